Background: an optimization exercise with open tools, aiming at small area. Do not read the settings as production practice.
Where RTL was checked, it was by simulation tests only, not by an equivalence proof against the original.
Order is by start time. A run may have started before the one above it ended, and the first run may already hold edits.
Not every run is shown, and edits may drop behaviour that the tests do not exercise.
No functional check of the RTL was part of runs 4 to 6 and 8 to 11.
Power and IR drop assume default switching activity.

### flow/run.sh
#!/bin/bash
# synth_recipe.tcl (not shown) runs the flow's synth.tcl, then flattens the netlist and writes it again
# the make line also repeats each setting of config.mk as NAME=value (left out here)
make -C /OpenROAD-flow-scripts/flow DESIGN_CONFIG=/design/flow/config.mk WORK_HOME=/design/flow/orfs CLKGATE_MAP_FILE= SYNTH_SCRIPT=/design/flow/synth_recipe.tcl finish
### flow/config.mk
export PLATFORM = sky130hd
export DESIGN_NAME = debug_controller
export DESIGN_NICKNAME = debug_controller
export VERILOG_FILES = /design/flow/design.v
export SDC_FILE = /design/flow/constraint.sdc
export NUM_CORES = 4
export LEC_CHECK = 0
export CAP_MARGIN = 20
export CORE_MARGIN = 2
export CORE_UTILIZATION = 40
export SLEW_MARGIN = 20
### flow/constraint.sdc
create_clock -name core_clock -period 7.0 [get_ports {clk}]
set_input_delay 1.4000 -clock core_clock [delete_from_list [all_inputs] [get_ports {clk}]]
set_output_delay 1.4000 -clock core_clock [all_outputs]
set_load 0.01 [all_outputs]
### flow/design.v
`timescale 1ns / 1ps
module uart_rx #(parameter CLKS_PER_BIT=-1)(
    input        i_Clock,
    input        i_Rst,
    input        i_Rx_Serial,
    output       o_Rx_DV,
    output [7:0] o_Rx_Byte
);
    localparam CNT_SIZE = $clog2(CLKS_PER_BIT);   
    localparam s_IDLE         = 3'b000;
    localparam s_RX_START_BIT = 3'b001;
    localparam s_RX_DATA_BITS = 3'b010;
    localparam s_RX_STOP_BIT  = 3'b011;
    localparam s_CLEANUP      = 3'b100;
    reg r_Rx_Data_R;
    reg r_Rx_Data;
    logic [CNT_SIZE-1:0]  r_Clock_Count;
    logic [2:0]           r_Bit_Index;  
    logic [7:0]           r_Rx_Byte;
    logic                 r_Rx_DV;
    logic [2:0]           r_SM_Main;
    always_ff @(posedge i_Clock) begin
        if (i_Rst) begin
            r_Rx_Data_R <= 1'b1;
            r_Rx_Data   <= 1'b1;
        end
        else begin
            r_Rx_Data_R <= i_Rx_Serial;
            r_Rx_Data   <= r_Rx_Data_R;
        end
    end
    always_ff @(posedge i_Clock) begin
      if (i_Rst) begin
        r_Clock_Count <= 0;
        r_Bit_Index   <= 0;
        r_Rx_Byte     <= 0;
        r_Rx_DV       <= 0;
        r_SM_Main     <= 0;
      end
      else begin
        case (r_SM_Main)
            s_IDLE: begin
                r_Rx_DV       <= 1'b0;
                r_Clock_Count <= 0;
                r_Bit_Index   <= 0;
                if (r_Rx_Data == 1'b0)
                    r_SM_Main <= s_RX_START_BIT;
                else
                    r_SM_Main <= s_IDLE;
            end  
            s_RX_START_BIT: begin
                if (r_Clock_Count == (CLKS_PER_BIT-1)/2) begin
                    if (r_Rx_Data == 1'b0)
                    begin
                        r_Clock_Count <= 0;   
                        r_SM_Main     <= s_RX_DATA_BITS;
                    end
                    else
                        r_SM_Main <= s_IDLE;
                end
                else begin
                    r_Clock_Count <= r_Clock_Count + 1;
                    r_SM_Main     <= s_RX_START_BIT;
                end
            end  
            s_RX_DATA_BITS: begin
                if (r_Clock_Count < CLKS_PER_BIT-1) begin
                    r_Clock_Count <= r_Clock_Count + 1;
                    r_SM_Main     <= s_RX_DATA_BITS;
                end
                else begin
                    r_Clock_Count          <= 0;
                    r_Rx_Byte[r_Bit_Index] <= r_Rx_Data;
                    if (r_Bit_Index < 7) begin
                        r_Bit_Index <= r_Bit_Index + 1;
                        r_SM_Main   <= s_RX_DATA_BITS;
                    end
                    else begin
                        r_Bit_Index <= 0;
                        r_SM_Main   <= s_RX_STOP_BIT;
                    end
                end  
            end  
            s_RX_STOP_BIT: begin
                if (r_Clock_Count < CLKS_PER_BIT-1) begin
                    r_Clock_Count <= r_Clock_Count + 1;
                    r_SM_Main     <= s_RX_STOP_BIT;
                end
                else begin
                    r_Rx_DV       <= 1'b1;
                    r_Clock_Count <= 0;
                    r_SM_Main     <= s_CLEANUP;
                end
            end  
            s_CLEANUP: begin
                r_SM_Main <= s_IDLE;
                r_Rx_DV   <= 1'b0;
            end  
            default: r_SM_Main <= s_IDLE;
        endcase  
      end
    end  
    assign o_Rx_DV   = r_Rx_DV;
    assign o_Rx_Byte = r_Rx_Byte;
endmodule  
`timescale 1ns / 1ps
module uart_rx_word #(
    parameter CLK_RATE = -1,            
    parameter BAUD = -1,                
    parameter IB_TIMEOUT = 200          
    )(
    input clk,
    input rst,
    input srx,
    output ready,   
    output [31:0] rx_word
    );
    localparam TIMEOUT_CLKS = CLK_RATE * IB_TIMEOUT * 1000;
    enum logic [0:0] {
        WAIT_RX_BYTE,
        OUTPUT_WORD
    } state;
    logic [$clog2(TIMEOUT_CLKS+1)-1:0] timeout_counter;
    logic [1:0] num_bytes_recvd;
    logic [23:0] r_rx_bytes;   
    logic [31:0] r_rx_word;   
    wire rx_byte_ready;
    wire [7:0] rx_byte;
    uart_rx #(.CLKS_PER_BIT(CLK_RATE*1_000_000/BAUD)) uart_rx(
        .i_Clock(clk),
        .i_Rst(rst),
        .i_Rx_Serial(srx),
        .o_Rx_DV(rx_byte_ready),
        .o_Rx_Byte(rx_byte)
    );
    assign rx_word = r_rx_word;
    assign ready = (state == OUTPUT_WORD);
    always_ff @(posedge clk) begin
        if (rst) begin
            state <= WAIT_RX_BYTE;
            timeout_counter <= 0;
            num_bytes_recvd <= 0;
            r_rx_bytes <= 0;
            r_rx_word <= 0;
        end
        else begin
            case (state)
                WAIT_RX_BYTE: begin
                    if (rx_byte_ready) begin
                        if (num_bytes_recvd == 3) begin   
                            r_rx_word <= {r_rx_bytes, rx_byte};   
                            num_bytes_recvd <= 0;
                            state <= OUTPUT_WORD;
                        end
                        else begin
                            num_bytes_recvd <= num_bytes_recvd + 1;
                        end
                        r_rx_bytes <= {r_rx_bytes[15:0], rx_byte};   
                        timeout_counter <= 0;
                    end
                    else if (timeout_counter == TIMEOUT_CLKS) begin
                        num_bytes_recvd <= 0;   
                    end
                    else begin
                        timeout_counter <= timeout_counter + 1;
                    end
                end
                OUTPUT_WORD: begin   
                    state <= WAIT_RX_BYTE;
                end
                default:
                    state <= WAIT_RX_BYTE;
            endcase
        end
    end
endmodule
`timescale 1ns / 1ps
module uart_tx #(parameter CLKS_PER_BIT = -1)(
    input        i_Clock,
    input        i_Rst,
    input        i_Tx_DV,
    input [7:0]  i_Tx_Byte,
    output       o_Tx_Active,
    output logic o_Tx_Serial,
    output       o_Tx_Done
);
    localparam CNT_SIZE = $clog2(CLKS_PER_BIT);   
    localparam s_IDLE         = 3'b000;
    localparam s_TX_START_BIT = 3'b001;
    localparam s_TX_DATA_BITS = 3'b010;
    localparam s_TX_STOP_BIT  = 3'b011;
    localparam s_CLEANUP      = 3'b100;
    logic [2:0]           r_SM_Main;
    logic [CNT_SIZE-1:0]  r_Clock_Count;
    logic [2:0]           r_Bit_Index;
    logic [7:0]           r_Tx_Data;
    logic                 r_Tx_Done;
    logic                 r_Tx_Active;
    always_ff @(posedge i_Clock) begin
      if (i_Rst) begin
        o_Tx_Serial   <= 1'b1;
        r_SM_Main     <= 0;
        r_Clock_Count <= 0;
        r_Bit_Index   <= 0;
        r_Tx_Data     <= 0;
        r_Tx_Done     <= 0;
        r_Tx_Active   <= 0;
      end
      else begin
        case (r_SM_Main)
            s_IDLE: begin
                o_Tx_Serial   <= 1'b1;          
                r_Tx_Done     <= 1'b0;
                r_Clock_Count <= 0;
                r_Bit_Index   <= 0;
                if (i_Tx_DV == 1'b1) begin
                    r_Tx_Active <= 1'b1;
                    r_Tx_Data   <= i_Tx_Byte;
                    r_SM_Main   <= s_TX_START_BIT;
                end
                else
                    r_SM_Main <= s_IDLE;
            end  
            s_TX_START_BIT: begin
                o_Tx_Serial <= 1'b0;
                if (r_Clock_Count < CLKS_PER_BIT-1) begin
                    r_Clock_Count <= r_Clock_Count + 1;
                    r_SM_Main     <= s_TX_START_BIT;
                end
                else begin
                    r_Clock_Count <= 0;
                    r_SM_Main     <= s_TX_DATA_BITS;
                end
            end  
            s_TX_DATA_BITS: begin
                o_Tx_Serial <= r_Tx_Data[r_Bit_Index];
                if (r_Clock_Count < CLKS_PER_BIT-1) begin
                    r_Clock_Count <= r_Clock_Count + 1;
                    r_SM_Main     <= s_TX_DATA_BITS;
                end
                else begin
                    r_Clock_Count <= 0;
                    if (r_Bit_Index < 7) begin
                        r_Bit_Index <= r_Bit_Index + 1;
                        r_SM_Main   <= s_TX_DATA_BITS;
                    end
                    else begin
                        r_Bit_Index <= 0;
                        r_SM_Main   <= s_TX_STOP_BIT;
                    end
                end
            end  
            s_TX_STOP_BIT: begin
                o_Tx_Serial <= 1'b1;
                if (r_Clock_Count < CLKS_PER_BIT-1) begin
                    r_Clock_Count <= r_Clock_Count + 1;
                    r_SM_Main     <= s_TX_STOP_BIT;
                end
                else begin
                    r_Tx_Done     <= 1'b1;
                    r_Clock_Count <= 0;
                    r_SM_Main     <= s_CLEANUP;
                    r_Tx_Active   <= 1'b0;
                end
            end  
            s_CLEANUP: begin
                r_Tx_Done <= 1'b1;
                r_SM_Main <= s_IDLE;
            end
            default: r_SM_Main <= s_IDLE;
        endcase  
      end
    end  
    assign o_Tx_Active = r_Tx_Active;
    assign o_Tx_Done   = r_Tx_Done;
endmodule  
`timescale 1ns / 1ps
module uart_tx_word #(
    parameter CLK_RATE = -1,   
    parameter BAUD = -1    
    )(
    input clk,
    input rst,
    input start,   
    input [31:0] tx_word,
    output stx,
    output idle    
    );
    enum logic [1:0] {
        IDLE,
        WAIT_START,
        INIT_TX_BYTE,
        WAIT_TX_BYTE
    } state;
    logic [1:0] sending_byte_num;
    logic [31:0] r_tx_word;
    wire byte_start;
    wire byte_busy;
    uart_tx #(.CLKS_PER_BIT(CLK_RATE*1_000_000/BAUD)) uart_tx(
        .i_Clock(clk),
        .i_Rst(rst),
        .i_Tx_DV(byte_start),
        .i_Tx_Byte(r_tx_word[31:24]),
        .o_Tx_Active(byte_busy),
        .o_Tx_Serial(stx),
        .o_Tx_Done()
    );
    assign byte_start = (state == INIT_TX_BYTE);
    assign idle = (state == IDLE);
    always_ff @(posedge clk) begin
        if (rst) begin
            state <= IDLE;
            sending_byte_num <= 0;
            r_tx_word <= 0;
        end
        else begin
            case (state)
                IDLE: begin
                    if (start) begin
                        r_tx_word <= tx_word;
                        sending_byte_num <= 0;
                        state <= WAIT_START;
                    end
                end
                WAIT_START: begin
                    if (!byte_busy) begin
                        state <= INIT_TX_BYTE;
                    end
                end
                INIT_TX_BYTE: begin
                    state <= WAIT_TX_BYTE;
                end
                WAIT_TX_BYTE: begin
                    if (!byte_busy) begin
                        if (sending_byte_num == 3) begin
                            sending_byte_num <= 0;
                            state <= IDLE;
                        end
                        else begin
                            r_tx_word <= {r_tx_word[23:0], 8'd0};   
                            sending_byte_num <= sending_byte_num + 1;
                            state <= INIT_TX_BYTE;
                        end
                    end
                end
            endcase
        end
    end
endmodule
`timescale 1ns / 1ps
module serial_driver #(
    parameter CLK_RATE = 50,   
    parameter BAUD = 115200,   
    parameter TIMEOUT = 200    
    )(
    input logic             clk,
    input logic             reset,
    input logic             srx,
    output logic            stx,
    input logic              ctrlr_busy,
    input logic       [31:0] d_rd,
    input logic       [1:0]  error,
    output logic [3:0]  cmd,
    output logic [31:0] addr,
    output logic [31:0] d_in,
    output logic        out_valid
);
    localparam PROGRAM        = 4'h000F;
    localparam FN_MEM_WR_WORD = 4'h000C;
    localparam TIMEOUT_COUNT  = TIMEOUT*CLK_RATE*'d1000;
    logic [31:0] l_rx_word;
    logic l_rx_ready;
    uart_rx_word #(.CLK_RATE(CLK_RATE), .BAUD(BAUD)) rx(
        .clk(clk),
        .srx(srx),
        .rst(reset),
        .ready(l_rx_ready),
        .rx_word(l_rx_word)
    );
    logic [31:0] r_tx_word;
    logic r_tx_start;  
    logic l_tx_idle;
    uart_tx_word #(.CLK_RATE(CLK_RATE), .BAUD(BAUD)) tx(
        .clk(clk),
        .rst(reset),
        .start(r_tx_start),
        .tx_word(r_tx_word),
        .stx(stx),
        .idle(l_tx_idle)
    );
    typedef enum logic [3:0] {
        S_WAIT_CMD,
        S_ECHO_CMD,
        S_WAIT_ADDR,
        S_ECHO_ADDR,
        S_WAIT_DATA,
        S_ECHO_DATA,
        S_CTRLR,
        S_SEND_DATA,
        S_SEND_ERROR,
        S_PROG_RCV,
        S_PROG_WR
    } STATE;
    STATE r_ps;
    logic [31:0] r_addr, r_d_in;
    logic [3:0] r_cmd;
    logic r_out_valid;
    logic [31:0] r_time;
    assign out_valid = r_out_valid;
    assign cmd = r_cmd;
    assign d_in = r_d_in;
    assign addr = r_addr;
    always_ff @(posedge clk) begin
      if (reset) begin
        r_ps        <= S_WAIT_CMD;
        r_tx_start  <= 0;
        r_tx_word   <= 0;
        r_out_valid <= 0;
        r_time      <= 0;
        r_addr      <= 0;
        r_d_in      <= 0;
        r_cmd       <= 0;
      end
      else begin
        case(r_ps)
            S_WAIT_CMD: begin
                if (l_rx_ready) begin
                    if (l_rx_word[3:0] == PROGRAM) begin
                        r_ps  <= S_PROG_RCV;
                        r_cmd <= FN_MEM_WR_WORD;
                        r_addr <= 0;
                    end
                    else begin
                        r_cmd <= l_rx_word[3:0];
                        r_ps <= S_ECHO_CMD;
                        r_tx_start <= 1;
                        r_tx_word <= {28'b0, l_rx_word[3:0]};
                    end
                end
            end  
            S_ECHO_CMD: begin
                r_tx_start <= 0;
                if (l_tx_idle && !r_tx_start) begin
                    r_ps <= S_WAIT_ADDR;
                end
            end  
            S_WAIT_ADDR: begin
                r_time <= r_time + 1;
                if (l_rx_ready) begin
                    r_addr <= l_rx_word;
                    r_ps <= S_ECHO_ADDR;
                    r_tx_start <= 1;
                    r_tx_word <= l_rx_word;
                    r_time <= 0;
                end
                else if (r_time > TIMEOUT_COUNT) begin
                    r_time <= 0;
                    r_ps <= S_WAIT_CMD;
                end
            end  
            S_ECHO_ADDR: begin
                r_tx_start <= 0;
                if (l_tx_idle && !r_tx_start) begin
                    r_ps <= S_WAIT_DATA;
                end
            end  
            S_WAIT_DATA: begin
                r_time <= r_time + 1;
                if (l_rx_ready) begin
                    r_d_in <= l_rx_word;
                    r_ps <= S_ECHO_DATA;
                    r_tx_start <= 1;
                    r_tx_word <= l_rx_word;
                    r_time <= 0;
                end
                else if (r_time > TIMEOUT_COUNT) begin
                    r_time <= 0;
                    r_ps <= S_WAIT_CMD;
                end
            end  
            S_ECHO_DATA: begin
                r_tx_start <= 0;
                if (l_tx_idle && !r_tx_start) begin
                    r_ps <= S_CTRLR;
                    r_out_valid <= 1;
                end
            end  
            S_CTRLR: begin
                r_out_valid <= 0;
                if (!ctrlr_busy && !r_out_valid) begin
                    r_ps <= S_SEND_DATA;
                    r_tx_word <= d_rd;
                    r_tx_start <= 1;
                end
            end  
            S_SEND_DATA: begin
                r_tx_start <= 0;
                if (l_tx_idle && !r_tx_start) begin
                    r_ps <= S_SEND_ERROR;
                    r_tx_word <= error;
                    r_tx_start <= 1;
                end
            end  
            S_SEND_ERROR: begin
                r_tx_start <= 0;
                if (l_tx_idle && !r_tx_start) begin
                    r_ps <= S_WAIT_CMD;
                end
            end
            S_PROG_RCV: begin
                if (l_rx_ready) begin
                    r_d_in <= l_rx_word;
                    r_out_valid <= 1;
                    r_time <= 0;
                    r_ps <= S_PROG_WR;
                end
                else if (r_time >= TIMEOUT_COUNT) begin
                    r_time     <= 0;
                    r_ps       <= S_WAIT_CMD;
                end
                else begin
                    r_time <= r_time + 1;
                end
            end
            S_PROG_WR: begin
                r_out_valid <= 0;
                r_addr <= r_addr + 4;
                r_ps <= S_PROG_RCV;
            end
        endcase  
      end
    end  
endmodule  
`timescale 1ns / 1ps
module controller_fsm #(
    parameter CLK_RATE = 50,     
    parameter TIMEOUT  = 200    
    )(
    input logic clk,
    input logic rst,
    input logic [3:0] cmd,
    input logic [31:0] addr,
    input logic in_valid,
    input logic [31:0] pc,
    input logic mcu_busy,
    output logic pause,
    output logic reset,
    output logic resume,
    output logic out_valid,
    output logic reg_rd,
    output logic mem_rd,
    output logic reg_wr,
    output logic mem_wr,
    output logic [1:0] mem_size,
    output logic ctrlr_busy,
    output logic error
);
    localparam FN_NONE         = 4'h0;
    localparam FN_PAUSE        = 4'h1;
    localparam FN_RESUME       = 4'h2;
    localparam FN_STEP         = 4'h3;
    localparam FN_RESET        = 4'h4;
    localparam FN_STATUS       = 4'h5;
    localparam FN_MEM_RD_BYTE  = 4'h6;
    localparam FN_MEM_RD_WORD  = 4'h7;
    localparam FN_REG_RD       = 4'h8;
    localparam FN_BR_PT_ADD    = 4'h9;
    localparam FN_BR_PT_RM     = 4'hA;
    localparam FN_MEM_WR_BYTE  = 4'hB;
    localparam FN_MEM_WR_WORD  = 4'hC;
    localparam FN_REG_WR       = 4'hD;
    localparam TIMEOUT_COUNT  = TIMEOUT*CLK_RATE*'d1000;
    logic r_mcu_paused;
    logic r_ctrlr_busy;
    assign ctrlr_busy = (r_ctrlr_busy || in_valid);
    logic [31:0] r_time;
    localparam MAX_BREAK_PTS = 8;
    logic [32:0] break_pts[MAX_BREAK_PTS];
    logic l_bp_hit;
    logic r_bp_en;
    localparam S_IDLE = 1'b0;
    localparam S_WAIT = 1'b1;
    logic r_ps;
    always_comb begin
        l_bp_hit = 0;
        for (int i = 0; i < MAX_BREAK_PTS; i++) begin
            if ((break_pts[i][32] == 1) && (break_pts[i][31:0] == pc)) begin
                l_bp_hit = 1;
            end
        end
    end
    logic       l_bp_free;
    logic [2:0] l_bp_slot;
    always_comb begin
        l_bp_free = 0;
        l_bp_slot = 0;
        for (int i = MAX_BREAK_PTS-1; i >= 0; i--) begin
            if (break_pts[i][32] == 0) begin
                l_bp_free = 1;
                l_bp_slot = i[2:0];
            end
        end
    end
    always_ff @(posedge clk) begin
      if (rst) begin
        pause        <= 0;
        reset        <= 0;
        resume       <= 0;
        out_valid    <= 0;
        reg_rd       <= 0;
        mem_rd       <= 0;
        reg_wr       <= 0;
        mem_wr       <= 0;
        mem_size     <= 2;
        error        <= 0;
        r_mcu_paused <= 0;
        r_ctrlr_busy <= 0;
        r_time       <= 0;
        r_bp_en      <= 1;
        r_ps         <= S_IDLE;
        for (int i = 0; i < MAX_BREAK_PTS; i++) begin
            break_pts[i] <= 0;
        end
      end
      else begin
        case(r_ps)
            S_IDLE: begin
                if (in_valid) begin
                    r_ctrlr_busy <= 1;
                    case(cmd)
                        FN_PAUSE: begin
                            pause        <= 1;
                            out_valid    <= 1;
                            r_mcu_paused <= 1;
                            r_ps         <= S_WAIT;
                        end
                        FN_RESUME: begin
                            resume       <= 1;
                            out_valid    <= 1;
                            r_bp_en      <= 1;
                            r_mcu_paused <= 0;
                            r_ps         <= S_WAIT;
                        end
                        FN_RESET: begin
                            reset        <= 1;
                            out_valid    <= 1;
                            r_mcu_paused <= 0;
                            r_ps         <= S_IDLE;
                        end
                        FN_BR_PT_ADD: begin
                            r_ps <= S_IDLE;
                            if (l_bp_free) begin
                                break_pts[l_bp_slot][31:0] <= addr;
                                break_pts[l_bp_slot][32]   <= 1'b1;
                            end
                        end
                        FN_BR_PT_RM: begin
                            r_ps <= S_IDLE;
                            if (addr < MAX_BREAK_PTS)
                                break_pts[addr[2:0]][32] <= 0;
                        end
                        FN_MEM_RD_WORD: begin
                            mem_rd    <= 1;
                            mem_size  <= 2;
                            out_valid <= 1;
                            r_ps      <= S_WAIT;
                        end
                        FN_MEM_WR_WORD: begin
                            mem_wr    <= 1;
                            mem_size  <= 2;
                            out_valid <= 1;
                            r_ps      <= S_WAIT;
                        end
                        FN_MEM_RD_BYTE: begin
                            mem_rd    <= 1;
                            mem_size  <= 0;
                            out_valid <= 1;
                            r_ps      <= S_WAIT;
                        end
                        FN_MEM_WR_BYTE: begin
                            mem_wr    <= 1;
                            mem_size  <= 0;
                            out_valid <= 1;
                            r_ps      <= S_WAIT;
                        end
                        FN_REG_RD: begin
                            reg_rd    <= 1;
                            out_valid <= 1;
                            r_ps      <= S_WAIT;
                        end
                        FN_REG_WR: begin
                            reg_wr    <= 1;
                            out_valid <= 1;
                            r_ps      <= S_WAIT;
                        end
                        default: begin
                            reg_wr    <= 0;
                            mem_wr    <= 0;
                        end
                    endcase  
                end  
                else if (!r_mcu_paused && l_bp_hit && r_bp_en) begin
                    pause        <= 1;
                    out_valid    <= 1;
                    r_mcu_paused <= 1;
                    r_bp_en      <= 0;
                    r_ps         <= S_WAIT;
                end
                else begin
                    pause        <= 0;
                    resume       <= 0;
                    reset        <= 0;
                    mem_rd       <= 0;
                    mem_wr       <= 0;
                    reg_rd       <= 0;
                    reg_wr       <= 0;
                    out_valid    <= 0;
                    r_ctrlr_busy <= 0;
                    r_ps         <= S_IDLE;
                end
            end  
            S_WAIT: begin
                out_valid <= 0;
                r_time <= r_time + 1;
                if (!mcu_busy) begin
                    pause        <= 0;
                    resume       <= 0;
                    reset        <= 0;
                    mem_rd       <= 0;
                    mem_wr       <= 0;
                    reg_rd       <= 0;
                    reg_wr       <= 0;
                    error        <= 0;
                    r_time       <= 0;
                    r_ps         <= S_IDLE;
                end
                else if (r_time > TIMEOUT_COUNT) begin
                    error        <= 1;
                    r_time       <= 0;
                    r_ps         <= S_IDLE;
                end
            end
        endcase  
      end
    end  
endmodule  
`timescale 1ns / 1ps
module debug_controller #(
    parameter BAUD = 625000,  
    parameter CLK_RATE = 10,  
    parameter TIMEOUT  = 1    
    )(
    input logic clk,
    input logic rst,
    input logic srx,
    output logic stx,
    input logic [31:0] pc,
    input logic mcu_busy,
    input logic [31:0] d_rd,
    input logic error,
    output logic [31:0] d_in,
    output logic [31:0] addr,
    output logic pause,
    output logic resume,
    output logic reset,
    output logic reg_rd,
    output logic reg_wr,
    output logic mem_rd,
    output logic mem_wr,
    output logic [1:0] mem_size,
    output logic valid
);
    localparam ERR_TIMEOUT = 2;
    localparam ERR_MCU = 1;
    localparam ERR_NONE = 0;
    logic l_ctrlr_busy, l_serial_valid, l_ctrlr_error;
    logic [3:0] r_cmd;
    logic [31:0] r_addr, r_d_in;
    logic [3:0] l_cmd;
    logic [31:0] l_addr, l_d_in;
    logic [1:0] r_ec;
    assign addr = l_addr;
    assign d_in = l_d_in;
    always_ff @(posedge clk) begin
      if (rst) begin
        r_ec <= ERR_NONE;
      end
      else begin
        if (l_serial_valid) begin
            r_cmd <= l_cmd;
            r_addr <= l_addr;
            r_d_in <= l_d_in;
            r_ec <= ERR_NONE;
        end
        if (l_ctrlr_error) begin
            r_ec <= ERR_TIMEOUT;
        end
        if (error) begin
            r_ec <= ERR_MCU;
        end
      end
    end
    serial_driver #(
        .BAUD(BAUD),
        .CLK_RATE(CLK_RATE),
        .TIMEOUT(TIMEOUT)
    ) serial(
        .clk(clk),
        .reset(rst),
        .srx(srx),
        .error(r_ec),
        .ctrlr_busy(l_ctrlr_busy),
        .d_rd(d_rd),
        .stx(stx),
        .cmd(l_cmd),
        .addr(l_addr),
        .d_in(l_d_in),
        .out_valid(l_serial_valid)
    );
    controller_fsm #(
        .CLK_RATE(CLK_RATE),
        .TIMEOUT(TIMEOUT)
    ) fsm(
        .clk(clk),
        .rst(rst),
        .cmd(l_cmd),
        .addr(l_addr),
        .in_valid(l_serial_valid),
        .pc(pc),
        .mcu_busy(mcu_busy),
        .pause(pause),
        .reset(reset),
        .resume(resume),
        .reg_rd(reg_rd),
        .reg_wr(reg_wr),
        .mem_rd(mem_rd),
        .mem_wr(mem_wr),
        .mem_size(mem_size),
        .out_valid(valid),
        .error(l_ctrlr_error),
        .ctrlr_busy(l_ctrlr_busy)
    );
endmodule  
==> results of run 1 <==
## worst max-delay path: stages
cell	delay (ps)
clkbuf_8	320
inv_1	220
nand4_2	180
nor3_4	410
a311oi_1	130
a21oi_1	190
nand2_1	580
o21ai_4	1060
## state kept, by name (all words and copies together) (netlist names), 8 cells and up
register,count
serial.r_tx_word,32
serial.rx.uart_rx.r_Rx_Byte,8
serial.rx.r_rx_word,32
serial.rx.timeout_counter,21
serial.r_time,32
serial.r_addr,32
fsm.r_time,32
serial.tx.uart_tx.r_Tx_Data,8
serial.rx.r_rx_bytes,24
fsm.break_pts,264
serial.tx.r_tx_word,32
serial.r_d_in,32
## logic make-up after synthesis
group | after synthesis | synth area share (%)
and+or+nand+nor | 1212 | 21.5
DFF | 607 | 52.1
buffers and inverters | 245 | 3.92
xor gates and xnor gates | 329 | 10.1
adders and majority gates | 20 | 0.881
AOI/OAI and AO/OA | 467 | 10.2
muxes | 32 | 1.22
other | 1 | 0.0132
## layout make-up
type | instances | area [um^2]
fill | 6628 | 37700
clock inverter | 18 | 90.1
tap | 940 | 1180
sequential | 607 | 14800
clock buffer | 93 | 1870
multi-input combinational | 2061 | 12600
inverter | 34 | 128
timing repair buffer | 189 | 1790
## cells in the final DEF (no fill, tap or decap), types with 7 or more instances in the layout
cell type	n
clkinv_1	8
a21oi_1	201
and3_1	33
clkdlybuf4s50_1	141
inv_1	32
nor3_1	61
xor2_1	233
ha_1	19
nand4_1	51
or2_2	7
or3_1	14
a221oi_1	8
nand3_1	70
edfxtp_1	264
nand3b_1	17
o31ai_1	7
clkbuf_16	69
nand2b_1	12
a31oi_1	20
mux2i_1	29
o21ai_4	8
a22oi_1	42
o21ai_0	63
and2_1	246
nand2_1	311
xnor2_1	96
a211oi_1	65
nor4_1	74
nor2_1	267
buf_4	46
clkbuf_1	19
clkinv_2	10
dfxtp_1	343
## power groups by stage
stage	Clock (mW)	Combinational, mW	Sequential (mW)
after CTS	3.31	0.970	4.04
after floorplan	0	0.737	4.04
after detailed placement	0	0.965	4.12
after global placement	0	0.944	4.11
after global routing	3.45	1.07	4.07
final	3.26	0.973	4.04
## metal layers
metal / vias up / track usage [%]
met3: 195 / 4.99
met5: - / 0
met2: 839 / 38.0
met4: 2 / 9.57
li1: 10200 / -
met1: 10600 / 30.4
## synth_stat cells, drive strengths merged (7+ instances only)
cell type and number:
dfxtp 343, nand2 313, nor2 276, edfxtp 264, and2 246, xor2 233
a21oi 202, clkbuf 133, xnor2 96, buf 78, nor4 75, o21ai 74
nand3 70, a211oi 66, nor3 64, nand4 53, a22oi 42, and3 33
inv 32, mux2i 29, a31oi 20, ha 20, nand3b 17, or3 15
nand2b 12, a221oi 8, or2 8, nor3b 7, o31ai 7
## final timing paths
path | startpoint | endpoint | slack [ps] | cells after the start
worst min register to register | serial.rx.uart_rx.r_Rx_Data_R | serial.rx.uart_rx.r_Rx_Data | 420 | 1
worst min-delay path | serial.rx.uart_rx.r_Rx_Data_R | serial.rx.uart_rx.r_Rx_Data | 420 | 1
worst max-delay path | rst | fsm.break_pts[5][25] | 2640 | 8
worst max register to register | serial.r_addr[3] | fsm.break_pts[5][25] | 2690 | 7
==> reports/qor.yml, run 1 <==
net-switching-power_mw: 2.19
clock_sinks: 607
num_io_pins: 144
status: "finished clean"
route.met3.wl_um: 7080
finalSetupViolCount: 0
dr.pass1.iters: 5
wl_met2_um: 40900
avgSynthCellArea_um2: 9.75
synth_nets: 3002
drtAntennaViolNets: 0
synthArstFlopShare_pct: 0
design_area_mm2: 0.0325
yosysSeqAreaShare_pct: 52.1
dp.cells: 3830
yosysTopAreaCell: "edfxtp_1"
cap_violations: 0
worstMarginPinSlew_ps: 1070
nets: 3049
die_area_mm2: 0.0731
dp_hpwl_um: 57500
synthFlopType: "dfxtp_1"
clkTransAtPathRegs_ps: 60
cts_buffers: 67
synth_edf_count: 264
synth.top_cell.area_share_pct: 27.9
ctsResizeCount: 0
drive_gt1_share_pct: 6.30
cts_tree: "done"
clock_skew_ps: 42.0
slew_headroom_pct: 28.4
synth_seq_cells: 607
worstPathRequired_ps: 7210
die_x_um: 270
grt_overflow: 0
p_sw_share_pct: 26.5
initial_utilization_pct: 40.5
yosys-top-cells-area: "edfxtp_1 28%, dfxtp_1 24%, xor2_1 7.2%, and2_1 5.4%, nand2_1 4.1%"
crit_fanout: 112
arrival_ps: 4570
holdWs_ps: 425
synthDistinctLibCells: 84
drt-initial-drc-count: 2118
power_density_mw_per_mm2: 255
wl_per_cell_um: 22.3
gp_congestion: 0.899
placed_cell_area_mm2: 0.0305
grt_pass1_vias: 21100
drc: 0
met1_length_um: 36100
antenna_found_initial: 5
fin_ws_ps: 2640
syn_to_final_growth_pct: 14.4
min_path_type: "flop to flop"
p_leak_nw: 11.2
hold_viol: 0
cp-end-kind: "flop"
via_per_inst: 5.54
p_total_mw: 8.28
p_int_mw: 6.08
grt_max_degree: 113
power_frac_comb_pct: 11.8
clockBufferDepth: 3
yosys_warnings: 7
vias: 21800
holdBufCountCts: 0
stdcell_count: 3942
antennaDiodeCount: 0
rows: 97
core_area_mm2: 0.0701
postCtsSetupBuffers: 0
rsz0062_at_grt: "false"
post-route-util_pct: 46.3
peakVddDrop_mv: 0.129
syn_inst: 2913
setup_tns_ps: 0
grt_pass1_wl_um: 130000
min_period_ps: 4360
drt-total-wl_um: 87700
final_max_slew_viol_count: 0
critPathKind: "input port to flop"
grt_usage_pct: 23.5
die_h_um: 270
fin_crit_sh_pct: 62.3
clk_latency_ps: 620
max_freq_ghz: 0.229
synth_area_mm2: 0.0284
top_layer: "met5"
htree_levels: 3
dp_slack_ps: 2040
cts-root-buf: "clkbuf_16"
clkPwrFrac_pct: 39.4
start_kind: "input port"
seq_power_share_pct: 48.9
port_buffers: 142
==> run 2, diff against run 1 <==
==> flow/design.v (replaced) <==
`timescale 1ns / 1ps
module debug_controller #(
    parameter BAUD = 625000,  
    parameter CLK_RATE = 10,  
    parameter TIMEOUT  = 1    
    )(
    input logic clk,
    input logic rst,
    input logic srx,
    output logic stx,
    input logic [31:0] pc,
    input logic mcu_busy,
    input logic [31:0] d_rd,
    input logic error,
    output logic [31:0] d_in,
    output logic [31:0] addr,
    output logic pause,
    output logic resume,
    output logic reset,
    output logic reg_rd,
    output logic reg_wr,
    output logic mem_rd,
    output logic mem_wr,
    output logic [1:0] mem_size,
    output logic valid
);
    localparam R_IDLE  = 3'd0;
    localparam R_START = 3'd1;
    localparam R_DATA  = 3'd2;
    localparam R_STOP  = 3'd3;
    localparam R_CLEAN = 3'd4;
    logic       rxd1, rxd;
    logic [2:0] rs;
    logic [6:0] rc;
    logic [31:0] rxsr;       
    always_ff @(posedge clk) begin
        if (rst) begin
            rxd1 <= 1'b1;
            rxd  <= 1'b1;
        end
        else begin
            rxd1 <= srx;
            rxd  <= rxd1;
        end
    end
    always_ff @(posedge clk) begin
        if (rst) begin
            rs <= R_IDLE;
            rc <= 0;
        end
        else begin
            case (rs)
                R_IDLE: begin
                    rc <= 0;
                    if (!rxd) rs <= R_START;
                end
                R_START: begin
                    if (rc[2:0] == 3'd7) begin
                        rc <= 0;
                        rs <= rxd ? R_IDLE : R_DATA;
                    end
                    else rc <= rc + 1;
                end
                R_DATA: begin
                    rc <= rc + 1;
                    if (rc == 7'd127) rs <= R_STOP;
                end
                R_STOP: begin
                    rc <= rc + 1;
                    if (rc[3:0] == 4'd15) rs <= R_CLEAN;
                end
                default: rs <= R_IDLE;
            endcase
        end
    end
    always_ff @(posedge clk) begin
        if (rs == R_DATA && rc[3:0] == 4'd15)
            rxsr <= {rxd, rxsr[31:1]};
    end
    wire rx_dv = (rs == R_CLEAN);
    logic [1:0]  nb;
    logic        rdy;
    logic [20:0] ibt;
    wire ibt_hit = (ibt == 21'h1f0f7d);
    always_ff @(posedge clk) begin
        if (rst || rx_dv) ibt <= 21'd1;
        else              ibt <= {ibt[19:0], ibt[20] ^ ibt[18]};
    end
    always_ff @(posedge clk) begin
        if (rst) begin
            nb  <= 0;
            rdy <= 0;
        end
        else begin
            rdy <= rx_dv && (nb == 2'd3);
            if (rx_dv)        nb <= nb + 1;
            else if (ibt_hit) nb <= 0;
        end
    end
    wire [31:0] rxw = {rxsr[7:0], rxsr[15:8], rxsr[23:16], rxsr[31:24]};
    localparam S_WAIT_CMD   = 4'd0;
    localparam S_ECHO_CMD   = 4'd1;
    localparam S_WAIT_ADDR  = 4'd2;
    localparam S_ECHO_ADDR  = 4'd3;
    localparam S_WAIT_DATA  = 4'd4;
    localparam S_ECHO_DATA  = 4'd5;
    localparam S_CTRLR      = 4'd6;
    localparam S_SEND_DATA  = 4'd7;
    localparam S_SEND_ERROR = 4'd8;
    localparam S_PROG_RCV   = 4'd9;
    localparam S_PROG_WR    = 4'd10;
    logic [3:0]  ss;
    logic [31:0] r_addr, r_d_in;
    logic [3:0]  r_cmd;
    logic        s_valid;
    logic [1:0]  r_ec;
    logic        cbusy;       
    logic [7:0]  tr;
    logic [5:0]  th;
    logic        txb;         
    logic [31:0] txsr;        
    wire s_cnt   = (ss == S_WAIT_ADDR) || (ss == S_WAIT_DATA) || (ss == S_PROG_RCV);
    wire tr_wrap = (tr == 8'd161);
    wire to_wait = (th == 6'd61) && (tr == 8'd119);    
    wire to_prog = (th == 6'd61) && (tr == 8'd118);    
    wire ld_echo = rdy && (((ss == S_WAIT_CMD) && (rxw[3:0] != 4'hF)) ||
                           (ss == S_WAIT_ADDR) || (ss == S_WAIT_DATA));
    wire ld_cmd  = (ss == S_WAIT_CMD);
    wire ld_d    = (ss == S_CTRLR) && !cbusy && !s_valid;
    wire ld_e    = (ss == S_SEND_DATA) && !txb;
    wire tx_load = ld_echo || ld_d || ld_e;
    wire tx_shift = txb && (tr[3:0] == 4'd15) && (tr[7:4] != 4'd0) && (tr[7:4] <= 4'd8);
    always_ff @(posedge clk) begin
        if (tx_load) begin
            tr <= 8'd159;
            th <= 0;
        end
        else if (rst || !(s_cnt || txb)) begin
            tr <= 0;
            th <= 0;
        end
        else begin
            tr <= tr_wrap ? 8'd0 : tr + 1;
            th <= th + tr_wrap;
        end
    end
    always_ff @(posedge clk) begin
        if (rst)                              txb <= 0;
        else if (tx_load)                     txb <= 1;
        else if (th == 6'd4 && tr == 8'd160)  txb <= 0;
    end
    always_ff @(posedge clk) begin
        if (ld_echo)
            txsr <= ld_cmd ? {4'b0, rxsr[27:24], 24'b0} : rxsr;
        else if (ld_d)
            txsr <= {d_rd[7:0], d_rd[15:8], d_rd[23:16], d_rd[31:24]};
        else if (ld_e)
            txsr <= {6'b0, r_ec, 24'b0};
        else if (tx_shift)
            txsr <= {1'b0, txsr[31:1]};
    end
    always_ff @(posedge clk) begin
        if (rst) stx <= 1'b1;
        else     stx <= !txb || ((tr[7:4] != 4'd0) && ((tr[7:4] > 4'd8) || txsr[0]));
    end
    always_ff @(posedge clk) begin
        if (rst) begin
            ss      <= S_WAIT_CMD;
            s_valid <= 0;
            r_addr  <= 0;
            r_d_in  <= 0;
            r_cmd   <= 0;
        end
        else begin
            case (ss)
                S_WAIT_CMD: begin
                    if (rdy) begin
                        if (rxw[3:0] == 4'hF) begin
                            ss     <= S_PROG_RCV;
                            r_cmd  <= 4'hC;
                            r_addr <= 0;
                        end
                        else begin
                            r_cmd <= rxw[3:0];
                            ss    <= S_ECHO_CMD;
                        end
                    end
                end
                S_ECHO_CMD:  if (!txb) ss <= S_WAIT_ADDR;
                S_WAIT_ADDR: begin
                    if (rdy) begin
                        r_addr <= rxw;
                        ss     <= S_ECHO_ADDR;
                    end
                    else if (to_wait) ss <= S_WAIT_CMD;
                end
                S_ECHO_ADDR: if (!txb) ss <= S_WAIT_DATA;
                S_WAIT_DATA: begin
                    if (rdy) begin
                        r_d_in <= rxw;
                        ss     <= S_ECHO_DATA;
                    end
                    else if (to_wait) ss <= S_WAIT_CMD;
                end
                S_ECHO_DATA: begin
                    if (!txb) begin
                        ss      <= S_CTRLR;
                        s_valid <= 1;
                    end
                end
                S_CTRLR: begin
                    s_valid <= 0;
                    if (!cbusy && !s_valid) ss <= S_SEND_DATA;
                end
                S_SEND_DATA:  if (!txb) ss <= S_SEND_ERROR;
                S_SEND_ERROR: if (!txb) ss <= S_WAIT_CMD;
                S_PROG_RCV: begin
                    if (rdy) begin
                        r_d_in  <= rxw;
                        s_valid <= 1;
                        ss      <= S_PROG_WR;
                    end
                    else if (to_prog) ss <= S_WAIT_CMD;
                end
                S_PROG_WR: begin
                    s_valid <= 0;
                    r_addr  <= r_addr + 4;
                    ss      <= S_PROG_RCV;
                end
                default: ss <= S_WAIT_CMD;
            endcase
        end
    end
    assign addr = r_addr;
    assign d_in = r_d_in;
    localparam FN_PAUSE        = 4'h1;
    localparam FN_RESUME       = 4'h2;
    localparam FN_RESET        = 4'h4;
    localparam FN_MEM_RD_BYTE  = 4'h6;
    localparam FN_MEM_RD_WORD  = 4'h7;
    localparam FN_REG_RD       = 4'h8;
    localparam FN_BR_PT_ADD    = 4'h9;
    localparam FN_BR_PT_RM     = 4'hA;
    localparam FN_MEM_WR_BYTE  = 4'hB;
    localparam FN_MEM_WR_WORD  = 4'hC;
    localparam FN_REG_WR       = 4'hD;
    logic        c_wait;      
    logic        c_err;
    logic        mcu_paused;
    logic        bp_en;
    logic        ms1;
    logic [13:0] ct;          
    wire c_to = (ct == 14'h11bb);    
    logic [7:0]  bpv;
    logic [31:0] bpa [8];
    logic        bp_hit;
    logic        bp_free;
    logic [2:0]  bp_slot;
    always_comb begin
        bp_hit = 0;
        for (int i = 0; i < 8; i++)
            if (bpv[i] && (bpa[i] == pc)) bp_hit = 1;
    end
    always_comb begin
        bp_free = 0;
        bp_slot = 0;
        for (int i = 7; i >= 0; i--) begin
            if (!bpv[i]) begin
                bp_free = 1;
                bp_slot = i[2:0];
            end
        end
    end
    wire c_cmd  = !c_wait && s_valid;
    wire bp_add = c_cmd && (r_cmd == FN_BR_PT_ADD) && bp_free;
    wire bp_rm  = c_cmd && (r_cmd == FN_BR_PT_RM) && (r_addr[31:3] == 0);
    always_ff @(posedge clk) begin
        if (rst) bpv <= 0;
        else begin
            if (bp_add) bpv[bp_slot] <= 1'b1;
            if (bp_rm)  bpv[r_addr[2:0]] <= 1'b0;
        end
    end
    always_ff @(posedge clk) begin
        for (int i = 0; i < 8; i++)
            if (bp_add && bp_slot == i) bpa[i] <= r_addr;
    end
    always_ff @(posedge clk) begin
        if (!c_wait) ct <= 14'd1;
        else         ct <= {ct[12:0], ct[13] ^ ct[12]};
    end
    always_ff @(posedge clk) begin
        if (rst) begin
            pause      <= 0;
            reset      <= 0;
            resume     <= 0;
            valid      <= 0;
            reg_rd     <= 0;
            mem_rd     <= 0;
            reg_wr     <= 0;
            mem_wr     <= 0;
            ms1        <= 1;
            c_err      <= 0;
            mcu_paused <= 0;
            cbusy      <= 0;
            bp_en      <= 1;
            c_wait     <= 0;
        end
        else if (!c_wait) begin
            if (s_valid) begin
                cbusy <= 1;
                case (r_cmd)
                    FN_PAUSE: begin
                        pause      <= 1;
                        valid      <= 1;
                        mcu_paused <= 1;
                        c_wait     <= 1;
                    end
                    FN_RESUME: begin
                        resume     <= 1;
                        valid      <= 1;
                        bp_en      <= 1;
                        mcu_paused <= 0;
                        c_wait     <= 1;
                    end
                    FN_RESET: begin
                        reset      <= 1;
                        valid      <= 1;
                        mcu_paused <= 0;
                    end
                    FN_BR_PT_ADD, FN_BR_PT_RM: ;
                    FN_MEM_RD_WORD: begin
                        mem_rd <= 1;
                        ms1    <= 1;
                        valid  <= 1;
                        c_wait <= 1;
                    end
                    FN_MEM_WR_WORD: begin
                        mem_wr <= 1;
                        ms1    <= 1;
                        valid  <= 1;
                        c_wait <= 1;
                    end
                    FN_MEM_RD_BYTE: begin
                        mem_rd <= 1;
                        ms1    <= 0;
                        valid  <= 1;
                        c_wait <= 1;
                    end
                    FN_MEM_WR_BYTE: begin
                        mem_wr <= 1;
                        ms1    <= 0;
                        valid  <= 1;
                        c_wait <= 1;
                    end
                    FN_REG_RD: begin
                        reg_rd <= 1;
                        valid  <= 1;
                        c_wait <= 1;
                    end
                    FN_REG_WR: begin
                        reg_wr <= 1;
                        valid  <= 1;
                        c_wait <= 1;
                    end
                    default: begin
                        reg_wr <= 0;
                        mem_wr <= 0;
                    end
                endcase
            end
            else if (!mcu_paused && bp_hit && bp_en) begin
                pause      <= 1;
                valid      <= 1;
                mcu_paused <= 1;
                bp_en      <= 0;
                c_wait     <= 1;
            end
            else begin
                pause  <= 0;
                resume <= 0;
                reset  <= 0;
                mem_rd <= 0;
                mem_wr <= 0;
                reg_rd <= 0;
                reg_wr <= 0;
                valid  <= 0;
                cbusy  <= 0;
            end
        end
        else begin
            valid <= 0;
            if (!mcu_busy) begin
                pause  <= 0;
                resume <= 0;
                reset  <= 0;
                mem_rd <= 0;
                mem_wr <= 0;
                reg_rd <= 0;
                reg_wr <= 0;
                c_err  <= 0;
                c_wait <= 0;
            end
            else if (c_to) begin
                c_err  <= 1;
                c_wait <= 0;
            end
        end
    end
    assign mem_size = {ms1, 1'b0};
    always_ff @(posedge clk) begin
        if (rst) r_ec <= 0;
        else begin
            if (s_valid) r_ec <= 2'd0;
            if (c_err)   r_ec <= 2'd2;
            if (error)   r_ec <= 2'd1;
        end
    end
endmodule  
==> run 2 against run 1 <==
Effect of this change: still clean on timing, DRC and antenna; clock skew is 28 ps lower; total power down 23%; setup slack better by 43 ps; cell count down 33%.
==> reports/qor.yml, run 2 <==
wl_per_cell_um: 22.5  # was 22.3 um
yosys_warnings: 2  # was 7
power_density_mw_per_mm2: 257  # was 255 mW/mm^2
finalSetupViolCount: 0  # unchanged
core_area_mm2: 0.0515  # was 0.0701 mm^2
post-route-util_pct: 48.2  # was 46.3%
min_path_type: "flop to flop"  # unchanged
drt-total-wl_um: 59800  # was 87700 um
dp_slack_ps: 2150  # was 2040 ps
antenna_found_initial: 1  # was 5
design_area_mm2: 0.0248  # was 0.0325 mm^2
die_area_mm2: 0.0541  # was 0.0731 mm^2
gp_congestion: 0.882  # was 0.899
arrival_ps: 4800  # was 4570 ps
synthArstFlopShare_pct: 0  # unchanged
fin_crit_sh_pct: 61.7  # was 62.3%
layout_commonest_cell: "edfxtp_1"  # was dfxtp_1
synth.top_cell.area_share_pct: 46.0  # was 27.9%
setup_tns_ps: 0  # unchanged
clock_sinks: 483  # was 607
drt-initial-drc-count: 1356  # was 2118
drive_gt1_share_pct: 7.55  # was 6.30%
yosysMostFrequentCell: "edfxtp_1"  # was dfxtp_1
yosysSeqAreaShare_pct: 61.6  # was 52.1%
yosys-top-cells-area: "edfxtp_1 46%, dfxtp_1 16%, xnor2_1 8.9%, nand2_1 3.1%, a21oi_1 3.0%"  # was edfxtp_1 28%, dfxtp_1 24%, xor2_1 7.2%, and2_1 5.4%, nand2_1 4.1%
rows: 83  # was 97
status: "finished clean"  # unchanged
synth_nets: 1886  # was 3002
worstMarginPinSlew_ps: 1130  # was 1070 ps
largest_reg_flops: 256  # was 264
dp_hpwl_um: 40100  # was 57500 um
postCtsSetupBuffers: 0  # unchanged
max_freq_ghz: 0.232  # was 0.229 GHz
synth_seq_cells: 483  # was 607
synth_area_mm2: 0.0209  # was 0.0284 mm^2
initial_utilization_pct: 40.6  # was 40.5%
slew_headroom_pct: 23.8  # was 28.4%
synth_common_cells: "320 x edfxtp_1, 213 x xnor2_1, 174 x nand2_1"  # was 343 x dfxtp_1, 312 x nand2_1, 272 x nor2_1
grt_pass1_vias: 14100  # was 21100
syn_to_final_growth_pct: 18.9  # was 14.4%
fin_ws_ps: 2680  # was 2640 ps
most-common-layout-cells: "320 x edfxtp_1, 213 x xnor2_1, 174 x nand2_1"  # was 343 x dfxtp_1, 311 x nand2_1, 267 x nor2_1
dr.pass1.iters: 7  # was 5
cap_violations: 0  # unchanged
hold_viol: 0  # unchanged
antennaDiodeCount: 0  # unchanged
synthDistinctLibCells: 73  # was 84
critPathKind: "input port to flop"  # unchanged
regMostFlops: "bpa"  # was fsm.break_pts
grt_overflow: 0  # unchanged
crit_fanout: 8  # was 112
avgSynthCellArea_um2: 11.6  # was 9.75 um^2
clockBufferDepth: 3  # unchanged
p_leak_nw: 8.24  # was 11.2 nW
placed_cell_area_mm2: 0.0231  # was 0.0305 mm^2
cts_buffers: 51  # was 67
clock_skew_ps: 14.5  # was 42.0 ps
min_period_ps: 4320  # was 4360 ps
drtAntennaViolNets: 0  # unchanged
final_max_slew_viol_count: 0  # unchanged
synthFlopType: "edfxtp_1"  # was dfxtp_1
stdcell_count: 2653  # was 3942
ctsResizeCount: 0  # unchanged
yosysTopAreaCell: "edfxtp_1"  # unchanged
die_x_um: 233  # was 270 um
drc: 0  # unchanged
peakVddDrop_mv: 0.179  # was 0.129 mV
grt_max_degree: 79  # was 113
port_buffers: 142  # unchanged
dp.cells: 2558  # was 3830
clk_latency_ps: 600  # was 620 ps
cts-root-buf: "clkbuf_16"  # unchanged
cts_tree: "done"  # unchanged
cp-end-kind: "flop"  # unchanged
syn_inst: 1796  # was 2913
grt_usage_pct: 22.2  # was 23.5%
nets: 2021  # was 3049
vias: 14600  # was 21800
start_kind: "input port"  # unchanged
holdBufCountCts: 0  # unchanged
rsz0062_at_grt: "false"  # unchanged
htree_levels: 2  # was 3
via_per_inst: 5.50  # was 5.54
synth_edf_count: 320  # was 264
clkTransAtPathRegs_ps: 60  # about the same
worstPathRequired_ps: 7480  # was 7210 ps
grt_pass1_wl_um: 89900  # was 130000 um
n_fill_cell: 4618  # was 6628
num_io_pins: 144  # unchanged
die_h_um: 233  # was 270 um
[run 2: worst paths after layout]
kind,startpoint,to,slack [ps],depth (start not counted)
worst min register to register,rxd1,rxd,420,1
worst min-delay path,rxd1,rxd,420,1
worst max-delay path,pc[12],mem_wr,2680,9
worst max register to register,ss[2],tr[4],3540,10
[run 2: cells by family (layout without fill, tap and decap cells)]
family	Yosys count	in the layout	synth area share (%)
XOR/XNOR	281	281	11.8
adder cells (fa/ha/maj)	22	22	1.30
AO/OA/AOI/OAI	283	283	8.17
other	1	1	0.0179
flip-flops	483	483	61.6
multiplexers	4	4	0.192
buffers and inverters	128	305	2.54
AND/OR/NAND/NOR	594	594	14.4
[run 2: final cells by class]
class	count	area [um^2]	share of cell area, %
clock buffers	76	1560	6.26
multi-input cells	1185	7520	30.3
flip-flops and latches	483	12900	51.8
repair buffers	186	1750	7.04
well taps	680	851	3.42
clock inverters	19	204	0.821
inverters	24	90.1	0.363
[run 2: stage by stage]
stage               hold WS, ps  power (mW)
global placement            406        3.61
CTS                         421        6.43
floorplan                   389        3.47
global route                425        6.59
detailed placement          404        3.62
finish                      418        6.39
[run 2: where the power goes]
| part | total, mW | internal [mW] | leakage (nW) | switching, mW |
|---|---|---|---|---|
| Sequential | 3.10 | 3.04 | 4.26 | 0.0588 |
| Combinational | 0.466 | 0.189 | 3.12 | 0.278 |
| Clock | 2.82 | 1.68 | 0.862 | 1.14 |
| Total | 6.39 | 4.91 | 8.24 | 1.48 |
[run 2: worst max-delay path, cell delays in order]
cell and delay (ps):
clkdlybuf4s50_1 800, xnor2_1 360, nand4_1 250, nor4_1 820, nand4_1 180, o22ai_1 210, o41ai_2 250, o211a_1 300
o221a_1 210
[run 2: per-layer routing]
layer  GRT usage [%]  up-vias  share of wire [%]
met3            3.13       80                6.5
li1                -     6747                  -
met1            30.5     7240                 43
met5               0        -                  0
met2            36.7      537                 48
met4            6.13        0                2.3
==> run 3, diff against run 2 <==
==> flow/flow/run.sh (new file) <==
#!/bin/bash
set -euo pipefail
export BUFFER_PORTS_ARGS="-buffer_cell sky130_fd_sc_hd__buf_1"
export CTS_ARGS="-sink_clustering_enable -repair_clock_nets -dont_use_dummy_load -buf_list {sky130_fd_sc_hd__clkbuf_4 sky130_fd_sc_hd__clkbuf_8}"
bash standard.sh > flow.log 2>&1
==> flow/standard.sh (new file) <==
#!/bin/bash
# synth_recipe.tcl (not shown) runs the flow's synth.tcl, then flattens the netlist and writes it again
# the make line also repeats each setting of config.mk as NAME=value (left out here)
make -C /OpenROAD-flow-scripts/flow DESIGN_CONFIG=/design/flow/config.mk WORK_HOME=/design/flow/orfs CLKGATE_MAP_FILE= SYNTH_SCRIPT=/design/flow/synth_recipe.tcl "${@:-finish}"
removed: flow/run.sh
==> run 3 against run 2 <==
Effect of this change: wire length is 0.77% higher; design area fell by 6.1%; critical path type unchanged; still clean on timing, DRC and antenna; combinational power is 6.4% lower; highest routed layer unchanged; largest cell class unchanged; register-to-register slack lost 170 ps.
==> reports/qor.yml, run 3 <==
net-switching-power_mw: 1.34  # was 1.48 mW
worstMarginPinSlew_ps: 952  # was 1130 ps
nets: 2049  # was 2021
clk_latency_ps: 670  # was 600 ps
synthDistinctLibCells: 73  # unchanged
fin_crit_sh_pct: 57.0  # was 61.7%
placed_cell_area_mm2: 0.0222  # was 0.0231 mm^2
min_path_type: "flop to flop"  # unchanged
cts-root-buf: "clkbuf_8"  # was clkbuf_16
finalSetupViolCount: 0  # unchanged
clockBufferDepth: 3  # unchanged
holdBufCountCts: 0  # unchanged
status: "finished clean"  # unchanged
cap_violations: 0  # unchanged
synth_nets: 1886  # unchanged
grt_overflow: 0  # unchanged
n_fill_cell: 4847  # was 4618
die_h_um: 233  # unchanged
core_area_mm2: 0.0515  # unchanged
most-common-layout-cells: "320 x edfxtp_1, 213 x xnor2_1, 174 x nand2_1"  # unchanged
power_density_mw_per_mm2: 239  # was 257 mW/mm^2
cpMostUsedCell: "nand4_1"  # unchanged
via_per_inst: 5.59  # was 5.50
slowest_delay_ps: 810  # was 820 ps
peakVddDrop_mv: 0.102  # was 0.179 mV
die_area_mm2: 0.0541  # unchanged
die_x_um: 233  # unchanged
dp_hpwl_um: 40300  # was 40100 um
p_sw_share_pct: 24.1  # was 23.1%
yosysMostFrequentCell: "edfxtp_1"  # unchanged
worstPathCellList: "buf_1, xnor2_1, nand4_1, nor4_1, nand4_1, o22ai_1, o41ai_2, buf_4, o211a_1, o221a_1"  # was clkdlybuf4s50_1, xnor2_1, nand4_1, nor4_1, nand4_1, o22ai_1, o41ai_2, o211a_1, o221a_1
antenna_found_initial: 1  # unchanged
ctsResizeCount: 0  # unchanged
worstPathRequired_ps: 7530  # was 7480 ps
gp_congestion: 0.924  # was 0.882
synth_edf_count: 320  # unchanged
arrival_ps: 4520  # was 4800 ps
port_buffers: 142  # unchanged
yosysTopAreaCell: "edfxtp_1"  # unchanged
grt_pass1_wl_um: 90400  # was 89900 um
synthArstFlopShare_pct: 0  # unchanged
yosysSeqAreaShare_pct: 61.6  # unchanged
grt_pass1_vias: 14400  # was 14100
p_int_mw: 4.23  # was 4.91 mW
synth_area_mm2: 0.0209  # unchanged
slew_headroom_pct: 36.5  # was 23.8%
wl_per_cell_um: 22.8  # was 22.5 um
seq_power_share_pct: 55.7  # was 48.5%
p_total_mw: 5.58  # was 6.39 mW
grt_usage_pct: 22.4  # was 22.2%
synth_seq_cells: 483  # unchanged
critPathKind: "input port to flop"  # unchanged
crit_fanout: 8  # unchanged
final_max_slew_viol_count: 0  # unchanged
syn_inst: 1796  # unchanged
rsz0062_at_grt: "false"  # unchanged
clkTransAtPathRegs_ps: 60  # about the same
dp_slack_ps: 2450  # was 2150 ps
clock_sinks: 483  # unchanged
clock_skew_ps: 61.8  # was 14.5 ps
avgSynthCellArea_um2: 11.6  # unchanged
cts_buffers: 82  # was 51
cpMaxStageDelayCell: "nor4_1"  # unchanged
dr.pass1.iters: 6  # was 7
postCtsSetupBuffers: 0  # unchanged
synth_common_cells: "320 x edfxtp_1, 213 x xnor2_1, 174 x nand2_1"  # unchanged
drc: 0  # unchanged
fin_ws_ps: 3010  # was 2680 ps
stdcell_count: 2638  # was 2653
synth.top_cell.area_share_pct: 46.0  # unchanged
drtAntennaViolNets: 0  # unchanged
design_area_mm2: 0.0233  # was 0.0248 mm^2
layout_commonest_cell: "edfxtp_1"  # unchanged
yosys-top-cells-area: "edfxtp_1 46%, dfxtp_1 16%, xnor2_1 8.9%, nand2_1 3.1%, a21oi_1 3.0%"  # unchanged
grt_max_degree: 83  # was 79
setup_tns_ps: 0  # unchanged
largest_reg_flops: 256  # unchanged
cts_tree: "done"  # unchanged
power_frac_comb_pct: 7.8  # was 7.3%
drive_gt1_share_pct: 7.46  # was 7.55%
synthFlopType: "edfxtp_1"  # unchanged
hold_viol: 0  # unchanged
p_leak_nw: 7.61  # was 8.24 nW
min_period_ps: 3990  # was 4320 ps
rows: 83  # unchanged
cp-end-kind: "flop"  # unchanged
drt-total-wl_um: 60300  # was 59800 um
regMostFlops: "bpa"  # unchanged
cpLargestDelayFamily: "simple AND/OR/NAND/NOR gates"  # unchanged
clkPwrFrac_pct: 36.5  # was 44.2%
worst-path-buf-inv: 2  # was 1
htree_levels: 3  # was 2
vias: 14700  # was 14600
post-route-util_pct: 45.3  # was 48.2%
yosys_warnings: 2  # unchanged
holdWs_ps: 417  # was 418 ps
initial_utilization_pct: 40.6  # unchanged
drt-initial-drc-count: 1345  # was 1356
syn_to_final_growth_pct: 11.6  # was 18.9%
max_freq_ghz: 0.251  # was 0.232 GHz
start_kind: "input port"  # unchanged
num_io_pins: 144  # unchanged
dp.cells: 2555  # was 2558
## run 3: cell counts after synthesis
Identical to the previous run, type by type.
## run 3: worst register-to-register path: stages, from the launching register on
cell and delay (ps):
dfxtp_1 690, nand2b_1 330, nand2_1 160, and3_1 170
buf_4 300, a21o_1 760, nor2_2 330, nand2_1 140
buf_4 390
## run 3: cells by family after synthesis
logic type,share of synthesized area [%]
buffers and inverters,2.54
adders and majority gates,1.30
xor gates and xnor gates,11.8
and+or+nand+nor,14.4
muxes,0.192
DFF,61.6
AOI/OAI and AO/OA,8.17
other,0.0179
## run 3: final timing paths
| kind | slack, ps | endpoint | cells after the start | start |
|---|---|---|---|---|
| max | 3010 | mem_wr | 10 | pc[22] |
| min | 420 | rxd | 1 | rxd1 |
| max reg2reg | 3370 | txsr[21] | 8 | ss[1] |
| min reg2reg | 420 | rxd | 1 | rxd1 |
## run 3: cell type report
cell class              count  area, um^2  share of cell area [%]
repair buffers            183         845                    3.62
flip-flops and latches    483       12900                    55.2
diodes                      1        2.50                  0.0107
inverters                  24        90.1                   0.386
multi-input cells        1185        7530                    32.3
clock buffers              82        1130                    4.84
well taps                 680         851                    3.65
## run 3: routing by layer
metal | part of all wire, % | GRT usage [%] | vias to the layer above
met2 | 48 | 36.4 | 608
met3 | 7.6 | 4.40 | 92
met5 | 0 | 0 | -
met1 | 42 | 30.2 | 7297
li1 | - | - | 6743
met4 | 2.5 | 6.93 | 0
## run 3: power groups by stage
| stage | registers [mW] | clock network (mW) | logic, mW |
|---|---|---|---|
| 4_1_cts | 3.10 | 2.09 | 0.437 |
| 3_3_place_gp | 3.16 | 0 | 0.427 |
| 2_1_floorplan | 3.12 | 0 | 0.343 |
| 3_5_place_dp | 3.16 | 0 | 0.433 |
| 5_1_grt | 3.11 | 2.21 | 0.480 |
| 6_report | 3.10 | 2.04 | 0.436 |
==> run 4, diff against run 3 <==
--- a/flow/design.v
+++ b/flow/design.v
@@ -253,12 +253,18 @@
     wire c_to = (ct == 14'h11bb);    
     logic [7:0]  bpv;
-    logic [31:0] bpa [8];
+    logic [31:0] ring [8];
+    logic [2:0]  rot;
+    logic        pend;
+    logic [2:0]  pk;
     logic        bp_hit;
     logic        bp_free;
     logic [2:0]  bp_slot;
+    wire [15:0] vv    = {bpv, bpv} << rot;
+    wire [7:0]  vphys = vv[15:8];           
+    wire        ins   = pend && ((pk + rot) == 3'd7);
     always_comb begin
-        bp_hit = 0;
-        for (int i = 0; i < 8; i++)
-            if (bpv[i] && (bpa[i] == pc)) bp_hit = 1;
+        bp_hit = pend && (r_addr == pc);
+        for (int p = 0; p < 8; p++)
+            if (vphys[p] && (ring[p] == pc)) bp_hit = 1;
     end
     always_comb begin
@@ -276,13 +282,25 @@
     wire bp_rm  = c_cmd && (r_cmd == FN_BR_PT_RM) && (r_addr[31:3] == 0);
     always_ff @(posedge clk) begin
-        if (rst) bpv <= 0;
+        if (rst) begin
+            bpv  <= 0;
+            pend <= 0;
+            rot  <= 0;
+        end
         else begin
-            if (bp_add) bpv[bp_slot] <= 1'b1;
-            if (bp_rm)  bpv[r_addr[2:0]] <= 1'b0;
+            rot <= rot + 1;
+            if (bp_add) pend <= 1'b1;
+            if (ins) begin
+                pend     <= 1'b0;
+                bpv[pk]  <= 1'b1;
+            end
+            if (bp_rm) bpv[r_addr[2:0]] <= 1'b0;
         end
     end
     always_ff @(posedge clk) begin
-        for (int i = 0; i < 8; i++)
-            if (bp_add && bp_slot == i) bpa[i] <= r_addr;
+        if (bp_add) pk <= bp_slot;
+    end
+    always_ff @(posedge clk) begin
+        ring[0] <= ins ? r_addr : ring[7];
+        for (int p = 1; p < 8; p++) ring[p] <= ring[p-1];
     end
     always_ff @(posedge clk) begin
==> flow/flow/run.sh (replaced) <==
#!/bin/bash
set -euo pipefail
export BUFFER_PORTS_ARGS="-buffer_cell sky130_fd_sc_hd__buf_1"
export CTS_ARGS="-sink_clustering_enable -repair_clock_nets -dont_use_dummy_load -sink_clustering_size 20 -sink_clustering_max_diameter 60 -buf_list {sky130_fd_sc_hd__clkbuf_8 sky130_fd_sc_hd__clkbuf_16}"
bash standard.sh > flow.log 2>&1
==> run 4 against run 3 <==
Effect of this change: non-clock buffer count shrank 24; count of clock-buffer cells in the layout shrank 44; setup slack lost 170 ps; total power shrank 5.1%; clock skew shrank 24 ps; first-iteration DRC count shrank 28%; global-route usage shrank 0.49 points; sequential share of layout area shrank 6.0 points; die area shrank 6.9%; critical path depth shrank 1; critical endpoint is now bp_en.
==> reports/qor.yml, run 4 <==
critPathKind: "input port to flop"  # unchanged
cts-root-buf: "clkbuf_16"  # was clkbuf_8
min_period_ps: 4160  # was 3990 ps
clockBufferDepth: 3  # unchanged
htree_levels: 2  # was 3
rr_endpoint: "txsr[9]"  # was txsr[21]
cpMostUsedCell: "nor3_1"  # was nand4_1
p_sw_share_pct: 24.6  # was 24.1%
yosys-top-cells-area: "dfxtp_1 44%, xor2_1 13%, edfxtp_1 10%, nor2_1 2.7%, nor4_1 2.6%"  # was edfxtp_1 46%, dfxtp_1 16%, xnor2_1 8.9%, nand2_1 3.1%, a21oi_1 3.0%
synth.top_cell.area_share_pct: 43.6  # was 46.0%
drive_gt1_share_pct: 6.34  # was 7.46%
synth_edf_count: 67  # was 320
finalSetupViolCount: 0  # unchanged
vias: 13700  # was 14700
cts_tree: "done"  # unchanged
p_int_mw: 3.99  # was 4.23 mW
regMostFlops: "ring"  # was bpa
net-switching-power_mw: 1.30  # was 1.34 mW
clk_latency_ps: 560  # was 670 ps
grt_overflow: 0  # unchanged
worstMarginPinSlew_ps: 1150  # was 952 ps
synthDistinctLibCells: 72  # was 73
clkTransAtPathRegs_ps: 70  # was 60 ps
max_freq_ghz: 0.240  # was 0.251 GHz
crit_fanout: 9  # was 8
drt-total-wl_um: 55400  # was 60300 um
grt_pass1_wl_um: 83100  # was 90400 um
rows: 80  # was 83
hold_viol: 0  # unchanged
setup_tns_ps: 0  # unchanged
antenna_found_initial: 2  # was 1
peakVddDrop_mv: 0.184  # was 0.102 mV
clkPwrFrac_pct: 36.0  # was 36.5%
synth_area_mm2: 0.0194  # was 0.0209 mm^2
n_fill_cell: 4531  # was 4847
drc: 0  # unchanged
min_from: "ring[1][9]"  # was rxd1
drtAntennaViolNets: 0  # unchanged
holdBufCountCts: 0  # unchanged
seq_power_share_pct: 55.7  # about the same
nets: 2001  # was 2049
rr_startpoint: "ss[1]"  # unchanged
core_area_mm2: 0.0478  # was 0.0515 mm^2
die_area_mm2: 0.0503  # was 0.0541 mm^2
yosys_warnings: 2  # unchanged
drt-initial-drc-count: 967  # was 1345
design_area_mm2: 0.0213  # was 0.0233 mm^2
postCtsSetupBuffers: 0  # unchanged
syn_to_final_growth_pct: 9.55  # was 11.6%
initial_utilization_pct: 40.6  # about the same
status: "finished clean"  # unchanged
reg2reg_depth: 7  # was 8
power_frac_comb_pct: 8.3  # was 7.8%
port_buffers: 142  # unchanged
yosysMostFrequentCell: "dfxtp_1"  # was edfxtp_1
gp_congestion: 0.953  # was 0.924
die_h_um: 224  # was 233 um
r2r_slack_ps: 3340  # was 3370 ps
cap_violations: 0  # unchanged
p_leak_nw: 8.04  # was 7.61 nW
rsz0062_at_grt: "false"  # unchanged
avgSynthCellArea_um2: 10.6  # was 11.6 um^2
worstPathCellList: "buf_1, xor2_1, nor4_1, nand4_1, nor3_1, nor3_1, a311oi_2, nand2_2, a221o_1"  # was buf_1, xnor2_1, nand4_1, nor4_1, nand4_1, o22ai_1, o41ai_2, buf_4, o211a_1, o221a_1
yosysSeqAreaShare_pct: 54.0  # was 61.6%
grt_usage_pct: 21.9  # was 22.4%
fin_crit_sh_pct: 59.5  # was 57.0%
synthArstFlopShare_pct: 0  # unchanged
synthFlopType: "dfxtp_1"  # was edfxtp_1
holdWs_ps: 334  # was 417 ps
dp_hpwl_um: 41500  # was 40300 um
grt_pass1_vias: 13400  # was 14400
synth_seq_cells: 490  # was 483
slowest_delay_ps: 990  # was 810 ps
num_io_pins: 144  # unchanged
wl_per_cell_um: 21.9  # was 22.8 um
layout_commonest_cell: "dfxtp_1"  # was edfxtp_1
worstPathRequired_ps: 7430  # was 7530 ps
via_per_inst: 5.42  # was 5.59
yosysTopAreaCell: "dfxtp_1"  # was edfxtp_1
dr.pass1.iters: 5  # was 6
ctsResizeCount: 0  # unchanged
start_kind: "input port"  # unchanged
seq_area_mm2: 0.0105  # was 0.0129 mm^2
clock_sinks: 490  # was 483
cp-end-kind: "flop"  # unchanged
most-common-layout-cells: "423 x dfxtp_1, 295 x xor2_1, 141 x buf_1"  # was 320 x edfxtp_1, 213 x xnor2_1, 174 x nand2_1
arrival_ps: 4600  # was 4520 ps
cpMaxStageDelayCell: "nor4_1"  # unchanged
hold_end: "ring[2][9]"  # was rxd
placed_cell_area_mm2: 0.0203  # was 0.0222 mm^2
largest_reg_flops: 256  # unchanged
min_path_cells: 0  # was 1
grt_max_degree: 67  # was 83
final_max_slew_viol_count: 0  # unchanged
die_x_um: 224  # was 233 um
antennaDiodeCount: 0  # was 1
clock_skew_ps: 38.0  # was 61.8 ps
cts_buffers: 38  # was 82
power_density_mw_per_mm2: 249  # was 239 mW/mm^2
syn_inst: 1835  # was 1796
min_path_type: "flop to flop"  # unchanged
synth_common_cells: "423 x dfxtp_1, 295 x xor2_1, 142 x nor2_1"  # was 320 x edfxtp_1, 213 x xnor2_1, 174 x nand2_1
slew_headroom_pct: 22.8  # was 36.5%
synth_nets: 1925  # was 1886
multiInputGateArea_mm2: 0.00835  # was 0.00753 mm^2
run 4: worst max-delay path by stage:
stage / from / to / slack, ps / cells past startpoint
final: pc[25] / bp_en / 2840 / 9
after global routing: pc[25] / bp_en / 2770 / 9
after detailed placement: pc[25] / bp_en / 2430 / 9
after floorplan: tr[4] / txsr[0] / 3370 / 3
after global placement: pc[25] / bp_en / 2370 / 9
after CTS: ss[1] / txsr[9] / 2970 / 7
run 4: logic make-up (layout without fill, tap and decap cells):
logic type                 after synthesis  in the layout  share of synthesized area [%]
AOI/OAI and AO/OA                      249            249                           7.98
xor gates and xnor gates               321            321                           14.5
adders and majority gates               22             22                           1.44
buffers and inverters                  140            214                           3.26
DFF                                    490            490                           54.0
muxes                                   84             84                           5.06
other                                    1              1                         0.0193
and+or+nand+nor                        528            528                           13.8
run 4: critical path: cells and delay by family:
family | cells | cell delay [ps]
and+or+nand+nor | 5 | 1680
AOI/OAI and AO/OA | 2 | 860
xor gates and xnor gates | 1 | 140
buffers and inverters | 1 | 520
run 4: per-layer routing:
metal | wire [um] | global-route usage, %
met2 | 24300 | 33.3
met5 | 22 | 0
met4 | 1870 | 8.40
met3 | 4200 | 5.07
met1 | 25000 | 30.2
run 4: metrics by stage:
step	power [mW]	cells	worst slack, ps	utilization (%)
after global routing	5.50	2524	2770	44.5
after CTS	5.34	2524	2970	44.5
after detailed placement	3.44	2486	2430	42.5
after global placement	3.44	2486	2370	42.5
after floorplan	3.31	1835	3370	-
final	5.29	2524	2840	44.5
run 4: power by group through the flow:
stage / clock [mW] / combinational, mW / sequential, mW
after floorplan: 0 / 0.341 / 2.97
after global placement: 0 / 0.432 / 3.01
after detailed placement: 0 / 0.433 / 3.01
after CTS: 1.95 / 0.436 / 2.95
after global routing: 2.06 / 0.488 / 2.96
final: 1.91 / 0.438 / 2.95
run 4: layout make-up:
type,instances,area share [%]
sequential,490,49.2
multi-input combinational,1205,39.2
clock buffer,38,4.47
tap,615,3.62
timing repair buffer,159,3.12
inverter,17,0.300
==> run 5, diff against run 4 <==
==> flow/flow/run.sh (replaced) <==
#!/bin/bash
set -euo pipefail
export BUFFER_PORTS_ARGS="-buffer_cell sky130_fd_sc_hd__buf_1"
export CTS_ARGS="-sink_clustering_enable -repair_clock_nets -dont_use_dummy_load -sink_clustering_size 30 -sink_clustering_max_diameter 100 -buf_list {sky130_fd_sc_hd__clkbuf_16}"
bash standard.sh > flow.log 2>&1
==> run 5 against run 4 <==
Effect of this change: via count decreased by 1.0%; worst hold slack improved by 22 ps; still clean; combinational power about the same.
==> reports/qor.yml, run 5 <==
clock_sinks: 490  # unchanged
min_period_ps: 3990  # was 4160 ps
largest_reg_flops: 256  # unchanged
syn_inst: 1835  # unchanged
most-common-layout-cells: "423 x dfxtp_1, 295 x xor2_1, 141 x buf_1"  # unchanged
hold_viol: 0  # unchanged
reg2reg_depth: 7  # unchanged
synth_edf_count: 67  # unchanged
via_per_inst: 5.40  # was 5.42
multiInputGateArea_mm2: 0.00835  # unchanged
critPathKind: "input port to flop"  # unchanged
synth_seq_cells: 490  # unchanged
n_fill_cell: 4568  # was 4531
rows: 80  # unchanged
min_path_cells: 0  # unchanged
arrival_ps: 4450  # was 4600 ps
drt-total-wl_um: 55100  # was 55400 um
synthDistinctLibCells: 72  # unchanged
die_h_um: 224  # unchanged
drt-initial-drc-count: 1074  # was 967
port_buffers: 142  # unchanged
grt_usage_pct: 21.6  # was 21.9%
synthFlopType: "dfxtp_1"  # unchanged
gp_congestion: 0.953  # unchanged
final_max_slew_viol_count: 0  # unchanged
yosysSeqAreaShare_pct: 54.0  # unchanged
synth_nets: 1925  # unchanged
cp-end-kind: "flop"  # unchanged
postCtsSetupBuffers: 0  # unchanged
synth.top_cell.area_share_pct: 43.6  # unchanged
peakVddDrop_mv: 0.159  # was 0.184 mV
holdWs_ps: 355  # was 334 ps
worstMarginPinSlew_ps: 1050  # was 1150 ps
wl_per_cell_um: 22.0  # was 21.9 um
core_area_mm2: 0.0478  # unchanged
cts-root-buf: "clkbuf_16"  # unchanged
layout_commonest_cell: "dfxtp_1"  # unchanged
avgSynthCellArea_um2: 10.6  # unchanged
yosys-top-cells-area: "dfxtp_1 44%, xor2_1 13%, edfxtp_1 10%, nor2_1 2.7%, nor4_1 2.6%"  # unchanged
yosys_warnings: 2  # unchanged
clock_skew_ps: 38.8  # was 38.0 ps
vias: 13500  # was 13700
die_x_um: 224  # unchanged
drc: 0  # unchanged
fin_crit_sh_pct: 57.0  # was 59.5%
yosysMostFrequentCell: "dfxtp_1"  # unchanged
cts_buffers: 21  # was 38
ctsResizeCount: 0  # unchanged
clkTransAtPathRegs_ps: 110  # was 70 ps
setup_tns_ps: 0  # unchanged
placed_cell_area_mm2: 0.0203  # unchanged
clk_latency_ps: 560  # about the same
synth_area_mm2: 0.0194  # unchanged
antennaDiodeCount: 0  # unchanged
nets: 1984  # was 2001
num_io_pins: 144  # unchanged
p_leak_nw: 7.83  # was 8.04 nW
cts_tree: "done"  # unchanged
die_area_mm2: 0.0503  # unchanged
design_area_mm2: 0.0209  # was 0.0213 mm^2
max_freq_ghz: 0.251  # was 0.240 GHz
worstPathRequired_ps: 7470  # was 7430 ps
crit_fanout: 9  # unchanged
rsz0062_at_grt: "false"  # unchanged
grt_overflow: 0  # unchanged
yosysTopAreaCell: "dfxtp_1"  # unchanged
drive_gt1_share_pct: 5.50  # was 6.34%
regMostFlops: "ring"  # unchanged
dr.pass1.iters: 5  # unchanged
p_total_mw: 4.79  # was 5.29 mW
antenna_found_initial: 2  # unchanged
min_path_type: "flop to flop"  # unchanged
initial_utilization_pct: 40.6  # unchanged
grt_pass1_wl_um: 82600  # was 83100 um
synth_common_cells: "423 x dfxtp_1, 295 x xor2_1, 142 x nor2_1"  # unchanged
synthArstFlopShare_pct: 0  # unchanged
power_density_mw_per_mm2: 230  # was 249 mW/mm^2
status: "finished clean"  # unchanged
clockBufferDepth: 3  # unchanged
seq_area_mm2: 0.0105  # unchanged
dp_hpwl_um: 41500  # unchanged
grt_max_degree: 67  # unchanged
htree_levels: 1  # was 2
finalSetupViolCount: 0  # unchanged
syn_to_final_growth_pct: 7.36  # was 9.55%
grt_pass1_vias: 13200  # was 13400
holdBufCountCts: 0  # unchanged
start_kind: "input port"  # unchanged
drtAntennaViolNets: 0  # unchanged
cap_violations: 0  # unchanged
slew_headroom_pct: 30.3  # was 22.8%
r2r_slack_ps: 3340  # about the same
-- run 5: cell type report --
cell class	instances	area share (%)
flip-flops and latches	490	50.3
multi-input cells	1205	40.0
well taps	615	3.69
repair buffers	159	3.19
clock buffers	21	2.52
inverters	17	0.306
-- run 5: kinds of logic (layout without fill, tap and decap cells) --
logic type	count (synthesis)	count (layout)	share of synthesized area [%]
flip-flops	490	490	54.0
other	1	1	0.0193
multiplexers	84	84	5.06
AND/OR/NAND/NOR	528	528	13.8
AO/OA/AOI/OAI	249	249	7.98
adder cells (fa/ha/maj)	22	22	1.44
buffers and inverters	140	197	3.26
XOR/XNOR	321	321	14.5
-- run 5: power by group --
group	total, mW	internal [mW]	switching [mW]
logic	0.437	0.150	0.288
clock network	1.40	0.543	0.858
registers	2.95	2.88	0.0692
total	4.79	3.57	1.21
-- run 5: worst max-delay path, cell delays in order --
cell	delay, ps
buf_1	500
xor2_1	240
nor4_1	760
nand4_1	190
nor3_1	220
nor3_1	130
a311oi_2	500
nand2_2	140
a221o_1	360
-- run 5: per-stage QoR --
stage | cells | worst slack, ps | util [%]
after CTS | 2507 | 2970 | 43.6
after detailed placement | 2486 | 2430 | 42.5
after global routing | 2507 | 2910 | 43.6
after floorplan | 1835 | 3370 | -
after global placement | 2486 | 2370 | 42.5
final | 2507 | 3010 | 43.6
-- run 5: path summary, 6_finish.rpt --
check,from,to
setup / recovery,pc[16],bp_en
hold / removal,ring[1][4],ring[2][4]
setup reg to reg,ss[1],txsr[15]
hold reg to reg,ring[1][4],ring[2][4]
-- run 5: routing by layer --
metal	up-vias	global-route usage, %	wire (um)
met4	4	6.41	1670
met1	6583	30.2	25100
met2	388	33.4	24400
met3	73	4.74	3920
li1	6479	-	-
met5	-	0	27
==> run 6, diff against run 5 <==
--- a/flow/design.v
+++ b/flow/design.v
@@ -150,13 +150,13 @@
         else if (th == 6'd4 && tr == 8'd160)  txb <= 0;
     end
-    always_ff @(posedge clk) begin
-        if (ld_echo)
-            txsr <= ld_cmd ? {4'b0, rxsr[27:24], 24'b0} : rxsr;
-        else if (ld_d)
-            txsr <= {d_rd[7:0], d_rd[15:8], d_rd[23:16], d_rd[31:24]};
-        else if (ld_e)
-            txsr <= {6'b0, r_ec, 24'b0};
-        else if (tx_shift)
-            txsr <= {1'b0, txsr[31:1]};
+    wire [31:0] tx_rx  = rxsr & {{4{!ld_cmd}}, 4'hF, {24{!ld_cmd}}};
+    wire [31:0] tx_drd = {d_rd[7:0], d_rd[15:8], d_rd[23:16], d_rd[31:24]};
+    wire [31:0] tx_ec  = {6'b0, r_ec, 24'b0};
+    always_ff @(posedge clk) begin
+        if (tx_load || tx_shift)
+            txsr <= ({32{ld_echo}}  & tx_rx) |
+                    ({32{ld_d}}     & tx_drd) |
+                    ({32{ld_e}}     & tx_ec) |
+                    ({32{tx_shift}} & {1'b0, txsr[31:1]});
     end
     always_ff @(posedge clk) begin
@@ -168,5 +168,4 @@
             ss      <= S_WAIT_CMD;
             s_valid <= 0;
-            r_addr  <= 0;
             r_d_in  <= 0;
             r_cmd   <= 0;
@@ -179,5 +178,4 @@
                             ss     <= S_PROG_RCV;
                             r_cmd  <= 4'hC;
-                            r_addr <= 0;
                         end
                         else begin
@@ -190,5 +188,4 @@
                 S_WAIT_ADDR: begin
                     if (rdy) begin
-                        r_addr <= rxw;
                         ss     <= S_ECHO_ADDR;
                     end
@@ -225,5 +222,4 @@
                 S_PROG_WR: begin
                     s_valid <= 0;
-                    r_addr  <= r_addr + 4;
                     ss      <= S_PROG_RCV;
                 end
@@ -232,4 +228,13 @@
         end
     end
+    wire        a_clr = (ss == S_WAIT_CMD) && rdy && (rxw[3:0] == 4'hF);
+    wire        a_ld  = (ss == S_WAIT_ADDR) && rdy;
+    wire        a_inc = (ss == S_PROG_WR);
+    wire [29:0] a_nx  = r_addr[31:2] + 30'd1;
+    always_ff @(posedge clk) begin
+        if (rst || a_clr)  r_addr <= 0;
+        else if (a_ld)     r_addr <= rxw;
+        else if (a_inc)    r_addr[31:2] <= a_nx;
+    end
     assign addr = r_addr;
     assign d_in = r_d_in;
@@ -255,6 +260,4 @@
     logic [31:0] ring [8];
     logic [2:0]  rot;
-    logic        pend;
-    logic [2:0]  pk;
     logic        bp_hit;
     logic        bp_free;
@@ -262,7 +265,6 @@
     wire [15:0] vv    = {bpv, bpv} << rot;
     wire [7:0]  vphys = vv[15:8];           
-    wire        ins   = pend && ((pk + rot) == 3'd7);
     always_comb begin
-        bp_hit = pend && (r_addr == pc);
+        bp_hit = 0;
         for (int p = 0; p < 8; p++)
             if (vphys[p] && (ring[p] == pc)) bp_hit = 1;
@@ -279,26 +281,20 @@
     end
     wire c_cmd  = !c_wait && s_valid;
-    wire bp_add = c_cmd && (r_cmd == FN_BR_PT_ADD) && bp_free;
+    wire is_add = (r_cmd == FN_BR_PT_ADD);
+    wire bp_add = c_cmd && is_add && bp_free;
     wire bp_rm  = c_cmd && (r_cmd == FN_BR_PT_RM) && (r_addr[31:3] == 0);
+    wire ins    = is_add && bp_free && ((bp_slot + rot) == 3'd7);
     always_ff @(posedge clk) begin
         if (rst) begin
-            bpv  <= 0;
-            pend <= 0;
-            rot  <= 0;
+            bpv <= 0;
+            rot <= 0;
         end
         else begin
             rot <= rot + 1;
-            if (bp_add) pend <= 1'b1;
-            if (ins) begin
-                pend     <= 1'b0;
-                bpv[pk]  <= 1'b1;
-            end
-            if (bp_rm) bpv[r_addr[2:0]] <= 1'b0;
+            if (bp_add) bpv[bp_slot] <= 1'b1;
+            if (bp_rm)  bpv[r_addr[2:0]] <= 1'b0;
         end
     end
     always_ff @(posedge clk) begin
-        if (bp_add) pk <= bp_slot;
-    end
-    always_ff @(posedge clk) begin
         ring[0] <= ins ? r_addr : ring[7];
         for (int p = 1; p < 8; p++) ring[p] <= ring[p-1];
==> flow/flow/run.sh (replaced) <==
#!/bin/bash
set -euo pipefail
export BUFFER_PORTS_ARGS="-buffer_cell sky130_fd_sc_hd__buf_1"
export CTS_ARGS="-sink_clustering_enable -repair_clock_nets -dont_use_dummy_load -sink_clustering_size 25 -sink_clustering_max_diameter 80 -buf_list {sky130_fd_sc_hd__clkbuf_16}"
bash standard.sh > flow.log 2>&1
==> run 6 against run 5 <==
Effect of this change: still clean on timing, DRC and antenna; setup slack lost 110 ps; critical path depth stayed put; count of clock-buffer cells in the layout is 6 higher; combinational power shrank 59%; design area decreased by 2.1%; utilization is 0.44 points higher; global-route usage decreased by 0.15 points; clock skew fell by 0.72 ps; first-iteration DRC count down 4.5%; synthesized area decreased by 3.6%; die area shrank 3.5%; via count shrank 2.9%.
==> reports/qor.yml, run 6 <==
synth_seq_cells: 486  # was 490
cpMostUsedCell: "nor4_1"  # was nor3_1
finalSetupViolCount: 0  # unchanged
wl_per_cell_um: 21.6  # was 22.0 um
synth_nets: 1851  # was 1925
cp-end-kind: "flop"  # unchanged
yosysTopAreaCell: "dfxtp_1"  # unchanged
peakVddDrop_mv: 0.213  # was 0.159 mV
status: "finished clean"  # unchanged
syn_inst: 1762  # was 1835
clock_skew_ps: 38.1  # was 38.8 ps
start_kind: "input port"  # unchanged
hold_viol: 0  # unchanged
cts_buffers: 27  # was 21
drive_gt1_share_pct: 6.05  # was 5.50%
synth.top_cell.area_share_pct: 45.1  # was 43.6%
cpLargestDelayFamily: "simple AND/OR/NAND/NOR gates"  # unchanged
power_density_mw_per_mm2: 224  # was 230 mW/mm^2
postCtsSetupBuffers: 0  # unchanged
cts_tree: "done"  # unchanged
rsz0062_at_grt: "false"  # unchanged
ctsResizeCount: 0  # unchanged
crit_fanout: 8  # was 9
grt_max_degree: 47  # was 67
dp_hpwl_um: 39600  # was 41500 um
gp_congestion: 0.933  # was 0.953
p_total_mw: 4.57  # was 4.79 mW
cpMaxStageDelayCell: "nor4_1"  # unchanged
cap_violations: 0  # unchanged
slowest_delay_ps: 760  # about the same
setup_tns_ps: 0  # unchanged
synthFlopType: "dfxtp_1"  # unchanged
synthDistinctLibCells: 75  # was 72
drt-initial-drc-count: 1026  # was 1074
drc: 0  # unchanged
regMostFlops: "ring"  # unchanged
synthArstFlopShare_pct: 0  # unchanged
clkTransAtPathRegs_ps: 90  # was 110 ps
die_x_um: 220  # was 224 um
clockBufferDepth: 3  # unchanged
layout_commonest_cell: "dfxtp_1"  # unchanged
synth_common_cells: "422 x dfxtp_1, 265 x xor2_1, 131 x nand2_1"  # was 423 x dfxtp_1, 295 x xor2_1, 142 x nor2_1
slew_headroom_pct: 43.0  # was 30.3%
dp_slack_ps: 2470  # was 2430 ps
nets: 1926  # was 1984
cts-root-buf: "clkbuf_16"  # unchanged
syn_to_final_growth_pct: 8.94  # was 7.36%
n_fill_cell: 4394  # was 4568
core_area_mm2: 0.0464  # was 0.0478 mm^2
fin_crit_sh_pct: 58.5  # was 57.0%
avgSynthCellArea_um2: 10.6  # about the same
port_buffers: 142  # unchanged
worst-path-buf-inv: 1  # unchanged
p_leak_nw: 7.87  # was 7.83 nW
grt_usage_pct: 21.5  # was 21.6%
yosysSeqAreaShare_pct: 55.4  # was 54.0%
grt_overflow: 0  # unchanged
worstPathCellList: "buf_1, xor2_1, nor4_1, nand4_1, nor3_1, nor4_1, a21oi_1, nand3_1, a211o_1"  # was buf_1, xor2_1, nor4_1, nand4_1, nor3_1, nor3_1, a311oi_2, nand2_2, a221o_1
stdcell_count: 2444  # was 2507
synth_area_mm2: 0.0187  # was 0.0194 mm^2
num_io_pins: 144  # unchanged
htree_levels: 1  # unchanged
worstPathRequired_ps: 7460  # was 7470 ps
min_path_type: "flop to flop"  # unchanged
dp.cells: 2415  # was 2486
fin_ws_ps: 2910  # was 3010 ps
drt-total-wl_um: 52700  # was 55100 um
min_period_ps: 4090  # was 3990 ps
dr.pass1.iters: 8  # was 5
final_max_slew_viol_count: 0  # unchanged
arrival_ps: 4550  # was 4450 ps
drtAntennaViolNets: 0  # unchanged
yosys-top-cells-area: "dfxtp_1 45%, xor2_1 12%, edfxtp_1 10%, nor4_1 2.7%, a21oi_1 2.6%"  # was dfxtp_1 44%, xor2_1 13%, edfxtp_1 10%, nor2_1 2.7%, nor4_1 2.6%
antenna_found_initial: 4  # was 2
placed_cell_area_mm2: 0.0197  # was 0.0203 mm^2
most-common-layout-cells: "422 x dfxtp_1, 265 x xor2_1, 141 x buf_1"  # was 423 x dfxtp_1, 295 x xor2_1, 141 x buf_1
grt_pass1_wl_um: 78500  # was 82600 um
design_area_mm2: 0.0204  # was 0.0209 mm^2
die_area_mm2: 0.0486  # was 0.0503 mm^2
die_h_um: 220  # was 224 um
clock_sinks: 486  # was 490
clk_latency_ps: 580  # was 560 ps
initial_utilization_pct: 40.4  # was 40.6%
yosys_warnings: 2  # unchanged
max_freq_ghz: 0.244  # was 0.251 GHz
yosysMostFrequentCell: "dfxtp_1"  # unchanged
largest_reg_flops: 256  # unchanged
holdBufCountCts: 0  # unchanged
worstMarginPinSlew_ps: 848  # was 1050 ps
vias: 13100  # was 13500
rows: 79  # was 80
synth_edf_count: 64  # was 67
via_per_inst: 5.37  # was 5.40
critPathKind: "input port to flop"  # unchanged
grt_pass1_vias: 12900  # was 13200
-- run 6: cell types whose count changed after synthesis, moves of 22 or more --
cell / change
nor3_1: -22
nor2_1: -54
a22oi_1: -29
o21ai_0: -30
xor2_1: -30
mux2i_1: -31
inv_1: +33
a222oi_1: +33
nand2_1: +42
a21oi_1: +27
-- run 6: layout make-up --
cell class	instances	area [um^2]	share of cell area, %
diodes	2	5.00	0.0245
inverters	50	188	0.920
clock buffers	27	676	3.31
multi-input cells	1114	7760	38.0
repair buffers	158	654	3.21
well taps	607	759	3.72
flip-flops and latches	486	10400	50.8
-- run 6: where the power goes --
| part | switching [mW] | internal, mW | leakage, nW | total (mW) |
|---|---|---|---|---|
| sequential | 0.0118 | 2.82 | 3.92 | 2.83 |
| clock | 0.872 | 0.685 | 0.333 | 1.56 |
| combinational | 0.121 | 0.0593 | 3.62 | 0.180 |
-- run 6: cells by family after synthesis --
logic type      count (synthesis)  synth area share, %
compound gates                247                 8.52
xor+xnor                      282                 13.2
fa+ha+maj                      21                 1.43
buf+inv                       162                 3.44
flops                         486                 55.4
mux                            55                 3.71
other cells                     1               0.0200
simple gates                  508                 14.3
-- run 6: worst paths after layout --
| kind | start | cells after the start | slack [ps] | to |
|---|---|---|---|---|
| worst min register to register | ring[1][11] | 0 | 350 | ring[2][11] |
| worst max register to register | bpv[6] | 12 | 3680 | ring[0][7] |
| worst max-delay path | pc[9] | 9 | 2910 | bp_en |
| worst min-delay path | ring[1][11] | 0 | 350 | ring[2][11] |
-- run 6: worst reg2reg max path, delay by kind of cell (launching register included) --
kind                     cells  cell delay, ps
AO/OA/AOI/OAI                2             630
adder cells (fa/ha/maj)      2             480
flip-flops                   1             480
buffers and inverters        1             480
multiplexers                 1             450
AND/OR/NAND/NOR              4             450
XOR/XNOR                     2             240
-- run 6: per-layer routing --
layer  up-vias  global-route usage, %  wire length [um]
met3        74                   3.37              2680
met5         -                      0                11
li1       6277                      -                 -
met4         2                   7.25              1770
met1      6415                   28.1             23200
met2       363                   36.1             25100
-- run 6: per-stage QoR --
| stage | utilization [%] | hold slack, ps |
|---|---|---|
| after floorplan | - | 349 |
| after global placement | 42.5 | 351 |
| after detailed placement | 42.5 | 354 |
| after CTS | 44.0 | 346 |
| after global routing | 44.0 | 352 |
| final | 44.0 | 350 |
==> run 7, diff against run 6 <==
--- a/flow/design.v
+++ b/flow/design.v
@@ -150,13 +150,13 @@
         else if (th == 6'd4 && tr == 8'd160)  txb <= 0;
     end
-    wire [31:0] tx_rx  = rxsr & {{4{!ld_cmd}}, 4'hF, {24{!ld_cmd}}};
-    wire [31:0] tx_drd = {d_rd[7:0], d_rd[15:8], d_rd[23:16], d_rd[31:24]};
-    wire [31:0] tx_ec  = {6'b0, r_ec, 24'b0};
     always_ff @(posedge clk) begin
-        if (tx_load || tx_shift)
-            txsr <= ({32{ld_echo}}  & tx_rx) |
-                    ({32{ld_d}}     & tx_drd) |
-                    ({32{ld_e}}     & tx_ec) |
-                    ({32{tx_shift}} & {1'b0, txsr[31:1]});
+        if (ld_echo)
+            txsr <= ld_cmd ? {4'b0, rxsr[27:24], 24'b0} : rxsr;
+        else if (ld_d)
+            txsr <= {d_rd[7:0], d_rd[15:8], d_rd[23:16], d_rd[31:24]};
+        else if (ld_e)
+            txsr <= {6'b0, r_ec, 24'b0};
+        else if (tx_shift)
+            txsr <= {1'b0, txsr[31:1]};
     end
     always_ff @(posedge clk) begin
@@ -168,4 +168,5 @@
             ss      <= S_WAIT_CMD;
             s_valid <= 0;
+            r_addr  <= 0;
             r_d_in  <= 0;
             r_cmd   <= 0;
@@ -178,4 +179,5 @@
                             ss     <= S_PROG_RCV;
                             r_cmd  <= 4'hC;
+                            r_addr <= 0;
                         end
                         else begin
@@ -188,4 +190,5 @@
                 S_WAIT_ADDR: begin
                     if (rdy) begin
+                        r_addr <= rxw;
                         ss     <= S_ECHO_ADDR;
                     end
@@ -222,4 +225,5 @@
                 S_PROG_WR: begin
                     s_valid <= 0;
+                    r_addr  <= r_addr + 4;
                     ss      <= S_PROG_RCV;
                 end
@@ -228,13 +232,4 @@
         end
     end
-    wire        a_clr = (ss == S_WAIT_CMD) && rdy && (rxw[3:0] == 4'hF);
-    wire        a_ld  = (ss == S_WAIT_ADDR) && rdy;
-    wire        a_inc = (ss == S_PROG_WR);
-    wire [29:0] a_nx  = r_addr[31:2] + 30'd1;
-    always_ff @(posedge clk) begin
-        if (rst || a_clr)  r_addr <= 0;
-        else if (a_ld)     r_addr <= rxw;
-        else if (a_inc)    r_addr[31:2] <= a_nx;
-    end
     assign addr = r_addr;
     assign d_in = r_d_in;
==> run 7 against run 6 <==
Effect of this change: still clean; design area grew 0.67%; total power grew 6.7%; flip-flop and latch count is the same; via count grew 0.21%; worst hold slack lost 18 ps; die area grew 1.2%; setup slack gained 350 ps; global-route usage shrank 0.62 points; clock skew grew 29 ps.
==> reports/qor.yml, run 7 <==
drtAntennaViolNets: 0  # unchanged
yosysSeqAreaShare_pct: 54.7  # was 55.4%
rsz0062_at_grt: "false"  # unchanged
holdBufCountCts: 0  # unchanged
fin_crit_sh_pct: 53.5  # was 58.5%
grt_overflow: 0  # unchanged
drc: 0  # unchanged
yosys_warnings: 2  # unchanged
max_freq_ghz: 0.267  # was 0.244 GHz
cp-end-kind: "flop"  # unchanged
cts-root-buf: "clkbuf_16"  # unchanged
synth_nets: 1877  # was 1851
crit_fanout: 8  # unchanged
start_kind: "input port"  # unchanged
setup_tns_ps: 0  # unchanged
min_path_type: "flop to flop"  # unchanged
synth_common_cells: "422 x dfxtp_1, 143 x xnor2_1, 141 x xor2_1"  # was 422 x dfxtp_1, 265 x xor2_1, 131 x nand2_1
postCtsSetupBuffers: 0  # unchanged
status: "finished clean"  # unchanged
holdWs_ps: 332  # was 350 ps
die_x_um: 222  # was 220 um
yosysMostFrequentCell: "dfxtp_1"  # unchanged
wl_per_cell_um: 21.0  # was 21.6 um
final_max_slew_viol_count: 0  # unchanged
clkPwrFrac_pct: 31.3  # was 34.1%
htree_levels: 1  # unchanged
vias: 13200  # was 13100
clk_latency_ps: 600  # was 580 ps
min_period_ps: 3750  # was 4090 ps
die_area_mm2: 0.0492  # was 0.0486 mm^2
clock_sinks: 486  # unchanged
clockBufferDepth: 3  # unchanged
num_io_pins: 144  # unchanged
p_sw_share_pct: 24.7  # was 22.0%
slew_headroom_pct: 32.2  # was 43.0%
syn_inst: 1788  # was 1762
yosys-top-cells-area: "dfxtp_1 45%, edfxtp_1 10%, xnor2_1 6.6%, xor2_1 6.5%, nor2_1 2.7%"  # was dfxtp_1 45%, xor2_1 12%, edfxtp_1 10%, nor4_1 2.7%, a21oi_1 2.6%
layout_commonest_cell: "dfxtp_1"  # unchanged
port_buffers: 142  # unchanged
clock_skew_ps: 66.6  # was 38.1 ps
avgSynthCellArea_um2: 10.6  # about the same
worstPathRequired_ps: 7500  # was 7460 ps
grt_pass1_vias: 12900  # about the same
power_frac_comb_pct: 8.9  # was 3.9%
most-common-layout-cells: "422 x dfxtp_1, 143 x xnor2_1, 141 x xor2_1, 141 x buf_1, 134 x nor2_1"  # was 422 x dfxtp_1, 265 x xor2_1, 141 x buf_1
synthArstFlopShare_pct: 0  # unchanged
grt_max_degree: 79  # was 47
ctsResizeCount: 0  # unchanged
hold_viol: 0  # unchanged
p_leak_nw: 7.17  # was 7.87 nW
stdcell_count: 2470  # was 2444
via_per_inst: 5.33  # was 5.37
nets: 1953  # was 1926
synth_area_mm2: 0.0190  # was 0.0187 mm^2
antenna_found_initial: 1  # was 4
cap_violations: 0  # unchanged
yosysTopAreaCell: "dfxtp_1"  # unchanged
grt_pass1_wl_um: 79200  # was 78500 um
dp_hpwl_um: 38800  # was 39600 um
drt-initial-drc-count: 1056  # was 1026
synth_edf_count: 64  # unchanged
grt_usage_pct: 20.8  # was 21.5%
initial_utilization_pct: 40.6  # was 40.4%
drive_gt1_share_pct: 5.69  # was 6.05%
clkTransAtPathRegs_ps: 90  # about the same
worstMarginPinSlew_ps: 1020  # was 848 ps
peakVddDrop_mv: 0.199  # was 0.213 mV
synth_seq_cells: 486  # unchanged
p_int_mw: 3.67  # was 3.56 mW
reg2reg_depth: 8  # was 12
synth.top_cell.area_share_pct: 44.6  # was 45.1%
core_area_mm2: 0.0467  # was 0.0464 mm^2
gp_congestion: 0.961  # was 0.933
critPathKind: "input port to flop"  # unchanged
drt-total-wl_um: 52000  # was 52700 um
cts_tree: "done"  # unchanged
power_density_mw_per_mm2: 237  # was 224 mW/mm^2
seq_power_share_pct: 59.8  # was 62.0%
synthFlopType: "dfxtp_1"  # unchanged
rows: 79  # unchanged
die_h_um: 222  # was 220 um
dp.cells: 2443  # was 2415
syn_to_final_growth_pct: 8.36  # was 8.94%
dr.pass1.iters: 21  # was 8
arrival_ps: 4250  # was 4550 ps
finalSetupViolCount: 0  # unchanged
largest_reg_flops: 256  # unchanged
cts_buffers: 26  # was 27
regMostFlops: "ring"  # unchanged
net-switching-power_mw: 1.20  # was 1.00 mW
synthDistinctLibCells: 67  # was 75
min_path_cells: 0  # unchanged
## run 7: final timing paths
path	slack, ps	endpoint	startpoint
hold / removal	330	ring[2][7]	ring[1][7]
setup / recovery	3250	reg_wr	pc[16]
setup reg to reg	3280	txsr[13]	ss[3]
hold reg to reg	330	ring[2][7]	ring[1][7]
## run 7: power by group through the flow
stage / logic [mW] / registers [mW] / clock network (mW)
final: 0.434 / 2.92 / 1.53
after global routing: 0.480 / 2.92 / 1.66
after CTS: 0.434 / 2.91 / 1.56
after detailed placement: 0.431 / 2.98 / 0
after floorplan: 0.364 / 2.93 / 0
after global placement: 0.430 / 2.98 / 0
## run 7: critical path: stages
cell and delay [ps]:
buf_1 430, xor2_1 230, nor4_1 730, nand4_1 180
nor3_1 220, nor4_1 140, a2111o_1 540, a31o_2 280
nor2_1 90
## run 7: cells by family after synthesis
| logic type | synth area share, % |
|---|---|
| compound gates | 8.01 |
| xor+xnor | 13.1 |
| fa+ha+maj | 1.41 |
| buf+inv | 3.23 |
| flops | 54.7 |
| mux | 5.14 |
| other cells | 0.0198 |
| simple gates | 14.4 |
## run 7: metrics by stage
step / setup WS [ps] / util [%] / power [mW] / cell area, um^2
final: 3250 / 44.0 / 4.87 / 20500
after global routing: 2950 / 44.0 / 5.06 / 20500
after CTS: 3270 / 44.0 / 4.91 / 20500
after detailed placement: 2670 / 42.6 / 3.41 / 19900
after global placement: 2620 / 42.6 / 3.41 / 19900
after floorplan: 3570 / - / 3.29 / 19000
## run 7: final cells by class
cell class | instances | area (um^2)
tap | 607 | 759
sequential | 486 | 10400
timing repair buffer | 158 | 657
multi-input combinational | 1170 | 8020
inverter | 22 | 82.6
antenna | 1 | 2.50
clock buffer | 26 | 651
fill | 4494 | 26100
## run 7: per-layer routing
layer	global-route usage, %	share of wire [%]
met1	29.2	46
met5	0	0
met2	33.7	46
met4	5.56	2.5
met3	3.02	5.8
==> run 8, diff against run 7 <==
--- a/flow/design.v
+++ b/flow/design.v
@@ -150,13 +150,13 @@
         else if (th == 6'd4 && tr == 8'd160)  txb <= 0;
     end
+    wire [31:0] tx_rx  = rxsr & {{4{!ld_cmd}}, 4'hF, {24{!ld_cmd}}};
+    wire [31:0] tx_drd = {d_rd[7:0], d_rd[15:8], d_rd[23:16], d_rd[31:24]};
+    wire [31:0] tx_ec  = {6'b0, r_ec, 24'b0};
     always_ff @(posedge clk) begin
-        if (ld_echo)
-            txsr <= ld_cmd ? {4'b0, rxsr[27:24], 24'b0} : rxsr;
-        else if (ld_d)
-            txsr <= {d_rd[7:0], d_rd[15:8], d_rd[23:16], d_rd[31:24]};
-        else if (ld_e)
-            txsr <= {6'b0, r_ec, 24'b0};
-        else if (tx_shift)
-            txsr <= {1'b0, txsr[31:1]};
+        if (tx_load || tx_shift)
+            txsr <= ({32{ld_echo}}  & tx_rx) |
+                    ({32{ld_d}}     & tx_drd) |
+                    ({32{ld_e}}     & tx_ec) |
+                    ({32{tx_shift}} & {1'b0, txsr[31:1]});
     end
     always_ff @(posedge clk) begin
@@ -168,5 +168,4 @@
             ss      <= S_WAIT_CMD;
             s_valid <= 0;
-            r_addr  <= 0;
             r_d_in  <= 0;
             r_cmd   <= 0;
@@ -179,5 +178,4 @@
                             ss     <= S_PROG_RCV;
                             r_cmd  <= 4'hC;
-                            r_addr <= 0;
                         end
                         else begin
@@ -190,5 +188,4 @@
                 S_WAIT_ADDR: begin
                     if (rdy) begin
-                        r_addr <= rxw;
                         ss     <= S_ECHO_ADDR;
                     end
@@ -225,5 +222,4 @@
                 S_PROG_WR: begin
                     s_valid <= 0;
-                    r_addr  <= r_addr + 4;
                     ss      <= S_PROG_RCV;
                 end
@@ -232,4 +228,13 @@
         end
     end
+    wire        a_clr = (ss == S_WAIT_CMD) && rdy && (rxw[3:0] == 4'hF);
+    wire        a_ld  = (ss == S_WAIT_ADDR) && rdy;
+    wire        a_inc = (ss == S_PROG_WR);
+    wire [29:0] a_nx  = r_addr[31:2] + 30'd1;
+    always_ff @(posedge clk) begin
+        if (rst || a_clr)  r_addr <= 0;
+        else if (a_ld)     r_addr <= rxw;
+        else if (a_inc)    r_addr[31:2] <= a_nx;
+    end
     assign addr = r_addr;
     assign d_in = r_d_in;
==> flow/flow/run.sh (replaced) <==
#!/bin/bash
set -euo pipefail
export BUFFER_PORTS_ARGS="-buffer_cell sky130_fd_sc_hd__buf_1"
export CTS_ARGS="-sink_clustering_enable -repair_clock_nets -dont_use_dummy_load -sink_clustering_size 10 -sink_clustering_max_diameter 40 -buf_list {sky130_fd_sc_hd__clkbuf_4}"
bash standard.sh > flow.log 2>&1
==> run 8 against run 7 <==
Effect of this change: non-clock buffer count did not move; wire length is 2.7% higher; utilization decreased by 0.27 points; total power fell by 9.6%; global-route usage is 1.2 points higher; count of clock-buffer cells in the layout up 47; cell count grew 0.93%; via count increased by 1.6%; largest cell class unchanged.
==> reports/qor.yml, run 8 <==
clk_latency_ps: 830  # was 600 ps
p_int_mw: 3.36  # was 3.67 mW
drt-total-wl_um: 53400  # was 52000 um
power_frac_comb_pct: 4.1  # was 8.9%
gp_congestion: 0.933  # was 0.961
die_area_mm2: 0.0486  # was 0.0492 mm^2
die_x_um: 220  # was 222 um
yosysTopAreaCell: "dfxtp_1"  # unchanged
synth_seq_cells: 486  # unchanged
min_path_type: "flop to flop"  # unchanged
synth.top_cell.area_share_pct: 45.1  # was 44.6%
postCtsSetupBuffers: 0  # unchanged
htree_levels: 3  # was 1
cts_buffers: 73  # was 26
wl_per_cell_um: 21.4  # was 21.0 um
yosys-top-cells-area: "dfxtp_1 45%, xor2_1 12%, edfxtp_1 10%, nor4_1 2.7%, a21oi_1 2.6%"  # was dfxtp_1 45%, edfxtp_1 10%, xnor2_1 6.6%, xor2_1 6.5%, nor2_1 2.7%
ctsResizeCount: 0  # unchanged
yosysSeqAreaShare_pct: 55.4  # was 54.7%
die_h_um: 220  # was 222 um
cts_tree: "done"  # unchanged
slew_headroom_pct: 42.5  # was 32.2%
syn_to_final_growth_pct: 8.30  # was 8.36%
layout_commonest_cell: "dfxtp_1"  # unchanged
grt_usage_pct: 22.1  # was 20.8%
final_max_slew_viol_count: 0  # unchanged
grt_overflow: 0  # unchanged
fin_crit_sh_pct: 56.1  # was 53.5%
setup_tns_ps: 0  # unchanged
drive_gt1_share_pct: 8.35  # was 5.69%
synthArstFlopShare_pct: 0  # unchanged
power_density_mw_per_mm2: 217  # was 237 mW/mm^2
holdBufCountCts: 0  # unchanged
p_leak_nw: 7.87  # was 7.17 nW
nets: 1972  # was 1953
worstPathRequired_ps: 7630  # was 7500 ps
net-switching-power_mw: 1.05  # was 1.20 mW
port_buffers: 142  # unchanged
worstMarginPinSlew_ps: 855  # was 1020 ps
antenna_found_initial: 4  # was 1
synthFlopType: "dfxtp_1"  # unchanged
cts-root-buf: "clkbuf_4"  # was clkbuf_16
drc: 0  # unchanged
avgSynthCellArea_um2: 10.6  # about the same
vias: 13400  # was 13200
rows: 79  # unchanged
grt_max_degree: 47  # was 79
yosys_warnings: 2  # unchanged
dr.pass1.iters: 8  # was 21
start_kind: "input port"  # unchanged
cap_violations: 0  # unchanged
drt-initial-drc-count: 1072  # was 1056
via_per_inst: 5.36  # was 5.33
clkTransAtPathRegs_ps: 90  # about the same
rsz0062_at_grt: "false"  # unchanged
clock_sinks: 486  # unchanged
peakVddDrop_mv: 0.129  # was 0.199 mV
crit_fanout: 8  # unchanged
core_area_mm2: 0.0464  # was 0.0467 mm^2
slowest_delay_ps: 760  # was 730 ps
cpMaxStageDelayCell: "nor4_1"  # unchanged
synth_common_cells: "422 x dfxtp_1, 265 x xor2_1, 131 x nand2_1"  # was 422 x dfxtp_1, 143 x xnor2_1, 141 x xor2_1
critPathKind: "input port to flop"  # unchanged
synth_area_mm2: 0.0187  # was 0.0190 mm^2
clock_skew_ps: 93.8  # was 66.6 ps
drtAntennaViolNets: 0  # unchanged
synth_edf_count: 64  # unchanged
cpMostUsedCell: "nor4_1"  # unchanged
initial_utilization_pct: 40.4  # was 40.6%
arrival_ps: 4560  # was 4250 ps
syn_inst: 1762  # was 1788
post-route-util_pct: 43.8  # was 44.0%
most-common-layout-cells: "422 x dfxtp_1, 265 x xor2_1, 141 x buf_1"  # was 422 x dfxtp_1, 143 x xnor2_1, 141 x xor2_1, 141 x buf_1, 134 x nor2_1
status: "finished clean"  # unchanged
seq_power_share_pct: 64.3  # was 59.8%
grt_pass1_vias: 13200  # was 12900
p_sw_share_pct: 23.8  # was 24.7%
worst-path-buf-inv: 1  # unchanged
min_period_ps: 3930  # was 3750 ps
regMostFlops: "ring"  # unchanged
hold_viol: 0  # unchanged
cpLargestDelayFamily: "simple AND/OR/NAND/NOR gates"  # unchanged
synthDistinctLibCells: 75  # was 67
clkPwrFrac_pct: 31.7  # was 31.3%
grt_pass1_wl_um: 80000  # was 79200 um
largest_reg_flops: 256  # unchanged
finalSetupViolCount: 0  # unchanged
clockBufferDepth: 3  # unchanged
max_freq_ghz: 0.255  # was 0.267 GHz
dp_hpwl_um: 39600  # was 38800 um
worstPathCellList: "buf_1, xor2_1, nor4_1, nand4_1, nor3_1, nor4_1, a21oi_1, nand3_1, a211o_1"  # was buf_1, xor2_1, nor4_1, nand4_1, nor3_1, nor4_1, a2111o_1, a31o_2, nor2_1
cp-end-kind: "flop"  # unchanged
synth_nets: 1851  # was 1877
num_io_pins: 144  # unchanged
yosysMostFrequentCell: "dfxtp_1"  # unchanged
-- run 8: changes by cell type after synthesis, sizes merged, moves of 26 or more --
cell    previous run  this run
inv               22        50
a222oi             1        33
a22oi             33         7
xnor2            143        17
mux2i             40        12
xor2             141       265
nor4              52        83
a21oi             68        99
nor2             135        89
nand4             56        27
-- run 8: worst paths after layout --
| check | start | endpoint | slack, ps | depth (start not counted) |
|---|---|---|---|---|
| worst max register to register | bpv[6] | ring[0][7] | 3690 | 12 |
| worst min-delay path | ring[1][11] | ring[2][11] | 330 | 0 |
| worst max-delay path | pc[9] | bp_en | 3070 | 9 |
| worst min register to register | ring[1][11] | ring[2][11] | 330 | 0 |
-- run 8: kinds of logic (layout without fill, tap and decap cells) --
family | Yosys count | count (layout) | share of synthesized area, %
compound gates | 247 | 247 | 8.52
xor+xnor | 282 | 282 | 13.2
other cells | 1 | 6 | 0.0200
flops | 486 | 486 | 55.4
mux | 55 | 55 | 3.71
simple gates | 508 | 508 | 14.3
fa+ha+maj | 21 | 21 | 1.43
buf+inv | 162 | 281 | 3.44
-- run 8: cell type report --
cell class,instances,area (um^2)
Antenna cell,5,12.5
Clock buffer,73,548
Fill cell,4433,26100
Inverter,50,188
Multi-Input combinational cell,1114,7760
Sequential cell,486,10400
Tap cell,607,759
Timing Repair Buffer,158,654
-- run 8: through the flow --
stage | setup WS [ps] | cells | total power [mW] | hold slack, ps | cell area, um^2
3_3_place_gp | 2470 | 2415 | 3.07 | 351 | 19700
5_1_grt | 3160 | 2493 | 4.59 | 328 | 20300
3_5_place_dp | 2470 | 2415 | 3.07 | 354 | 19700
2_1_floorplan | 3570 | 1762 | 3.01 | 349 | 18700
4_1_cts | 3280 | 2488 | 4.46 | 313 | 20300
6_report | 3070 | 2493 | 4.41 | 330 | 20300
-- run 8: worst register-to-register path: stages, from the launching register on --
cell	delay, ps
dfxtp_1	480
nor2b_1	170
o21ai_0	80
nand2_1	80
nand2_1	50
a21boi_0	550
ha_1	280
fa_1	190
xnor2_1	90
xnor2_1	150
nor3_2	150
buf_4	490
mux2_2	460
-- run 8: layer usage --
layer / vias to the layer above / GRT usage [%] / wire, um
met5: - / 0 / 12
met4: 2 / 7.85 / 1660
met3: 85 / 4.65 / 3060
met2: 415 / 36.5 / 25400
met1: 6497 / 28.5 / 23300
li1: 6373 / - / -
-- run 8: power by group through the flow --
stage	clock, mW	combinational (mW)	sequential, mW
after floorplan	0	0.128	2.89
after detailed placement	0	0.179	2.90
final	1.39	0.180	2.83
after global routing	1.56	0.192	2.83
after global placement	0	0.179	2.90
after CTS	1.44	0.180	2.83
==> run 9, diff against run 8 <==
--- a/flow/design.v
+++ b/flow/design.v
@@ -231,5 +231,13 @@
     wire        a_ld  = (ss == S_WAIT_ADDR) && rdy;
     wire        a_inc = (ss == S_PROG_WR);
-    wire [29:0] a_nx  = r_addr[31:2] + 30'd1;
+    logic [29:0] a_nx;
+    logic [30:0] a_cy;
+    always_comb begin
+        a_cy[0] = 1'b1;
+        for (int i = 0; i < 30; i++) begin
+            a_nx[i]   = r_addr[i+2] ^ a_cy[i];
+            a_cy[i+1] = r_addr[i+2] & a_cy[i];
+        end
+    end
     always_ff @(posedge clk) begin
         if (rst || a_clr)  r_addr <= 0;
==> flow/flow/run.sh (replaced) <==
#!/bin/bash
set -euo pipefail
export BUFFER_PORTS_ARGS="-buffer_cell sky130_fd_sc_hd__buf_1"
export CTS_ARGS="-sink_clustering_enable -repair_clock_nets -dont_use_dummy_load -sink_clustering_size 25 -sink_clustering_max_diameter 80 -buf_list {sky130_fd_sc_hd__clkbuf_16}"
bash standard.sh > flow.log 2>&1
==> run 9 against run 8 <==
Effect of this change: still clean; design area fell by 0.56%; critical path depth rose by 21; setup slack got worse by 2000 ps; synthesized area down 0.84%; fmax decreased by 34%; critical path type is now flop to flop.
==> reports/qor.yml, run 9 <==
power_density_mw_per_mm2: 228  # was 217 mW/mm^2
grt_util_met3_pct: 3.22  # was 4.65%
stdcell_count: 2369  # was 2493
num_io_pins: 144  # unchanged
reg2reg_depth: 30  # was 12
cap_violations: 0  # unchanged
synth_common_cells: "422 x dfxtp_1, 263 x xor2_1, 128 x nand2_1"  # was 422 x dfxtp_1, 265 x xor2_1, 131 x nand2_1
r2r_slack_ps: 1060  # was 3690 ps
nets: 1886  # was 1972
drtAntennaViolNets: 0  # unchanged
synth_edf_count: 64  # unchanged
yosys_warnings: 2  # unchanged
rr_endpoint: "r_addr[30]"  # was ring[0][7]
use_met1_pct: 27.5  # was 28.5%
antenna_found_initial: 3  # was 4
yosysTopAreaCell: "dfxtp_1"  # unchanged
avgSynthCellArea_um2: 11.0  # was 10.6 um^2
cts-root-buf: "clkbuf_16"  # was clkbuf_4
grt_pass1_vias: 12200  # was 13200
dp_hpwl_um: 37800  # was 39600 um
vias: 12600  # was 13400
yosys-top-cells-area: "dfxtp_1 45%, xor2_1 12%, edfxtp_1 10%, ha_1 3.1%, a21oi_1 2.7%"  # was dfxtp_1 45%, xor2_1 12%, edfxtp_1 10%, nor4_1 2.7%, a21oi_1 2.6%
hold_end: "ring[2][31]"  # was ring[2][11]
ctsResizeCount: 0  # unchanged
clkTransAtPathRegs_ps: 100  # was 90 ps
synth_nets: 1803  # was 1851
htree_levels: 1  # was 3
slowest_delay_ps: 370  # was 760 ps
grt_usage_pct: 20.5  # was 22.1%
syn_inst: 1687  # was 1762
dp_slack_ps: 1050  # was 2470 ps
post-route-util_pct: 44.3  # was 43.8%
arrival_ps: 6380  # was 4560 ps
status: "finished clean"  # unchanged
cpMostUsedCell: "ha_1"  # was nor4_1
largest_reg_flops: 256  # unchanged
initial_utilization_pct: 40.8  # was 40.4%
syn_to_final_growth_pct: 8.62  # was 8.30%
finalSetupViolCount: 0  # unchanged
holdBufCountCts: 0  # unchanged
drt-total-wl_um: 49700  # was 53400 um
postCtsSetupBuffers: 0  # unchanged
synthDistinctLibCells: 65  # was 75
clockBufferDepth: 3  # unchanged
crit_fanout: 7  # was 8
dr.pass1.iters: 7  # was 8
yosysSeqAreaShare_pct: 55.8  # was 55.4%
rr_startpoint: "r_addr[2]"  # was bpv[6]
port_buffers: 142  # unchanged
min_period_ps: 5940  # was 3930 ps
grt_pass1_wl_um: 74000  # was 80000 um
max_freq_ghz: 0.168  # was 0.255 GHz
fin_crit_sh_pct: 84.8  # was 56.1%
slew_headroom_pct: 39.4  # was 42.5%
drt-initial-drc-count: 1136  # was 1072
regMostFlops: "ring"  # unchanged
grt_overflow: 0  # unchanged
via_per_inst: 5.33  # was 5.36
worstMarginPinSlew_ps: 908  # was 855 ps
peakVddDrop_mv: 0.200  # was 0.129 mV
min_from: "ring[1][31]"  # was ring[1][11]
synthArstFlopShare_pct: 0  # unchanged
clk_latency_ps: 590  # was 830 ps
synth.top_cell.area_share_pct: 45.5  # was 45.1%
placed_cell_area_mm2: 0.0195  # was 0.0197 mm^2
grt_max_degree: 43  # was 47
die_x_um: 219  # was 220 um
synth_area_mm2: 0.0186  # was 0.0187 mm^2
fin_ws_ps: 1060  # was 3070 ps
holdWs_ps: 347  # was 330 ps
die_area_mm2: 0.0482  # was 0.0486 mm^2
clock_skew_ps: 42.9  # was 93.8 ps
min_path_cells: 0  # unchanged
cp-end-kind: "flop"  # unchanged
synthFlopType: "dfxtp_1"  # unchanged
yosysMostFrequentCell: "dfxtp_1"  # unchanged
wl_per_cell_um: 21.0  # was 21.4 um
design_area_mm2: 0.0202  # was 0.0203 mm^2
p_total_mw: 4.60  # was 4.41 mW
rows: 78  # was 79
grt-busiest-layer: "met2"  # unchanged
use_met2_pct: 33.3  # was 36.5%
most-common-layout-cells: "422 x dfxtp_1, 263 x xor2_1, 141 x buf_1"  # was 422 x dfxtp_1, 265 x xor2_1, 141 x buf_1
cts_buffers: 26  # was 73
synth_seq_cells: 486  # unchanged
drc: 0  # unchanged
cpMaxStageDelayCell: "dfxtp_1"  # was nor4_1
layout_commonest_cell: "dfxtp_1"  # unchanged
die_h_um: 219  # was 220 um
clock_sinks: 486  # unchanged
core_area_mm2: 0.0456  # was 0.0464 mm^2
cts_tree: "done"  # unchanged
p_leak_nw: 7.93  # was 7.87 nW
min_path_type: "flop to flop"  # unchanged
setup_tns_ps: 0  # unchanged
dp.cells: 2342  # was 2415
start_kind: "flop"  # was input port
critPathKind: "flop to flop"  # was input port to flop
final_max_slew_viol_count: 0  # unchanged
worstPathRequired_ps: 7450  # was 7630 ps
rsz0062_at_grt: "false"  # unchanged
gp_congestion: 0.927  # was 0.933
drive_gt1_share_pct: 5.15  # was 8.35%
hold_viol: 0  # unchanged
## run 9: how the worst max path moves through the flow
stage                          from    endpoint  slack [ps]  cells past startpoint
after CTS                 r_addr[2]  r_addr[30]        1030                     30
after detailed placement  r_addr[2]  r_addr[30]        1050                     30
after floorplan           r_addr[2]  r_addr[30]        1360                     30
final                     r_addr[2]  r_addr[30]        1060                     30
after global placement    r_addr[2]  r_addr[31]        1170                     31
after global routing      r_addr[2]  r_addr[30]         780                     30
## run 9: cell families after synthesis
group	synth area share [%]
muxes	3.72
AOI/OAI and AO/OA	8.29
DFF	55.8
and+or+nand+nor	12.0
xor gates and xnor gates	13.2
buffers and inverters	3.61
adders and majority gates	3.26
other	0.0202
## run 9: worst max-delay path, delay by kind of cell, from the launching register on
family	cells	cell delay [ps]
AO/OA/AOI/OAI	2	250
adder cells (fa/ha/maj)	28	5200
flip-flops	1	370
## run 9: cell type report
type,instances,area [um^2]
fillers,4348,25400
flip-flops and latches,486,10400
multi-input cells,1050,7570
well taps,600,751
clock buffers,26,651
repair buffers,155,639
inverters,51,191
diodes,1,2.50
## run 9: where the power goes
group | total (mW) | internal [mW] | switching (mW)
sequential | 2.86 | 2.82 | 0.0321
clock | 1.53 | 0.661 | 0.867
combinational | 0.218 | 0.0777 | 0.140
## run 9: per-layer routing
| metal | wire [um] | share of wire [%] |
|---|---|---|
| met3 | 2700 | 5.4 |
| met2 | 23200 | 47 |
| met1 | 22000 | 44 |
| met5 | 10 | 0.020 |
| met4 | 1860 | 3.7 |
==> run 10, diff against run 9 <==
--- a/flow/design.v
+++ b/flow/design.v
@@ -30,4 +30,5 @@
     localparam R_STOP  = 3'd3;
     localparam R_CLEAN = 3'd4;
+    localparam R_POST  = 3'd5;    
     logic       rxd1, rxd;
     logic [2:0] rs;
@@ -51,7 +52,7 @@
         else begin
             case (rs)
-                R_IDLE: begin
+                R_IDLE, R_POST: begin
                     rc <= 0;
-                    if (!rxd) rs <= R_START;
+                    rs <= rxd ? R_IDLE : R_START;
                 end
                 R_START: begin
@@ -70,4 +71,5 @@
                     if (rc[3:0] == 4'd15) rs <= R_CLEAN;
                 end
+                R_CLEAN: rs <= R_POST;
                 default: rs <= R_IDLE;
             endcase
@@ -80,5 +82,4 @@
     wire rx_dv = (rs == R_CLEAN);
     logic [1:0]  nb;
-    logic        rdy;
     logic [20:0] ibt;
     wire ibt_hit = (ibt == 21'h1f0f7d);
@@ -90,12 +91,11 @@
         if (rst) begin
             nb  <= 0;
-            rdy <= 0;
         end
         else begin
-            rdy <= rx_dv && (nb == 2'd3);
             if (rx_dv)        nb <= nb + 1;
             else if (ibt_hit) nb <= 0;
         end
     end
+    wire rdy = (rs == R_POST) && (nb == 2'd0);
     wire [31:0] rxw = {rxsr[7:0], rxsr[15:8], rxsr[23:16], rxsr[31:24]};
     localparam S_WAIT_CMD   = 4'd0;
@@ -110,8 +110,8 @@
     localparam S_PROG_RCV   = 4'd9;
     localparam S_PROG_WR    = 4'd10;
+    localparam S_CTRLR2     = 4'd11;    
     logic [3:0]  ss;
     logic [31:0] r_addr, r_d_in;
     logic [3:0]  r_cmd;
-    logic        s_valid;
     logic [1:0]  r_ec;
     logic        cbusy;       
@@ -127,5 +127,6 @@
                            (ss == S_WAIT_ADDR) || (ss == S_WAIT_DATA));
     wire ld_cmd  = (ss == S_WAIT_CMD);
-    wire ld_d    = (ss == S_CTRLR) && !cbusy && !s_valid;
+    wire s_valid = (ss == S_CTRLR) || (ss == S_PROG_WR);    
+    wire ld_d    = (ss == S_CTRLR2) && !cbusy;
     wire ld_e    = (ss == S_SEND_DATA) && !txb;
     wire tx_load = ld_echo || ld_d || ld_e;
@@ -133,5 +134,5 @@
     always_ff @(posedge clk) begin
         if (tx_load) begin
-            tr <= 8'd159;
+            tr <= 8'd158;
             th <= 0;
         end
@@ -148,5 +149,5 @@
         if (rst)                              txb <= 0;
         else if (tx_load)                     txb <= 1;
-        else if (th == 6'd4 && tr == 8'd160)  txb <= 0;
+        else if (th == 6'd4 && tr == 8'd159)  txb <= 0;
     end
     wire [31:0] tx_rx  = rxsr & {{4{!ld_cmd}}, 4'hF, {24{!ld_cmd}}};
@@ -160,12 +161,8 @@
                     ({32{tx_shift}} & {1'b0, txsr[31:1]});
     end
-    always_ff @(posedge clk) begin
-        if (rst) stx <= 1'b1;
-        else     stx <= !txb || ((tr[7:4] != 4'd0) && ((tr[7:4] > 4'd8) || txsr[0]));
-    end
+    assign stx = !txb || ((tr[7:4] != 4'd0) && ((tr[7:4] > 4'd8) || txsr[0]));
     always_ff @(posedge clk) begin
         if (rst) begin
             ss      <= S_WAIT_CMD;
-            s_valid <= 0;
             r_d_in  <= 0;
             r_cmd   <= 0;
@@ -203,11 +200,8 @@
                     if (!txb) begin
                         ss      <= S_CTRLR;
-                        s_valid <= 1;
                     end
                 end
-                S_CTRLR: begin
-                    s_valid <= 0;
-                    if (!cbusy && !s_valid) ss <= S_SEND_DATA;
-                end
+                S_CTRLR:  ss <= S_CTRLR2;
+                S_CTRLR2: if (!cbusy) ss <= S_SEND_DATA;
                 S_SEND_DATA:  if (!txb) ss <= S_SEND_ERROR;
                 S_SEND_ERROR: if (!txb) ss <= S_WAIT_CMD;
@@ -215,5 +209,4 @@
                     if (rdy) begin
                         r_d_in  <= rxw;
-                        s_valid <= 1;
                         ss      <= S_PROG_WR;
                     end
@@ -221,5 +214,4 @@
                 end
                 S_PROG_WR: begin
-                    s_valid <= 0;
                     ss      <= S_PROG_RCV;
                 end
==> flow/flow/run.sh (replaced) <==
#!/bin/bash
set -euo pipefail
export BUFFER_PORTS_ARGS="-buffer_cell sky130_fd_sc_hd__buf_1"
export CTS_ARGS="-sink_clustering_enable -repair_clock_nets -dont_use_dummy_load -sink_clustering_size 10 -sink_clustering_max_diameter 40 -buf_list {sky130_fd_sc_hd__clkbuf_4}"
bash standard.sh > flow.log 2>&1
==> run 10 against run 9 <==
Effect of this change: critical path type unchanged; global-route usage decreased by 0.41 points; setup slack got worse by 34 ps; non-clock buffer count decreased by 3; register-to-register slack got worse by 30 ps; highest routed layer unchanged; clock power decreased by 12%; synthesized cell count increased by 0.41%; design area decreased by 0.13%; largest power group unchanged; utilization decreased by 0.71 points; cell count increased by 2.4%; critical endpoint unchanged; clock skew increased by 110 ps; die area increased by 0.33%.
==> reports/qor.yml, run 10 <==
status: "finished clean"  # unchanged
via_per_inst: 5.25  # was 5.33
wl_per_cell_um: 19.9  # was 21.0 um
yosysTopAreaCell: "dfxtp_1"  # unchanged
nets: 1934  # was 1886
rsz0062_at_grt: "false"  # unchanged
max_freq_ghz: 0.167  # was 0.168 GHz
synth_edf_count: 64  # unchanged
drtAntennaViolNets: 0  # unchanged
grt_max_degree: 63  # was 43
gp_congestion: 0.915  # was 0.927
clock_sinks: 483  # was 486
crit_fanout: 7  # unchanged
p_total_mw: 4.45  # was 4.60 mW
min_path_cells: 0  # unchanged
cap_violations: 0  # unchanged
drt-initial-drc-count: 1001  # was 1136
final_max_slew_viol_count: 0  # unchanged
layout_commonest_cell: "dfxtp_1"  # unchanged
initial_utilization_pct: 40.3  # was 40.8%
grt_pass1_wl_um: 72900  # was 74000 um
cts_tree: "done"  # unchanged
min_path_type: "flop to flop"  # unchanged
synth_common_cells: "419 x dfxtp_1, 231 x xor2_1, 109 x nand2_1"  # was 422 x dfxtp_1, 263 x xor2_1, 128 x nand2_1
use_met1_pct: 26.9  # was 27.5%
start_kind: "flop"  # unchanged
grt-busiest-layer: "met2"  # unchanged
yosys_warnings: 2  # unchanged
p_leak_nw: 7.92  # was 7.93 nW
yosysMostFrequentCell: "dfxtp_1"  # unchanged
syn_to_final_growth_pct: 8.11  # was 8.62%
synth.top_cell.area_share_pct: 45.0  # was 45.5%
peakVddDrop_mv: 0.101  # was 0.200 mV
holdBufCountCts: 0  # unchanged
hold_viol: 0  # unchanged
largest_reg_flops: 256  # unchanged
crit_cells: 30  # unchanged
synthFlopType: "dfxtp_1"  # unchanged
drive_gt1_share_pct: 7.59  # was 5.15%
drc: 0  # unchanged
cts_buffers: 70  # was 26
slowest_delay_ps: 390  # was 370 ps
grt_overflow: 0  # unchanged
avgSynthCellArea_um2: 11.0  # about the same
grt_pass1_vias: 12500  # was 12200
drt-total-wl_um: 48300  # was 49700 um
r2r_slack_ps: 1030  # was 1060 ps
die_h_um: 220  # was 219 um
synthDistinctLibCells: 63  # was 65
vias: 12700  # was 12600
worstPathRequired_ps: 7700  # was 7450 ps
finalSetupViolCount: 0  # unchanged
cpMostUsedCell: "ha_1"  # unchanged
syn_inst: 1694  # was 1687
port_buffers: 142  # unchanged
power_density_mw_per_mm2: 221  # was 228 mW/mm^2
grt_util_met3_pct: 4.78  # was 3.22%
ctsResizeCount: 0  # unchanged
antenna_found_initial: 3  # unchanged
clk_latency_ps: 830  # was 590 ps
regMostFlops: "ring"  # unchanged
clockBufferDepth: 3  # unchanged
yosysSeqAreaShare_pct: 55.3  # was 55.8%
critPathKind: "flop to flop"  # unchanged
cpMaxStageDelayCell: "dfxtp_1"  # unchanged
cpLargestDelayFamily: "adder cells"  # unchanged
num_io_pins: 144  # unchanged
clkTransAtPathRegs_ps: 110  # was 100 ps
synth_area_mm2: 0.0186  # about the same
die_x_um: 220  # was 219 um
grt_usage_pct: 20.1  # was 20.5%
min_period_ps: 5970  # was 5940 ps
clock_skew_ps: 153  # was 42.9 ps
cp-end-kind: "flop"  # unchanged
synth_nets: 1809  # was 1803
fin_crit_sh_pct: 85.3  # was 84.8%
most-common-layout-cells: "419 x dfxtp_1, 231 x xor2_1, 141 x buf_1"  # was 422 x dfxtp_1, 263 x xor2_1, 141 x buf_1
slew_headroom_pct: 35.0  # was 39.4%
dr.pass1.iters: 7  # unchanged
rows: 79  # was 78
worst-path-buf-inv: 0  # unchanged
core_area_mm2: 0.0463  # was 0.0456 mm^2
die_area_mm2: 0.0483  # was 0.0482 mm^2
htree_levels: 3  # was 1
postCtsSetupBuffers: 0  # unchanged
dp_hpwl_um: 36200  # was 37800 um
setup_tns_ps: 0  # unchanged
reg2reg_depth: 30  # unchanged
yosys-top-cells-area: "dfxtp_1 45%, xor2_1 11%, edfxtp_1 10%, ha_1 3.0%, nor4_1 2.3%"  # was dfxtp_1 45%, xor2_1 12%, edfxtp_1 10%, ha_1 3.1%, a21oi_1 2.7%
use_met2_pct: 30.8  # was 33.3%
cts-root-buf: "clkbuf_4"  # was clkbuf_16
arrival_ps: 6680  # was 6380 ps
n_fill_cell: 4510  # was 4348
worstMarginPinSlew_ps: 971  # was 908 ps
synthArstFlopShare_pct: 0  # unchanged
synth_seq_cells: 483  # was 486
## run 10: changes by cell type after synthesis, moves of 23 or more
cell	before	now
xnor2_1	18	47
a21oi_1	99	76
xor2_1	263	231
a22oi_1	32	3
a211oi_1	11	39
nor2_1	59	91
mux2i_1	12	37
## run 10: cell families after synthesis
group           synth area share, %
buf+inv                        3.41
fa+ha+maj                      3.13
flops                          55.3
compound gates                 7.84
simple gates                   12.3
other cells                  0.0201
xor+xnor                       13.1
mux                            4.89
## run 10: path summary, 6_finish.rpt
kind,startpoint,endpoint
worst max register to register,r_addr[2],r_addr[30]
worst min-delay path,ring[6][1],ring[7][1]
worst min register to register,ring[6][1],ring[7][1]
worst max-delay path,r_addr[2],r_addr[30]
## run 10: cell type report
cell class / instances / area (um^2) / share of cell area, %
diodes: 2 / 5.00 / 0.0248
clock buffers: 70 / 526 / 2.61
inverters: 50 / 188 / 0.931
multi-input cells: 1062 / 7730 / 38.4
flip-flops and latches: 483 / 10300 / 51.2
well taps: 607 / 759 / 3.77
repair buffers: 152 / 629 / 3.12
## run 10: per-layer routing
| layer | wire length [um] | share of wire (%) |
|---|---|---|
| met3 | 3430 | 7.1 |
| met1 | 21700 | 45 |
| met5 | 10 | 0.021 |
| met4 | 1550 | 3.2 |
| met2 | 21600 | 45 |
## run 10: report_power, final
| group | internal (mW) | switching, mW | leakage (nW) | total [mW] |
|---|---|---|---|---|
| Clock | 0.460 | 0.895 | 0.322 | 1.35 |
| Combinational | 0.0906 | 0.158 | 3.58 | 0.248 |
| Sequential | 2.81 | 0.0351 | 4.02 | 2.85 |
## run 10: worst register-to-register path, delay by kind of cell, from the launching register on
family,cells,cell delay (ps)
compound gates,1,230
flops,1,390
mux,1,60
fa+ha+maj,28,5250
## run 10: per-stage QoR
stage / instances / util [%] / hold slack [ps] / cell area [um^2] / worst slack (ps)
finish: 2426 / 43.6 / 286 / 20100 / 1030
global route: 2426 / 43.6 / 302 / 20100 / 653
CTS: 2423 / 43.5 / 287 / 20100 / 983
detailed placement: 2353 / 42.3 / 353 / 19600 / 1020
global placement: 2353 / 42.3 / 351 / 19600 / 1020
floorplan: 1694 / - / 349 / 18600 / 1330
==> run 11, diff against run 10 <==
==> flow/design.v: back to that of run 9 <==
==> run 11 against run 10 <==
Effect of this change: die area down 0.33%; synthesized cell count down 0.41%; setup slack worse by 13 ps; highest routed layer unchanged.
==> reports/qor.yml, run 11 <==
slowest_delay_ps: 380  # was 390 ps
dr.pass1.iters: 7  # unchanged
clkTransAtPathRegs_ps: 100  # was 110 ps
avgSynthCellArea_um2: 11.0  # about the same
holdBufCountCts: 0  # unchanged
clk_latency_ps: 780  # was 830 ps
grt_pass1_vias: 12600  # was 12500
drc: 0  # unchanged
synthArstFlopShare_pct: 0  # unchanged
critPathKind: "flop to flop"  # unchanged
setup_tns_ps: 0  # unchanged
worstMarginPinSlew_ps: 936  # was 971 ps
arrival_ps: 6610  # was 6680 ps
synthFlopType: "dfxtp_1"  # unchanged
die_x_um: 219  # was 220 um
placed_cell_area_mm2: 0.0195  # was 0.0196 mm^2
vias: 12800  # was 12700
synth_edf_count: 64  # unchanged
rsz0062_at_grt: "false"  # unchanged
syn_inst: 1687  # was 1694
cap_violations: 0  # unchanged
nets: 1931  # was 1934
postCtsSetupBuffers: 0  # unchanged
peakVddDrop_mv: 0.113  # was 0.101 mV
cts_buffers: 71  # was 70
clock_sinks: 486  # was 483
syn_to_final_growth_pct: 8.04  # was 8.11%
gp_congestion: 0.927  # was 0.915
ctsResizeCount: 0  # unchanged
min_path_type: "flop to flop"  # unchanged
largest_reg_flops: 256  # unchanged
synth_seq_cells: 486  # was 483
cpMaxStageDelayCell: "dfxtp_1"  # unchanged
p_leak_nw: 7.94  # was 7.92 nW
htree_levels: 3  # unchanged
final_max_slew_viol_count: 0  # unchanged
cp-end-kind: "flop"  # unchanged
yosysTopAreaCell: "dfxtp_1"  # unchanged
drt-initial-drc-count: 995  # was 1001
fin_crit_sh_pct: 85.5  # was 85.3%
wl_per_cell_um: 20.9  # was 19.9 um
power_density_mw_per_mm2: 222  # was 221 mW/mm^2
grt_max_degree: 43  # was 63
drtAntennaViolNets: 0  # unchanged
max_freq_ghz: 0.167  # about the same
synth_area_mm2: 0.0186  # about the same
slew_headroom_pct: 37.6  # was 35.0%
die_area_mm2: 0.0482  # was 0.0483 mm^2
yosys-top-cells-area: "dfxtp_1 45%, xor2_1 12%, edfxtp_1 10%, ha_1 3.1%, a21oi_1 2.7%"  # was dfxtp_1 45%, xor2_1 11%, edfxtp_1 10%, ha_1 3.0%, nor4_1 2.3%
min_period_ps: 5980  # was 5970 ps
crit_fanout: 7  # unchanged
yosysSeqAreaShare_pct: 55.8  # was 55.3%
synth.top_cell.area_share_pct: 45.5  # was 45.0%
dp_hpwl_um: 37800  # was 36200 um
most-common-layout-cells: "422 x dfxtp_1, 263 x xor2_1, 141 x buf_1"  # was 419 x dfxtp_1, 231 x xor2_1, 141 x buf_1
holdWs_ps: 293  # was 286 ps
num_io_pins: 144  # unchanged
synth_nets: 1803  # was 1809
port_buffers: 142  # unchanged
start_kind: "flop"  # unchanged
worstPathRequired_ps: 7630  # was 7700 ps
layout_commonest_cell: "dfxtp_1"  # unchanged
via_per_inst: 5.31  # was 5.25
hold_viol: 0  # unchanged
p_total_mw: 4.45  # about the same
finalSetupViolCount: 0  # unchanged
grt_pass1_wl_um: 75300  # was 72900 um
cpMostUsedCell: "ha_1"  # unchanged
synthDistinctLibCells: 65  # was 63
rows: 78  # was 79
grt_usage_pct: 21.0  # was 20.1%
status: "finished clean"  # unchanged
n_fill_cell: 4401  # was 4510
initial_utilization_pct: 40.8  # was 40.3%
clock_skew_ps: 85.2  # was 153 ps
core_area_mm2: 0.0456  # was 0.0463 mm^2
regMostFlops: "ring"  # unchanged
antenna_found_initial: 5  # was 3
cts_tree: "done"  # unchanged
die_h_um: 219  # was 220 um
design_area_mm2: 0.0201  # about the same
cts-root-buf: "clkbuf_4"  # unchanged
yosysMostFrequentCell: "dfxtp_1"  # unchanged
drt-total-wl_um: 50500  # was 48300 um
grt_overflow: 0  # unchanged
synth_common_cells: "422 x dfxtp_1, 263 x xor2_1, 128 x nand2_1"  # was 419 x dfxtp_1, 231 x xor2_1, 109 x nand2_1
clockBufferDepth: 3  # unchanged
yosys_warnings: 2  # unchanged
drive_gt1_share_pct: 7.50  # was 7.59%
==> run 11: cell types whose count changed after synthesis, moves of 23 or more <==
cell,before,now
nor2_1,91,59
xor2_1,231,263
a22oi_1,3,32
xnor2_1,47,18
a211oi_1,39,11
mux2i_1,37,12
a21oi_1,76,99
==> run 11: cell families after synthesis <==
logic type                 synth area share (%)
muxes                                      3.72
DFF                                        55.8
AOI/OAI and AO/OA                          8.29
buffers and inverters                      3.61
adders and majority gates                  3.26
other                                    0.0202
xor gates and xnor gates                   13.2
and+or+nand+nor                            12.0
==> run 11: cell type report <==
class | instances | area (um^2) | share of cell area [%]
diodes | 5 | 12.5 | 0.0623
clock buffers | 71 | 533 | 2.66
inverters | 51 | 191 | 0.954
multi-input cells | 1050 | 7570 | 37.7
flip-flops and latches | 486 | 10400 | 51.7
well taps | 600 | 751 | 3.74
repair buffers | 155 | 639 | 3.19
==> run 11: worst max-delay path: cells and delay by family, from the launching register on <==
family          cells  cell delay, ps
fa+ha+maj          28            5230
flops               1             380
compound gates      2             250
==> run 11: metrics by stage <==
step	worst slack (ps)	util, %	instances
2_1_floorplan	1360	-	1687
4_1_cts	970	44.0	2413
5_1_grt	725	44.0	2418
3_3_place_gp	1170	42.8	2341
3_5_place_dp	1050	42.8	2342
6_report	1020	44.0	2418
==> run 11: metal layers <==
| metal | share of wire [%] | track usage (%) | up-vias |
|---|---|---|---|
| met5 | 0.020 | 0 | - |
| met4 | 3.8 | 8.69 | 2 |
| met3 | 6.1 | 4.65 | 98 |
| met2 | 46 | 33.3 | 390 |
| met1 | 44 | 27.8 | 6209 |
| li1 | - | - | 6143 |
==> run 11: worst paths after layout <==
kind                             startpoint  slack (ps)           to  cells after the start
worst min register to register  ring[1][23]         290  ring[2][23]                      0
worst max register to register    r_addr[2]        1020   r_addr[30]                     30
worst max-delay path              r_addr[2]        1020   r_addr[30]                     30
worst min-delay path            ring[1][23]         290  ring[2][23]                      0
==> run 11: where the power goes <==
part,switching [mW],internal [mW]
clock,0.907,0.467
sequential,0.0322,2.82
combinational,0.140,0.0776
total,1.08,3.37
==> run 12, diff against run 11 <==
--- a/flow/design.v
+++ b/flow/design.v
@@ -30,4 +30,5 @@
     localparam R_STOP  = 3'd3;
     localparam R_CLEAN = 3'd4;
+    localparam R_POST  = 3'd5;    
     logic       rxd1, rxd;
     logic [2:0] rs;
@@ -51,7 +52,7 @@
         else begin
             case (rs)
-                R_IDLE: begin
+                R_IDLE, R_POST: begin
                     rc <= 0;
-                    if (!rxd) rs <= R_START;
+                    rs <= rxd ? R_IDLE : R_START;
                 end
                 R_START: begin
@@ -70,4 +71,5 @@
                     if (rc[3:0] == 4'd15) rs <= R_CLEAN;
                 end
+                R_CLEAN: rs <= R_POST;
                 default: rs <= R_IDLE;
             endcase
@@ -80,5 +82,4 @@
     wire rx_dv = (rs == R_CLEAN);
     logic [1:0]  nb;
-    logic        rdy;
     logic [20:0] ibt;
     wire ibt_hit = (ibt == 21'h1f0f7d);
@@ -90,12 +91,11 @@
         if (rst) begin
             nb  <= 0;
-            rdy <= 0;
         end
         else begin
-            rdy <= rx_dv && (nb == 2'd3);
             if (rx_dv)        nb <= nb + 1;
             else if (ibt_hit) nb <= 0;
         end
     end
+    wire rdy = (rs == R_POST) && (nb == 2'd0);
     wire [31:0] rxw = {rxsr[7:0], rxsr[15:8], rxsr[23:16], rxsr[31:24]};
     localparam S_WAIT_CMD   = 4'd0;
@@ -110,8 +110,8 @@
     localparam S_PROG_RCV   = 4'd9;
     localparam S_PROG_WR    = 4'd10;
+    localparam S_CTRLR2     = 4'd11;    
     logic [3:0]  ss;
     logic [31:0] r_addr, r_d_in;
     logic [3:0]  r_cmd;
-    logic        s_valid;
     logic [1:0]  r_ec;
     logic        cbusy;       
@@ -127,5 +127,6 @@
                            (ss == S_WAIT_ADDR) || (ss == S_WAIT_DATA));
     wire ld_cmd  = (ss == S_WAIT_CMD);
-    wire ld_d    = (ss == S_CTRLR) && !cbusy && !s_valid;
+    wire s_valid = (ss == S_CTRLR) || (ss == S_PROG_WR);    
+    wire ld_d    = (ss == S_CTRLR2) && !cbusy;
     wire ld_e    = (ss == S_SEND_DATA) && !txb;
     wire tx_load = ld_echo || ld_d || ld_e;
@@ -133,5 +134,5 @@
     always_ff @(posedge clk) begin
         if (tx_load) begin
-            tr <= 8'd159;
+            tr <= 8'd158;
             th <= 0;
         end
@@ -148,5 +149,5 @@
         if (rst)                              txb <= 0;
         else if (tx_load)                     txb <= 1;
-        else if (th == 6'd4 && tr == 8'd160)  txb <= 0;
+        else if (th == 6'd4 && tr == 8'd159)  txb <= 0;
     end
     wire [31:0] tx_rx  = rxsr & {{4{!ld_cmd}}, 4'hF, {24{!ld_cmd}}};
@@ -160,12 +161,8 @@
                     ({32{tx_shift}} & {1'b0, txsr[31:1]});
     end
-    always_ff @(posedge clk) begin
-        if (rst) stx <= 1'b1;
-        else     stx <= !txb || ((tr[7:4] != 4'd0) && ((tr[7:4] > 4'd8) || txsr[0]));
-    end
+    assign stx = !txb || ((tr[7:4] != 4'd0) && ((tr[7:4] > 4'd8) || txsr[0]));
     always_ff @(posedge clk) begin
         if (rst) begin
             ss      <= S_WAIT_CMD;
-            s_valid <= 0;
             r_d_in  <= 0;
             r_cmd   <= 0;
@@ -203,11 +200,8 @@
                     if (!txb) begin
                         ss      <= S_CTRLR;
-                        s_valid <= 1;
                     end
                 end
-                S_CTRLR: begin
-                    s_valid <= 0;
-                    if (!cbusy && !s_valid) ss <= S_SEND_DATA;
-                end
+                S_CTRLR:  ss <= S_CTRLR2;
+                S_CTRLR2: if (!cbusy) ss <= S_SEND_DATA;
                 S_SEND_DATA:  if (!txb) ss <= S_SEND_ERROR;
                 S_SEND_ERROR: if (!txb) ss <= S_WAIT_CMD;
@@ -215,5 +209,4 @@
                     if (rdy) begin
                         r_d_in  <= rxw;
-                        s_valid <= 1;
                         ss      <= S_PROG_WR;
                     end
@@ -221,5 +214,4 @@
                 end
                 S_PROG_WR: begin
-                    s_valid <= 0;
                     ss      <= S_PROG_RCV;
                 end
@@ -234,5 +226,5 @@
     logic [30:0] a_cy;
     always_comb begin
-        a_cy[0] = 1'b1;
+        a_cy[0] = a_inc;
         for (int i = 0; i < 30; i++) begin
             a_nx[i]   = r_addr[i+2] ^ a_cy[i];
@@ -243,5 +235,5 @@
         if (rst || a_clr)  r_addr <= 0;
         else if (a_ld)     r_addr <= rxw;
-        else if (a_inc)    r_addr[31:2] <= a_nx;
+        else               r_addr[31:2] <= a_nx;
     end
     assign addr = r_addr;
==> flow/flow/run.sh (replaced) <==
#!/bin/bash
set -euo pipefail
export BUFFER_PORTS_ARGS="-buffer_cell sky130_fd_sc_hd__buf_1"
export CTS_ARGS="-sink_clustering_enable -repair_clock_nets -dont_use_dummy_load -sink_clustering_size 10 -sink_clustering_max_diameter 40 -buf_list {sky130_fd_sc_hd__clkbuf_4}"
export RECOVER_POWER=100
bash standard.sh > flow.log 2>&1
==> run 12 against run 11 <==
Effect of this change: the layout now fails its checks (capacitance limit, slew limit); critical path type unchanged; flip-flop and latch count decreased by 3; critical endpoint is now r_addr[31]; cell count is 0.17% higher; total power fell by 0.66%; first-iteration DRC count is 5.7% lower; design area shrank 0.84%; sequential share of layout area rose by 0.13 points; largest cell class unchanged.
==> reports/qor.yml, run 12 <==
status: "failed layout checks"  # was finished clean
so_faults: "capacitance limit, slew limit"
wl_per_cell_um: 18.4  # was 20.9 um
antenna_found_initial: 1  # was 5
rows: 78  # unchanged
rsz0062_at_grt: "false"  # unchanged
clockBufferDepth: 3  # unchanged
peakVddDrop_mv: 0.116  # was 0.113 mV
crit_fanout: 12  # was 7
slowest_delay_ps: 450  # was 380 ps
ctsResizeCount: 0  # unchanged
synth_top_family_by_area: "XOR/XNOR gates"  # unchanged
synth_area_mm2: 0.0184  # was 0.0186 mm^2
drt-total-wl_um: 44600  # was 50500 um
cap_violations: 4  # was 0
synthFlopType: "dfxtp_1"  # unchanged
p_total_mw: 4.42  # was 4.45 mW
max_freq_ghz: 0.157  # was 0.167 GHz
grt_overflow: 0  # unchanged
final_max_slew_viol_count: 177  # was 0
cpLargestDelayFamily: "adder cells"  # unchanged
cts-root-buf: "clkbuf_4"  # unchanged
synth_xor_area_share_pct: 13.2  # about the same
postCtsSetupBuffers: 0  # unchanged
cp-end-kind: "flop"  # unchanged
grt_pass1_vias: 12400  # was 12600
yosys_warnings: 2  # unchanged
synthDistinctLibCells: 64  # was 65
cpMaxStageDelayCell: "dfxtp_1"  # unchanged
synth_common_cells: "419 x dfxtp_1, 264 x xor2_1, 169 x nand2_1"  # was 422 x dfxtp_1, 263 x xor2_1, 128 x nand2_1
die_x_um: 219  # about the same
grt_usage_pct: 18.8  # was 21.0%
drive_gt1_share_pct: 6.59  # was 7.50%
yosysTopAreaCell: "dfxtp_1"  # unchanged
setup_tns_ps: 0  # unchanged
design_area_mm2: 0.0199  # was 0.0201 mm^2
placed_cell_area_mm2: 0.0194  # was 0.0195 mm^2
min_period_ps: 6380  # was 5980 ps
htree_levels: 3  # unchanged
r2r_slack_ps: 620  # was 1020 ps
critPathKind: "flop to flop"  # unchanged
gp_congestion: 0.851  # was 0.927
clock_skew_ps: 115  # was 85.2 ps
synthArstFlopShare_pct: 0  # unchanged
die_h_um: 219  # about the same
yosys-top-cells-area: "dfxtp_1 46%, xor2_1 13%, edfxtp_1 10%, nand2_1 3.4%, ha_1 3.2%"  # was dfxtp_1 45%, xor2_1 12%, edfxtp_1 10%, ha_1 3.1%, a21oi_1 2.7%
start_kind: "flop"  # unchanged
slew_headroom_pct: -153  # was 37.6%
worstPathRequired_ps: 7640  # was 7630 ps
most-common-layout-cells: "419 x dfxtp_1, 264 x xor2_1, 169 x nand2_1"  # was 422 x dfxtp_1, 263 x xor2_1, 141 x buf_1
synth_seq_cells: 483  # was 486
grt_max_degree: 81  # was 43
arrival_ps: 7020  # was 6610 ps
synth-adder-area-share_pct: 3.30  # was 3.26%
cts_buffers: 70  # was 71
drtAntennaViolNets: 0  # unchanged
die_area_mm2: 0.0478  # was 0.0482 mm^2
vias: 12500  # was 12800
num_io_pins: 144  # unchanged
syn_inst: 1691  # was 1687
power_density_mw_per_mm2: 222  # about the same
yosysMostFrequentCell: "dfxtp_1"  # unchanged
synth-simple-area-share_pct: 13.2  # was 12.0%
muxShareOfSynthArea_pct: 3.64  # was 3.72%
synth_edf_count: 64  # unchanged
port_buffers: 142  # unchanged
clkTransAtPathRegs_ps: 110  # was 100 ps
layout_commonest_cell: "dfxtp_1"  # unchanged
dr.pass1.iters: 6  # was 7
grt_pass1_wl_um: 69800  # was 75300 um
clock_sinks: 483  # was 486
drt-initial-drc-count: 938  # was 995
p_leak_nw: 7.99  # was 7.94 nW
min_path_type: "flop to flop"  # unchanged
hold_viol: 0  # unchanged
nets: 1939  # was 1931
worst-path-buf-inv: 0  # unchanged
yosysSeqAreaShare_pct: 56.0  # was 55.8%
dp_hpwl_um: 32300  # was 37800 um
cts_tree: "done"  # unchanged
regMostFlops: "ring"  # unchanged
finalSetupViolCount: 0  # unchanged
holdBufCountCts: 0  # unchanged
syn_to_final_growth_pct: 8.04  # about the same
initial_utilization_pct: 40.6  # was 40.8%
avgSynthCellArea_um2: 10.9  # was 11.0 um^2
worstMarginPinSlew_ps: 3790  # was 936 ps
fin_crit_sh_pct: 91.1  # was 85.5%
largest_reg_flops: 256  # unchanged
synth.top_cell.area_share_pct: 45.5  # about the same
cpMostUsedCell: "ha_1"  # unchanged
drc: 0  # unchanged
clk_latency_ps: 770  # was 780 ps
synth_nets: 1808  # was 1803
synth_compound_area_share_pct: 7.42  # was 8.29%
via_per_inst: 5.16  # was 5.31
core_area_mm2: 0.0454  # was 0.0456 mm^2
holdWs_ps: 292  # was 293 ps
run 12: cell type report:
type                       instances  area [um^2]
multi-input combinational       1063         7510
antenna                            2         5.00
sequential                       483        10300
tap                              600          751
fill                            4373        25500
inverter                          48          180
clock buffer                      70          526
timing repair buffer             156          616
run 12: power by group:
group	internal (mW)	switching (mW)
Sequential	2.81	0.0162
Clock	0.461	0.880
Combinational	0.0901	0.158
run 12: cell families (layout without fill, tap and decap cells):
kind of cell	Yosys count	after routing
adders and majority gates	48	48
muxes	50	50
and+or+nand+nor	477	477
buffers and inverters	145	274
other	1	3
xor gates and xnor gates	277	277
AOI/OAI and AO/OA	210	210
DFF	483	483
run 12: stage by stage:
| step | utilization (%) | setup WS, ps | cells |
|---|---|---|---|
| floorplan | - | 984 | 1691 |
| global placement | 42.8 | 715 | 2350 |
| global route | 43.8 | 237 | 2421 |
| finish | 43.9 | 620 | 2422 |
| CTS | 43.9 | 628 | 2420 |
| detailed placement | 42.8 | 574 | 2350 |
run 12: path summary, 6_finish.rpt:
kind / start / endpoint / cells after the start
hold reg to reg: ring[4][18] / ring[5][18] / 0
hold / removal: ring[4][18] / ring[5][18] / 0
setup / recovery: ss[3] / r_addr[31] / 33
setup reg to reg: ss[3] / r_addr[31] / 33
run 12: routing by layer:
metal	wire (um)	track usage, %
met4	1260	7.23
met1	20500	25.7
met5	0	0
met3	3120	4.30
met2	19700	29.0
==> run 13, diff against run 12 <==
==> flow/flow/run.sh (replaced) <==
#!/bin/bash
set -euo pipefail
export BUFFER_PORTS_ARGS="-buffer_cell sky130_fd_sc_hd__buf_1"
export CTS_ARGS="-sink_clustering_enable -repair_clock_nets -dont_use_dummy_load -sink_clustering_size 10 -sink_clustering_max_diameter 40 -buf_list {sky130_fd_sc_hd__clkbuf_4}"
bash standard.sh > flow.log 2>&1
==> run 13 against run 12 <==
Effect of this change: the run now finishes clean; count of clock-buffer cells in the layout unchanged; register-to-register slack about the same; worst hold slack about the same; critical path depth unchanged; sequential share of layout area decreased by 0.098 points; sequential power about the same; global-route usage unchanged; flip-flop and latch count unchanged; combinational power about the same; synthesized cell count unchanged; clock power about the same; design area increased by 0.19%; highest routed layer unchanged.
==> reports/qor.yml, run 13 <==
worstPathRequired_ps: 7660  # was 7640 ps
yosysTopAreaCell: "dfxtp_1"  # unchanged
crit_path_end: "r_addr[31]"  # unchanged
syn_to_final_growth_pct: 8.24  # was 8.04%
start_kind: "flop"  # unchanged
cpMostUsedCell: "ha_1"  # unchanged
wl_per_cell_um: 18.4  # about the same
synth-simple-area-share_pct: 13.2  # unchanged
cts-root-buf: "clkbuf_4"  # unchanged
cpMaxStageDelayCell: "dfxtp_1"  # unchanged
final_max_slew_viol_count: 0  # was 177
muxShareOfSynthArea_pct: 3.64  # unchanged
worstMarginPinSlew_ps: 979  # was 3790 ps
placed_cell_area_mm2: 0.0194  # unchanged
synthArstFlopShare_pct: 0  # unchanged
via_per_inst: 5.16  # about the same
dp_hpwl_um: 32300  # unchanged
most-common-layout-cells: "419 x dfxtp_1, 264 x xor2_1, 169 x nand2_1"  # unchanged
synthFlopType: "dfxtp_1"  # unchanged
reg2reg_depth: 33  # unchanged
dp_slack_ps: 574  # unchanged
min_period_ps: 6370  # was 6380 ps
r2r_slack_ps: 630  # was 620 ps
core_area_mm2: 0.0454  # unchanged
dr.pass1.iters: 7  # was 6
synthDistinctLibCells: 64  # unchanged
drive_gt1_share_pct: 7.31  # was 6.59%
rr_startpoint: "ss[3]"  # unchanged
regMostFlops: "ring"  # unchanged
synth.top_cell.area_share_pct: 45.5  # unchanged
grt_overflow: 0  # unchanged
nets: 1939  # unchanged
antenna_found_initial: 1  # unchanged
layout_commonest_cell: "dfxtp_1"  # unchanged
cp-end-kind: "flop"  # unchanged
fin_ws_ps: 630  # was 620 ps
holdWs_ps: 292  # about the same
yosysMostFrequentCell: "dfxtp_1"  # unchanged
synth_compound_area_share_pct: 7.42  # unchanged
fin_crit_sh_pct: 91.0  # was 91.1%
synth_top_family_by_area: "XOR/XNOR gates"  # unchanged
clock_skew_ps: 120  # was 115 ps
cap_violations: 0  # was 4
die_h_um: 219  # unchanged
crit_fanout: 12  # unchanged
setup_tns_ps: 0  # unchanged
drt-initial-drc-count: 924  # was 938
rr_endpoint: "r_addr[31]"  # unchanged
design_area_mm2: 0.0199  # about the same
grt_pass1_vias: 12400  # unchanged
vias: 12500  # about the same
yosys_warnings: 2  # unchanged
min_path_type: "flop to flop"  # unchanged
drt-total-wl_um: 44600  # about the same
htree_levels: 3  # unchanged
gp_congestion: 0.851  # unchanged
dp.cells: 2350  # unchanged
grt_max_degree: 81  # unchanged
power_density_mw_per_mm2: 222  # about the same
cts_tree: "done"  # unchanged
die_area_mm2: 0.0478  # unchanged
yosysSeqAreaShare_pct: 56.0  # unchanged
synth_common_cells: "419 x dfxtp_1, 264 x xor2_1, 169 x nand2_1"  # unchanged
num_io_pins: 144  # unchanged
critical_path.startpoint: "ss[3]"  # unchanged
synth_edf_count: 64  # unchanged
avgSynthCellArea_um2: 10.9  # unchanged
arrival_ps: 7030  # was 7020 ps
slew_headroom_pct: 34.2  # was -153%
synth_area_mm2: 0.0184  # unchanged
post-route-util_pct: 43.9  # about the same
synth_seq_cells: 483  # unchanged
port_buffers: 142  # unchanged
largest_reg_flops: 256  # unchanged
drtAntennaViolNets: 0  # unchanged
cts_buffers: 70  # unchanged
clock_sinks: 483  # unchanged
max_freq_ghz: 0.157  # about the same
critPathKind: "flop to flop"  # unchanged
peakVddDrop_mv: 0.117  # was 0.116 mV
yosys-top-cells-area: "dfxtp_1 46%, xor2_1 13%, edfxtp_1 10%, nand2_1 3.4%, ha_1 3.2%"  # unchanged
ctsResizeCount: 0  # unchanged
finalSetupViolCount: 0  # unchanged
clk_latency_ps: 770  # about the same
holdBufCountCts: 0  # unchanged
clockBufferDepth: 3  # unchanged
postCtsSetupBuffers: 0  # unchanged
p_total_mw: 4.42  # about the same
p_leak_nw: 8.04  # was 7.99 nW
synth-adder-area-share_pct: 3.30  # unchanged
stdcell_count: 2421  # was 2422
syn_inst: 1691  # unchanged
slowest_delay_ps: 440  # was 450 ps
synth_xor_area_share_pct: 13.2  # unchanged
grt_usage_pct: 18.8  # unchanged
initial_utilization_pct: 40.6  # unchanged
rsz0062_at_grt: "false"  # unchanged
rows: 78  # unchanged
drc: 0  # unchanged
clkTransAtPathRegs_ps: 110  # about the same
hold_viol: 0  # unchanged
synth_nets: 1808  # unchanged
status: "finished clean"  # was failed layout checks
die_x_um: 219  # unchanged
grt_pass1_wl_um: 69800  # unchanged
[run 13: cell counts after synthesis]
No cell type changed its count.
[run 13: worst min path at each step]
stage	from	endpoint	cells past startpoint
after CTS	ring[5][15]	ring[6][15]	0
after detailed placement	ring[4][11]	ring[5][11]	0
after global placement	ring[5][19]	ring[6][19]	0
after global routing	ring[4][18]	ring[5][18]	0
final	ring[4][18]	ring[5][18]	0
after floorplan	ring[1][0]	ring[2][0]	0
[run 13: cell type report]
cell class | count | area, um^2
fill | 4364 | 25400
sequential | 483 | 10300
multi-input combinational | 1063 | 7530
tap | 600 | 751
timing repair buffer | 156 | 639
clock buffer | 70 | 526
inverter | 48 | 180
antenna | 1 | 2.50
[run 13: cells by family after synthesis]
logic type | Yosys count
xor+xnor | 277
mux | 50
fa+ha+maj | 48
buf+inv | 145
other cells | 1
simple gates | 477
compound gates | 210
flops | 483
[run 13: worst max-delay path, delay by kind of cell (launching register included)]
kind | cells | cell delay (ps)
AO/OA/AOI/OAI | 1 | 210
XOR/XNOR | 1 | 120
adder cells (fa/ha/maj) | 29 | 5250
flip-flops | 1 | 440
AND/OR/NAND/NOR | 2 | 310
[run 13: power by group]
| part | total, mW | internal, mW | switching [mW] |
|---|---|---|---|
| sequential | 2.83 | 2.81 | 0.0162 |
| combinational | 0.248 | 0.0904 | 0.158 |
| clock | 1.34 | 0.461 | 0.880 |
[run 13: routing by layer]
layer	share of wire (%)	vias up	wire (um)	global-route usage, %
met5	0	-	0	0
met4	2.8	0	1260	7.23
met3	7.3	73	3260	4.30
met2	44	377	19700	29.0
met1	46	5948	20300	25.7
li1	-	6101	-	-
==> run 14, diff against run 13 <==
==> flow/flow/run.sh (replaced) <==
#!/bin/bash
set -euo pipefail
export BUFFER_PORTS_ARGS="-buffer_cell sky130_fd_sc_hd__buf_1"
export CTS_ARGS="-sink_clustering_enable -repair_clock_nets -dont_use_dummy_load -sink_clustering_size 7 -sink_clustering_max_diameter 30 -buf_list {sky130_fd_sc_hd__clkbuf_2 sky130_fd_sc_hd__clkbuf_4}"
bash standard.sh > flow.log 2>&1
==> run 14 against run 13 <==
Effect of this change: non-clock buffer count is the same; total power grew 5.0%; die area is the same; critical path depth is the same; register-to-register slack gained 20 ps; still clean on timing, DRC and antenna; design area grew 1.1%; wire length grew 0.44%; sequential share of layout area shrank 0.54 points; via count grew 1.1%; largest power group unchanged; utilization grew 0.46 points.
==> reports/qor.yml, run 14 <==
dp.cells: 2350  # unchanged
die_x_um: 219  # unchanged
n_fill_cell: 4333  # was 4364
seq_power_share_pct: 61.0  # was 64.0%
synth_seq_cells: 483  # unchanged
layout_commonest_cell: "dfxtp_1"  # unchanged
fin_crit_sh_pct: 90.6  # was 91.0%
ctsResizeCount: 0  # unchanged
power_density_mw_per_mm2: 230  # was 222 mW/mm^2
drc: 0  # unchanged
hold_viol: 0  # unchanged
synth.top_cell.area_share_pct: 45.5  # unchanged
drt-initial-drc-count: 986  # was 924
yosysTopAreaCell: "dfxtp_1"  # unchanged
antenna_found_initial: 1  # unchanged
die_area_mm2: 0.0478  # unchanged
final_max_slew_viol_count: 0  # unchanged
max_freq_ghz: 0.158  # was 0.157 GHz
synthFlopType: "dfxtp_1"  # unchanged
rows: 78  # unchanged
power_frac_comb_pct: 5.4  # was 5.6%
arrival_ps: 7070  # was 7030 ps
p_int_mw: 3.54  # was 3.36 mW
grt_overflow: 0  # unchanged
placed_cell_area_mm2: 0.0194  # unchanged
die_h_um: 219  # unchanged
synthDistinctLibCells: 64  # unchanged
holdBufCountCts: 0  # unchanged
setup_tns_ps: 0  # unchanged
cts_buffers: 98  # was 70
grt_pass1_wl_um: 70200  # was 69800 um
critPathKind: "flop to flop"  # unchanged
drtAntennaViolNets: 0  # unchanged
drt-total-wl_um: 44800  # was 44600 um
gp_congestion: 0.851  # unchanged
worstPathRequired_ps: 7720  # was 7660 ps
dr.pass1.iters: 10  # was 7
core_area_mm2: 0.0454  # unchanged
synth-adder-area-share_pct: 3.30  # unchanged
p_sw_share_pct: 23.7  # was 23.9%
initial_utilization_pct: 40.6  # unchanged
nets: 1967  # was 1939
clkTransAtPathRegs_ps: 80  # was 110 ps
start_kind: "flop"  # unchanged
yosysSeqAreaShare_pct: 56.0  # unchanged
drive_gt1_share_pct: 8.71  # was 7.31%
via_per_inst: 5.16  # about the same
largest_reg_flops: 256  # unchanged
status: "finished clean"  # unchanged
synthArstFlopShare_pct: 0  # unchanged
dp_hpwl_um: 32300  # unchanged
clock_sinks: 483  # unchanged
clockBufferDepth: 3  # unchanged
htree_levels: 3  # unchanged
net-switching-power_mw: 1.10  # was 1.05 mW
post-route-util_pct: 44.4  # was 43.9%
slew_headroom_pct: 33.7  # was 34.2%
syn_to_final_growth_pct: 9.38  # was 8.24%
synth_common_cells: "419 x dfxtp_1, 264 x xor2_1, 169 x nand2_1"  # unchanged
yosysMostFrequentCell: "dfxtp_1"  # unchanged
vias: 12600  # was 12500
cpMostUsedCell: "ha_1"  # unchanged
muxShareOfSynthArea_pct: 3.64  # unchanged
finalSetupViolCount: 0  # unchanged
num_io_pins: 144  # unchanged
synth-simple-area-share_pct: 13.2  # unchanged
min_period_ps: 6350  # was 6370 ps
peakVddDrop_mv: 0.0964  # was 0.117 mV
yosys_warnings: 2  # unchanged
synth_area_mm2: 0.0184  # unchanged
yosys-top-cells-area: "dfxtp_1 46%, xor2_1 13%, edfxtp_1 10%, nand2_1 3.4%, ha_1 3.2%"  # unchanged
port_buffers: 142  # unchanged
synth_top_family_by_area: "XOR/XNOR gates"  # unchanged
clk_latency_ps: 820  # was 770 ps
regMostFlops: "ring"  # unchanged
grt_pass1_vias: 12600  # was 12400
rsz0062_at_grt: "false"  # unchanged
grt_max_degree: 81  # unchanged
cap_violations: 0  # unchanged
crit_fanout: 12  # unchanged
clkPwrFrac_pct: 33.6  # was 30.3%
postCtsSetupBuffers: 0  # unchanged
cp-end-kind: "flop"  # unchanged
avgSynthCellArea_um2: 10.9  # unchanged
cts-root-buf: "clkbuf_4"  # unchanged
grt_usage_pct: 19.0  # was 18.8%
design_area_mm2: 0.0201  # was 0.0199 mm^2
dp_slack_ps: 574  # unchanged
syn_inst: 1691  # unchanged
cts_tree: "done"  # unchanged
wl_per_cell_um: 18.3  # was 18.4 um
fin_ws_ps: 655  # was 630 ps
clock_skew_ps: 123  # was 120 ps
min_path_type: "flop to flop"  # unchanged
stdcell_count: 2449  # was 2421
slowest_delay_ps: 430  # was 440 ps
synth_edf_count: 64  # unchanged
synth_compound_area_share_pct: 7.42  # unchanged
cpMaxStageDelayCell: "dfxtp_1"  # unchanged
synth_xor_area_share_pct: 13.2  # unchanged
synth_nets: 1808  # unchanged
p_leak_nw: 8.17  # was 8.04 nW
worstMarginPinSlew_ps: 987  # was 979 ps
most-common-layout-cells: "419 x dfxtp_1, 264 x xor2_1, 169 x nand2_1"  # unchanged
## run 14: cell types whose count changed in the layout (fill, tap and decap cells not counted), sizes merged
cell / change
clkbuf: +28
## run 14: through the flow
step,total power [mW],hold WS (ps)
after floorplan,3.08,349
after global placement,3.13,351
after detailed placement,3.14,353
after CTS,4.70,301
after global routing,4.85,319
final,4.64,295
## run 14: area by class of cell
| class | count | area (um^2) | share of cell area, % |
|---|---|---|---|
| Sequential cell | 483 | 10300 | 51.2 |
| Multi-Input combinational cell | 1063 | 7530 | 37.4 |
| Tap cell | 600 | 751 | 3.73 |
| Clock buffer | 98 | 736 | 3.65 |
| Timing Repair Buffer | 156 | 639 | 3.17 |
| Inverter | 48 | 180 | 0.894 |
| Antenna cell | 1 | 2.50 | 0.0124 |
## run 14: critical path, delay by kind of cell, from the launching register on
family,cells,cell delay (ps)
flip-flops,1,430
XOR/XNOR,1,120
AO/OA/AOI/OAI,1,210
adder cells (fa/ha/maj),29,5250
AND/OR/NAND/NOR,2,310
## run 14: power groups by stage
stage	combinational, mW	sequential, mW	clock (mW)
finish	0.249	2.83	1.56
global route	0.276	2.83	1.75
CTS	0.249	2.83	1.63
detailed placement	0.247	2.89	0
global placement	0.243	2.89	0
floorplan	0.193	2.89	0
## run 14: routing by layer
layer	wire, um	GRT usage, %
met3	3120	4.40
met4	1280	7.73
met5	0	0
met2	19900	29.1
met1	20500	25.7
## run 14: worst paths after layout
kind,startpoint,depth (start not counted),end,slack [ps]
max,ss[3],33,r_addr[31],650
min,ring[5][15],0,ring[6][15],300
max reg2reg,ss[3],33,r_addr[31],650
min reg2reg,ring[5][15],0,ring[6][15],300
## run 14: cells by family after synthesis
group,after synthesis
adder cells (fa/ha/maj),48
buffers and inverters,145
flip-flops,483
other,1
AO/OA/AOI/OAI,210
AND/OR/NAND/NOR,477
multiplexers,50
XOR/XNOR,277
==> run 15, diff against run 14 <==
==> flow/flow/run.sh (replaced) <==
#!/bin/bash
set -euo pipefail
here=$(pwd)
export BUFFER_PORTS_ARGS="-buffer_cell sky130_fd_sc_hd__buf_1"
export CTS_ARGS="-sink_clustering_enable -repair_clock_nets -dont_use_dummy_load -sink_clustering_size 10 -sink_clustering_max_diameter 40 -buf_list {sky130_fd_sc_hd__clkbuf_4}"
{
  echo "proc abc {args} {"
  echo "  set i [lsearch \$args -script]"
  echo "  if {\$i >= 0} { set args [lreplace \$args [expr {\$i + 1}] [expr {\$i + 1}] $here/flow/area.script] }"
  echo "  yosys abc {*}\$args"
  echo "}"
  cat synth_recipe.tcl
} > flow_synth.tcl
sed "s|SYNTH_SCRIPT=[^ ]*|SYNTH_SCRIPT=$here/flow_synth.tcl|" standard.sh > flow_standard.sh
grep -q "SYNTH_SCRIPT=$here/flow_synth.tcl" flow_standard.sh
bash flow_standard.sh > flow.log 2>&1
==> flow/flow/area.script (new file) <==
&get -n
&st
&syn2
&dch -f
&nf -R 1000
&st
&syn2
&dch -f
&nf -R 1000
&st
&dch -f
&nf -R 1000
&put
==> run 15 against run 14 <==
Effect of this change: synthesized area shrank 3.4%; critical endpoint unchanged; design area fell by 2.0%; still clean; clock power fell by 11%.
==> reports/qor.yml, run 15 <==
worstMarginPinSlew_ps: 1010  # was 987 ps
synthDistinctLibCells: 51  # was 64
grt_overflow: 0  # unchanged
grt_usage_pct: 19.9  # was 19.0%
final_max_slew_viol_count: 0  # unchanged
die_x_um: 215  # was 219 um
most-common-layout-cells: "419 x dfxtp_1, 176 x nand2_1, 166 x xor2_1"  # was 419 x dfxtp_1, 264 x xor2_1, 169 x nand2_1
yosysSeqAreaShare_pct: 57.9  # was 56.0%
synthArstFlopShare_pct: 0  # unchanged
rows: 77  # was 78
p_sw_share_pct: 24.8  # was 23.7%
synth.top_cell.area_share_pct: 47.1  # was 45.5%
wl_per_cell_um: 19.1  # was 18.3 um
crit_cells: 33  # unchanged
clk_latency_ps: 820  # about the same
cap_violations: 0  # unchanged
via_per_inst: 5.17  # was 5.16
htree_levels: 3  # unchanged
seq_power_share_pct: 63.0  # was 61.0%
crit_fanout: 14  # was 12
synthFlopType: "dfxtp_1"  # unchanged
syn_inst: 1606  # was 1691
clock_skew_ps: 137  # was 123 ps
grt_pass1_vias: 12500  # was 12600
gp_congestion: 0.892  # was 0.851
cts_buffers: 74  # was 98
drc: 0  # unchanged
core_area_mm2: 0.0440  # was 0.0454 mm^2
finalSetupViolCount: 0  # unchanged
min_path_cells: 0  # unchanged
cts_tree: "done"  # unchanged
regMostFlops: "ring"  # unchanged
cp-end-kind: "flop"  # unchanged
postCtsSetupBuffers: 0  # unchanged
muxShareOfSynthArea_pct: 2.59  # was 3.64%
power_frac_comb_pct: 6.3  # was 5.4%
avgSynthCellArea_um2: 11.1  # was 10.9 um^2
start_kind: "flop"  # unchanged
peakVddDrop_mv: 0.101  # was 0.0964 mV
slew_headroom_pct: 32.6  # was 33.7%
dr.pass1.iters: 6  # was 10
synth_seq_cells: 483  # unchanged
synth_nets: 1723  # was 1808
yosysTopAreaCell: "dfxtp_1"  # unchanged
reg2reg_depth: 33  # unchanged
antenna_found_initial: 4  # was 1
port_buffers: 142  # unchanged
cpMaxStageDelayCell: "dfxtp_1"  # unchanged
drtAntennaViolNets: 0  # unchanged
synth-simple-area-share_pct: 13.7  # was 13.2%
hold_viol: 0  # unchanged
num_io_pins: 144  # unchanged
p_leak_nw: 7.29  # was 8.17 nW
yosysMostFrequentCell: "dfxtp_1"  # unchanged
rsz0062_at_grt: "false"  # unchanged
status: "finished clean"  # unchanged
net-switching-power_mw: 1.12  # was 1.10 mW
clockBufferDepth: 3  # unchanged
stdcell_count: 2424  # was 2449
holdBufCountCts: 0  # unchanged
setup_tns_ps: 0  # unchanged
die_h_um: 215  # was 219 um
grt_pass1_wl_um: 71600  # was 70200 um
synth_top_family_by_area: "simple AND/OR/NAND/NOR gates"  # was XOR/XNOR gates
cpMostUsedCell: "ha_1"  # unchanged
nets: 1949  # was 1967
n_fill_cell: 4281  # was 4333
clkPwrFrac_pct: 30.7  # was 33.6%
drive_gt1_share_pct: 5.19  # was 8.71%
ctsResizeCount: 0  # unchanged
die_area_mm2: 0.0462  # was 0.0478 mm^2
yosys_warnings: 2  # unchanged
yosys-top-cells-area: "dfxtp_1 47%, edfxtp_1 11%, xor2_1 8.2%, xnor2_1 5.3%, nand2_1 3.7%"  # was dfxtp_1 46%, xor2_1 13%, edfxtp_1 10%, nand2_1 3.4%, ha_1 3.2%
synth_edf_count: 64  # unchanged
worst-path-buf-inv: 0  # unchanged
grt_max_degree: 71  # was 81
cpLargestDelayFamily: "adder cells"  # unchanged
drt-initial-drc-count: 897  # was 986
p_int_mw: 3.41  # was 3.54 mW
slowest_delay_ps: 550  # was 430 ps
dp_hpwl_um: 34300  # was 32300 um
initial_utilization_pct: 40.4  # was 40.6%
drt-total-wl_um: 46200  # was 44800 um
critPathKind: "flop to flop"  # unchanged
synth_common_cells: "419 x dfxtp_1, 177 x nand2_1, 166 x xor2_1"  # was 419 x dfxtp_1, 264 x xor2_1, 169 x nand2_1
min_path_type: "flop to flop"  # unchanged
vias: 12500  # was 12600
max_freq_ghz: 0.152  # was 0.158 GHz
synth-adder-area-share_pct: 3.42  # was 3.30%
synth_area_mm2: 0.0178  # was 0.0184 mm^2
fin_crit_sh_pct: 94.3  # was 90.6%
synth_xor_area_share_pct: 13.5  # was 13.2%
dp.cells: 2348  # was 2350
cts-root-buf: "clkbuf_4"  # unchanged
clock_sinks: 483  # unchanged
syn_to_final_growth_pct: 10.9  # was 9.38%
clkTransAtPathRegs_ps: 100  # was 80 ps
synth_compound_area_share_pct: 7.73  # was 7.42%
largest_reg_flops: 256  # unchanged
worstPathRequired_ps: 7640  # was 7720 ps
min_period_ps: 6600  # was 6350 ps
power_density_mw_per_mm2: 229  # was 230 mW/mm^2
arrival_ps: 7240  # was 7070 ps
layout_commonest_cell: "dfxtp_1"  # unchanged
run 15: power by group through the flow:
stage	Sequential (mW)	Clock [mW]	Combinational, mW
after floorplan	2.91	0	0.169
after global placement	2.91	0	0.279
after detailed placement	2.92	0	0.281
after CTS	2.85	1.45	0.283
after global routing	2.86	1.56	0.319
final	2.85	1.39	0.286
run 15: cell families (layout without fill, tap and decap cells):
| kind of cell | after synthesis | in the layout |
|---|---|---|
| compound gates | 214 | 214 |
| xor+xnor | 274 | 274 |
| fa+ha+maj | 48 | 48 |
| buf+inv | 48 | 272 |
| flops | 483 | 483 |
| mux | 42 | 42 |
| other cells | 1 | 3 |
| simple gates | 496 | 496 |
run 15: worst paths after layout:
kind,start,to,slack (ps)
setup / recovery,ss[0],r_addr[31],400
hold / removal,ring[2][0],ring[3][0],280
setup reg to reg,ss[0],r_addr[31],400
hold reg to reg,ring[2][0],ring[3][0],280
run 15: cell type report:
class	count	area (um^2)	share of cell area (%)
timing repair buffer	152	609	3.09
inverter	46	173	0.875
multi-input combinational	1075	7340	37.2
clock buffer	74	556	2.81
tap	592	741	3.75
sequential	483	10300	52.2
antenna	2	5.00	0.0254
run 15: layer usage:
| layer | routed length [um] | vias to the layer above | track usage, % | part of all wire [%] |
|---|---|---|---|---|
| met5 | 0 | - | 0 | 0 |
| met4 | 1030 | 0 | 6.99 | 2.2 |
| met3 | 2650 | 72 | 3.89 | 5.7 |
| met2 | 21100 | 319 | 31.5 | 46 |
| met1 | 21400 | 6032 | 27.3 | 46 |
| li1 | - | 6117 | - | - |
run 15: metrics by stage:
| stage | hold slack (ps) | setup slack, ps | util (%) | instance area [um^2] | total power, mW |
|---|---|---|---|---|---|
| final | 281 | 402 | 44.8 | 19700 | 4.53 |
| after global routing | 300 | 47.4 | 44.8 | 19700 | 4.73 |
| after floorplan | 349 | 816 | - | 17800 | 3.08 |
| after detailed placement | 353 | 403 | 43.5 | 19200 | 3.20 |
| after global placement | 352 | 456 | 43.5 | 19200 | 3.19 |
| after CTS | 288 | 379 | 44.8 | 19700 | 4.58 |
==> run 16, diff against run 15 <==
--- a/flow/config.mk
+++ b/flow/config.mk
@@ -8,4 +8,4 @@
 export CAP_MARGIN = 20
 export CORE_MARGIN = 2
-export CORE_UTILIZATION = 40
+export CORE_UTILIZATION = 65
 export SLEW_MARGIN = 20
==> run 16 against run 15 <==
Effect of this change: utilization rose by 27 points; total power decreased by 3.8%; critical path depth stayed put; highest routed layer is now met5; critical path type unchanged; count of clock-buffer cells in the layout decreased by 16.
==> reports/qor.yml, run 16 <==
yosys-top-cells-area: "dfxtp_1 47%, edfxtp_1 11%, xor2_1 8.2%, xnor2_1 5.3%, nand2_1 3.7%"  # unchanged
antenna_found_initial: 3  # was 4
cpMaxStageDelayCell: "dfxtp_1"  # unchanged
dr.pass1.iters: 7  # was 6
vias: 12600  # was 12500
layout_commonest_cell: "dfxtp_1"  # unchanged
synthArstFlopShare_pct: 0  # unchanged
power_density_mw_per_mm2: 226  # was 229 mW/mm^2
rows: 60  # was 77
core_area_mm2: 0.0270  # was 0.0440 mm^2
via_per_inst: 5.85  # was 5.17
yosys_warnings: 2  # unchanged
clkTransAtPathRegs_ps: 100  # about the same
syn_to_final_growth_pct: 8.54  # was 10.9%
max_freq_ghz: 0.152  # about the same
cts_buffers: 58  # was 74
synthFlopType: "dfxtp_1"  # unchanged
synth.top_cell.area_share_pct: 47.1  # unchanged
synth_edf_count: 64  # unchanged
cts-root-buf: "clkbuf_4"  # unchanged
clockBufferDepth: 3  # unchanged
cts_tree: "done"  # unchanged
drc: 0  # unchanged
syn_inst: 1606  # unchanged
grt_usage_pct: 29.5  # was 19.9%
dp_hpwl_um: 31700  # was 34300 um
initial_utilization_pct: 66.0  # was 40.4%
peakVddDrop_mv: 0.181  # was 0.101 mV
drtAntennaViolNets: 0  # unchanged
net-switching-power_mw: 1.05  # was 1.12 mW
slowest_delay_ps: 600  # was 550 ps
die_x_um: 169  # was 215 um
yosysMostFrequentCell: "dfxtp_1"  # unchanged
grt_pass1_vias: 12000  # was 12500
rsz0062_at_grt: "false"  # unchanged
htree_levels: 2  # was 3
die_area_mm2: 0.0287  # was 0.0462 mm^2
cpMostUsedCell: "ha_1"  # unchanged
avgSynthCellArea_um2: 11.1  # unchanged
synth_area_mm2: 0.0178  # unchanged
grt_pass1_wl_um: 65100  # was 71600 um
drive_gt1_share_pct: 4.46  # was 5.19%
status: "finished clean"  # unchanged
cp-end-kind: "flop"  # unchanged
clock_skew_ps: 94.8  # was 137 ps
p_sw_share_pct: 24.2  # was 24.8%
slew_headroom_pct: 33.3  # was 32.6%
crit_fanout: 15  # was 14
yosysTopAreaCell: "dfxtp_1"  # unchanged
postCtsSetupBuffers: 0  # unchanged
synth_common_cells: "419 x dfxtp_1, 177 x nand2_1, 166 x xor2_1"  # unchanged
power_frac_comb_pct: 6.8  # was 6.3%
largest_reg_flops: 256  # unchanged
grt_max_degree: 70  # was 71
hold_viol: 0  # unchanged
setup_tns_ps: 0  # unchanged
grt_overflow: 0  # unchanged
final_max_slew_viol_count: 0  # unchanged
p_leak_nw: 7.23  # was 7.29 nW
cap_violations: 0  # unchanged
clkPwrFrac_pct: 27.9  # was 30.7%
num_io_pins: 144  # unchanged
clk_latency_ps: 730  # was 820 ps
nets: 1937  # was 1949
fin_crit_sh_pct: 93.7  # was 94.3%
worstMarginPinSlew_ps: 1000  # was 1010 ps
finalSetupViolCount: 0  # unchanged
holdBufCountCts: 0  # unchanged
synth_seq_cells: 483  # unchanged
holdWs_ps: 297  # was 281 ps
ctsResizeCount: 0  # unchanged
port_buffers: 142  # unchanged
worstPathRequired_ps: 7630  # was 7640 ps
seq_power_share_pct: 65.3  # was 63.0%
arrival_ps: 7190  # was 7240 ps
synth_nets: 1723  # unchanged
gp_congestion: 0.888  # was 0.892
drt-total-wl_um: 42800  # was 46200 um
most-common-layout-cells: "419 x dfxtp_1, 176 x nand2_1, 166 x xor2_1"  # unchanged
synthDistinctLibCells: 51  # unchanged
regMostFlops: "ring"  # unchanged
min_path_type: "flop to flop"  # unchanged
drt-initial-drc-count: 1135  # was 897
yosysSeqAreaShare_pct: 57.9  # unchanged
wl_per_cell_um: 19.8  # was 19.1 um
critPathKind: "flop to flop"  # unchanged
min_period_ps: 6560  # was 6600 ps
start_kind: "flop"  # unchanged
die_h_um: 169  # was 215 um
clock_sinks: 483  # unchanged
p_int_mw: 3.30  # was 3.41 mW
## run 16: stage by stage
step	util (%)	total power, mW	setup WS, ps	area, um^2	instances
after floorplan	-	3.08	816	17800	1606
after global placement	70.0	3.19	474	18900	2100
after detailed placement	70.0	3.20	337	18900	2100
after CTS	71.6	4.37	404	19300	2158
after global routing	71.7	4.51	91.6	19300	2160
final	71.7	4.36	440	19300	2160
## run 16: worst max-delay path: cells and delay by family (launching register included)
family | cells | cell delay (ps)
AO/OA/AOI/OAI | 1 | 220
XOR/XNOR | 1 | 120
adder cells (fa/ha/maj) | 29 | 5250
flip-flops | 1 | 600
AND/OR/NAND/NOR | 2 | 380
## run 16: cell families after synthesis
logic type	Yosys count	synth area share (%)
other cells	1	0.0211
flops	483	57.9
buf+inv	48	1.05
xor+xnor	274	13.5
mux	42	2.59
fa+ha+maj	48	3.42
compound gates	214	7.73
simple gates	496	13.7
## run 16: final timing paths
check | start | endpoint | slack, ps | cells after the start
max | ss[2] | r_addr[31] | 440 | 33
max reg2reg | ss[2] | r_addr[31] | 440 | 33
min reg2reg | ring[0][4] | ring[1][4] | 300 | 0
min | ring[0][4] | ring[1][4] | 300 | 0
## run 16: layer usage
metal  track usage (%)  up-vias  part of all wire [%]
met1              38.1     6016                    42
met4              13.7        2                   4.9
met5                 0        -                 0.042
met3              5.48      110                   6.1
met2              48.4      426                    47
li1                  -     6083                     -
## run 16: layout make-up
cell class                      count  area [um^2]
Antenna cell                        1         2.50
Clock buffer                       58          435
Fill cell                        2108         7640
Inverter                           46          173
Multi-Input combinational cell   1075         7330
Sequential cell                   483        10300
Tap cell                          341          427
Timing Repair Buffer              156          637
## run 16: power groups by stage
stage          Combinational (mW)  Sequential [mW]  Clock (mW)
5_1_grt                     0.323             2.85        1.34
3_3_place_gp                0.288             2.91           0
6_report                    0.295             2.84        1.22
3_5_place_dp                0.292             2.91           0
2_1_floorplan               0.169             2.91           0
4_1_cts                     0.294             2.84        1.24
==> run 17, diff against run 16 <==
--- a/flow/config.mk
+++ b/flow/config.mk
@@ -8,4 +8,4 @@
 export CAP_MARGIN = 20
 export CORE_MARGIN = 2
-export CORE_UTILIZATION = 65
+export CORE_UTILIZATION = 55
 export SLEW_MARGIN = 20
==> run 17 against run 16 <==
Effect of this change: global-route usage fell by 2.8 points; sequential share of layout area fell by 0.24 points; synthesized cell count did not move; fmax rose by 0.53%; register-to-register slack improved by 30 ps; clock power barely moved; critical endpoint unchanged; largest cell class unchanged.
==> reports/qor.yml, run 17 <==
cp-end-kind: "flop"  # unchanged
avgSynthCellArea_um2: 11.1  # unchanged
cpMaxStageDelayCell: "dfxtp_1"  # unchanged
most-common-layout-cells: "417 x dfxtp_1, 176 x nand2_1, 166 x xor2_1"  # was 419 x dfxtp_1, 176 x nand2_1, 166 x xor2_1
status: "finished clean"  # unchanged
vias: 12300  # was 12600
rsz0062_at_grt: "false"  # unchanged
yosysSeqAreaShare_pct: 57.9  # unchanged
port_buffers: 142  # unchanged
seq_power_share_pct: 65.3  # about the same
synth_nets: 1723  # unchanged
grt_overflow: 0  # unchanged
n_fill_cell: 2773  # was 2108
postCtsSetupBuffers: 0  # unchanged
yosysTopAreaCell: "dfxtp_1"  # unchanged
grt_pass1_wl_um: 68700  # was 65100 um
drc: 0  # unchanged
arrival_ps: 7200  # was 7190 ps
net-switching-power_mw: 1.07  # was 1.05 mW
max_freq_ghz: 0.153  # was 0.152 GHz
setup_tns_ps: 0  # unchanged
power_density_mw_per_mm2: 226  # about the same
rows: 65  # was 60
syn_to_final_growth_pct: 9.06  # was 8.54%
grt_max_degree: 42  # was 70
clk_latency_ps: 790  # was 730 ps
hold_viol: 0  # unchanged
yosysMostFrequentCell: "dfxtp_1"  # unchanged
drtAntennaViolNets: 0  # unchanged
cts_tree: "done"  # unchanged
wl_per_cell_um: 20.0  # was 19.8 um
gp_congestion: 0.893  # was 0.888
synth_area_mm2: 0.0178  # unchanged
start_kind: "flop"  # unchanged
dp_hpwl_um: 32700  # was 31700 um
crit_fanout: 17  # was 15
finalSetupViolCount: 0  # unchanged
drive_gt1_share_pct: 4.62  # was 4.46%
clock_skew_ps: 104  # was 94.8 ps
cpMostUsedCell: "ha_1"  # unchanged
power_frac_comb_pct: 6.3  # was 6.8%
yosys_warnings: 2  # unchanged
synth_edf_count: 64  # unchanged
dp.cells: 2160  # was 2100
min_period_ps: 6530  # was 6560 ps
p_int_mw: 3.31  # was 3.30 mW
critPathKind: "flop to flop"  # unchanged
die_area_mm2: 0.0338  # was 0.0287 mm^2
min_path_type: "flop to flop"  # unchanged
clock_sinks: 483  # unchanged
synthFlopType: "dfxtp_1"  # unchanged
grt_usage_pct: 26.7  # was 29.5%
cap_violations: 0  # unchanged
core_area_mm2: 0.0317  # was 0.0270 mm^2
clkPwrFrac_pct: 28.4  # was 27.9%
cts_buffers: 60  # was 58
slowest_delay_ps: 490  # was 600 ps
syn_inst: 1606  # unchanged
worstMarginPinSlew_ps: 1010  # was 1000 ps
p_leak_nw: 7.23  # about the same
p_sw_share_pct: 24.4  # was 24.2%
clockBufferDepth: 3  # unchanged
worstPathRequired_ps: 7680  # was 7630 ps
htree_levels: 2  # unchanged
initial_utilization_pct: 56.1  # was 66.0%
stdcell_count: 2223  # was 2160
via_per_inst: 5.55  # was 5.85
fin_crit_sh_pct: 93.2  # was 93.7%
synth_seq_cells: 483  # unchanged
synthDistinctLibCells: 51  # unchanged
ctsResizeCount: 0  # unchanged
num_io_pins: 144  # unchanged
die_h_um: 184  # was 169 um
antenna_found_initial: 2  # was 3
drt-initial-drc-count: 881  # was 1135
yosys-top-cells-area: "dfxtp_1 47%, edfxtp_1 11%, xor2_1 8.2%, xnor2_1 5.3%, nand2_1 3.7%"  # unchanged
holdBufCountCts: 0  # unchanged
clkTransAtPathRegs_ps: 110  # was 100 ps
synth_common_cells: "419 x dfxtp_1, 177 x nand2_1, 166 x xor2_1"  # unchanged
slew_headroom_pct: 32.5  # was 33.3%
largest_reg_flops: 256  # unchanged
synth.top_cell.area_share_pct: 47.1  # unchanged
peakVddDrop_mv: 0.125  # was 0.181 mV
drt-total-wl_um: 44500  # was 42800 um
cts-root-buf: "clkbuf_4"  # unchanged
nets: 1937  # unchanged
grt_pass1_vias: 12100  # was 12000
layout_commonest_cell: "dfxtp_1"  # unchanged
dr.pass1.iters: 9  # was 7
regMostFlops: "ring"  # unchanged
final_max_slew_viol_count: 0  # unchanged
synthArstFlopShare_pct: 0  # unchanged
die_x_um: 184  # was 169 um
-- run 17: changes by cell type in the layout (fill, tap and decap cells not counted), sizes merged --
cell and delta:
diode +2, clkbuf +1, buf -1
-- run 17: layout make-up --
cell class | count | area, um^2 | area share (%)
timing repair buffer | 154 | 624 | 3.22
antenna | 3 | 7.51 | 0.0387
tap | 402 | 503 | 2.59
multi-input combinational | 1075 | 7330 | 37.8
clock buffer | 60 | 450 | 2.32
sequential | 483 | 10300 | 53.1
inverter | 46 | 173 | 0.890
-- run 17: metrics by stage --
| stage | util [%] | setup WS, ps | cell area [um^2] | power [mW] | hold WS (ps) |
|---|---|---|---|---|---|
| 6_report | 61.2 | 474 | 19400 | 4.38 | 314 |
| 5_1_grt | 61.2 | 17.5 | 19400 | 4.56 | 308 |
| 4_1_cts | 61.1 | 322 | 19400 | 4.42 | 323 |
| 3_5_place_dp | 59.7 | 333 | 18900 | 3.19 | 353 |
| 3_3_place_gp | 59.7 | 468 | 18900 | 3.19 | 350 |
| 2_1_floorplan | - | 816 | 17800 | 3.08 | 349 |
-- run 17: kinds of logic after synthesis --
group,after synthesis,share of synthesized area [%]
other cells,1,0.0211
flops,483,57.9
buf+inv,48,1.05
compound gates,214,7.73
fa+ha+maj,48,3.42
simple gates,496,13.7
xor+xnor,274,13.5
mux,42,2.59
-- run 17: worst max-delay path, delay by kind of cell (launching register included) --
family | cells | cell delay (ps)
xor gates and xnor gates | 1 | 120
and+or+nand+nor | 2 | 380
adders and majority gates | 29 | 5250
DFF | 1 | 490
AOI/OAI and AO/OA | 1 | 210
-- run 17: power by group through the flow --
stage	Clock, mW	Sequential (mW)	Combinational, mW
2_1_floorplan	0	2.91	0.169
3_3_place_gp	0	2.92	0.273
3_5_place_dp	0	2.92	0.273
4_1_cts	1.28	2.86	0.276
5_1_grt	1.39	2.87	0.310
6_report	1.24	2.86	0.276
-- run 17: path summary, 6_finish.rpt --
check | start | endpoint | slack [ps] | depth (start not counted)
hold / removal | ring[4][13] | ring[5][13] | 310 | 0
hold reg to reg | ring[4][13] | ring[5][13] | 310 | 0
setup / recovery | ss[1] | r_addr[31] | 470 | 33
setup reg to reg | ss[1] | r_addr[31] | 470 | 33
-- run 17: metal layers --
| metal | share of wire [%] | GRT usage, % | routed length [um] | vias to the layer above |
|---|---|---|---|---|
| li1 | - | - | - | 6089 |
| met1 | 45 | 35.1 | 20000 | 5861 |
| met2 | 47 | 44.2 | 21000 | 307 |
| met3 | 4.5 | 4.56 | 2000 | 86 |
| met4 | 3.5 | 9.92 | 1550 | 0 |
| met5 | 0 | 0 | 0 | - |

==> port drivers added, routing unchanged <==
Ports are ideal in the flow. The routed layouts listed here were re-timed in OpenROAD.
Step 1 assumes that a clkbuf_16 drives the clock port and a buf_2 every other input.
Step 2 moves the port delays by t, midway between the first and last clock arrival at a register: inputs arrive t later, outputs are due t later. That takes back most of the time a late clock gives input paths.
Slacks: ideal ports / drivers / drivers and shift; pairs: ideal ports / drivers.
run | shift t [ns] | setup WS [ns] | worst register clock-pin slew, ns | worst slew at a driven data input, ns | pins driven straight from the clock port
run 1 | 0.659 | 2.638 / 2.644 / 1.985 | 0.06 / 0.06 | 0.07 | 1
run 2 | 0.645 | 2.682 / 2.711 / 2.066 | 0.06 / 0.06 | 0.06 | 1
run 3 | 0.690 | 3.008 / 3.030 / 2.340 | 0.06 / 0.06 | 0.05 | 1
run 4 | 0.594 | 2.835 / 2.861 / 2.267 | 0.08 / 0.08 | 0.09 | 1
run 5 | 0.601 | 3.013 / 3.026 / 2.425 | 0.12 / 0.12 | 0.08 | 1
run 6 | 0.618 | 2.907 / 2.932 / 2.314 | 0.10 / 0.10 | 0.10 | 1
run 7 | 0.619 | 3.253 / 3.279 / 2.660 | 0.10 / 0.10 | 0.09 | 1
run 8 | 0.835 | 3.072 / 3.091 / 2.256 | 0.11 / 0.11 | 0.10 | 1
run 9 | 0.625 | 1.062 / 1.062 / 1.062 | 0.11 / 0.11 | 0.09 | 1
run 10 | 0.801 | 1.028 / 1.028 / 1.028 | 0.12 / 0.12 | 0.09 | 1
run 11 | 0.798 | 1.016 / 1.016 / 1.016 | 0.11 / 0.11 | 0.08 | 1
run 12 | 0.759 | 0.620 / 0.620 / 0.620 | 0.11 / 0.11 | 0.06 | 1
run 13 | 0.762 | 0.630 / 0.630 / 0.630 | 0.11 / 0.11 | 0.06 | 1
run 14 | 0.803 | 0.655 / 0.655 / 0.655 | 0.08 / 0.08 | 0.06 | 1
run 15 | 0.802 | 0.402 / 0.402 / 0.402 | 0.11 / 0.11 | 0.08 | 1
run 16 | 0.736 | 0.440 / 0.440 / 0.440 | 0.12 / 0.12 | 0.07 | 1
run 17 | 0.794 | 0.474 / 0.474 / 0.474 | 0.11 / 0.11 | 0.08 | 1
For run 8, which loses most, drivers alone change the setup slack by +0.019 ns; drivers and shift together by -0.816 ns.
